Source: an optimization exercise on an open RTL-to-GDS flow (aim: small area, a short achievable clock period and few clock cycles per item). Production flows keep margins and buffers that such runs may drop. In this exercise RTL edits were held to simulation tests only and were not proved equivalent to the original. Order is by start time. A run may have started before the one above it ended, and the first run may already hold edits. Not every run is shown, and edits may drop behaviour that the tests do not exercise.

--- flow/config.mk ---
export PLATFORM = sky130hd
export DESIGN_NAME = FloatALUUnit
export DESIGN_NICKNAME = FloatALUUnit
export VERILOG_FILES = /design/flow/design.v
export SDC_FILE = /design/flow/constraint.sdc
export NUM_CORES = 4
export LEC_CHECK = 0
export CAP_MARGIN = 20
export CORE_MARGIN = 2
export CORE_UTILIZATION = 40
export SLEW_MARGIN = 20
export SYNTH_HIERARCHICAL = 1
--- flow/constraint.sdc ---
create_clock -name core_clock -period 100.0 [get_ports {clk}]
set_input_delay 20.0000 -clock core_clock [delete_from_list [all_inputs] [get_ports {clk}]]
set_output_delay 20.0000 -clock core_clock [all_outputs]
set_load 0.01 [all_outputs]
--- flow/design.v ---
`timescale 1ns / 1ps
module FA(input a, input b, input c, output s, output co);
assign s  = a ^ b ^ c;
assign co = (a & b) | (a & c) | (b & c);
endmodule
module HAN(input a, input b, output s, output co);
assign s  = ~(a ^ b);
assign co = a | b;
endmodule
module HAS(input a, input b, output s, output co);
assign s  = a ^ ~b;
assign co = a & ~b;
endmodule
module AO22(input a1, input a2, input b1, input b2, output y);
assign y = (a1 & a2) | (b1 & b2);
endmodule
module Norm24(input [23:0] x, output reg [27:0] y);    
integer k;
reg [4:0] z;
reg found;
always @* begin
    z = 5'd0; found = 1'b0;
    for (k = 23; k >= 0; k = k - 1)
        if (!found && x[k]) begin z = 23 - k; found = 1'b1; end
    if (!found || z == 5'd19)
        y = 28'd0;
    else
        y = {z, x[22:0] << z};
end
endmodule
module NAND2(input a, input b, output y);
assign y = ~(a & b);
endmodule
module MulTree(input [23:0] a, input [23:0] b, output [47:0] xn, output [47:0] yn);
wire [575:0] ppn;
genvar gi, gj;
generate for (gi = 0; gi < 24; gi = gi + 1) begin : ppi
  for (gj = 0; gj < 24; gj = gj + 1) begin : ppj
    NAND2 u(.a(a[gi]), .b(b[gj]), .y(ppn[gi*24+gj]));
  end
end endgenerate
wire t1, t2; HAN ut1 (.a(ppn[19]), .b(ppn[42]), .s(t1), .co(t2));
wire t3, t4; FA ut3 (.a(ppn[20]), .b(ppn[43]), .c(ppn[66]), .s(t3), .co(t4));
wire t5, t6; HAN ut5 (.a(ppn[89]), .b(ppn[112]), .s(t5), .co(t6));
wire t7, t8; FA ut7 (.a(ppn[21]), .b(ppn[44]), .c(ppn[67]), .s(t7), .co(t8));
wire t9, t10; FA ut9 (.a(ppn[90]), .b(ppn[113]), .c(ppn[136]), .s(t9), .co(t10));
wire t11, t12; HAN ut11 (.a(ppn[159]), .b(ppn[182]), .s(t11), .co(t12));
wire t13, t14; FA ut13 (.a(ppn[22]), .b(ppn[45]), .c(ppn[68]), .s(t13), .co(t14));
wire t15, t16; FA ut15 (.a(ppn[91]), .b(ppn[114]), .c(ppn[137]), .s(t15), .co(t16));
wire t17, t18; FA ut17 (.a(ppn[160]), .b(ppn[183]), .c(ppn[206]), .s(t17), .co(t18));
wire t19, t20; HAN ut19 (.a(ppn[229]), .b(ppn[252]), .s(t19), .co(t20));
wire t21, t22; FA ut21 (.a(ppn[23]), .b(ppn[46]), .c(ppn[69]), .s(t21), .co(t22));
wire t23, t24; FA ut23 (.a(ppn[92]), .b(ppn[115]), .c(ppn[138]), .s(t23), .co(t24));
wire t25, t26; FA ut25 (.a(ppn[161]), .b(ppn[184]), .c(ppn[207]), .s(t25), .co(t26));
wire t27, t28; FA ut27 (.a(ppn[230]), .b(ppn[253]), .c(ppn[276]), .s(t27), .co(t28));
wire t29, t30; HAN ut29 (.a(ppn[299]), .b(ppn[322]), .s(t29), .co(t30));
wire t31, t32; FA ut31 (.a(ppn[47]), .b(ppn[70]), .c(ppn[93]), .s(t31), .co(t32));
wire t33, t34; FA ut33 (.a(ppn[116]), .b(ppn[139]), .c(ppn[162]), .s(t33), .co(t34));
wire t35, t36; FA ut35 (.a(ppn[185]), .b(ppn[208]), .c(ppn[231]), .s(t35), .co(t36));
wire t37, t38; FA ut37 (.a(ppn[254]), .b(ppn[277]), .c(ppn[300]), .s(t37), .co(t38));
wire t39, t40; HAN ut39 (.a(ppn[323]), .b(ppn[346]), .s(t39), .co(t40));
wire t41, t42; FA ut41 (.a(ppn[71]), .b(ppn[94]), .c(ppn[117]), .s(t41), .co(t42));
wire t43, t44; FA ut43 (.a(ppn[140]), .b(ppn[163]), .c(ppn[186]), .s(t43), .co(t44));
wire t45, t46; FA ut45 (.a(ppn[209]), .b(ppn[232]), .c(ppn[255]), .s(t45), .co(t46));
wire t47, t48; FA ut47 (.a(ppn[278]), .b(ppn[301]), .c(ppn[324]), .s(t47), .co(t48));
wire t49, t50; FA ut49 (.a(ppn[95]), .b(ppn[118]), .c(ppn[141]), .s(t49), .co(t50));
wire t51, t52; FA ut51 (.a(ppn[164]), .b(ppn[187]), .c(ppn[210]), .s(t51), .co(t52));
wire t53, t54; FA ut53 (.a(ppn[233]), .b(ppn[256]), .c(ppn[279]), .s(t53), .co(t54));
wire t55, t56; FA ut55 (.a(ppn[119]), .b(ppn[142]), .c(ppn[165]), .s(t55), .co(t56));
wire t57, t58; FA ut57 (.a(ppn[188]), .b(ppn[211]), .c(ppn[234]), .s(t57), .co(t58));
wire t59, t60; FA ut59 (.a(ppn[143]), .b(ppn[166]), .c(ppn[189]), .s(t59), .co(t60));
wire t61, t62; HAN ut61 (.a(ppn[13]), .b(ppn[36]), .s(t61), .co(t62));
wire t63, t64; FA ut63 (.a(ppn[14]), .b(ppn[37]), .c(ppn[60]), .s(t63), .co(t64));
wire t65, t66; HAN ut65 (.a(ppn[83]), .b(ppn[106]), .s(t65), .co(t66));
wire t67, t68; FA ut67 (.a(ppn[15]), .b(ppn[38]), .c(ppn[61]), .s(t67), .co(t68));
wire t69, t70; FA ut69 (.a(ppn[84]), .b(ppn[107]), .c(ppn[130]), .s(t69), .co(t70));
wire t71, t72; HAN ut71 (.a(ppn[153]), .b(ppn[176]), .s(t71), .co(t72));
wire t73, t74; FA ut73 (.a(ppn[16]), .b(ppn[39]), .c(ppn[62]), .s(t73), .co(t74));
wire t75, t76; FA ut75 (.a(ppn[85]), .b(ppn[108]), .c(ppn[131]), .s(t75), .co(t76));
wire t77, t78; FA ut77 (.a(ppn[154]), .b(ppn[177]), .c(ppn[200]), .s(t77), .co(t78));
wire t79, t80; HAN ut79 (.a(ppn[223]), .b(ppn[246]), .s(t79), .co(t80));
wire t81, t82; FA ut81 (.a(ppn[17]), .b(ppn[40]), .c(ppn[63]), .s(t81), .co(t82));
wire t83, t84; FA ut83 (.a(ppn[86]), .b(ppn[109]), .c(ppn[132]), .s(t83), .co(t84));
wire t85, t86; FA ut85 (.a(ppn[155]), .b(ppn[178]), .c(ppn[201]), .s(t85), .co(t86));
wire t87, t88; FA ut87 (.a(ppn[224]), .b(ppn[247]), .c(ppn[270]), .s(t87), .co(t88));
wire t89, t90; HAN ut89 (.a(ppn[293]), .b(ppn[316]), .s(t89), .co(t90));
wire t91, t92; FA ut91 (.a(ppn[18]), .b(ppn[41]), .c(ppn[64]), .s(t91), .co(t92));
wire t93, t94; FA ut93 (.a(ppn[87]), .b(ppn[110]), .c(ppn[133]), .s(t93), .co(t94));
wire t95, t96; FA ut95 (.a(ppn[156]), .b(ppn[179]), .c(ppn[202]), .s(t95), .co(t96));
wire t97, t98; FA ut97 (.a(ppn[225]), .b(ppn[248]), .c(ppn[271]), .s(t97), .co(t98));
wire t99, t100; FA ut99 (.a(ppn[294]), .b(ppn[317]), .c(ppn[340]), .s(t99), .co(t100));
wire t101, t102; HAN ut101 (.a(ppn[363]), .b(ppn[386]), .s(t101), .co(t102));
wire t103, t104; FA ut103 (.a(t1), .b(ppn[65]), .c(ppn[88]), .s(t103), .co(t104));
wire t105, t106; FA ut105 (.a(ppn[111]), .b(ppn[134]), .c(ppn[157]), .s(t105), .co(t106));
wire t107, t108; FA ut107 (.a(ppn[180]), .b(ppn[203]), .c(ppn[226]), .s(t107), .co(t108));
wire t109, t110; FA ut109 (.a(ppn[249]), .b(ppn[272]), .c(ppn[295]), .s(t109), .co(t110));
wire t111, t112; FA ut111 (.a(ppn[318]), .b(ppn[341]), .c(ppn[364]), .s(t111), .co(t112));
wire t113, t114; FA ut113 (.a(ppn[387]), .b(ppn[410]), .c(ppn[433]), .s(t113), .co(t114));
wire t115, t116; FA ut115 (.a(t2), .b(t3), .c(t5), .s(t115), .co(t116));
wire t117, t118; FA ut117 (.a(ppn[135]), .b(ppn[158]), .c(ppn[181]), .s(t117), .co(t118));
wire t119, t120; FA ut119 (.a(ppn[204]), .b(ppn[227]), .c(ppn[250]), .s(t119), .co(t120));
wire t121, t122; FA ut121 (.a(ppn[273]), .b(ppn[296]), .c(ppn[319]), .s(t121), .co(t122));
wire t123, t124; FA ut123 (.a(ppn[342]), .b(ppn[365]), .c(ppn[388]), .s(t123), .co(t124));
wire t125, t126; FA ut125 (.a(ppn[411]), .b(ppn[434]), .c(ppn[457]), .s(t125), .co(t126));
wire t127, t128; FA ut127 (.a(t4), .b(t6), .c(t7), .s(t127), .co(t128));
wire t129, t130; FA ut129 (.a(t9), .b(t11), .c(ppn[205]), .s(t129), .co(t130));
wire t131, t132; FA ut131 (.a(ppn[228]), .b(ppn[251]), .c(ppn[274]), .s(t131), .co(t132));
wire t133, t134; FA ut133 (.a(ppn[297]), .b(ppn[320]), .c(ppn[343]), .s(t133), .co(t134));
wire t135, t136; FA ut135 (.a(ppn[366]), .b(ppn[389]), .c(ppn[412]), .s(t135), .co(t136));
wire t137, t138; FA ut137 (.a(ppn[435]), .b(ppn[458]), .c(ppn[481]), .s(t137), .co(t138));
wire t139, t140; FA ut139 (.a(t8), .b(t10), .c(t12), .s(t139), .co(t140));
wire t141, t142; FA ut141 (.a(t13), .b(t15), .c(t17), .s(t141), .co(t142));
wire t143, t144; FA ut143 (.a(t19), .b(ppn[275]), .c(ppn[298]), .s(t143), .co(t144));
wire t145, t146; FA ut145 (.a(ppn[321]), .b(ppn[344]), .c(ppn[367]), .s(t145), .co(t146));
wire t147, t148; FA ut147 (.a(ppn[390]), .b(ppn[413]), .c(ppn[436]), .s(t147), .co(t148));
wire t149, t150; FA ut149 (.a(ppn[459]), .b(ppn[482]), .c(ppn[505]), .s(t149), .co(t150));
wire t151, t152; FA ut151 (.a(t14), .b(t16), .c(t18), .s(t151), .co(t152));
wire t153, t154; FA ut153 (.a(t20), .b(t21), .c(t23), .s(t153), .co(t154));
wire t155, t156; FA ut155 (.a(t25), .b(t27), .c(t29), .s(t155), .co(t156));
wire t157, t158; FA ut157 (.a(ppn[345]), .b(ppn[368]), .c(ppn[391]), .s(t157), .co(t158));
wire t159, t160; FA ut159 (.a(ppn[414]), .b(ppn[437]), .c(ppn[460]), .s(t159), .co(t160));
wire t161, t162; FA ut161 (.a(ppn[483]), .b(ppn[506]), .c(ppn[529]), .s(t161), .co(t162));
wire t163, t164; FA ut163 (.a(t22), .b(t24), .c(t26), .s(t163), .co(t164));
wire t165, t166; FA ut165 (.a(t28), .b(t30), .c(t31), .s(t165), .co(t166));
wire t167, t168; FA ut167 (.a(t33), .b(t35), .c(t37), .s(t167), .co(t168));
wire t169, t170; FA ut169 (.a(t39), .b(ppn[369]), .c(ppn[392]), .s(t169), .co(t170));
wire t171, t172; FA ut171 (.a(ppn[415]), .b(ppn[438]), .c(ppn[461]), .s(t171), .co(t172));
wire t173, t174; FA ut173 (.a(ppn[484]), .b(ppn[507]), .c(ppn[530]), .s(t173), .co(t174));
wire t175, t176; FA ut175 (.a(t32), .b(t34), .c(t36), .s(t175), .co(t176));
wire t177, t178; FA ut177 (.a(t38), .b(t40), .c(t41), .s(t177), .co(t178));
wire t179, t180; FA ut179 (.a(t43), .b(t45), .c(t47), .s(t179), .co(t180));
wire t181, t182; FA ut181 (.a(ppn[347]), .b(ppn[370]), .c(ppn[393]), .s(t181), .co(t182));
wire t183, t184; FA ut183 (.a(ppn[416]), .b(ppn[439]), .c(ppn[462]), .s(t183), .co(t184));
wire t185, t186; FA ut185 (.a(ppn[485]), .b(ppn[508]), .c(ppn[531]), .s(t185), .co(t186));
wire t187, t188; FA ut187 (.a(t42), .b(t44), .c(t46), .s(t187), .co(t188));
wire t189, t190; FA ut189 (.a(t48), .b(t49), .c(t51), .s(t189), .co(t190));
wire t191, t192; FA ut191 (.a(t53), .b(ppn[302]), .c(ppn[325]), .s(t191), .co(t192));
wire t193, t194; FA ut193 (.a(ppn[348]), .b(ppn[371]), .c(ppn[394]), .s(t193), .co(t194));
wire t195, t196; FA ut195 (.a(ppn[417]), .b(ppn[440]), .c(ppn[463]), .s(t195), .co(t196));
wire t197, t198; FA ut197 (.a(ppn[486]), .b(ppn[509]), .c(ppn[532]), .s(t197), .co(t198));
wire t199, t200; FA ut199 (.a(t50), .b(t52), .c(t54), .s(t199), .co(t200));
wire t201, t202; FA ut201 (.a(t55), .b(t57), .c(ppn[257]), .s(t201), .co(t202));
wire t203, t204; FA ut203 (.a(ppn[280]), .b(ppn[303]), .c(ppn[326]), .s(t203), .co(t204));
wire t205, t206; FA ut205 (.a(ppn[349]), .b(ppn[372]), .c(ppn[395]), .s(t205), .co(t206));
wire t207, t208; FA ut207 (.a(ppn[418]), .b(ppn[441]), .c(ppn[464]), .s(t207), .co(t208));
wire t209, t210; FA ut209 (.a(ppn[487]), .b(ppn[510]), .c(ppn[533]), .s(t209), .co(t210));
wire t211, t212; FA ut211 (.a(t56), .b(t58), .c(t59), .s(t211), .co(t212));
wire t213, t214; FA ut213 (.a(ppn[212]), .b(ppn[235]), .c(ppn[258]), .s(t213), .co(t214));
wire t215, t216; FA ut215 (.a(ppn[281]), .b(ppn[304]), .c(ppn[327]), .s(t215), .co(t216));
wire t217, t218; FA ut217 (.a(ppn[350]), .b(ppn[373]), .c(ppn[396]), .s(t217), .co(t218));
wire t219, t220; FA ut219 (.a(ppn[419]), .b(ppn[442]), .c(ppn[465]), .s(t219), .co(t220));
wire t221, t222; FA ut221 (.a(ppn[488]), .b(ppn[511]), .c(ppn[534]), .s(t221), .co(t222));
wire t223, t224; FA ut223 (.a(t60), .b(ppn[167]), .c(ppn[190]), .s(t223), .co(t224));
wire t225, t226; FA ut225 (.a(ppn[213]), .b(ppn[236]), .c(ppn[259]), .s(t225), .co(t226));
wire t227, t228; FA ut227 (.a(ppn[282]), .b(ppn[305]), .c(ppn[328]), .s(t227), .co(t228));
wire t229, t230; FA ut229 (.a(ppn[351]), .b(ppn[374]), .c(ppn[397]), .s(t229), .co(t230));
wire t231, t232; FA ut231 (.a(ppn[420]), .b(ppn[443]), .c(ppn[466]), .s(t231), .co(t232));
wire t233, t234; FA ut233 (.a(ppn[489]), .b(ppn[512]), .c(ppn[535]), .s(t233), .co(t234));
wire t235, t236; FA ut235 (.a(ppn[191]), .b(ppn[214]), .c(ppn[237]), .s(t235), .co(t236));
wire t237, t238; FA ut237 (.a(ppn[260]), .b(ppn[283]), .c(ppn[306]), .s(t237), .co(t238));
wire t239, t240; FA ut239 (.a(ppn[329]), .b(ppn[352]), .c(ppn[375]), .s(t239), .co(t240));
wire t241, t242; FA ut241 (.a(ppn[398]), .b(ppn[421]), .c(ppn[444]), .s(t241), .co(t242));
wire t243, t244; FA ut243 (.a(ppn[467]), .b(ppn[490]), .c(ppn[513]), .s(t243), .co(t244));
wire t245, t246; FA ut245 (.a(ppn[215]), .b(ppn[238]), .c(ppn[261]), .s(t245), .co(t246));
wire t247, t248; FA ut247 (.a(ppn[284]), .b(ppn[307]), .c(ppn[330]), .s(t247), .co(t248));
wire t249, t250; FA ut249 (.a(ppn[353]), .b(ppn[376]), .c(ppn[399]), .s(t249), .co(t250));
wire t251, t252; FA ut251 (.a(ppn[422]), .b(ppn[445]), .c(ppn[468]), .s(t251), .co(t252));
wire t253, t254; FA ut253 (.a(ppn[239]), .b(ppn[262]), .c(ppn[285]), .s(t253), .co(t254));
wire t255, t256; FA ut255 (.a(ppn[308]), .b(ppn[331]), .c(ppn[354]), .s(t255), .co(t256));
wire t257, t258; FA ut257 (.a(ppn[377]), .b(ppn[400]), .c(ppn[423]), .s(t257), .co(t258));
wire t259, t260; FA ut259 (.a(ppn[263]), .b(ppn[286]), .c(ppn[309]), .s(t259), .co(t260));
wire t261, t262; FA ut261 (.a(ppn[332]), .b(ppn[355]), .c(ppn[378]), .s(t261), .co(t262));
wire t263, t264; FA ut263 (.a(ppn[287]), .b(ppn[310]), .c(ppn[333]), .s(t263), .co(t264));
wire t265, t266; HAN ut265 (.a(ppn[9]), .b(ppn[32]), .s(t265), .co(t266));
wire t267, t268; FA ut267 (.a(ppn[10]), .b(ppn[33]), .c(ppn[56]), .s(t267), .co(t268));
wire t269, t270; HAN ut269 (.a(ppn[79]), .b(ppn[102]), .s(t269), .co(t270));
wire t271, t272; FA ut271 (.a(ppn[11]), .b(ppn[34]), .c(ppn[57]), .s(t271), .co(t272));
wire t273, t274; FA ut273 (.a(ppn[80]), .b(ppn[103]), .c(ppn[126]), .s(t273), .co(t274));
wire t275, t276; HAN ut275 (.a(ppn[149]), .b(ppn[172]), .s(t275), .co(t276));
wire t277, t278; FA ut277 (.a(ppn[12]), .b(ppn[35]), .c(ppn[58]), .s(t277), .co(t278));
wire t279, t280; FA ut279 (.a(ppn[81]), .b(ppn[104]), .c(ppn[127]), .s(t279), .co(t280));
wire t281, t282; FA ut281 (.a(ppn[150]), .b(ppn[173]), .c(ppn[196]), .s(t281), .co(t282));
wire t283, t284; HAN ut283 (.a(ppn[219]), .b(ppn[242]), .s(t283), .co(t284));
wire t285, t286; FA ut285 (.a(t61), .b(ppn[59]), .c(ppn[82]), .s(t285), .co(t286));
wire t287, t288; FA ut287 (.a(ppn[105]), .b(ppn[128]), .c(ppn[151]), .s(t287), .co(t288));
wire t289, t290; FA ut289 (.a(ppn[174]), .b(ppn[197]), .c(ppn[220]), .s(t289), .co(t290));
wire t291, t292; FA ut291 (.a(ppn[243]), .b(ppn[266]), .c(ppn[289]), .s(t291), .co(t292));
wire t293, t294; FA ut293 (.a(t62), .b(t63), .c(t65), .s(t293), .co(t294));
wire t295, t296; FA ut295 (.a(ppn[129]), .b(ppn[152]), .c(ppn[175]), .s(t295), .co(t296));
wire t297, t298; FA ut297 (.a(ppn[198]), .b(ppn[221]), .c(ppn[244]), .s(t297), .co(t298));
wire t299, t300; FA ut299 (.a(ppn[267]), .b(ppn[290]), .c(ppn[313]), .s(t299), .co(t300));
wire t301, t302; FA ut301 (.a(t64), .b(t66), .c(t67), .s(t301), .co(t302));
wire t303, t304; FA ut303 (.a(t69), .b(t71), .c(ppn[199]), .s(t303), .co(t304));
wire t305, t306; FA ut305 (.a(ppn[222]), .b(ppn[245]), .c(ppn[268]), .s(t305), .co(t306));
wire t307, t308; FA ut307 (.a(ppn[291]), .b(ppn[314]), .c(ppn[337]), .s(t307), .co(t308));
wire t309, t310; FA ut309 (.a(t68), .b(t70), .c(t72), .s(t309), .co(t310));
wire t311, t312; FA ut311 (.a(t73), .b(t75), .c(t77), .s(t311), .co(t312));
wire t313, t314; FA ut313 (.a(t79), .b(ppn[269]), .c(ppn[292]), .s(t313), .co(t314));
wire t315, t316; FA ut315 (.a(ppn[315]), .b(ppn[338]), .c(ppn[361]), .s(t315), .co(t316));
wire t317, t318; FA ut317 (.a(t74), .b(t76), .c(t78), .s(t317), .co(t318));
wire t319, t320; FA ut319 (.a(t80), .b(t81), .c(t83), .s(t319), .co(t320));
wire t321, t322; FA ut321 (.a(t85), .b(t87), .c(t89), .s(t321), .co(t322));
wire t323, t324; FA ut323 (.a(ppn[339]), .b(ppn[362]), .c(ppn[385]), .s(t323), .co(t324));
wire t325, t326; FA ut325 (.a(t82), .b(t84), .c(t86), .s(t325), .co(t326));
wire t327, t328; FA ut327 (.a(t88), .b(t90), .c(t91), .s(t327), .co(t328));
wire t329, t330; FA ut329 (.a(t93), .b(t95), .c(t97), .s(t329), .co(t330));
wire t331, t332; FA ut331 (.a(t99), .b(t101), .c(ppn[409]), .s(t331), .co(t332));
wire t333, t334; FA ut333 (.a(t92), .b(t94), .c(t96), .s(t333), .co(t334));
wire t335, t336; FA ut335 (.a(t98), .b(t100), .c(t102), .s(t335), .co(t336));
wire t337, t338; FA ut337 (.a(t103), .b(t105), .c(t107), .s(t337), .co(t338));
wire t339, t340; FA ut339 (.a(t109), .b(t111), .c(t113), .s(t339), .co(t340));
wire t341, t342; FA ut341 (.a(t104), .b(t106), .c(t108), .s(t341), .co(t342));
wire t343, t344; FA ut343 (.a(t110), .b(t112), .c(t114), .s(t343), .co(t344));
wire t345, t346; FA ut345 (.a(t115), .b(t117), .c(t119), .s(t345), .co(t346));
wire t347, t348; FA ut347 (.a(t121), .b(t123), .c(t125), .s(t347), .co(t348));
wire t349, t350; FA ut349 (.a(t116), .b(t118), .c(t120), .s(t349), .co(t350));
wire t351, t352; FA ut351 (.a(t122), .b(t124), .c(t126), .s(t351), .co(t352));
wire t353, t354; FA ut353 (.a(t127), .b(t129), .c(t131), .s(t353), .co(t354));
wire t355, t356; FA ut355 (.a(t133), .b(t135), .c(t137), .s(t355), .co(t356));
wire t357, t358; FA ut357 (.a(t128), .b(t130), .c(t132), .s(t357), .co(t358));
wire t359, t360; FA ut359 (.a(t134), .b(t136), .c(t138), .s(t359), .co(t360));
wire t361, t362; FA ut361 (.a(t139), .b(t141), .c(t143), .s(t361), .co(t362));
wire t363, t364; FA ut363 (.a(t145), .b(t147), .c(t149), .s(t363), .co(t364));
wire t365, t366; FA ut365 (.a(t140), .b(t142), .c(t144), .s(t365), .co(t366));
wire t367, t368; FA ut367 (.a(t146), .b(t148), .c(t150), .s(t367), .co(t368));
wire t369, t370; FA ut369 (.a(t151), .b(t153), .c(t155), .s(t369), .co(t370));
wire t371, t372; FA ut371 (.a(t157), .b(t159), .c(t161), .s(t371), .co(t372));
wire t373, t374; FA ut373 (.a(t152), .b(t154), .c(t156), .s(t373), .co(t374));
wire t375, t376; FA ut375 (.a(t158), .b(t160), .c(t162), .s(t375), .co(t376));
wire t377, t378; FA ut377 (.a(t163), .b(t165), .c(t167), .s(t377), .co(t378));
wire t379, t380; FA ut379 (.a(t169), .b(t171), .c(t173), .s(t379), .co(t380));
wire t381, t382; FA ut381 (.a(t164), .b(t166), .c(t168), .s(t381), .co(t382));
wire t383, t384; FA ut383 (.a(t170), .b(t172), .c(t174), .s(t383), .co(t384));
wire t385, t386; FA ut385 (.a(t175), .b(t177), .c(t179), .s(t385), .co(t386));
wire t387, t388; FA ut387 (.a(t181), .b(t183), .c(t185), .s(t387), .co(t388));
wire t389, t390; FA ut389 (.a(t176), .b(t178), .c(t180), .s(t389), .co(t390));
wire t391, t392; FA ut391 (.a(t182), .b(t184), .c(t186), .s(t391), .co(t392));
wire t393, t394; FA ut393 (.a(t187), .b(t189), .c(t191), .s(t393), .co(t394));
wire t395, t396; FA ut395 (.a(t193), .b(t195), .c(t197), .s(t395), .co(t396));
wire t397, t398; FA ut397 (.a(t188), .b(t190), .c(t192), .s(t397), .co(t398));
wire t399, t400; FA ut399 (.a(t194), .b(t196), .c(t198), .s(t399), .co(t400));
wire t401, t402; FA ut401 (.a(t199), .b(t201), .c(t203), .s(t401), .co(t402));
wire t403, t404; FA ut403 (.a(t205), .b(t207), .c(t209), .s(t403), .co(t404));
wire t405, t406; FA ut405 (.a(t200), .b(t202), .c(t204), .s(t405), .co(t406));
wire t407, t408; FA ut407 (.a(t206), .b(t208), .c(t210), .s(t407), .co(t408));
wire t409, t410; FA ut409 (.a(t211), .b(t213), .c(t215), .s(t409), .co(t410));
wire t411, t412; FA ut411 (.a(t217), .b(t219), .c(t221), .s(t411), .co(t412));
wire t413, t414; FA ut413 (.a(t212), .b(t214), .c(t216), .s(t413), .co(t414));
wire t415, t416; FA ut415 (.a(t218), .b(t220), .c(t222), .s(t415), .co(t416));
wire t417, t418; FA ut417 (.a(t223), .b(t225), .c(t227), .s(t417), .co(t418));
wire t419, t420; FA ut419 (.a(t229), .b(t231), .c(t233), .s(t419), .co(t420));
wire t421, t422; FA ut421 (.a(t224), .b(t226), .c(t228), .s(t421), .co(t422));
wire t423, t424; FA ut423 (.a(t230), .b(t232), .c(t234), .s(t423), .co(t424));
wire t425, t426; FA ut425 (.a(t235), .b(t237), .c(t239), .s(t425), .co(t426));
wire t427, t428; FA ut427 (.a(t241), .b(t243), .c(ppn[536]), .s(t427), .co(t428));
wire t429, t430; FA ut429 (.a(t236), .b(t238), .c(t240), .s(t429), .co(t430));
wire t431, t432; FA ut431 (.a(t242), .b(t244), .c(t245), .s(t431), .co(t432));
wire t433, t434; FA ut433 (.a(t247), .b(t249), .c(t251), .s(t433), .co(t434));
wire t435, t436; FA ut435 (.a(ppn[491]), .b(ppn[514]), .c(ppn[537]), .s(t435), .co(t436));
wire t437, t438; FA ut437 (.a(t246), .b(t248), .c(t250), .s(t437), .co(t438));
wire t439, t440; FA ut439 (.a(t252), .b(t253), .c(t255), .s(t439), .co(t440));
wire t441, t442; FA ut441 (.a(t257), .b(ppn[446]), .c(ppn[469]), .s(t441), .co(t442));
wire t443, t444; FA ut443 (.a(ppn[492]), .b(ppn[515]), .c(ppn[538]), .s(t443), .co(t444));
wire t445, t446; FA ut445 (.a(t254), .b(t256), .c(t258), .s(t445), .co(t446));
wire t447, t448; FA ut447 (.a(t259), .b(t261), .c(ppn[401]), .s(t447), .co(t448));
wire t449, t450; FA ut449 (.a(ppn[424]), .b(ppn[447]), .c(ppn[470]), .s(t449), .co(t450));
wire t451, t452; FA ut451 (.a(ppn[493]), .b(ppn[516]), .c(ppn[539]), .s(t451), .co(t452));
wire t453, t454; FA ut453 (.a(t260), .b(t262), .c(t263), .s(t453), .co(t454));
wire t455, t456; FA ut455 (.a(ppn[356]), .b(ppn[379]), .c(ppn[402]), .s(t455), .co(t456));
wire t457, t458; FA ut457 (.a(ppn[425]), .b(ppn[448]), .c(ppn[471]), .s(t457), .co(t458));
wire t459, t460; FA ut459 (.a(ppn[494]), .b(ppn[517]), .c(ppn[540]), .s(t459), .co(t460));
wire t461, t462; FA ut461 (.a(t264), .b(ppn[311]), .c(ppn[334]), .s(t461), .co(t462));
wire t463, t464; FA ut463 (.a(ppn[357]), .b(ppn[380]), .c(ppn[403]), .s(t463), .co(t464));
wire t465, t466; FA ut465 (.a(ppn[426]), .b(ppn[449]), .c(ppn[472]), .s(t465), .co(t466));
wire t467, t468; FA ut467 (.a(ppn[495]), .b(ppn[518]), .c(ppn[541]), .s(t467), .co(t468));
wire t469, t470; FA ut469 (.a(ppn[335]), .b(ppn[358]), .c(ppn[381]), .s(t469), .co(t470));
wire t471, t472; FA ut471 (.a(ppn[404]), .b(ppn[427]), .c(ppn[450]), .s(t471), .co(t472));
wire t473, t474; FA ut473 (.a(ppn[473]), .b(ppn[496]), .c(ppn[519]), .s(t473), .co(t474));
wire t475, t476; FA ut475 (.a(ppn[359]), .b(ppn[382]), .c(ppn[405]), .s(t475), .co(t476));
wire t477, t478; FA ut477 (.a(ppn[428]), .b(ppn[451]), .c(ppn[474]), .s(t477), .co(t478));
wire t479, t480; FA ut479 (.a(ppn[383]), .b(ppn[406]), .c(ppn[429]), .s(t479), .co(t480));
wire t481, t482; HAN ut481 (.a(ppn[6]), .b(ppn[29]), .s(t481), .co(t482));
wire t483, t484; FA ut483 (.a(ppn[7]), .b(ppn[30]), .c(ppn[53]), .s(t483), .co(t484));
wire t485, t486; HAN ut485 (.a(ppn[76]), .b(ppn[99]), .s(t485), .co(t486));
wire t487, t488; FA ut487 (.a(ppn[8]), .b(ppn[31]), .c(ppn[54]), .s(t487), .co(t488));
wire t489, t490; FA ut489 (.a(ppn[77]), .b(ppn[100]), .c(ppn[123]), .s(t489), .co(t490));
wire t491, t492; HAN ut491 (.a(ppn[146]), .b(ppn[169]), .s(t491), .co(t492));
wire t493, t494; FA ut493 (.a(t265), .b(ppn[55]), .c(ppn[78]), .s(t493), .co(t494));
wire t495, t496; FA ut495 (.a(ppn[101]), .b(ppn[124]), .c(ppn[147]), .s(t495), .co(t496));
wire t497, t498; FA ut497 (.a(ppn[170]), .b(ppn[193]), .c(ppn[216]), .s(t497), .co(t498));
wire t499, t500; FA ut499 (.a(t266), .b(t267), .c(t269), .s(t499), .co(t500));
wire t501, t502; FA ut501 (.a(ppn[125]), .b(ppn[148]), .c(ppn[171]), .s(t501), .co(t502));
wire t503, t504; FA ut503 (.a(ppn[194]), .b(ppn[217]), .c(ppn[240]), .s(t503), .co(t504));
wire t505, t506; FA ut505 (.a(t268), .b(t270), .c(t271), .s(t505), .co(t506));
wire t507, t508; FA ut507 (.a(t273), .b(t275), .c(ppn[195]), .s(t507), .co(t508));
wire t509, t510; FA ut509 (.a(ppn[218]), .b(ppn[241]), .c(ppn[264]), .s(t509), .co(t510));
wire t511, t512; FA ut511 (.a(t272), .b(t274), .c(t276), .s(t511), .co(t512));
wire t513, t514; FA ut513 (.a(t277), .b(t279), .c(t281), .s(t513), .co(t514));
wire t515, t516; FA ut515 (.a(t283), .b(ppn[265]), .c(ppn[288]), .s(t515), .co(t516));
wire t517, t518; FA ut517 (.a(t278), .b(t280), .c(t282), .s(t517), .co(t518));
wire t519, t520; FA ut519 (.a(t284), .b(t285), .c(t287), .s(t519), .co(t520));
wire t521, t522; FA ut521 (.a(t289), .b(t291), .c(ppn[312]), .s(t521), .co(t522));
wire t523, t524; FA ut523 (.a(t286), .b(t288), .c(t290), .s(t523), .co(t524));
wire t525, t526; FA ut525 (.a(t292), .b(t293), .c(t295), .s(t525), .co(t526));
wire t527, t528; FA ut527 (.a(t297), .b(t299), .c(ppn[336]), .s(t527), .co(t528));
wire t529, t530; FA ut529 (.a(t294), .b(t296), .c(t298), .s(t529), .co(t530));
wire t531, t532; FA ut531 (.a(t300), .b(t301), .c(t303), .s(t531), .co(t532));
wire t533, t534; FA ut533 (.a(t305), .b(t307), .c(ppn[360]), .s(t533), .co(t534));
wire t535, t536; FA ut535 (.a(t302), .b(t304), .c(t306), .s(t535), .co(t536));
wire t537, t538; FA ut537 (.a(t308), .b(t309), .c(t311), .s(t537), .co(t538));
wire t539, t540; FA ut539 (.a(t313), .b(t315), .c(ppn[384]), .s(t539), .co(t540));
wire t541, t542; FA ut541 (.a(t310), .b(t312), .c(t314), .s(t541), .co(t542));
wire t543, t544; FA ut543 (.a(t316), .b(t317), .c(t319), .s(t543), .co(t544));
wire t545, t546; FA ut545 (.a(t321), .b(t323), .c(ppn[408]), .s(t545), .co(t546));
wire t547, t548; FA ut547 (.a(t318), .b(t320), .c(t322), .s(t547), .co(t548));
wire t549, t550; FA ut549 (.a(t324), .b(t325), .c(t327), .s(t549), .co(t550));
wire t551, t552; FA ut551 (.a(t329), .b(t331), .c(ppn[432]), .s(t551), .co(t552));
wire t553, t554; FA ut553 (.a(t326), .b(t328), .c(t330), .s(t553), .co(t554));
wire t555, t556; FA ut555 (.a(t332), .b(t333), .c(t335), .s(t555), .co(t556));
wire t557, t558; FA ut557 (.a(t337), .b(t339), .c(ppn[456]), .s(t557), .co(t558));
wire t559, t560; FA ut559 (.a(t334), .b(t336), .c(t338), .s(t559), .co(t560));
wire t561, t562; FA ut561 (.a(t340), .b(t341), .c(t343), .s(t561), .co(t562));
wire t563, t564; FA ut563 (.a(t345), .b(t347), .c(ppn[480]), .s(t563), .co(t564));
wire t565, t566; FA ut565 (.a(t342), .b(t344), .c(t346), .s(t565), .co(t566));
wire t567, t568; FA ut567 (.a(t348), .b(t349), .c(t351), .s(t567), .co(t568));
wire t569, t570; FA ut569 (.a(t353), .b(t355), .c(ppn[504]), .s(t569), .co(t570));
wire t571, t572; FA ut571 (.a(t350), .b(t352), .c(t354), .s(t571), .co(t572));
wire t573, t574; FA ut573 (.a(t356), .b(t357), .c(t359), .s(t573), .co(t574));
wire t575, t576; FA ut575 (.a(t361), .b(t363), .c(ppn[528]), .s(t575), .co(t576));
wire t577, t578; FA ut577 (.a(t358), .b(t360), .c(t362), .s(t577), .co(t578));
wire t579, t580; FA ut579 (.a(t364), .b(t365), .c(t367), .s(t579), .co(t580));
wire t581, t582; FA ut581 (.a(t369), .b(t371), .c(ppn[552]), .s(t581), .co(t582));
wire t583, t584; FA ut583 (.a(t366), .b(t368), .c(t370), .s(t583), .co(t584));
wire t585, t586; FA ut585 (.a(t372), .b(t373), .c(t375), .s(t585), .co(t586));
wire t587, t588; FA ut587 (.a(t377), .b(t379), .c(ppn[553]), .s(t587), .co(t588));
wire t589, t590; FA ut589 (.a(t374), .b(t376), .c(t378), .s(t589), .co(t590));
wire t591, t592; FA ut591 (.a(t380), .b(t381), .c(t383), .s(t591), .co(t592));
wire t593, t594; FA ut593 (.a(t385), .b(t387), .c(ppn[554]), .s(t593), .co(t594));
wire t595, t596; FA ut595 (.a(t382), .b(t384), .c(t386), .s(t595), .co(t596));
wire t597, t598; FA ut597 (.a(t388), .b(t389), .c(t391), .s(t597), .co(t598));
wire t599, t600; FA ut599 (.a(t393), .b(t395), .c(ppn[555]), .s(t599), .co(t600));
wire t601, t602; FA ut601 (.a(t390), .b(t392), .c(t394), .s(t601), .co(t602));
wire t603, t604; FA ut603 (.a(t396), .b(t397), .c(t399), .s(t603), .co(t604));
wire t605, t606; FA ut605 (.a(t401), .b(t403), .c(ppn[556]), .s(t605), .co(t606));
wire t607, t608; FA ut607 (.a(t398), .b(t400), .c(t402), .s(t607), .co(t608));
wire t609, t610; FA ut609 (.a(t404), .b(t405), .c(t407), .s(t609), .co(t610));
wire t611, t612; FA ut611 (.a(t409), .b(t411), .c(ppn[557]), .s(t611), .co(t612));
wire t613, t614; FA ut613 (.a(t406), .b(t408), .c(t410), .s(t613), .co(t614));
wire t615, t616; FA ut615 (.a(t412), .b(t413), .c(t415), .s(t615), .co(t616));
wire t617, t618; FA ut617 (.a(t417), .b(t419), .c(ppn[558]), .s(t617), .co(t618));
wire t619, t620; FA ut619 (.a(t414), .b(t416), .c(t418), .s(t619), .co(t620));
wire t621, t622; FA ut621 (.a(t420), .b(t421), .c(t423), .s(t621), .co(t622));
wire t623, t624; FA ut623 (.a(t425), .b(t427), .c(ppn[559]), .s(t623), .co(t624));
wire t625, t626; FA ut625 (.a(t422), .b(t424), .c(t426), .s(t625), .co(t626));
wire t627, t628; FA ut627 (.a(t428), .b(t429), .c(t431), .s(t627), .co(t628));
wire t629, t630; FA ut629 (.a(t433), .b(t435), .c(ppn[560]), .s(t629), .co(t630));
wire t631, t632; FA ut631 (.a(t430), .b(t432), .c(t434), .s(t631), .co(t632));
wire t633, t634; FA ut633 (.a(t436), .b(t437), .c(t439), .s(t633), .co(t634));
wire t635, t636; FA ut635 (.a(t441), .b(t443), .c(ppn[561]), .s(t635), .co(t636));
wire t637, t638; FA ut637 (.a(t438), .b(t440), .c(t442), .s(t637), .co(t638));
wire t639, t640; FA ut639 (.a(t444), .b(t445), .c(t447), .s(t639), .co(t640));
wire t641, t642; FA ut641 (.a(t449), .b(t451), .c(ppn[562]), .s(t641), .co(t642));
wire t643, t644; FA ut643 (.a(t446), .b(t448), .c(t450), .s(t643), .co(t644));
wire t645, t646; FA ut645 (.a(t452), .b(t453), .c(t455), .s(t645), .co(t646));
wire t647, t648; FA ut647 (.a(t457), .b(t459), .c(ppn[563]), .s(t647), .co(t648));
wire t649, t650; FA ut649 (.a(t454), .b(t456), .c(t458), .s(t649), .co(t650));
wire t651, t652; FA ut651 (.a(t460), .b(t461), .c(t463), .s(t651), .co(t652));
wire t653, t654; FA ut653 (.a(t465), .b(t467), .c(ppn[564]), .s(t653), .co(t654));
wire t655, t656; FA ut655 (.a(t462), .b(t464), .c(t466), .s(t655), .co(t656));
wire t657, t658; FA ut657 (.a(t468), .b(t469), .c(t471), .s(t657), .co(t658));
wire t659, t660; FA ut659 (.a(t473), .b(ppn[542]), .c(ppn[565]), .s(t659), .co(t660));
wire t661, t662; FA ut661 (.a(t470), .b(t472), .c(t474), .s(t661), .co(t662));
wire t663, t664; FA ut663 (.a(t475), .b(t477), .c(ppn[497]), .s(t663), .co(t664));
wire t665, t666; FA ut665 (.a(ppn[520]), .b(ppn[543]), .c(ppn[566]), .s(t665), .co(t666));
wire t667, t668; FA ut667 (.a(t476), .b(t478), .c(t479), .s(t667), .co(t668));
wire t669, t670; FA ut669 (.a(ppn[452]), .b(ppn[475]), .c(ppn[498]), .s(t669), .co(t670));
wire t671, t672; FA ut671 (.a(ppn[521]), .b(ppn[544]), .c(ppn[567]), .s(t671), .co(t672));
wire t673, t674; FA ut673 (.a(t480), .b(ppn[407]), .c(ppn[430]), .s(t673), .co(t674));
wire t675, t676; FA ut675 (.a(ppn[453]), .b(ppn[476]), .c(ppn[499]), .s(t675), .co(t676));
wire t677, t678; FA ut677 (.a(ppn[522]), .b(ppn[545]), .c(ppn[568]), .s(t677), .co(t678));
wire t679, t680; FA ut679 (.a(ppn[431]), .b(ppn[454]), .c(ppn[477]), .s(t679), .co(t680));
wire t681, t682; FA ut681 (.a(ppn[500]), .b(ppn[523]), .c(ppn[546]), .s(t681), .co(t682));
wire t683, t684; FA ut683 (.a(ppn[455]), .b(ppn[478]), .c(ppn[501]), .s(t683), .co(t684));
wire t685, t686; HAN ut685 (.a(ppn[4]), .b(ppn[27]), .s(t685), .co(t686));
wire t687, t688; FA ut687 (.a(ppn[5]), .b(ppn[28]), .c(ppn[51]), .s(t687), .co(t688));
wire t689, t690; HAN ut689 (.a(ppn[74]), .b(ppn[97]), .s(t689), .co(t690));
wire t691, t692; FA ut691 (.a(t481), .b(ppn[52]), .c(ppn[75]), .s(t691), .co(t692));
wire t693, t694; FA ut693 (.a(ppn[98]), .b(ppn[121]), .c(ppn[144]), .s(t693), .co(t694));
wire t695, t696; FA ut695 (.a(t482), .b(t483), .c(t485), .s(t695), .co(t696));
wire t697, t698; FA ut697 (.a(ppn[122]), .b(ppn[145]), .c(ppn[168]), .s(t697), .co(t698));
wire t699, t700; FA ut699 (.a(t484), .b(t486), .c(t487), .s(t699), .co(t700));
wire t701, t702; FA ut701 (.a(t489), .b(t491), .c(ppn[192]), .s(t701), .co(t702));
wire t703, t704; FA ut703 (.a(t488), .b(t490), .c(t492), .s(t703), .co(t704));
wire t705, t706; FA ut705 (.a(t493), .b(t495), .c(t497), .s(t705), .co(t706));
wire t707, t708; FA ut707 (.a(t494), .b(t496), .c(t498), .s(t707), .co(t708));
wire t709, t710; FA ut709 (.a(t499), .b(t501), .c(t503), .s(t709), .co(t710));
wire t711, t712; FA ut711 (.a(t500), .b(t502), .c(t504), .s(t711), .co(t712));
wire t713, t714; FA ut713 (.a(t505), .b(t507), .c(t509), .s(t713), .co(t714));
wire t715, t716; FA ut715 (.a(t506), .b(t508), .c(t510), .s(t715), .co(t716));
wire t717, t718; FA ut717 (.a(t511), .b(t513), .c(t515), .s(t717), .co(t718));
wire t719, t720; FA ut719 (.a(t512), .b(t514), .c(t516), .s(t719), .co(t720));
wire t721, t722; FA ut721 (.a(t517), .b(t519), .c(t521), .s(t721), .co(t722));
wire t723, t724; FA ut723 (.a(t518), .b(t520), .c(t522), .s(t723), .co(t724));
wire t725, t726; FA ut725 (.a(t523), .b(t525), .c(t527), .s(t725), .co(t726));
wire t727, t728; FA ut727 (.a(t524), .b(t526), .c(t528), .s(t727), .co(t728));
wire t729, t730; FA ut729 (.a(t529), .b(t531), .c(t533), .s(t729), .co(t730));
wire t731, t732; FA ut731 (.a(t530), .b(t532), .c(t534), .s(t731), .co(t732));
wire t733, t734; FA ut733 (.a(t535), .b(t537), .c(t539), .s(t733), .co(t734));
wire t735, t736; FA ut735 (.a(t536), .b(t538), .c(t540), .s(t735), .co(t736));
wire t737, t738; FA ut737 (.a(t541), .b(t543), .c(t545), .s(t737), .co(t738));
wire t739, t740; FA ut739 (.a(t542), .b(t544), .c(t546), .s(t739), .co(t740));
wire t741, t742; FA ut741 (.a(t547), .b(t549), .c(t551), .s(t741), .co(t742));
wire t743, t744; FA ut743 (.a(t548), .b(t550), .c(t552), .s(t743), .co(t744));
wire t745, t746; FA ut745 (.a(t553), .b(t555), .c(t557), .s(t745), .co(t746));
wire t747, t748; FA ut747 (.a(t554), .b(t556), .c(t558), .s(t747), .co(t748));
wire t749, t750; FA ut749 (.a(t559), .b(t561), .c(t563), .s(t749), .co(t750));
wire t751, t752; FA ut751 (.a(t560), .b(t562), .c(t564), .s(t751), .co(t752));
wire t753, t754; FA ut753 (.a(t565), .b(t567), .c(t569), .s(t753), .co(t754));
wire t755, t756; FA ut755 (.a(t566), .b(t568), .c(t570), .s(t755), .co(t756));
wire t757, t758; FA ut757 (.a(t571), .b(t573), .c(t575), .s(t757), .co(t758));
wire t759, t760; FA ut759 (.a(t572), .b(t574), .c(t576), .s(t759), .co(t760));
wire t761, t762; FA ut761 (.a(t577), .b(t579), .c(t581), .s(t761), .co(t762));
wire t763, t764; FA ut763 (.a(t578), .b(t580), .c(t582), .s(t763), .co(t764));
wire t765, t766; FA ut765 (.a(t583), .b(t585), .c(t587), .s(t765), .co(t766));
wire t767, t768; FA ut767 (.a(t584), .b(t586), .c(t588), .s(t767), .co(t768));
wire t769, t770; FA ut769 (.a(t589), .b(t591), .c(t593), .s(t769), .co(t770));
wire t771, t772; FA ut771 (.a(t590), .b(t592), .c(t594), .s(t771), .co(t772));
wire t773, t774; FA ut773 (.a(t595), .b(t597), .c(t599), .s(t773), .co(t774));
wire t775, t776; FA ut775 (.a(t596), .b(t598), .c(t600), .s(t775), .co(t776));
wire t777, t778; FA ut777 (.a(t601), .b(t603), .c(t605), .s(t777), .co(t778));
wire t779, t780; FA ut779 (.a(t602), .b(t604), .c(t606), .s(t779), .co(t780));
wire t781, t782; FA ut781 (.a(t607), .b(t609), .c(t611), .s(t781), .co(t782));
wire t783, t784; FA ut783 (.a(t608), .b(t610), .c(t612), .s(t783), .co(t784));
wire t785, t786; FA ut785 (.a(t613), .b(t615), .c(t617), .s(t785), .co(t786));
wire t787, t788; FA ut787 (.a(t614), .b(t616), .c(t618), .s(t787), .co(t788));
wire t789, t790; FA ut789 (.a(t619), .b(t621), .c(t623), .s(t789), .co(t790));
wire t791, t792; FA ut791 (.a(t620), .b(t622), .c(t624), .s(t791), .co(t792));
wire t793, t794; FA ut793 (.a(t625), .b(t627), .c(t629), .s(t793), .co(t794));
wire t795, t796; FA ut795 (.a(t626), .b(t628), .c(t630), .s(t795), .co(t796));
wire t797, t798; FA ut797 (.a(t631), .b(t633), .c(t635), .s(t797), .co(t798));
wire t799, t800; FA ut799 (.a(t632), .b(t634), .c(t636), .s(t799), .co(t800));
wire t801, t802; FA ut801 (.a(t637), .b(t639), .c(t641), .s(t801), .co(t802));
wire t803, t804; FA ut803 (.a(t638), .b(t640), .c(t642), .s(t803), .co(t804));
wire t805, t806; FA ut805 (.a(t643), .b(t645), .c(t647), .s(t805), .co(t806));
wire t807, t808; FA ut807 (.a(t644), .b(t646), .c(t648), .s(t807), .co(t808));
wire t809, t810; FA ut809 (.a(t649), .b(t651), .c(t653), .s(t809), .co(t810));
wire t811, t812; FA ut811 (.a(t650), .b(t652), .c(t654), .s(t811), .co(t812));
wire t813, t814; FA ut813 (.a(t655), .b(t657), .c(t659), .s(t813), .co(t814));
wire t815, t816; FA ut815 (.a(t656), .b(t658), .c(t660), .s(t815), .co(t816));
wire t817, t818; FA ut817 (.a(t661), .b(t663), .c(t665), .s(t817), .co(t818));
wire t819, t820; FA ut819 (.a(t662), .b(t664), .c(t666), .s(t819), .co(t820));
wire t821, t822; FA ut821 (.a(t667), .b(t669), .c(t671), .s(t821), .co(t822));
wire t823, t824; FA ut823 (.a(t668), .b(t670), .c(t672), .s(t823), .co(t824));
wire t825, t826; FA ut825 (.a(t673), .b(t675), .c(t677), .s(t825), .co(t826));
wire t827, t828; FA ut827 (.a(t674), .b(t676), .c(t678), .s(t827), .co(t828));
wire t829, t830; FA ut829 (.a(t679), .b(t681), .c(ppn[569]), .s(t829), .co(t830));
wire t831, t832; FA ut831 (.a(t680), .b(t682), .c(t683), .s(t831), .co(t832));
wire t833, t834; FA ut833 (.a(ppn[524]), .b(ppn[547]), .c(ppn[570]), .s(t833), .co(t834));
wire t835, t836; FA ut835 (.a(t684), .b(ppn[479]), .c(ppn[502]), .s(t835), .co(t836));
wire t837, t838; FA ut837 (.a(ppn[525]), .b(ppn[548]), .c(ppn[571]), .s(t837), .co(t838));
wire t839, t840; FA ut839 (.a(ppn[503]), .b(ppn[526]), .c(ppn[549]), .s(t839), .co(t840));
wire t841, t842; HAN ut841 (.a(ppn[3]), .b(ppn[26]), .s(t841), .co(t842));
wire t843, t844; FA ut843 (.a(t685), .b(ppn[50]), .c(ppn[73]), .s(t843), .co(t844));
wire t845, t846; FA ut845 (.a(t686), .b(t687), .c(t689), .s(t845), .co(t846));
wire t847, t848; FA ut847 (.a(t688), .b(t690), .c(t691), .s(t847), .co(t848));
wire t849, t850; FA ut849 (.a(t692), .b(t694), .c(t695), .s(t849), .co(t850));
wire t851, t852; FA ut851 (.a(t696), .b(t698), .c(t699), .s(t851), .co(t852));
wire t853, t854; FA ut853 (.a(t700), .b(t702), .c(t703), .s(t853), .co(t854));
wire t855, t856; FA ut855 (.a(t704), .b(t706), .c(t707), .s(t855), .co(t856));
wire t857, t858; FA ut857 (.a(t708), .b(t710), .c(t711), .s(t857), .co(t858));
wire t859, t860; FA ut859 (.a(t712), .b(t714), .c(t715), .s(t859), .co(t860));
wire t861, t862; FA ut861 (.a(t716), .b(t718), .c(t719), .s(t861), .co(t862));
wire t863, t864; FA ut863 (.a(t720), .b(t722), .c(t723), .s(t863), .co(t864));
wire t865, t866; FA ut865 (.a(t724), .b(t726), .c(t727), .s(t865), .co(t866));
wire t867, t868; FA ut867 (.a(t728), .b(t730), .c(t731), .s(t867), .co(t868));
wire t869, t870; FA ut869 (.a(t732), .b(t734), .c(t735), .s(t869), .co(t870));
wire t871, t872; FA ut871 (.a(t736), .b(t738), .c(t739), .s(t871), .co(t872));
wire t873, t874; FA ut873 (.a(t740), .b(t742), .c(t743), .s(t873), .co(t874));
wire t875, t876; FA ut875 (.a(t744), .b(t746), .c(t747), .s(t875), .co(t876));
wire t877, t878; FA ut877 (.a(t748), .b(t750), .c(t751), .s(t877), .co(t878));
wire t879, t880; FA ut879 (.a(t752), .b(t754), .c(t755), .s(t879), .co(t880));
wire t881, t882; FA ut881 (.a(t756), .b(t758), .c(t759), .s(t881), .co(t882));
wire t883, t884; FA ut883 (.a(t760), .b(t762), .c(t763), .s(t883), .co(t884));
wire t885, t886; FA ut885 (.a(t764), .b(t766), .c(t767), .s(t885), .co(t886));
wire t887, t888; FA ut887 (.a(t768), .b(t770), .c(t771), .s(t887), .co(t888));
wire t889, t890; FA ut889 (.a(t772), .b(t774), .c(t775), .s(t889), .co(t890));
wire t891, t892; FA ut891 (.a(t776), .b(t778), .c(t779), .s(t891), .co(t892));
wire t893, t894; FA ut893 (.a(t780), .b(t782), .c(t783), .s(t893), .co(t894));
wire t895, t896; FA ut895 (.a(t784), .b(t786), .c(t787), .s(t895), .co(t896));
wire t897, t898; FA ut897 (.a(t788), .b(t790), .c(t791), .s(t897), .co(t898));
wire t899, t900; FA ut899 (.a(t792), .b(t794), .c(t795), .s(t899), .co(t900));
wire t901, t902; FA ut901 (.a(t796), .b(t798), .c(t799), .s(t901), .co(t902));
wire t903, t904; FA ut903 (.a(t800), .b(t802), .c(t803), .s(t903), .co(t904));
wire t905, t906; FA ut905 (.a(t804), .b(t806), .c(t807), .s(t905), .co(t906));
wire t907, t908; FA ut907 (.a(t808), .b(t810), .c(t811), .s(t907), .co(t908));
wire t909, t910; FA ut909 (.a(t812), .b(t814), .c(t815), .s(t909), .co(t910));
wire t911, t912; FA ut911 (.a(t816), .b(t818), .c(t819), .s(t911), .co(t912));
wire t913, t914; FA ut913 (.a(t820), .b(t822), .c(t823), .s(t913), .co(t914));
wire t915, t916; FA ut915 (.a(t824), .b(t826), .c(t827), .s(t915), .co(t916));
wire t917, t918; FA ut917 (.a(t828), .b(t830), .c(t831), .s(t917), .co(t918));
wire t919, t920; FA ut919 (.a(t832), .b(t834), .c(t835), .s(t919), .co(t920));
wire t921, t922; FA ut921 (.a(t836), .b(t838), .c(t839), .s(t921), .co(t922));
wire t923, t924; FA ut923 (.a(t840), .b(ppn[527]), .c(ppn[550]), .s(t923), .co(t924));
wire t925, t926; HAN ut925 (.a(ppn[2]), .b(ppn[25]), .s(t925), .co(t926));
wire t927, t928; FA ut927 (.a(t841), .b(ppn[49]), .c(ppn[72]), .s(t927), .co(t928));
wire t929, t930; FA ut929 (.a(t842), .b(t843), .c(ppn[96]), .s(t929), .co(t930));
wire t931, t932; FA ut931 (.a(t844), .b(t845), .c(ppn[120]), .s(t931), .co(t932));
wire t933, t934; FA ut933 (.a(t846), .b(t847), .c(t693), .s(t933), .co(t934));
wire t935, t936; FA ut935 (.a(t848), .b(t849), .c(t697), .s(t935), .co(t936));
wire t937, t938; FA ut937 (.a(t850), .b(t851), .c(t701), .s(t937), .co(t938));
wire t939, t940; FA ut939 (.a(t852), .b(t853), .c(t705), .s(t939), .co(t940));
wire t941, t942; FA ut941 (.a(t854), .b(t855), .c(t709), .s(t941), .co(t942));
wire t943, t944; FA ut943 (.a(t856), .b(t857), .c(t713), .s(t943), .co(t944));
wire t945, t946; FA ut945 (.a(t858), .b(t859), .c(t717), .s(t945), .co(t946));
wire t947, t948; FA ut947 (.a(t860), .b(t861), .c(t721), .s(t947), .co(t948));
wire t949, t950; FA ut949 (.a(t862), .b(t863), .c(t725), .s(t949), .co(t950));
wire t951, t952; FA ut951 (.a(t864), .b(t865), .c(t729), .s(t951), .co(t952));
wire t953, t954; FA ut953 (.a(t866), .b(t867), .c(t733), .s(t953), .co(t954));
wire t955, t956; FA ut955 (.a(t868), .b(t869), .c(t737), .s(t955), .co(t956));
wire t957, t958; FA ut957 (.a(t870), .b(t871), .c(t741), .s(t957), .co(t958));
wire t959, t960; FA ut959 (.a(t872), .b(t873), .c(t745), .s(t959), .co(t960));
wire t961, t962; FA ut961 (.a(t874), .b(t875), .c(t749), .s(t961), .co(t962));
wire t963, t964; FA ut963 (.a(t876), .b(t877), .c(t753), .s(t963), .co(t964));
wire t965, t966; FA ut965 (.a(t878), .b(t879), .c(t757), .s(t965), .co(t966));
wire t967, t968; FA ut967 (.a(t880), .b(t881), .c(t761), .s(t967), .co(t968));
wire t969, t970; FA ut969 (.a(t882), .b(t883), .c(t765), .s(t969), .co(t970));
wire t971, t972; FA ut971 (.a(t884), .b(t885), .c(t769), .s(t971), .co(t972));
wire t973, t974; FA ut973 (.a(t886), .b(t887), .c(t773), .s(t973), .co(t974));
wire t975, t976; FA ut975 (.a(t888), .b(t889), .c(t777), .s(t975), .co(t976));
wire t977, t978; FA ut977 (.a(t890), .b(t891), .c(t781), .s(t977), .co(t978));
wire t979, t980; FA ut979 (.a(t892), .b(t893), .c(t785), .s(t979), .co(t980));
wire t981, t982; FA ut981 (.a(t894), .b(t895), .c(t789), .s(t981), .co(t982));
wire t983, t984; FA ut983 (.a(t896), .b(t897), .c(t793), .s(t983), .co(t984));
wire t985, t986; FA ut985 (.a(t898), .b(t899), .c(t797), .s(t985), .co(t986));
wire t987, t988; FA ut987 (.a(t900), .b(t901), .c(t801), .s(t987), .co(t988));
wire t989, t990; FA ut989 (.a(t902), .b(t903), .c(t805), .s(t989), .co(t990));
wire t991, t992; FA ut991 (.a(t904), .b(t905), .c(t809), .s(t991), .co(t992));
wire t993, t994; FA ut993 (.a(t906), .b(t907), .c(t813), .s(t993), .co(t994));
wire t995, t996; FA ut995 (.a(t908), .b(t909), .c(t817), .s(t995), .co(t996));
wire t997, t998; FA ut997 (.a(t910), .b(t911), .c(t821), .s(t997), .co(t998));
wire t999, t1000; FA ut999 (.a(t912), .b(t913), .c(t825), .s(t999), .co(t1000));
wire t1001, t1002; FA ut1001 (.a(t914), .b(t915), .c(t829), .s(t1001), .co(t1002));
wire t1003, t1004; FA ut1003 (.a(t916), .b(t917), .c(t833), .s(t1003), .co(t1004));
wire t1005, t1006; FA ut1005 (.a(t918), .b(t919), .c(t837), .s(t1005), .co(t1006));
wire t1007, t1008; FA ut1007 (.a(t920), .b(t921), .c(ppn[572]), .s(t1007), .co(t1008));
wire t1009, t1010; FA ut1009 (.a(t922), .b(t923), .c(ppn[573]), .s(t1009), .co(t1010));
wire t1011, t1012; FA ut1011 (.a(t924), .b(ppn[551]), .c(ppn[574]), .s(t1011), .co(t1012));
assign xn = {1'b1, t1012, t1010, t1008, t1006, t1004, t1002, t1000, t998, t996, t994, t992, t990, t988, t986, t984, t982, t980, t978, t976, t974, t972, t970, t968, t966, t964, t962, t960, t958, t956, t954, t952, t950, t948, t946, t944, t942, t940, t938, t936, t934, t932, t930, t928, t926, t925, ppn[1], ppn[0]};
assign yn = {1'b1, ppn[575], t1011, t1009, t1007, t1005, t1003, t1001, t999, t997, t995, t993, t991, t989, t987, t985, t983, t981, t979, t977, t975, t973, t971, t969, t967, t965, t963, t961, t959, t957, t955, t953, t951, t949, t947, t945, t943, t941, t939, t937, t935, t933, t931, t929, t927, ppn[48], ppn[24], 1'b1};
endmodule
module Mul24(input [23:0] a, input [23:0] b, output [47:0] p);
wire [47:0] xn, yn;
MulTree T(.a(a), .b(b), .xn(xn), .yn(yn));
assign p = ~(xn + yn + 48'd1);
endmodule
`timescale 1ns / 1ps
module SrtStep(input [26:1] s2, input [26:1] c2, input [22:0] dm, input [22:0] dmn,
               output [26:0] so, output [26:2] cm, output p, output n);
wire [3:0] t  = s2[26:23] ^ c2[26:23];
wire [3:0] g  = s2[26:23] & c2[26:23];
wire       c3 = g[2] | (t[2] & g[1]) | (t[2] & t[1] & g[0]);
wire       y3 = t[3] ^ c3;
assign p = ~y3;
assign n = y3 & ~&t;
wire [26:1] a;
genvar i;
AO22 s0(.a1(p), .a2(dmn[0]), .b1(n), .b2(dm[0]), .y(so[0]));
generate for (i = 1; i < 23; i = i + 1) begin : sel
    AO22 u(.a1(p), .a2(dmn[i]), .b1(n), .b2(dm[i]), .y(a[i]));
end endgenerate
assign a[23] = n;
assign a[26:24] = {3{p}};
wire unused_c27;
generate for (i = 1; i < 26; i = i + 1) begin : fa
    FA u(.a(s2[i]), .b(c2[i]), .c(a[i]), .s(so[i]), .co(cm[i+1]));
end endgenerate
FA f26(.a(s2[26]), .b(c2[26]), .c(a[26]), .s(so[26]), .co(unused_c27));
endmodule
module SrtFirst(input [22:0] xm, input [22:0] dm, output [22:0] s, output [22:0] c);
genvar i;
generate for (i = 0; i < 23; i = i + 1) begin : hs
    HAS u(.a(xm[i]), .b(dm[i]), .s(s[i]), .co(c[i]));
end endgenerate
endmodule
`timescale 1ns / 1ps
module FloatALUUnit(
    input             clk,
    input             rst,
    input             in_valid,
    output            in_ready,
    input      [1:0]  oper,
    input      [31:0] n1,
    input      [31:0] n2,
    output reg        out_valid,
    output reg [31:0] result,
    output reg        LessThan,
    output reg        Overflow,
    output reg        Underflow,
    output reg        Exception
    );
localparam N1 = 7, N2 = 7, N3 = 7, N4 = 4;    
reg        v1, st1, nst1, lts1;
reg [1:0]  op1;
reg [31:0] a1, b1;
reg [4:0]  k1, k2;
wire       rdy1 = a1[22] | ~|a1[22:0];
wire       rdy2 = b1[22] | ~|b1[22:0];
wire       irdy1 = n1[22] | ~|n1[22:0];
wire       irdy2 = n2[22] | ~|n2[22:0];
assign in_ready = ~st1;
always @(posedge clk) begin
    if (st1) begin
        st1  <= ~rst & ~((rdy1 | a1[21]) & (rdy2 | b1[21]));
        v1   <= ~rst & v1;
        if (!rdy1) begin a1[22:0] <= {a1[21:0], 1'b0}; k1 <= k1 + 5'd1; end
        if (!rdy2) begin b1[22:0] <= {b1[21:0], 1'b0}; k2 <= k2 + 5'd1; end
        nst1 <= 1'b1;
        if (!nst1) lts1 <= lt;
    end else begin
        st1  <= ~rst & in_valid & (oper == 2'd3) & ~|n1[30:23] & ~(irdy1 & irdy2);
        v1   <= ~rst & in_valid;
        op1  <= oper;
        a1   <= n1;
        b1   <= n2;
        k1   <= 5'd0;
        k2   <= 5'd0;
        nst1 <= 1'b0;
    end
end
wire        sa = a1[31], sb = b1[31];
wire [7:0]  e1 = a1[30:23], e2 = b1[30:23];
wire        h  = |e1;
wire [23:0] A  = {h, a1[22:0]};
wire [23:0] B  = {h, b1[22:0]};
wire        exc_ab = (&e1) | (&e2);
wire [8:0]  ediff = {1'b0, e1} - {1'b0, e2};
wire        isGT  = ~ediff[8];
wire [7:0]  ad    = isGT ? ediff[7:0] : (8'd0 - ediff[7:0]);
wire [7:0]  Ebig  = isGT ? e1 : e2;
wire [23:0] big   = isGT ? A : B;
wire [23:0] sml   = isGT ? B : A;
wire [23:0] shd   = sml >> ad;
wire [24:0] asum  = {1'b0, big} + {1'b0, shd};
wire [24:0] adif  = {1'b0, big} - {1'b0, shd};
wire [23:0] adifn = shd - big;
wire        bge   = ~adif[24];
wire        deq   = (adif[23:0] == 24'd0);
wire        mcmp  = isGT ? bge : (~bge | deq);       
wire [23:0] aabs  = bge ? adif[23:0] : adifn;
wire        ro    = op1[0] ^ sa ^ sb;
wire        acar  = ~ro & asum[24];
wire [23:0] ax    = ro ? aabs : asum[23:0];
wire [27:0] anrm;
Norm24 NA(.x(ax), .y(anrm));
wire [22:0] acM   = asum[23:1] + {22'd0, asum[0]};
wire [22:0] aM    = acar ? acM : anrm[22:0];
wire [4:0]  ash   = acar ? 5'd0 : anrm[27:23];
wire [7:0]  anE   = acar ? Ebig + 8'd1 : Ebig;
wire [8:0]  aE    = {1'b0, anE} - {4'd0, ash};
wire        aUf   = aE[8];
wire        aOv   = (Ebig == 8'd254) & (ash == 5'd0);
wire        asg   = ro ? (sa ~^ mcmp) : sa;
wire        lt    = (sa ^ sb) ? sa : (sa ~^ mcmp);
wire [47:0] P;
Mul24 MT(.a(A), .b(B), .p(P));
wire        p47  = P[47];
wire        mrnd = p47 ? |P[23:0] : |P[22:0];
wire [22:0] mM   = (p47 ? P[46:24] : P[45:23]) + {22'd0, mrnd};
wire [9:0]  mEs  = {2'd0, e1} + {2'd0, e2} + {9'd0, p47};
wire [9:0]  mEf  = mEs - 10'd127;
wire        mUf  = mEf[9];
wire        mOv  = ~mEf[9] & mEf[8];
wire        ismul = op1 == 2'd2;
wire        isdiv = op1 == 2'd3;
wire [31:0] r4  = ismul ? {sa ^ sb, mEf[7:0], mM} : {asg, aE[7:0], aM};
wire        fOv = ismul ? mOv : aOv;
wire        fUf = ismul ? mUf : aUf;
wire        fEx = exc_ab;
wire [31:0] nres = fOv ? {r4[31], 8'hff, 23'd0} :
                   fUf ? {r4[31], 31'd0} :
                   fEx ? 32'hffffffff : r4;
wire        dExc = exc_ab | ~|b1[30:0];
wire [7:0]  subE = e1 - e2;
wire        zq1  = ~|a1[22:0] | (k1 == 5'd18);
wire        zq2  = ~|b1[22:0] | (k2 == 5'd18);
wire [27:0] dn1  = h ? {5'd0, a1[22:0]} : zq1 ? 28'd0 : {k1 + 5'd1, a1[21:0], 1'b0};
wire [27:0] dn2  = h ? {5'd0, b1[22:0]} : zq2 ? 28'd0 : {k2 + 5'd1, b1[21:0], 1'b0};
wire [7:0]  tE1  = subE + 8'd127 - {3'd0, dn1[27:23]};
wire [8:0]  tE2  = {1'b0, tE1} + {4'd0, dn2[27:23]};
wire [26:0] s_1, c_1;
wire [N1-1:0] qp_1, qn_1;
wire [26:0] sv1 [0:N1-1];
wire [26:0] cv1 [0:N1-1];
wire [22:0] dmn1 = ~dn2[22:0];
wire [22:0] fs1, fc1;
SrtFirst F1(.xm(dn1[22:0]), .dm(dn2[22:0]), .s(fs1), .c(fc1));
assign sv1[0] = {4'b1111, fs1};
assign cv1[0] = {3'b000, fc1, 1'b1};
assign qp_1[N1-1] = 1'b1;
assign qn_1[N1-1] = 1'b0;
genvar g1;
generate for (g1 = 1; g1 < N1; g1 = g1 + 1) begin : ch1
    wire [26:2] cm;
    wire [26:1] si, ci;
    assign si = sv1[g1-1][25:0];
    assign ci = cv1[g1-1][25:0];
    SrtStep S(.s2(si), .c2(ci), .dm(dn2[22:0]), .dmn(dmn1), .so(sv1[g1]), .cm(cm),
              .p(qp_1[N1-1-g1]), .n(qn_1[N1-1-g1]));
    assign cv1[g1] = {cm, 1'b0, qp_1[N1-1-g1]};
end endgenerate
assign s_1 = sv1[N1-1];
assign c_1 = cv1[N1-1];
reg        v2, isd2, lt2;
reg [26:0] s2r, c2r;
reg [22:0] dm2;
reg [N1-1:0] qp2, qn2;
reg [8:0]  tE2r2;
reg        dsg2, dex2;
always @(posedge clk) begin
    v2    <= ~rst & v1 & ~st1;
    isd2  <= isdiv;
    lt2   <= nst1 ? lts1 : lt;
    s2r   <= s_1;
    c2r   <= c_1;
    dm2   <= isdiv ? dn2[22:0] : nres[22:0];
    tE2r2 <= isdiv ? tE2 : nres[31:23];
    dsg2  <= sa ^ sb;
    dex2  <= dExc;
    qp2   <= isdiv ? qp_1 : {fOv, fUf, fEx, {(N1-3){1'b0}}};
    qn2   <= qn_1;
end
wire [26:0] s_2, c_2;
wire [N2-1:0] qp_2, qn_2;
wire [26:0] sv2 [0:N2-1];
wire [26:0] cv2 [0:N2-1];
wire [22:0] dmn2 = ~dm2;
genvar g2;
generate for (g2 = 0; g2 < N2; g2 = g2 + 1) begin : ch2
    wire [26:2] cm;
    wire [26:1] si, ci;
    if (g2 == 0) begin : in
        assign si = s2r[25:0];
        assign ci = c2r[25:0];
    end else begin : mid
        assign si = sv2[g2-1][25:0];
        assign ci = cv2[g2-1][25:0];
    end
    SrtStep S(.s2(si), .c2(ci), .dm(dm2), .dmn(dmn2), .so(sv2[g2]), .cm(cm),
              .p(qp_2[N2-1-g2]), .n(qn_2[N2-1-g2]));
    assign cv2[g2] = {cm, 1'b0, qp_2[N2-1-g2]};
end endgenerate
assign s_2 = sv2[N2-1];
assign c_2 = cv2[N2-1];
reg        v3, isd3, lt3;
reg [26:0] s3r, c3r;
reg [22:0] dm3;
reg [N1+N2-1:0] qp3, qn3;
reg [8:0]  tE2r3;
reg        dsg3, dex3;
always @(posedge clk) begin
    v3 <= rst ? 1'b0 : v2;
    isd3 <= isd2; lt3 <= lt2;
    s3r <= s_2; c3r <= c_2; dm3 <= dm2;
    qp3 <= {qp2, qp_2}; qn3 <= {qn2, qn_2};
    tE2r3 <= tE2r2; dsg3 <= dsg2; dex3 <= dex2;
end
wire [26:0] s_3, c_3;
wire [N3-1:0] qp_3, qn_3;
wire [26:0] sv3 [0:N3-1];
wire [26:0] cv3 [0:N3-1];
wire [22:0] dmn3 = ~dm3;
genvar g3;
generate for (g3 = 0; g3 < N3; g3 = g3 + 1) begin : ch3
    wire [26:2] cm;
    wire [26:1] si, ci;
    if (g3 == 0) begin : in
        assign si = s3r[25:0];
        assign ci = c3r[25:0];
    end else begin : mid
        assign si = sv3[g3-1][25:0];
        assign ci = cv3[g3-1][25:0];
    end
    SrtStep S(.s2(si), .c2(ci), .dm(dm3), .dmn(dmn3), .so(sv3[g3]), .cm(cm),
              .p(qp_3[N3-1-g3]), .n(qn_3[N3-1-g3]));
    assign cv3[g3] = {cm, 1'b0, qp_3[N3-1-g3]};
end endgenerate
assign s_3 = sv3[N3-1];
assign c_3 = cv3[N3-1];
reg        v4, isd4, lt4;
reg [26:0] s4r, c4r;
reg [22:0] dm4;
reg [N1+N2+N3-1:0] qp4, qn4;
reg [8:0]  tE2r4;
reg        dsg4, dex4;
always @(posedge clk) begin
    v4 <= rst ? 1'b0 : v3;
    isd4 <= isd3; lt4 <= lt3;
    s4r <= s_3; c4r <= c_3; dm4 <= dm3;
    qp4 <= {qp3, qp_3}; qn4 <= {qn3, qn_3};
    tE2r4 <= tE2r3; dsg4 <= dsg3; dex4 <= dex3;
end
wire [26:0] s_4, c_4;
wire [N4-1:0] qp_4, qn_4;
wire [26:0] sv4 [0:N4-1];
wire [26:0] cv4 [0:N4-1];
wire [22:0] dmn4 = ~dm4;
genvar g4;
generate for (g4 = 0; g4 < N4; g4 = g4 + 1) begin : ch4
    wire [26:2] cm;
    wire [26:1] si, ci;
    if (g4 == 0) begin : in
        assign si = s4r[25:0];
        assign ci = c4r[25:0];
    end else begin : mid
        assign si = sv4[g4-1][25:0];
        assign ci = cv4[g4-1][25:0];
    end
    SrtStep S(.s2(si), .c2(ci), .dm(dm4), .dmn(dmn4), .so(sv4[g4]), .cm(cm),
              .p(qp_4[N4-1-g4]), .n(qn_4[N4-1-g4]));
    assign cv4[g4] = {cm, 1'b0, qp_4[N4-1-g4]};
end endgenerate
assign s_4 = sv4[N4-1];
assign c_4 = cv4[N4-1];
wire [26:0] wfin = s_4 + c_4;
wire        wneg = wfin[26];
wire [24:0] Qp   = {qp4, qp_4};
wire [24:0] Qn   = {qn4, qn_4};
wire [24:0] Q    = Qp - Qn - {24'd0, wneg};
wire        q24  = Q[24];
wire [22:0] dM   = q24 ? Q[23:1] : Q[22:0];
wire [7:0]  E3   = tE2r4[7:0] - 8'd1;
wire        E3c  = |tE2r4[7:0];
wire [7:0]  dE   = q24 ? tE2r4[7:0] : E3;
wire        dOv  = q24 ? 1'b0 : (tE2r4[8] & E3c);
wire        dUf  = q24 ? ~tE2r4[8] : ~(tE2r4[8] | E3c);
wire [31:0] dres = dOv ? {dsg4, 8'hff, 23'd0} :
                   dUf ? {dsg4, 31'd0} :
                   dex4 ? 32'hffffffff : {dsg4, dE, dM};
localparam QT = N1 + N2 + N3 - 1;
always @(posedge clk) begin
    out_valid <= rst ? 1'b0 : v4;
    LessThan  <= lt4;
    if (isd4) begin
        result <= dres; Overflow <= dOv; Underflow <= dUf; Exception <= dex4;
    end else begin
        result <= {tE2r4, dm4}; Overflow <= qp4[QT]; Underflow <= qp4[QT-1];
        Exception <= qp4[QT-2];
    end
end
endmodule
--- flow/run.sh ---
#!/bin/bash
# synth_recipe.tcl (not shown) runs the flow's synth.tcl, then flattens the netlist and writes it again
# the make line also repeats each setting of config.mk as NAME=value (left out here)
make -C /OpenROAD-flow-scripts/flow DESIGN_CONFIG=/design/flow/config.mk WORK_HOME=/design/flow/orfs CLKGATE_MAP_FILE= SYNTH_SCRIPT=/design/flow/synth_recipe.tcl finish
==> results by group, run 1 <==
Floorplan
  • Die Width: 400 µm
  • Core area: 156000 µm²
  • Initial Util: around two fifths
  • Die height: 400 µm
  • Die area: 160000 µm²
  • I/O pins: 107
  • Row cnt: between 100 and 150

Global routing
  • Initial antenna violation count: 3
  • Vias in the first global route: 51486
  • First-pass GRT wire length: 311000 µm
  • GR Util All Layers: between 20% and 30%
  • GR Overflow Total: 0
  • Largest net degree at the start of global routing: 55

Timing
  • Final period util: 22.0%
  • Setup violators final: 0
  • Final TNS setup: 0 ns
  • Post-layout min period: 21.97 ns
  • Hold_ws: 0.315 ns
  • Final hold violations: 0
  • Max-Slew Margin vs Limit: 25.3%
  • Setup Skew: between 0.02 and 0.03 ns
  • Max Clock Freq: 45.5 MHz
  • Worst-margin pin slew: 1.12 ns
  • RSZ-0062 raised after global routing: no
  • Final Max Tran Viols: 0

Setup path
  • Reg2Reg Capture Point: result[1]
  • Startpoint types: register
  • Worst Setup EP: in_ready
  • CP arrival: 1.97 ns
  • R2r setup slk: 84.07 ns
  • FF-to-FF Start: s4r[23]
  • Crit path launch: st1
  • CP endpoint kind: output pin
  • Worst Path Required: 80.00 ns
  • Critical path peak fanout: 7
  • Critical path class: register to output pin
  • Reg2reg path depth: 57

Final layout
  • Layout cell share with drive strength beyond 1: 6.86%
  • Area grow syn2layout: 9.18%
  • Fin cells: 8429
  • Filler Cells Inserted: 14891
  • Fin area: 68400 µm²
  • Fin nets: 7864
  • Commonest non-fill, non-tap cells in the layout: fa_1, nand2_1, a22o_1, inv_1, dfxtp_1
  • Most common cell after layout, fill and taps aside: fa_1

Route
  • WL per Instance: 24.0 µm
  • Starting DRT DRC Count: 4444
  • Residual DRC: 0
  • Antenna Nets Post-Route: 0
  • Via count: 50020
  • Drt first pass iters: 6
  • Via/cell ratio: 5.93
  • Routed Wire Length: 202000 µm

Clocking
  • Sink Count: 460
  • Clock latency (worst-skew pair): 0.66 ns
  • Num CTS Buffers: 50
  • Post CTS Setup Buffer Count: 0
  • Hold_buf cts: 0
  • CTS tree: built
  • CTS resizes: 0
  • CTS H-tree depth: 2
  • CTS clk-pin slew, worst paths: 0.07 ns
  • Root buffer cell: clkbuf_16
  • Clk buf depth: 3

Logic synthesis
  • Yosys synthesis warning count: 8
  • Synth Cell Area: approximately 63000 µm²
  • Mapped Cells: 6238
  • Avg Synthesized Cell Area: between 10 and 15 µm²

Job
  • MaxCap Viol Count: 0

Placed design
  • Cells after DPL: 8333
  • Gpl congestion: 0.968
  • Port bufs: 106
  • Post-DP HPWL: 155000 µm
  • Dpl cell area: approximately 67000 µm²

Run status
  • Run status: complete, no violations

Min path
  • Hold path start: qn2[4]
  • HP Class: register to register
-- worst max-delay path: stages (launching register included) --
cell and delay (ns):
dfxtp_2 0.31, clkinv_1 0.13, buf_4 0.28, clkdlybuf4s50_1 0.58
-- per-stage QoR --
stage | worst slack (ns) | utilization (%)
after floorplan | 78.63 | -
after global placement | 77.87 | 42.7
after detailed placement | 77.95 | 42.7
after CTS | 78.00 | 43.9
after global routing | 77.97 | 43.9
final | 78.03 | 43.9
-- how the worst min path moves through the flow --
stage	endpoint	cells past startpoint	slack [ns]
after floorplan	LessThan	0	0.31
after global placement	qn4[7]	0	0.31
after detailed placement	lt3	0	0.31
after CTS	qn3[11]	0	0.31
after global routing	qn3[10]	0	0.33
final	qn3[11]	0	0.31
-- cell type report --
cell class                 count  area (µm²)  area share (%)
antenna                        1        2.50         0.00366
multi-input combinational   5124       50300            73.6
clock inverter                34         427           0.624
inverter                     442        1660            2.43
clock buffer                  60        1380            2.02
sequential                   460        9880            14.4
tap                         2058        2570            3.77
timing repair buffer         250        2140            3.13
-- routing by layer --
metal	GRT usage (%)	vias to the layer above	wire length [µm]
li1	-	21913	-
met3	3.99	419	16400
met5	0	-	0
met2	40.0	2144	91000
met4	9.63	0	8560
met1	34.5	25544	86400
-- registers in the layout, indices dropped and copies added (netlist names), 2 cells and up --
register	flops
a1	32
b1	32
c2r	25
c3r	24
c4r	24
dm2	23
dm3	23
dm4	23
k1	5
k2	5
op1	2
qn2	6
qn3	13
qn4	20
qp2	7
qp3	14
qp4	21
result	32
s2r	26
s3r	26
s4r	26
tE2r2	9
tE2r3	9
tE2r4	9
Testbench counts, summed over its fixed seeds: cycles 32,040, items 32,000.
Power of run 1 is left out: the tool's default activity adds up to more than one toggle a clock period on the data nets, which glitch-free logic cannot reach.
==> inputs of run 2 (changes only) <==
==> flow/flow/run.sh (new file) <==
#!/bin/bash
# The standard layout, with the port buffers made plain buf_2 cells rather
# than the delay buffers buffer_ports picks by default.
set -euo pipefail
export BUFFER_PORTS_ARGS="-buffer_cell sky130_fd_sc_hd__buf_2"
bash standard.sh > make_flow.log 2>&1
==> flow/standard.sh (new file) <==
#!/bin/bash
# synth_recipe.tcl (not shown) runs the flow's synth.tcl, then flattens the netlist and writes it again
# the make line also repeats each setting of config.mk as NAME=value (left out here)
make -C /OpenROAD-flow-scripts/flow DESIGN_CONFIG=/design/flow/config.mk WORK_HOME=/design/flow/orfs CLKGATE_MAP_FILE= SYNTH_SCRIPT=/design/flow/synth_recipe.tcl "${@:-finish}"
removed: flow/run.sh
==> results by group, run 2 <==
Logic synthesis
  • Avg Synthesized Cell Area: 10.0 µm²
  • Yosys synthesis warning count: 8
  • Mapped Cells: a little over 6000
  • Synth Cell Area: approximately 63000 µm²

Timing
  • Setup Skew: 0.0760 ns
  • Max-Slew Margin vs Limit: 27.7%
  • RSZ-0062 raised after global routing: no
  • Final hold violations: 0
  • Final period util: around 22%
  • Final Max Tran Viols: 0
  • Worst-margin pin slew: 1.06 ns
  • Max Clock Freq: 45.4 MHz
  • Final TNS setup: 0 ns
  • Setup violators final: 0
  • Final worst slack: 77.95 ns
  • Post-layout min period: 22.05 ns

Final layout
  • Commonest non-fill, non-tap cells in the layout: fa_1, nand2_1, a22o_1, inv_1, dfxtp_1
  • Area grow syn2layout: 8.19%
  • Most common cell after layout, fill and taps aside: fa_1
  • Register area: 9880 µm²
  • Layout cell share with drive strength beyond 1: 8.48%
  • Biggest regs: a1: 32 flops, b1: 32 flops, result: 32 flops
  • Filler Cells Inserted: 15002
  • Multi-input gate area: 50300 µm²
  • Fin area: a little under 70000 µm²
  • Fin nets: 7862

Floorplan
  • Die height: approximately 400 µm
  • Die area: 160000 µm²
  • Initial Util: 40.2%
  • Core area: 156000 µm²
  • Die Width: 400 µm
  • Row cnt: 145
  • I/O pins: 107

Setup path
  • CP arrival: 2.05 ns
  • Critical path peak fanout: 9
  • CP endpoint kind: output pin
  • Startpoint types: register
  • Worst Path Required: 80.00 ns
  • Critical path class: register to output pin

Placed design
  • Post-DP HPWL: 155000 µm
  • Dpl cell area: 66000 µm²
  • Worst slack at placement: 78.35 ns
  • Port bufs: 106
  • Gpl congestion: 0.960

Run status
  • Run status: complete, no violations

Global routing
  • Initial antenna violation count: 3
  • Vias in the first global route: 52168
  • GR Overflow Total: 0
  • First-pass GRT wire length: about 310000 µm
  • Largest net degree at the start of global routing: 55
  • GR Util All Layers: 25.2%

Clocking
  • CTS H-tree depth: 2
  • Clock latency (worst-skew pair): 0.69 ns
  • CTS resizes: 0
  • Sink Count: 460
  • Post CTS Setup Buffer Count: 0
  • CTS tree: built
  • CTS clk-pin slew, worst paths: 0.06 ns
  • Clk buf depth: 3
  • Hold_buf cts: 0
  • Num CTS Buffers: 51
  • Root buffer cell: clkbuf_16

Route
  • Via count: 50267
  • Starting DRT DRC Count: about 4200
  • WL per Instance: between 20 and 25 µm
  • Residual DRC: 0
  • Via/cell ratio: 5.96
  • Routed Wire Length: 202000 µm
  • Drt first pass iters: 6
  • Antenna Nets Post-Route: 0

Min path
  • HP Class: register to register

Job
  • MaxCap Viol Count: 0
-- run 2: worst max-delay path: stages, from the launching register on --
cell      delay (ns)
dfxtp_2         0.33
clkinv_1        0.63
buf_2           0.40
-- run 2: through the flow --
stage / hold slack [ns] / std cells / utilization, %
floorplan: 0.310 / 6270 / -
global placement: 0.311 / 8331 / 42.4
detailed placement: 0.312 / 8331 / 42.4
CTS: 0.322 / 8426 / 43.5
global route: 0.328 / 8426 / 43.5
finish: 0.319 / 8430 / 43.5
-- run 2: final cells by class --
cell class | instances | share of cell area (%)
multi-input combinational | 5124 | 74.3
clock inverter | 32 | 0.495
inverter | 442 | 2.45
clock buffer | 63 | 2.05
antenna | 4 | 0.0148
tap | 2058 | 3.80
timing repair buffer | 247 | 2.34
sequential | 460 | 14.6
-- run 2: per-layer routing --
metal,part of all wire (%),track usage (%)
met5,0.0040,0
met4,4.6,10.5
met3,7.8,3.81
met2,45,39.9
met1,43,34.6
-- run 2: path summary, 6_finish.rpt --
| check | from | end | slack [ns] | depth (start not counted) |
|---|---|---|---|---|
| worst max-delay path | st1 | in_ready | 77.95 | 2 |
| worst max register to register | a1[24] | s2r[5] | 83.57 | 50 |
| worst min register to register | qp3[13] | qp4[20] | 0.32 | 0 |
| worst min-delay path | qp3[13] | qp4[20] | 0.32 | 0 |
Power of run 2 is left out for the same reason.
==> inputs of run 3 (changes only) <==
--- a/flow/design.v
+++ b/flow/design.v
@@ -31,7 +31,20 @@
 module NAND2(input a, input b, output y);
 assign y = ~(a & b);
 endmodule
-module MulTree(input [23:0] a, input [23:0] b, output [47:0] xn, output [47:0] yn);
+module AOI22(input a1, input a2, input b1, input b2, output y);
+assign y = ~((a1 & a2) | (b1 & b2));
+endmodule
+module HASN(input a, input b, output s, output co);
+assign s  = a ^ b;
+assign co = ~a | b;
+endmodule
+module HA(input a, input b, output s, output co);
+assign s  = a ^ b;
+assign co = a & b;
+endmodule
+`timescale 1ns / 1ps
+module Mul24(input [23:0] a, input [23:0] b, output [47:23] ph, output lz);
+wire [47:0] xn, yn;
 wire [575:0] ppn;
 genvar gi, gj;
 generate for (gi = 0; gi < 24; gi = gi + 1) begin : ppi
@@ -547,14 +560,19 @@
 wire t1011, t1012; FA ut1011 (.a(t924), .b(ppn[551]), .c(ppn[574]), .s(t1011), .co(t1012));
 assign xn = {1'b1, t1012, t1010, t1008, t1006, t1004, t1002, t1000, t998, t996, t994, t992, t990, t988, t986, t984, t982, t980, t978, t976, t974, t972, t970, t968, t966, t964, t962, t960, t958, t956, t954, t952, t950, t948, t946, t944, t942, t940, t938, t936, t934, t932, t930, t928, t926, t925, ppn[1], ppn[0]};
 assign yn = {1'b1, ppn[575], t1011, t1009, t1007, t1005, t1003, t1001, t999, t997, t995, t993, t991, t989, t987, t985, t983, t981, t979, t977, t975, t973, t971, t969, t967, t965, t963, t961, t959, t957, t955, t953, t951, t949, t947, t945, t943, t941, t939, t937, t935, t933, t931, t929, t927, ppn[48], ppn[24], 1'b1};
-endmodule
-module Mul24(input [23:0] a, input [23:0] b, output [47:0] p);
-wire [47:0] xn, yn;
-MulTree T(.a(a), .b(b), .xn(xn), .yn(yn));
-assign p = ~(xn + yn + 48'd1);
+wire [23:0] cl;
+wire [22:0] tl;
+assign cl[0] = 1'b1;
+genvar i;
+generate for (i = 0; i < 23; i = i + 1) begin : lo
+    FA u(.a(xn[i]), .b(yn[i]), .c(cl[i]), .s(tl[i]), .co(cl[i+1]));
+end endgenerate
+wire [24:0] th = xn[47:23] + yn[47:23] + {24'd0, cl[23]};
+assign ph = ~th;
+assign lz = &tl;
 endmodule
 `timescale 1ns / 1ps
-module SrtStep(input [26:1] s2, input [26:1] c2, input [22:0] dm, input [22:0] dmn,
+module SrtStep #(parameter C2Z = 1) (input [26:1] s2, input [26:1] c2, input [22:0] dm, input [22:0] dmn,
                output [26:0] so, output [26:2] cm, output p, output n);
 wire [3:0] t  = s2[26:23] ^ c2[26:23];
 wire [3:0] g  = s2[26:23] & c2[26:23];
@@ -572,7 +590,11 @@
 assign a[26:24] = {3{p}};
 wire unused_c27;
 generate for (i = 1; i < 26; i = i + 1) begin : fa
-    FA u(.a(s2[i]), .b(c2[i]), .c(a[i]), .s(so[i]), .co(cm[i+1]));
+    if (i == 2 && C2Z) begin : h
+        HA u(.a(s2[i]), .b(a[i]), .s(so[i]), .co(cm[i+1]));
+    end else begin : f
+        FA u(.a(s2[i]), .b(c2[i]), .c(a[i]), .s(so[i]), .co(cm[i+1]));
+    end
 end endgenerate
 FA f26(.a(s2[26]), .b(c2[26]), .c(a[26]), .s(so[26]), .co(unused_c27));
 endmodule
@@ -599,7 +621,7 @@
     output reg        Exception
     );
 localparam N1 = 7, N2 = 7, N3 = 7, N4 = 4;    
-reg        v1, st1, nst1, lts1;
+reg        v1, st1, nst1, lts1, irq;    
 reg [1:0]  op1;
 reg [31:0] a1, b1;
 reg [4:0]  k1, k2;
@@ -607,17 +629,21 @@
 wire       rdy2 = b1[22] | ~|b1[22:0];
 wire       irdy1 = n1[22] | ~|n1[22:0];
 wire       irdy2 = n2[22] | ~|n2[22:0];
-assign in_ready = ~st1;
+assign in_ready = irq;
+wire st1_hold = ~((rdy1 | a1[21]) & (rdy2 | b1[21]));
+wire st1_new  = in_valid & (oper == 2'd3) & ~|n1[30:23] & ~(irdy1 & irdy2);
 always @(posedge clk) begin
     if (st1) begin
-        st1  <= ~rst & ~((rdy1 | a1[21]) & (rdy2 | b1[21]));
+        st1  <= ~rst & st1_hold;
+        irq  <= rst | ~st1_hold;
         v1   <= ~rst & v1;
         if (!rdy1) begin a1[22:0] <= {a1[21:0], 1'b0}; k1 <= k1 + 5'd1; end
         if (!rdy2) begin b1[22:0] <= {b1[21:0], 1'b0}; k2 <= k2 + 5'd1; end
         nst1 <= 1'b1;
         if (!nst1) lts1 <= lt;
     end else begin
-        st1  <= ~rst & in_valid & (oper == 2'd3) & ~|n1[30:23] & ~(irdy1 & irdy2);
+        st1  <= ~rst & st1_new;
+        irq  <= rst | ~st1_new;
         v1   <= ~rst & in_valid;
         op1  <= oper;
         a1   <= n1;
@@ -640,20 +666,16 @@
 wire [23:0] big   = isGT ? A : B;
 wire [23:0] sml   = isGT ? B : A;
 wire [23:0] shd   = sml >> ad;
-wire [24:0] asum  = {1'b0, big} + {1'b0, shd};
-wire [24:0] adif  = {1'b0, big} - {1'b0, shd};
-wire [23:0] adifn = shd - big;
-wire        bge   = ~adif[24];
-wire        deq   = (adif[23:0] == 24'd0);
-wire        mcmp  = isGT ? bge : (~bge | deq);       
-wire [23:0] aabs  = bge ? adif[23:0] : adifn;
-wire        ro    = op1[0] ^ sa ^ sb;
-wire        acar  = ~ro & asum[24];
-wire [23:0] ax    = ro ? aabs : asum[23:0];
+wire        ro    = op1[0] ^ sa ^ sb;              
+wire [24:0] ares  = {1'b0, big} + {1'b0, ro ? ~shd : shd} + {24'd0, ro};
+wire        cge   = big >= shd;
+wire        ceq   = big == shd;
+wire        mcmp  = isGT ? cge : (~cge | ceq);       
+wire        acar  = ~ro & ares[24];
+wire        aneg  = ro & ~ares[24];
+wire [23:0] ax    = aneg ? 24'd0 - ares[23:0] : ares[23:0];
 wire [27:0] anrm;
 Norm24 NA(.x(ax), .y(anrm));
-wire [22:0] acM   = asum[23:1] + {22'd0, asum[0]};
-wire [22:0] aM    = acar ? acM : anrm[22:0];
 wire [4:0]  ash   = acar ? 5'd0 : anrm[27:23];
 wire [7:0]  anE   = acar ? Ebig + 8'd1 : Ebig;
 wire [8:0]  aE    = {1'b0, anE} - {4'd0, ash};
@@ -661,18 +683,20 @@
 wire        aOv   = (Ebig == 8'd254) & (ash == 5'd0);
 wire        asg   = ro ? (sa ~^ mcmp) : sa;
 wire        lt    = (sa ^ sb) ? sa : (sa ~^ mcmp);
-wire [47:0] P;
-Mul24 MT(.a(A), .b(B), .p(P));
+wire [47:23] P;
+wire        plz;
+Mul24 MT(.a(A), .b(B), .ph(P), .lz(plz));
 wire        p47  = P[47];
-wire        mrnd = p47 ? |P[23:0] : |P[22:0];
-wire [22:0] mM   = (p47 ? P[46:24] : P[45:23]) + {22'd0, mrnd};
+wire        mrnd = ~plz | (p47 & P[23]);
 wire [9:0]  mEs  = {2'd0, e1} + {2'd0, e2} + {9'd0, p47};
 wire [9:0]  mEf  = mEs - 10'd127;
 wire        mUf  = mEf[9];
 wire        mOv  = ~mEf[9] & mEf[8];
 wire        ismul = op1 == 2'd2;
 wire        isdiv = op1 == 2'd3;
-wire [31:0] r4  = ismul ? {sa ^ sb, mEf[7:0], mM} : {asg, aE[7:0], aM};
+wire [22:0] incr = (ismul ? (p47 ? P[46:24] : P[45:23]) : ares[23:1]) + {22'd0, ismul ? mrnd : ares[0]};
+wire [22:0] r4M = (ismul | acar) ? incr : anrm[22:0];
+wire [31:0] r4  = ismul ? {sa ^ sb, mEf[7:0], r4M} : {asg, aE[7:0], r4M};
 wire        fOv = ismul ? mOv : aOv;
 wire        fUf = ismul ? mUf : aUf;
 wire        fEx = exc_ab;
@@ -704,7 +728,7 @@
     wire [26:1] si, ci;
     assign si = sv1[g1-1][25:0];
     assign ci = cv1[g1-1][25:0];
-    SrtStep S(.s2(si), .c2(ci), .dm(dn2[22:0]), .dmn(dmn1), .so(sv1[g1]), .cm(cm),
+    SrtStep #(.C2Z(g1 > 1)) S(.s2(si), .c2(ci), .dm(dn2[22:0]), .dmn(dmn1), .so(sv1[g1]), .cm(cm),
               .p(qp_1[N1-1-g1]), .n(qn_1[N1-1-g1]));
     assign cv1[g1] = {cm, 1'b0, qp_1[N1-1-g1]};
 end endgenerate
==> results by group, run 3 <==
Run status
  • Run status: complete, no violations

Timing
  • Setup Skew: 0.0444 ns
  • Final hold violations: 0
  • Final period util: 21.1%
  • Worst-margin pin slew: between 1 and 1.5 ns
  • Setup violators final: 0
  • Final Max Tran Viols: 0
  • Post-layout min period: ~21 ns
  • Final TNS setup: 0 ns
  • RSZ-0062 raised after global routing: no
  • Max Clock Freq: 47.3 MHz
  • Hold_ws: between 0.2 and 0.3 ns
  • Max-Slew Margin vs Limit: 26.3%

Clocking
  • CTS tree: built
  • CTS H-tree depth: 2
  • Post CTS Setup Buffer Count: 0
  • Clk buf depth: 3
  • Hold_buf cts: 0
  • CTS clk-pin slew, worst paths: around 0.070 ns
  • Root buffer cell: clkbuf_16
  • Sink Count: 461
  • Clock latency (worst-skew pair): 0.68 ns
  • CTS resizes: 0
  • Num CTS Buffers: 51

Final layout
  • Multi-input gate area: 47800 µm²
  • Area grow syn2layout: 9.60%
  • Filler Cells Inserted: 14006
  • Register area: about 10000 µm²
  • Most common cell after layout, fill and taps aside: fa_1
  • Biggest regs: a1: 32 flops, b1: 32 flops, result: 32 flops
  • Fin nets: 7360
  • Layout cell share with drive strength beyond 1: 9.01%
  • Commonest non-fill, non-tap cells in the layout: fa_1, nand2_1, a22o_1, dfxtp_1, inv_1

Floorplan
  • I/O pins: 107
  • Initial Util: 40.2%
  • Die area: about 150000 µm²
  • Die Width: 389 µm
  • Row cnt: 141
  • Die height: around 390 µm
  • Core area: 147000 µm²

Setup path
  • Reg2Reg Capture Point: dm2[12]
  • FF-to-FF Start: a1[0]
  • CP arrival: between 1 and 1.5 ns
  • Crit-path max cell delay: 0.32 ns
  • Critical-path cell list: buf_2
  • Crit path depth: 1
  • Critical path peak fanout: 1
  • CP top delay family: flip-flops
  • Worst Setup EP: result[0]
  • Worst Path Required: 80.00 ns
  • CP Buf/Inv Count: 1
  • Startpoint types: register
  • Crit path launch: result[0]
  • Critical path class: register to output pin
  • R2r setup slk: 82.51 ns
  • Reg2reg path depth: 53
  • CP max stage cell: dfxtp_1
  • CP endpoint kind: output pin

Job
  • MaxCap Viol Count: 0

Placed design
  • Gpl congestion: 0.936
  • Post-DP HPWL: 139000 µm
  • Port bufs: 106

Global routing
  • First-pass GRT wire length: around 290000 µm
  • GR Overflow Total: 0
  • Initial antenna violation count: 4
  • Vias in the first global route: 50377
  • GR Util All Layers: 24.7%
  • Largest net degree at the start of global routing: 57

Route
  • Routed Wire Length: 184000 µm
  • Residual DRC: 0
  • Via count: 46663
  • Starting DRT DRC Count: 3721
  • Via/cell ratio: 5.96
  • WL per Instance: 23.5 µm
  • Drt first pass iters: 8
  • Antenna Nets Post-Route: 0

Min path
  • HP Class: register to register

Logic synthesis
  • Mapped Cells: 5673
  • Avg Synthesized Cell Area: 10.4 µm²
  • Yosys synthesis warning count: 8
  • Synth Cell Area: 59200 µm²
[run 3: cell count changes in the layout (fill, tap and decap cells not counted), sizes merged, moves of 13 or more]
cell	previous run	this run
mux2i	146	106
xnor2	151	115
nand2b	37	21
inv	445	383
nand2	922	865
nor2	248	210
mux4	2	17
a21oi	264	191
a211oi	60	38
and2	40	27
ha	368	342
conb	35	11
[run 3: through the flow]
stage,worst slack [ns],utilization (%),cells,area (µm²)
3_5_place_dp,78.37,42.8,7728,63100
4_1_cts,78.82,44.1,7822,64900
5_1_grt,78.82,44.1,7822,64900
2_1_floorplan,78.79,-,5681,59300
3_3_place_gp,78.38,42.8,7728,63100
6_report,78.88,44.1,7823,64900
[run 3: final cells by class]
type	instances	area share (%)
antenna	1	0.00385
clock buffer	68	2.25
clock inverter	26	0.542
inverter	380	2.20
multi-input combinational	4713	73.6
sequential	461	15.2
tap	1930	3.72
timing repair buffer	244	2.41
[run 3: worst min path at each step]
stage	cells after the start	slack (ns)	endpoint	from
3_5_place_dp	0	0.31	qp3[11]	qp2[4]
6_report	0	0.29	qn3[7]	qn2[0]
4_1_cts	0	0.27	qn3[7]	qn2[0]
3_3_place_gp	0	0.31	qp4[18]	qp3[11]
2_1_floorplan	0	0.31	LessThan	lt4
5_1_grt	0	0.29	qn3[7]	qn2[0]
[run 3: per-layer routing]
metal  share of wire [%]  vias up  track usage (%)
met5              0.0098        -                0
met4                 3.7        2             8.44
met3                 7.6      383             4.13
met2                  48     1913             41.4
met1                  41    24039             32.3
li1                    -    20326                -
Testbench counts for the RTL of run 3, summed over its fixed seeds: cycles 32,040, items 32,000.
Power of run 3 is left out for the same reason.
==> inputs of run 4 (changes only) <==
--- a/flow/design.v
+++ b/flow/design.v
@@ -622,6 +622,8 @@
     );
 localparam N1 = 7, N2 = 7, N3 = 7, N4 = 4;    
 reg        v1, st1, nst1, lts1, irq;    
+reg        cf1;                         
+reg        v2, isd2;
 reg [1:0]  op1;
 reg [31:0] a1, b1;
 reg [4:0]  k1, k2;
@@ -632,18 +634,26 @@
 assign in_ready = irq;
 wire st1_hold = ~((rdy1 | a1[21]) & (rdy2 | b1[21]));
 wire st1_new  = in_valid & (oper == 2'd3) & ~|n1[30:23] & ~(irdy1 & irdy2);
+wire cf1_new  = in_valid & (oper == 2'd3) & v2 & isd2;     
+wire cf1_hold = v1 & (op1 == 2'd3) & v2 & isd2;            
 always @(posedge clk) begin
     if (st1) begin
         st1  <= ~rst & st1_hold;
-        irq  <= rst | ~st1_hold;
+        cf1  <= ~rst & cf1_hold;
+        irq  <= rst | ~(st1_hold | cf1_hold);
         v1   <= ~rst & v1;
         if (!rdy1) begin a1[22:0] <= {a1[21:0], 1'b0}; k1 <= k1 + 5'd1; end
         if (!rdy2) begin b1[22:0] <= {b1[21:0], 1'b0}; k2 <= k2 + 5'd1; end
         nst1 <= 1'b1;
         if (!nst1) lts1 <= lt;
+    end else if (cf1) begin
+        cf1  <= ~rst & cf1_hold;
+        irq  <= rst | ~cf1_hold;
+        v1   <= ~rst & v1;
     end else begin
         st1  <= ~rst & st1_new;
-        irq  <= rst | ~st1_new;
+        cf1  <= ~rst & cf1_new;
+        irq  <= rst | ~(st1_new | cf1_new);
         v1   <= ~rst & in_valid;
         op1  <= oper;
         a1   <= n1;
@@ -711,144 +721,97 @@
 wire [27:0] dn2  = h ? {5'd0, b1[22:0]} : zq2 ? 28'd0 : {k2 + 5'd1, b1[21:0], 1'b0};
 wire [7:0]  tE1  = subE + 8'd127 - {3'd0, dn1[27:23]};
 wire [8:0]  tE2  = {1'b0, tE1} + {4'd0, dn2[27:23]};
-wire [26:0] s_1, c_1;
-wire [N1-1:0] qp_1, qn_1;
-wire [26:0] sv1 [0:N1-1];
-wire [26:0] cv1 [0:N1-1];
-wire [22:0] dmn1 = ~dn2[22:0];
+reg        v3, isd3, v4, isd4;
+reg [26:0] s2r, c2r, s3r, c3r, s4r, c4r;
+reg [22:0] dm2, dm3, dm4;
+wire       selX = v3 & isd3;
 wire [22:0] fs1, fc1;
 SrtFirst F1(.xm(dn1[22:0]), .dm(dn2[22:0]), .s(fs1), .c(fc1));
-assign sv1[0] = {4'b1111, fs1};
-assign cv1[0] = {3'b000, fc1, 1'b1};
-assign qp_1[N1-1] = 1'b1;
-assign qn_1[N1-1] = 1'b0;
+wire [26:2] g0cm;
+wire [26:0] g0s;
+wire        g0p, g0n;
+wire [22:0] dmn3 = ~dm3;
+SrtStep G0(.s2(s3r[25:0]), .c2(c3r[25:0]), .dm(dm3), .dmn(dmn3), .so(g0s), .cm(g0cm), .p(g0p), .n(g0n));
+wire [22:0] dmX  = selX ? dm3 : dn2[22:0];
+wire [22:0] dmnX = ~dmX;
+wire [26:0] sv1 [0:6];
+wire [26:0] cv1 [0:6];
+wire [5:0]  qpX, qnX;
+assign sv1[0] = selX ? g0s : {4'b1111, fs1};
+assign cv1[0] = selX ? {g0cm, 1'b0, g0p} : {3'b000, fc1, 1'b1};
 genvar g1;
-generate for (g1 = 1; g1 < N1; g1 = g1 + 1) begin : ch1
+generate for (g1 = 1; g1 < 7; g1 = g1 + 1) begin : chx
+    wire [26:2] cm;
+    SrtStep #(.C2Z(g1 > 1)) S(.s2(sv1[g1-1][25:0]), .c2(cv1[g1-1][25:0]), .dm(dmX), .dmn(dmnX),
+              .so(sv1[g1]), .cm(cm), .p(qpX[6-g1]), .n(qnX[6-g1]));
+    assign cv1[g1] = {cm, 1'b0, qpX[6-g1]};
+end endgenerate
+wire        selY = v4 & isd4;
+wire [26:0] sY0  = selY ? s4r : s2r;
+wire [26:0] cY0  = selY ? c4r : c2r;
+wire [22:0] dmY  = selY ? dm4 : dm2;
+wire [22:0] dmnY = ~dmY;
+wire [26:0] sv2 [0:6];
+wire [26:0] cv2 [0:6];
+wire [6:0]  qpY, qnY;
+genvar g2;
+generate for (g2 = 0; g2 < 7; g2 = g2 + 1) begin : chy
     wire [26:2] cm;
     wire [26:1] si, ci;
-    assign si = sv1[g1-1][25:0];
-    assign ci = cv1[g1-1][25:0];
-    SrtStep #(.C2Z(g1 > 1)) S(.s2(si), .c2(ci), .dm(dn2[22:0]), .dmn(dmn1), .so(sv1[g1]), .cm(cm),
-              .p(qp_1[N1-1-g1]), .n(qn_1[N1-1-g1]));
-    assign cv1[g1] = {cm, 1'b0, qp_1[N1-1-g1]};
+    if (g2 == 0) begin : in
+        assign si = sY0[25:0];
+        assign ci = cY0[25:0];
+    end else begin : mid
+        assign si = sv2[g2-1][25:0];
+        assign ci = cv2[g2-1][25:0];
+    end
+    SrtStep S(.s2(si), .c2(ci), .dm(dmY), .dmn(dmnY), .so(sv2[g2]), .cm(cm),
+              .p(qpY[6-g2]), .n(qnY[6-g2]));
+    assign cv2[g2] = {cm, 1'b0, qpY[6-g2]};
 end endgenerate
-assign s_1 = sv1[N1-1];
-assign c_1 = cv1[N1-1];
-reg        v2, isd2, lt2;
-reg [26:0] s2r, c2r;
-reg [22:0] dm2;
-reg [N1-1:0] qp2, qn2;
+reg        lt2;
+reg [6:0]  qp2, qn2;
 reg [8:0]  tE2r2;
 reg        dsg2, dex2;
 always @(posedge clk) begin
-    v2    <= ~rst & v1 & ~st1;
+    v2    <= ~rst & v1 & ~st1 & ~cf1;
     isd2  <= isdiv;
     lt2   <= nst1 ? lts1 : lt;
-    s2r   <= s_1;
-    c2r   <= c_1;
+    s2r   <= sv1[6];
+    c2r   <= cv1[6];
     dm2   <= isdiv ? dn2[22:0] : nres[22:0];
     tE2r2 <= isdiv ? tE2 : nres[31:23];
     dsg2  <= sa ^ sb;
     dex2  <= dExc;
-    qp2   <= isdiv ? qp_1 : {fOv, fUf, fEx, {(N1-3){1'b0}}};
-    qn2   <= qn_1;
+    qp2   <= isdiv ? {1'b1, qpX} : {fOv, fUf, fEx, 4'b0000};
+    qn2   <= {1'b0, qnX};
 end
-wire [26:0] s_2, c_2;
-wire [N2-1:0] qp_2, qn_2;
-wire [26:0] sv2 [0:N2-1];
-wire [26:0] cv2 [0:N2-1];
-wire [22:0] dmn2 = ~dm2;
-genvar g2;
-generate for (g2 = 0; g2 < N2; g2 = g2 + 1) begin : ch2
-    wire [26:2] cm;
-    wire [26:1] si, ci;
-    if (g2 == 0) begin : in
-        assign si = s2r[25:0];
-        assign ci = c2r[25:0];
-    end else begin : mid
-        assign si = sv2[g2-1][25:0];
-        assign ci = cv2[g2-1][25:0];
-    end
-    SrtStep S(.s2(si), .c2(ci), .dm(dm2), .dmn(dmn2), .so(sv2[g2]), .cm(cm),
-              .p(qp_2[N2-1-g2]), .n(qn_2[N2-1-g2]));
-    assign cv2[g2] = {cm, 1'b0, qp_2[N2-1-g2]};
-end endgenerate
-assign s_2 = sv2[N2-1];
-assign c_2 = cv2[N2-1];
-reg        v3, isd3, lt3;
-reg [26:0] s3r, c3r;
-reg [22:0] dm3;
-reg [N1+N2-1:0] qp3, qn3;
+reg        lt3;
+reg [13:0] qp3, qn3;
 reg [8:0]  tE2r3;
 reg        dsg3, dex3;
 always @(posedge clk) begin
-    v3 <= rst ? 1'b0 : v2;
+    v3 <= ~rst & v2;
     isd3 <= isd2; lt3 <= lt2;
-    s3r <= s_2; c3r <= c_2; dm3 <= dm2;
-    qp3 <= {qp2, qp_2}; qn3 <= {qn2, qn_2};
+    s3r <= sv2[6]; c3r <= cv2[6]; dm3 <= dm2;
+    qp3 <= {qp2, qpY}; qn3 <= {qn2, qnY};
     tE2r3 <= tE2r2; dsg3 <= dsg2; dex3 <= dex2;
 end
-wire [26:0] s_3, c_3;
-wire [N3-1:0] qp_3, qn_3;
-wire [26:0] sv3 [0:N3-1];
-wire [26:0] cv3 [0:N3-1];
-wire [22:0] dmn3 = ~dm3;
-genvar g3;
-generate for (g3 = 0; g3 < N3; g3 = g3 + 1) begin : ch3
-    wire [26:2] cm;
-    wire [26:1] si, ci;
-    if (g3 == 0) begin : in
-        assign si = s3r[25:0];
-        assign ci = c3r[25:0];
-    end else begin : mid
-        assign si = sv3[g3-1][25:0];
-        assign ci = cv3[g3-1][25:0];
-    end
-    SrtStep S(.s2(si), .c2(ci), .dm(dm3), .dmn(dmn3), .so(sv3[g3]), .cm(cm),
-              .p(qp_3[N3-1-g3]), .n(qn_3[N3-1-g3]));
-    assign cv3[g3] = {cm, 1'b0, qp_3[N3-1-g3]};
-end endgenerate
-assign s_3 = sv3[N3-1];
-assign c_3 = cv3[N3-1];
-reg        v4, isd4, lt4;
-reg [26:0] s4r, c4r;
-reg [22:0] dm4;
-reg [N1+N2+N3-1:0] qp4, qn4;
+reg        lt4;
+reg [20:0] qp4, qn4;
 reg [8:0]  tE2r4;
 reg        dsg4, dex4;
 always @(posedge clk) begin
-    v4 <= rst ? 1'b0 : v3;
+    v4 <= ~rst & v3;
     isd4 <= isd3; lt4 <= lt3;
-    s4r <= s_3; c4r <= c_3; dm4 <= dm3;
-    qp4 <= {qp3, qp_3}; qn4 <= {qn3, qn_3};
+    s4r <= sv1[6]; c4r <= cv1[6]; dm4 <= dm3;
+    qp4 <= {qp3, g0p, qpX}; qn4 <= {qn3, g0n, qnX};
     tE2r4 <= tE2r3; dsg4 <= dsg3; dex4 <= dex3;
 end
-wire [26:0] s_4, c_4;
-wire [N4-1:0] qp_4, qn_4;
-wire [26:0] sv4 [0:N4-1];
-wire [26:0] cv4 [0:N4-1];
-wire [22:0] dmn4 = ~dm4;
-genvar g4;
-generate for (g4 = 0; g4 < N4; g4 = g4 + 1) begin : ch4
-    wire [26:2] cm;
-    wire [26:1] si, ci;
-    if (g4 == 0) begin : in
-        assign si = s4r[25:0];
-        assign ci = c4r[25:0];
-    end else begin : mid
-        assign si = sv4[g4-1][25:0];
-        assign ci = cv4[g4-1][25:0];
-    end
-    SrtStep S(.s2(si), .c2(ci), .dm(dm4), .dmn(dmn4), .so(sv4[g4]), .cm(cm),
-              .p(qp_4[N4-1-g4]), .n(qn_4[N4-1-g4]));
-    assign cv4[g4] = {cm, 1'b0, qp_4[N4-1-g4]};
-end endgenerate
-assign s_4 = sv4[N4-1];
-assign c_4 = cv4[N4-1];
-wire [26:0] wfin = s_4 + c_4;
+wire [26:0] wfin = sv2[3] + cv2[3];
 wire        wneg = wfin[26];
-wire [24:0] Qp   = {qp4, qp_4};
-wire [24:0] Qn   = {qn4, qn_4};
+wire [24:0] Qp   = {qp4, qpY[6:3]};
+wire [24:0] Qn   = {qn4, qnY[6:3]};
 wire [24:0] Q    = Qp - Qn - {24'd0, wneg};
 wire        q24  = Q[24];
 wire [22:0] dM   = q24 ? Q[23:1] : Q[22:0];
@@ -860,15 +823,14 @@
 wire [31:0] dres = dOv ? {dsg4, 8'hff, 23'd0} :
                    dUf ? {dsg4, 31'd0} :
                    dex4 ? 32'hffffffff : {dsg4, dE, dM};
-localparam QT = N1 + N2 + N3 - 1;
 always @(posedge clk) begin
-    out_valid <= rst ? 1'b0 : v4;
+    out_valid <= ~rst & v4;
     LessThan  <= lt4;
     if (isd4) begin
         result <= dres; Overflow <= dOv; Underflow <= dUf; Exception <= dex4;
     end else begin
-        result <= {tE2r4, dm4}; Overflow <= qp4[QT]; Underflow <= qp4[QT-1];
-        Exception <= qp4[QT-2];
+        result <= {tE2r4, dm4}; Overflow <= qp4[20]; Underflow <= qp4[19];
+        Exception <= qp4[18];
     end
 end
 endmodule
==> results by group, run 4 <==
Timing
  • Worst-margin pin slew: around 1.1 ns
  • Final hold violations: 0
  • Post-layout min period: 21.14 ns
  • Max-Slew Margin vs Limit: 26.7%
  • Setup violators final: 0
  • Final period util: 21.1%
  • Max Clock Freq: 47.3 MHz
  • Setup Skew: around 0.032 ns
  • Final TNS setup: 0 ns
  • Hold_ws: approximately 0.32 ns
  • RSZ-0062 raised after global routing: no
  • Final Max Tran Viols: 0

Placed design
  • Post-DP HPWL: 135000 µm
  • Port bufs: 106
  • Gpl congestion: 0.948

Clocking
  • CTS tree: built
  • CTS H-tree depth: 2
  • Sink Count: 405
  • Num CTS Buffers: 49
  • Root buffer cell: clkbuf_16
  • CTS resizes: 0
  • CTS clk-pin slew, worst paths: roughly 0.060 ns
  • Clk buf depth: 3
  • Post CTS Setup Buffer Count: 0
  • Hold_buf cts: 0
  • Clock latency (worst-skew pair): 0.67 ns

Floorplan
  • Die Width: approximately 360 µm
  • I/O pins: 107
  • Die area: 132000 µm²
  • Row cnt: between 100 and 150
  • Core area: 128000 µm²
  • Die height: 363 µm
  • Initial Util: ~40%

Logic synthesis
  • Avg Synthesized Cell Area: 9.96 µm²
  • Yosys synthesis warning count: 8
  • Synth Cell Area: 51500 µm²
  • Mapped Cells: roughly 5200

Route
  • Residual DRC: 0
  • Antenna Nets Post-Route: 0
  • WL per Instance: about 26 µm
  • Drt first pass iters: 6
  • Starting DRT DRC Count: between 4000 and 5000
  • Via/cell ratio: approximately 6
  • Routed Wire Length: ~180000 µm
  • Via count: 42274

Run status
  • Run status: complete, no violations

Min path
  • HP Class: register to register

Setup path
  • Critical path class: primary input to register
  • CP endpoint kind: register
  • Crit-path max cell delay: 0.50 ns
  • R2r setup slk: 82.15 ns
  • Critical path peak fanout: 2
  • CP max stage cell: or4_1
  • Worst Path Required: 100.55 ns
  • CP arrival: 21.69 ns
  • Critical-path cell list: buf_2, or4_1, nor4_1, o22ai_1, nand4b_1, nor2_1, o21ba_2
  • Startpoint types: primary input

Final layout
  • Commonest non-fill, non-tap cells in the layout: nand2_1, fa_1, inv_1, a22o_1, dfxtp_1
  • Most common cell after layout, fill and taps aside: nand2_1
  • Area grow syn2layout: 9.81%
  • Fin nets: between 6000 and 7000
  • Filler Cells Inserted: 12153
  • Multi-input gate area: 40800 µm²
  • Register area: 8880 µm²
  • Biggest regs: a1: 32 flops, b1: 32 flops, result: 32 flops
  • Layout cell share with drive strength beyond 1: 10.3%

Global routing
  • Vias in the first global route: 43856
  • GR Overflow Total: 0
  • GR Util All Layers: 27.6%
  • Largest net degree at the start of global routing: 76
  • First-pass GRT wire length: 276000 µm
  • Initial antenna violation count: 5

Job
  • MaxCap Viol Count: 0
==> run 4: per-layer routing <==
metal	vias to the layer above	track usage, %	share of wire [%]
met2	2210	43.0	44
met1	21340	38.2	42
met4	4	9.24	3.8
met3	388	5.90	9.9
met5	-	0	0.015
li1	18332	-	-
==> run 4: path summary, 6_finish.rpt <==
path	depth (start not counted)	to	start
max	7	st1	n1[16]
min reg2reg	0	qp4[15]	qp3[8]
min	0	qp4[15]	qp3[8]
max reg2reg	56	dm2[16]	b1[3]
==> run 4: metrics by stage <==
| step | utilization (%) | cell area, µm² | setup WS, ns | instances |
|---|---|---|---|---|
| floorplan | - | 51500 | 78.72 | 5174 |
| global placement | 43.0 | 54900 | 78.19 | 6943 |
| detailed placement | 43.0 | 54900 | 78.17 | 6943 |
| CTS | 44.3 | 56500 | 78.86 | 7029 |
| global route | 44.3 | 56600 | 78.78 | 7030 |
| finish | 44.3 | 56600 | 78.86 | 7032 |
==> run 4: area by class of cell <==
cell class | count | area share (%)
sequential | 405 | 15.7
antenna | 2 | 0.00885
clock buffer | 58 | 2.32
inverter | 392 | 2.60
multi-input combinational | 4233 | 72.2
timing repair buffer | 252 | 2.88
clock inverter | 28 | 0.666
tap | 1662 | 3.68
==> run 4: critical path: cells and delay by family <==
| kind | cells | cell delay (ns) |
|---|---|---|
| and+or+nand+nor | 4 | 1.12 |
| buffers and inverters | 1 | 0.11 |
| AOI/OAI and AO/OA | 2 | 0.46 |
Testbench counts for the RTL of run 4, summed over its fixed seeds: cycles 34,437, items 32,000.
Power of run 4 is left out for the same reason.
==> inputs of run 5 (changes only) <==
--- a/flow/config.mk
+++ b/flow/config.mk
@@ -5,8 +5,8 @@
 export SDC_FILE = /design/flow/constraint.sdc
 export NUM_CORES = 4
 export LEC_CHECK = 0
-export CAP_MARGIN = 20
+export CAP_MARGIN = 0
 export CORE_MARGIN = 2
 export CORE_UTILIZATION = 40
-export SLEW_MARGIN = 20
+export SLEW_MARGIN = 0
 export SYNTH_HIERARCHICAL = 1
==> results by group, run 5 <==
Run status
  • Run status: complete, no violations

Timing
  • Final period util: 21.1%
  • Setup Skew: 0.0314 ns
  • Setup violators final: 0
  • Final TNS setup: 0 ns
  • Max-Slew Margin vs Limit: 21.5%
  • Post-layout min period: around 21 ns
  • Worst-margin pin slew: 1.17 ns
  • Final Max Tran Viols: 0
  • RSZ-0062 raised after global routing: no
  • Max Clock Freq: between 40 and 50 MHz
  • Final hold violations: 0

Logic synthesis
  • Yosys synthesis warning count: 8
  • Synth Cell Area: roughly 50000 µm²
  • Avg Synthesized Cell Area: 9.96 µm²
  • Mapped Cells: ~5200

Clocking
  • CTS resizes: 0
  • Post CTS Setup Buffer Count: 0
  • Clock latency (worst-skew pair): 0.67 ns
  • CTS tree: built
  • Root buffer cell: clkbuf_16
  • CTS clk-pin slew, worst paths: 0.06 ns
  • Sink Count: slightly above 400
  • Clk buf depth: 3
  • Num CTS Buffers: slightly below 50
  • CTS H-tree depth: 2
  • Hold_buf cts: 0

Min path
  • HP Class: register to register
  • Hold path start: qp3[8]

Floorplan
  • Die Width: 363 µm
  • I/O pins: 107
  • Core area: between 100000 and 150000 µm²
  • Initial Util: between 40% and 50%
  • Die height: 363 µm
  • Row cnt: ~130
  • Die area: 132000 µm²

Route
  • Residual DRC: 0
  • Via count: 42291
  • Antenna Nets Post-Route: 0
  • Drt first pass iters: 6
  • Routed Wire Length: 180000 µm
  • WL per Instance: approximately 26 µm
  • Via/cell ratio: 6.02
  • Starting DRT DRC Count: 4438

Final layout
  • Commonest non-fill, non-tap cells in the layout: nand2_1, fa_1, inv_1, a22o_1, dfxtp_1
  • Fin nets: 6561
  • Antenna diode count: 0
  • Most common cell after layout, fill and taps aside: nand2_1
  • Layout cell share with drive strength beyond 1: 10.3%
  • Biggest regs: a1: 32 flops, b1: 32 flops, result: 32 flops
  • Area grow syn2layout: 9.78%

Global routing
  • GR Overflow Total: 0
  • Initial antenna violation count: 5
  • Vias in the first global route: 43856
  • First-pass GRT wire length: 276000 µm
  • Largest net degree at the start of global routing: 76
  • GR Util All Layers: between 20 and 30%

Setup path
  • Critical path class: primary input to register
  • Crit path launch: n1[16]
  • Worst Path Required: 100.55 ns
  • FF-to-FF Start: b1[3]
  • CP endpoint kind: register
  • Startpoint types: primary input
  • Critical path peak fanout: 2
  • CP arrival: 21.67 ns

Placed design
  • Post-DP HPWL: approximately 140000 µm
  • Gpl congestion: 0.948
  • Port bufs: 106

Job
  • MaxCap Viol Count: 0
-- run 5: layout make-up --
| class | count | area (µm²) |
|---|---|---|
| Fill cell | 12151 | 71100 |
| Multi-Input combinational cell | 4233 | 40800 |
| Sequential cell | 405 | 8880 |
| Tap cell | 1662 | 2080 |
| Timing Repair Buffer | 251 | 1620 |
| Clock inverter | 28 | 377 |
| Clock buffer | 58 | 1310 |
| Inverter | 392 | 1470 |
-- run 5: critical path: stages --
cell and delay [ns]:
buf_2 0.11, or4_1 0.50, nor4_1 0.39, o22ai_1 0.22
nand4b_1 0.17, nor2_1 0.05, o21ba_2 0.22
-- run 5: metal layers --
metal / part of all wire (%) / vias to the layer above / routed length (µm) / GRT usage, %
li1: - / 18332 / - / -
met1: 42 / 21446 / 75800 / 38.2
met2: 45 / 2147 / 80400 / 43.0
met3: 9.6 / 362 / 17300 / 5.90
met4: 3.7 / 4 / 6660 / 9.24
met5: 0.015 / - / 27 / 0
-- run 5: path summary, 6_finish.rpt --
kind              endpoint  cells after the start  slack [ns]
hold reg to reg    qp4[15]                      0        0.32
setup reg to reg   dm2[16]                     56       82.12
hold / removal     qp4[15]                      0        0.32
setup / recovery       st1                      7       78.88
-- run 5: through the flow --
stage          setup WS [ns]  area [µm²]  utilization (%)  hold slack (ns)  std cells
2_1_floorplan          78.72       51500                -            0.310       5174
3_3_place_gp           78.19       54900             43.0            0.311       6943
3_5_place_dp           78.17       54900             43.0            0.312       6943
4_1_cts                78.86       56500             44.3            0.321       7029
5_1_grt                78.78       56500             44.3            0.327       7029
6_report               78.88       56500             44.3            0.319       7029
Power of run 5 is left out for the same reason.
==> inputs of run 6 (changes only) <==
--- a/flow/design.v
+++ b/flow/design.v
@@ -3,10 +3,6 @@
 assign s  = a ^ b ^ c;
 assign co = (a & b) | (a & c) | (b & c);
 endmodule
-module HAN(input a, input b, output s, output co);
-assign s  = ~(a ^ b);
-assign co = a | b;
-endmodule
 module HAS(input a, input b, output s, output co);
 assign s  = a ^ ~b;
 assign co = a & ~b;
@@ -14,30 +10,25 @@
 module AO22(input a1, input a2, input b1, input b2, output y);
 assign y = (a1 & a2) | (b1 & b2);
 endmodule
-module Norm24(input [23:0] x, output reg [27:0] y);    
-integer k;
-reg [4:0] z;
-reg found;
-always @* begin
-    z = 5'd0; found = 1'b0;
-    for (k = 23; k >= 0; k = k - 1)
-        if (!found && x[k]) begin z = 23 - k; found = 1'b1; end
-    if (!found || z == 5'd19)
-        y = 28'd0;
-    else
-        y = {z, x[22:0] << z};
-end
+module Norm24(input [23:0] x, output [27:0] y);    
+wire        z4 = ~|x[23:8];
+wire [23:0] x1 = z4 ? {x[7:0], 16'd0} : x;
+wire        z3 = ~|x1[23:16];
+wire [23:0] x2 = z3 ? {x1[15:0], 8'd0} : x1;
+wire        z2 = ~|x2[23:20];
+wire [23:0] x3 = z2 ? {x2[19:0], 4'd0} : x2;
+wire        z1 = ~|x3[23:22];
+wire [23:0] x4 = z1 ? {x3[21:0], 2'd0} : x3;
+wire        z0 = ~x4[23];
+wire [22:0] x5 = z0 ? {x4[21:0], 1'b0} : x4[22:0];
+wire [4:0]  z  = {z4, z3, z2, z1, z0};
+wire        q19 = (z == 5'd19);
+wire        nz  = ~(z4 & z3);                   
+assign y = {z & {5{nz & ~q19}}, x5 & {23{~q19}}};
 endmodule
 module NAND2(input a, input b, output y);
 assign y = ~(a & b);
 endmodule
-module AOI22(input a1, input a2, input b1, input b2, output y);
-assign y = ~((a1 & a2) | (b1 & b2));
-endmodule
-module HASN(input a, input b, output s, output co);
-assign s  = a ^ b;
-assign co = ~a | b;
-endmodule
 module HA(input a, input b, output s, output co);
 assign s  = a ^ b;
 assign co = a & b;
@@ -52,26 +43,26 @@
     NAND2 u(.a(a[gi]), .b(b[gj]), .y(ppn[gi*24+gj]));
   end
 end endgenerate
-wire t1, t2; HAN ut1 (.a(ppn[19]), .b(ppn[42]), .s(t1), .co(t2));
+wire t1, t2; FA ut1 (.a(ppn[19]), .b(ppn[42]), .c(1'b1), .s(t1), .co(t2));
 wire t3, t4; FA ut3 (.a(ppn[20]), .b(ppn[43]), .c(ppn[66]), .s(t3), .co(t4));
-wire t5, t6; HAN ut5 (.a(ppn[89]), .b(ppn[112]), .s(t5), .co(t6));
+wire t5, t6; FA ut5 (.a(ppn[89]), .b(ppn[112]), .c(1'b1), .s(t5), .co(t6));
 wire t7, t8; FA ut7 (.a(ppn[21]), .b(ppn[44]), .c(ppn[67]), .s(t7), .co(t8));
 wire t9, t10; FA ut9 (.a(ppn[90]), .b(ppn[113]), .c(ppn[136]), .s(t9), .co(t10));
-wire t11, t12; HAN ut11 (.a(ppn[159]), .b(ppn[182]), .s(t11), .co(t12));
+wire t11, t12; FA ut11 (.a(ppn[159]), .b(ppn[182]), .c(1'b1), .s(t11), .co(t12));
 wire t13, t14; FA ut13 (.a(ppn[22]), .b(ppn[45]), .c(ppn[68]), .s(t13), .co(t14));
 wire t15, t16; FA ut15 (.a(ppn[91]), .b(ppn[114]), .c(ppn[137]), .s(t15), .co(t16));
 wire t17, t18; FA ut17 (.a(ppn[160]), .b(ppn[183]), .c(ppn[206]), .s(t17), .co(t18));
-wire t19, t20; HAN ut19 (.a(ppn[229]), .b(ppn[252]), .s(t19), .co(t20));
+wire t19, t20; FA ut19 (.a(ppn[229]), .b(ppn[252]), .c(1'b1), .s(t19), .co(t20));
 wire t21, t22; FA ut21 (.a(ppn[23]), .b(ppn[46]), .c(ppn[69]), .s(t21), .co(t22));
 wire t23, t24; FA ut23 (.a(ppn[92]), .b(ppn[115]), .c(ppn[138]), .s(t23), .co(t24));
 wire t25, t26; FA ut25 (.a(ppn[161]), .b(ppn[184]), .c(ppn[207]), .s(t25), .co(t26));
 wire t27, t28; FA ut27 (.a(ppn[230]), .b(ppn[253]), .c(ppn[276]), .s(t27), .co(t28));
-wire t29, t30; HAN ut29 (.a(ppn[299]), .b(ppn[322]), .s(t29), .co(t30));
+wire t29, t30; FA ut29 (.a(ppn[299]), .b(ppn[322]), .c(1'b1), .s(t29), .co(t30));
 wire t31, t32; FA ut31 (.a(ppn[47]), .b(ppn[70]), .c(ppn[93]), .s(t31), .co(t32));
 wire t33, t34; FA ut33 (.a(ppn[116]), .b(ppn[139]), .c(ppn[162]), .s(t33), .co(t34));
 wire t35, t36; FA ut35 (.a(ppn[185]), .b(ppn[208]), .c(ppn[231]), .s(t35), .co(t36));
 wire t37, t38; FA ut37 (.a(ppn[254]), .b(ppn[277]), .c(ppn[300]), .s(t37), .co(t38));
-wire t39, t40; HAN ut39 (.a(ppn[323]), .b(ppn[346]), .s(t39), .co(t40));
+wire t39, t40; FA ut39 (.a(ppn[323]), .b(ppn[346]), .c(1'b1), .s(t39), .co(t40));
 wire t41, t42; FA ut41 (.a(ppn[71]), .b(ppn[94]), .c(ppn[117]), .s(t41), .co(t42));
 wire t43, t44; FA ut43 (.a(ppn[140]), .b(ppn[163]), .c(ppn[186]), .s(t43), .co(t44));
 wire t45, t46; FA ut45 (.a(ppn[209]), .b(ppn[232]), .c(ppn[255]), .s(t45), .co(t46));
@@ -82,27 +73,27 @@
 wire t55, t56; FA ut55 (.a(ppn[119]), .b(ppn[142]), .c(ppn[165]), .s(t55), .co(t56));
 wire t57, t58; FA ut57 (.a(ppn[188]), .b(ppn[211]), .c(ppn[234]), .s(t57), .co(t58));
 wire t59, t60; FA ut59 (.a(ppn[143]), .b(ppn[166]), .c(ppn[189]), .s(t59), .co(t60));
-wire t61, t62; HAN ut61 (.a(ppn[13]), .b(ppn[36]), .s(t61), .co(t62));
+wire t61, t62; FA ut61 (.a(ppn[13]), .b(ppn[36]), .c(1'b1), .s(t61), .co(t62));
 wire t63, t64; FA ut63 (.a(ppn[14]), .b(ppn[37]), .c(ppn[60]), .s(t63), .co(t64));
-wire t65, t66; HAN ut65 (.a(ppn[83]), .b(ppn[106]), .s(t65), .co(t66));
+wire t65, t66; FA ut65 (.a(ppn[83]), .b(ppn[106]), .c(1'b1), .s(t65), .co(t66));
 wire t67, t68; FA ut67 (.a(ppn[15]), .b(ppn[38]), .c(ppn[61]), .s(t67), .co(t68));
 wire t69, t70; FA ut69 (.a(ppn[84]), .b(ppn[107]), .c(ppn[130]), .s(t69), .co(t70));
-wire t71, t72; HAN ut71 (.a(ppn[153]), .b(ppn[176]), .s(t71), .co(t72));
+wire t71, t72; FA ut71 (.a(ppn[153]), .b(ppn[176]), .c(1'b1), .s(t71), .co(t72));
 wire t73, t74; FA ut73 (.a(ppn[16]), .b(ppn[39]), .c(ppn[62]), .s(t73), .co(t74));
 wire t75, t76; FA ut75 (.a(ppn[85]), .b(ppn[108]), .c(ppn[131]), .s(t75), .co(t76));
 wire t77, t78; FA ut77 (.a(ppn[154]), .b(ppn[177]), .c(ppn[200]), .s(t77), .co(t78));
-wire t79, t80; HAN ut79 (.a(ppn[223]), .b(ppn[246]), .s(t79), .co(t80));
+wire t79, t80; FA ut79 (.a(ppn[223]), .b(ppn[246]), .c(1'b1), .s(t79), .co(t80));
 wire t81, t82; FA ut81 (.a(ppn[17]), .b(ppn[40]), .c(ppn[63]), .s(t81), .co(t82));
 wire t83, t84; FA ut83 (.a(ppn[86]), .b(ppn[109]), .c(ppn[132]), .s(t83), .co(t84));
 wire t85, t86; FA ut85 (.a(ppn[155]), .b(ppn[178]), .c(ppn[201]), .s(t85), .co(t86));
 wire t87, t88; FA ut87 (.a(ppn[224]), .b(ppn[247]), .c(ppn[270]), .s(t87), .co(t88));
-wire t89, t90; HAN ut89 (.a(ppn[293]), .b(ppn[316]), .s(t89), .co(t90));
+wire t89, t90; FA ut89 (.a(ppn[293]), .b(ppn[316]), .c(1'b1), .s(t89), .co(t90));
 wire t91, t92; FA ut91 (.a(ppn[18]), .b(ppn[41]), .c(ppn[64]), .s(t91), .co(t92));
 wire t93, t94; FA ut93 (.a(ppn[87]), .b(ppn[110]), .c(ppn[133]), .s(t93), .co(t94));
 wire t95, t96; FA ut95 (.a(ppn[156]), .b(ppn[179]), .c(ppn[202]), .s(t95), .co(t96));
 wire t97, t98; FA ut97 (.a(ppn[225]), .b(ppn[248]), .c(ppn[271]), .s(t97), .co(t98));
 wire t99, t100; FA ut99 (.a(ppn[294]), .b(ppn[317]), .c(ppn[340]), .s(t99), .co(t100));
-wire t101, t102; HAN ut101 (.a(ppn[363]), .b(ppn[386]), .s(t101), .co(t102));
+wire t101, t102; FA ut101 (.a(ppn[363]), .b(ppn[386]), .c(1'b1), .s(t101), .co(t102));
 wire t103, t104; FA ut103 (.a(t1), .b(ppn[65]), .c(ppn[88]), .s(t103), .co(t104));
 wire t105, t106; FA ut105 (.a(ppn[111]), .b(ppn[134]), .c(ppn[157]), .s(t105), .co(t106));
 wire t107, t108; FA ut107 (.a(ppn[180]), .b(ppn[203]), .c(ppn[226]), .s(t107), .co(t108));
@@ -184,16 +175,16 @@
 wire t259, t260; FA ut259 (.a(ppn[263]), .b(ppn[286]), .c(ppn[309]), .s(t259), .co(t260));
 wire t261, t262; FA ut261 (.a(ppn[332]), .b(ppn[355]), .c(ppn[378]), .s(t261), .co(t262));
 wire t263, t264; FA ut263 (.a(ppn[287]), .b(ppn[310]), .c(ppn[333]), .s(t263), .co(t264));
-wire t265, t266; HAN ut265 (.a(ppn[9]), .b(ppn[32]), .s(t265), .co(t266));
+wire t265, t266; FA ut265 (.a(ppn[9]), .b(ppn[32]), .c(1'b1), .s(t265), .co(t266));
 wire t267, t268; FA ut267 (.a(ppn[10]), .b(ppn[33]), .c(ppn[56]), .s(t267), .co(t268));
-wire t269, t270; HAN ut269 (.a(ppn[79]), .b(ppn[102]), .s(t269), .co(t270));
+wire t269, t270; FA ut269 (.a(ppn[79]), .b(ppn[102]), .c(1'b1), .s(t269), .co(t270));
 wire t271, t272; FA ut271 (.a(ppn[11]), .b(ppn[34]), .c(ppn[57]), .s(t271), .co(t272));
 wire t273, t274; FA ut273 (.a(ppn[80]), .b(ppn[103]), .c(ppn[126]), .s(t273), .co(t274));
-wire t275, t276; HAN ut275 (.a(ppn[149]), .b(ppn[172]), .s(t275), .co(t276));
+wire t275, t276; FA ut275 (.a(ppn[149]), .b(ppn[172]), .c(1'b1), .s(t275), .co(t276));
 wire t277, t278; FA ut277 (.a(ppn[12]), .b(ppn[35]), .c(ppn[58]), .s(t277), .co(t278));
 wire t279, t280; FA ut279 (.a(ppn[81]), .b(ppn[104]), .c(ppn[127]), .s(t279), .co(t280));
 wire t281, t282; FA ut281 (.a(ppn[150]), .b(ppn[173]), .c(ppn[196]), .s(t281), .co(t282));
-wire t283, t284; HAN ut283 (.a(ppn[219]), .b(ppn[242]), .s(t283), .co(t284));
+wire t283, t284; FA ut283 (.a(ppn[219]), .b(ppn[242]), .c(1'b1), .s(t283), .co(t284));
 wire t285, t286; FA ut285 (.a(t61), .b(ppn[59]), .c(ppn[82]), .s(t285), .co(t286));
 wire t287, t288; FA ut287 (.a(ppn[105]), .b(ppn[128]), .c(ppn[151]), .s(t287), .co(t288));
 wire t289, t290; FA ut289 (.a(ppn[174]), .b(ppn[197]), .c(ppn[220]), .s(t289), .co(t290));
@@ -292,12 +283,12 @@
 wire t475, t476; FA ut475 (.a(ppn[359]), .b(ppn[382]), .c(ppn[405]), .s(t475), .co(t476));
 wire t477, t478; FA ut477 (.a(ppn[428]), .b(ppn[451]), .c(ppn[474]), .s(t477), .co(t478));
 wire t479, t480; FA ut479 (.a(ppn[383]), .b(ppn[406]), .c(ppn[429]), .s(t479), .co(t480));
-wire t481, t482; HAN ut481 (.a(ppn[6]), .b(ppn[29]), .s(t481), .co(t482));
+wire t481, t482; FA ut481 (.a(ppn[6]), .b(ppn[29]), .c(1'b1), .s(t481), .co(t482));
 wire t483, t484; FA ut483 (.a(ppn[7]), .b(ppn[30]), .c(ppn[53]), .s(t483), .co(t484));
-wire t485, t486; HAN ut485 (.a(ppn[76]), .b(ppn[99]), .s(t485), .co(t486));
+wire t485, t486; FA ut485 (.a(ppn[76]), .b(ppn[99]), .c(1'b1), .s(t485), .co(t486));
 wire t487, t488; FA ut487 (.a(ppn[8]), .b(ppn[31]), .c(ppn[54]), .s(t487), .co(t488));
 wire t489, t490; FA ut489 (.a(ppn[77]), .b(ppn[100]), .c(ppn[123]), .s(t489), .co(t490));
-wire t491, t492; HAN ut491 (.a(ppn[146]), .b(ppn[169]), .s(t491), .co(t492));
+wire t491, t492; FA ut491 (.a(ppn[146]), .b(ppn[169]), .c(1'b1), .s(t491), .co(t492));
 wire t493, t494; FA ut493 (.a(t265), .b(ppn[55]), .c(ppn[78]), .s(t493), .co(t494));
 wire t495, t496; FA ut495 (.a(ppn[101]), .b(ppn[124]), .c(ppn[147]), .s(t495), .co(t496));
 wire t497, t498; FA ut497 (.a(ppn[170]), .b(ppn[193]), .c(ppn[216]), .s(t497), .co(t498));
@@ -394,9 +385,9 @@
 wire t679, t680; FA ut679 (.a(ppn[431]), .b(ppn[454]), .c(ppn[477]), .s(t679), .co(t680));
 wire t681, t682; FA ut681 (.a(ppn[500]), .b(ppn[523]), .c(ppn[546]), .s(t681), .co(t682));
 wire t683, t684; FA ut683 (.a(ppn[455]), .b(ppn[478]), .c(ppn[501]), .s(t683), .co(t684));
-wire t685, t686; HAN ut685 (.a(ppn[4]), .b(ppn[27]), .s(t685), .co(t686));
+wire t685, t686; FA ut685 (.a(ppn[4]), .b(ppn[27]), .c(1'b1), .s(t685), .co(t686));
 wire t687, t688; FA ut687 (.a(ppn[5]), .b(ppn[28]), .c(ppn[51]), .s(t687), .co(t688));
-wire t689, t690; HAN ut689 (.a(ppn[74]), .b(ppn[97]), .s(t689), .co(t690));
+wire t689, t690; FA ut689 (.a(ppn[74]), .b(ppn[97]), .c(1'b1), .s(t689), .co(t690));
 wire t691, t692; FA ut691 (.a(t481), .b(ppn[52]), .c(ppn[75]), .s(t691), .co(t692));
 wire t693, t694; FA ut693 (.a(ppn[98]), .b(ppn[121]), .c(ppn[144]), .s(t693), .co(t694));
 wire t695, t696; FA ut695 (.a(t482), .b(t483), .c(t485), .s(t695), .co(t696));
@@ -472,7 +463,7 @@
 wire t835, t836; FA ut835 (.a(t684), .b(ppn[479]), .c(ppn[502]), .s(t835), .co(t836));
 wire t837, t838; FA ut837 (.a(ppn[525]), .b(ppn[548]), .c(ppn[571]), .s(t837), .co(t838));
 wire t839, t840; FA ut839 (.a(ppn[503]), .b(ppn[526]), .c(ppn[549]), .s(t839), .co(t840));
-wire t841, t842; HAN ut841 (.a(ppn[3]), .b(ppn[26]), .s(t841), .co(t842));
+wire t841, t842; FA ut841 (.a(ppn[3]), .b(ppn[26]), .c(1'b1), .s(t841), .co(t842));
 wire t843, t844; FA ut843 (.a(t685), .b(ppn[50]), .c(ppn[73]), .s(t843), .co(t844));
 wire t845, t846; FA ut845 (.a(t686), .b(t687), .c(t689), .s(t845), .co(t846));
 wire t847, t848; FA ut847 (.a(t688), .b(t690), .c(t691), .s(t847), .co(t848));
@@ -514,7 +505,7 @@
 wire t919, t920; FA ut919 (.a(t832), .b(t834), .c(t835), .s(t919), .co(t920));
 wire t921, t922; FA ut921 (.a(t836), .b(t838), .c(t839), .s(t921), .co(t922));
 wire t923, t924; FA ut923 (.a(t840), .b(ppn[527]), .c(ppn[550]), .s(t923), .co(t924));
-wire t925, t926; HAN ut925 (.a(ppn[2]), .b(ppn[25]), .s(t925), .co(t926));
+wire t925, t926; FA ut925 (.a(ppn[2]), .b(ppn[25]), .c(1'b1), .s(t925), .co(t926));
 wire t927, t928; FA ut927 (.a(t841), .b(ppn[49]), .c(ppn[72]), .s(t927), .co(t928));
 wire t929, t930; FA ut929 (.a(t842), .b(t843), .c(ppn[96]), .s(t929), .co(t930));
 wire t931, t932; FA ut931 (.a(t844), .b(t845), .c(ppn[120]), .s(t931), .co(t932));
@@ -629,11 +620,9 @@
 reg [4:0]  k1, k2;
 wire       rdy1 = a1[22] | ~|a1[22:0];
 wire       rdy2 = b1[22] | ~|b1[22:0];
-wire       irdy1 = n1[22] | ~|n1[22:0];
-wire       irdy2 = n2[22] | ~|n2[22:0];
 assign in_ready = irq;
 wire st1_hold = ~((rdy1 | a1[21]) & (rdy2 | b1[21]));
-wire st1_new  = in_valid & (oper == 2'd3) & ~|n1[30:23] & ~(irdy1 & irdy2);
+wire st1_new  = in_valid & (oper == 2'd3) & ~|n1[30:23];   
 wire cf1_new  = in_valid & (oper == 2'd3) & v2 & isd2;     
 wire cf1_hold = v1 & (op1 == 2'd3) & v2 & isd2;            
 always @(posedge clk) begin
@@ -675,7 +664,12 @@
 wire [7:0]  Ebig  = isGT ? e1 : e2;
 wire [23:0] big   = isGT ? A : B;
 wire [23:0] sml   = isGT ? B : A;
-wire [23:0] shd   = sml >> ad;
+wire [23:0] sh0   = |ad[7:5] ? 24'd0 : sml;
+wire [23:0] sh1   = ad[4] ? {16'd0, sh0[23:16]} : sh0;
+wire [23:0] sh2   = ad[3] ? {8'd0, sh1[23:8]} : sh1;
+wire [23:0] sh3   = ad[2] ? {4'd0, sh2[23:4]} : sh2;
+wire [23:0] sh4   = ad[1] ? {2'd0, sh3[23:2]} : sh3;
+wire [23:0] shd   = ad[0] ? {1'd0, sh4[23:1]} : sh4;       
 wire        ro    = op1[0] ^ sa ^ sb;              
 wire [24:0] ares  = {1'b0, big} + {1'b0, ro ? ~shd : shd} + {24'd0, ro};
 wire        cge   = big >= shd;
@@ -812,7 +806,7 @@
 wire        wneg = wfin[26];
 wire [24:0] Qp   = {qp4, qpY[6:3]};
 wire [24:0] Qn   = {qn4, qnY[6:3]};
-wire [24:0] Q    = Qp - Qn - {24'd0, wneg};
+wire [24:0] Q    = Qp + ~Qn + {24'd0, ~wneg};    
 wire        q24  = Q[24];
 wire [22:0] dM   = q24 ? Q[23:1] : Q[22:0];
 wire [7:0]  E3   = tE2r4[7:0] - 8'd1;
--- a/flow/config.mk
+++ b/flow/config.mk
@@ -5,8 +5,8 @@
 export SDC_FILE = /design/flow/constraint.sdc
 export NUM_CORES = 4
 export LEC_CHECK = 0
-export CAP_MARGIN = 0
+export CAP_MARGIN = 20
 export CORE_MARGIN = 2
 export CORE_UTILIZATION = 40
-export SLEW_MARGIN = 0
+export SLEW_MARGIN = 20
 export SYNTH_HIERARCHICAL = 1
==> results by group, run 6 <==
Run status
  • Run status: complete, no violations

Clocking
  • CTS clk-pin slew, worst paths: 0.06 ns
  • Root buffer cell: clkbuf_16
  • Num CTS Buffers: 48
  • CTS H-tree depth: 2
  • Sink Count: 405
  • CTS resizes: 0
  • Hold_buf cts: 0
  • CTS tree: built
  • Clock latency (worst-skew pair): 0.66 ns
  • Post CTS Setup Buffer Count: 0
  • Clk buf depth: 3

Timing
  • Worst-margin pin slew: 1.23 ns
  • Post-layout min period: 21.08 ns
  • Final period util: 21.1%
  • Final TNS setup: 0 ns
  • Final Max Tran Viols: 0
  • Setup violators final: 0
  • Max Clock Freq: 47.4 MHz
  • Setup Skew: 0.0537 ns
  • Max-Slew Margin vs Limit: 17.3%
  • RSZ-0062 raised after global routing: no
  • Final hold violations: 0

Route
  • M1 WL: 70500 µm
  • Via/cell ratio: 5.90
  • Via count: 39661
  • Residual DRC: 0
  • Routed Wire Length: 168000 µm
  • Met3 WL: 14000 µm
  • Antenna Nets Post-Route: 0
  • WL per Instance: ~25 µm
  • DR top layer: met5
  • Drt first pass iters: 6
  • Routed wl met2: 76100 µm
  • Starting DRT DRC Count: 3145

Setup path
  • Critical-path cell list: buf_2
  • CP Buf/Inv Count: 1
  • Worst Path Required: 80.00 ns
  • CP max stage cell: dfxtp_1
  • CP endpoint kind: output pin
  • FF-to-FF Start: a1[0]
  • Reg2Reg Capture Point: tE2r2[8]
  • CP arrival: 1.08 ns
  • Crit-path max cell delay: approximately 0.32 ns
  • R2r setup slk: between 80 and 90 ns
  • CP top delay family: flip-flops
  • Startpoint types: register
  • Reg2reg path depth: 54
  • Critical path class: register to output pin
  • Critical path peak fanout: 1

Min path
  • HP Class: register to register
  • Hold path start: qp3[12]
  • Worst hold stages: 0
  • Hold endpoint: qp4[19]

Floorplan
  • Initial Util: 40.2%
  • Core area: 123000 µm²
  • Die area: 127000 µm²
  • Row cnt: 129
  • I/O pins: between 100 and 150
  • Die height: 356 µm
  • Die Width: 356 µm

Final layout
  • Filler Cells Inserted: 11877
  • Multi-input gate area: 39800 µm²
  • Register area: 8880 µm²
  • Area grow syn2layout: 10.6%
  • Fin nets: 6247
  • Layout cell share with drive strength beyond 1: 11.0%
  • Biggest regs: a1: 32 flops, b1: 32 flops, result: 32 flops
  • Most common cell after layout, fill and taps aside: fa_1
  • Commonest non-fill, non-tap cells in the layout: fa_1, nand2_1, a22o_1, dfxtp_1, ha_1

Global routing
  • GR Util All Layers: 26.8%
  • Initial antenna violation count: 8
  • GR Overflow Total: 0
  • Vias in the first global route: 41346
  • Largest net degree at the start of global routing: 68
  • First-pass GRT wire length: 259000 µm

Placed design
  • Gpl congestion: 0.948
  • Port bufs: 106
  • Post-DP HPWL: 129000 µm

Logic synthesis
  • Yosys synthesis warning count: 7
  • Synth Cell Area: 49600 µm²
  • Avg Synthesized Cell Area: about 10 µm²
  • Mapped Cells: 4840

Job
  • MaxCap Viol Count: 0
run 6: changes by cell type in the layout (fill, tap and decap cells not counted), moves of 11 or more:
| cell | before | now |
|---|---|---|
| buf_4 | 145 | 156 |
| ha_1 | 302 | 256 |
| fa_1 | 858 | 881 |
| a21o_1 | 97 | 73 |
| nand3_1 | 88 | 70 |
| inv_1 | 391 | 215 |
| a211oi_1 | 43 | 31 |
| conb_1 | 2 | 25 |
| mux2i_1 | 131 | 105 |
| o2bb2ai_1 | 1 | 23 |
| nor2_1 | 216 | 188 |
| nor2b_1 | 31 | 42 |
run 6: stage by stage:
step	util, %	std cells	instance area (µm²)	worst slack, ns	hold slack (ns)
after floorplan	-	4864	49700	78.80	0.310
after global placement	43.1	6628	53200	78.29	0.310
after detailed placement	43.1	6628	53200	78.29	0.312
after CTS	44.5	6717	54900	78.88	0.320
after global routing	44.5	6717	54900	78.86	0.330
final	44.5	6719	54900	78.92	0.316
run 6: metal layers:
metal | vias to the layer above | track usage (%)
met4 | 4 | 10.9
met2 | 1667 | 42.7
met5 | - | 0
li1 | 17365 | -
met3 | 363 | 4.72
met1 | 20262 | 36.1
run 6: area by class of cell:
| class | instances | share of cell area [%] |
|---|---|---|
| diodes | 2 | 0.00911 |
| clock buffers | 60 | 2.42 |
| clock inverters | 29 | 0.708 |
| inverters | 217 | 1.48 |
| multi-input cells | 4107 | 72.4 |
| flip-flops and latches | 405 | 16.2 |
| well taps | 1637 | 3.73 |
| repair buffers | 262 | 3.10 |
run 6: how the worst max path moves through the flow:
stage / from / end / slack (ns) / cells after the start
after global placement: n1[27] / irq / 78.29 / 8
after detailed placement: n1[27] / irq / 78.29 / 8
after CTS: result[13] / result[13] / 78.88 / 1
after floorplan: n1[23] / irq / 78.80 / 7
final: result[17] / result[17] / 78.92 / 1
after global routing: n1[27] / irq / 78.86 / 8
Testbench counts for the RTL of run 6, summed over its fixed seeds: cycles 34,437, items 32,000.
Power of run 6 is left out for the same reason.
==> inputs of run 7 (changes only) <==
--- a/flow/config.mk
+++ b/flow/config.mk
@@ -7,6 +7,9 @@
 export LEC_CHECK = 0
 export CAP_MARGIN = 20
 export CORE_MARGIN = 2
-export CORE_UTILIZATION = 40
+export CORE_UTILIZATION = 55
+export CTS_CLUSTER_DIAMETER = 100
+export CTS_CLUSTER_SIZE = 24
+export GPL_TIMING_DRIVEN = 0
 export SLEW_MARGIN = 20
 export SYNTH_HIERARCHICAL = 1
==> results by group, run 7 <==
Setup path
  • FF-to-FF Start: a1[0]
  • Reg2Reg Capture Point: dm2[5]
  • Critical path peak fanout: 2
  • Reg2reg path depth: 54
  • Critical path class: primary input to register
  • Worst Path Required: 100.52 ns
  • CP arrival: 21.73 ns
  • R2r setup slk: between 80 and 90 ns
  • Startpoint types: primary input
  • CP endpoint kind: register

Clocking
  • Hold_buf cts: 0
  • Clk buf depth: 3
  • CTS clk-pin slew, worst paths: 0.10 ns
  • CTS resizes: 0
  • Post CTS Setup Buffer Count: 0
  • Num CTS Buffers: 24
  • CTS H-tree depth: 1
  • Sink Count: 405
  • Root buffer cell: clkbuf_16
  • CTS tree: built
  • Clock latency (worst-skew pair): 0.64 ns

Logic synthesis
  • Synth Cell Area: 49600 µm²
  • Yosys synthesis warning count: 7
  • Avg Synthesized Cell Area: roughly 10 µm²
  • Mapped Cells: roughly 4800

Placed design
  • Gpl congestion: approximately 1
  • Port bufs: 106
  • Post-DP HPWL: 141000 µm

Route
  • Via count: 40634
  • Antenna Nets Post-Route: 0
  • WL per Instance: between 20 and 30 µm
  • Residual DRC: 0
  • Starting DRT DRC Count: 3424
  • Via/cell ratio: between 6 and 7
  • Routed Wire Length: 171000 µm
  • Drt first pass iters: 5

Final layout
  • Fin nets: 6337
  • Filler Cells Inserted: 7529
  • Area grow syn2layout: 12.1%
  • Biggest regs: a1: 32 flops, b1: 32 flops, result: 32 flops
  • Commonest non-fill, non-tap cells in the layout: fa_1, nand2_1, a22o_1, dfxtp_1, ha_1
  • Most common cell after layout, fill and taps aside: fa_1
  • Layout cell share with drive strength beyond 1: 9.81%

Global routing
  • Largest net degree at the start of global routing: 31
  • Initial antenna violation count: 2
  • Vias in the first global route: 42631
  • First-pass GRT wire length: 264000 µm
  • GR Overflow Total: 0
  • GR Util All Layers: approximately 37%

Timing
  • Final TNS setup: 0 ns
  • Max Clock Freq: 47.2 MHz
  • RSZ-0062 raised after global routing: no
  • Worst-margin pin slew: 1.15 ns
  • Final period util: a little over a fifth
  • Final hold violations: 0
  • Max-Slew Margin vs Limit: 23.2%
  • Final Max Tran Viols: 0
  • Post-layout min period: 21.21 ns
  • Hold_ws: between 0.3 and 0.4 ns
  • Setup Skew: 0.0305 ns
  • Setup violators final: 0

Run status
  • Run status: complete, no violations

Floorplan
  • Die area: between 90000 and 100000 µm²
  • I/O pins: 107
  • Core area: about 90000 µm²
  • Initial Util: 55.3%
  • Row cnt: 110
  • Die height: 304 µm
  • Die Width: 304 µm

Min path
  • Worst hold stages: 0
  • Hold endpoint: qp4[10]
  • HP Class: register to register
  • Hold path start: qp3[3]

Job
  • MaxCap Viol Count: 0
## run 7: how the worst max path moves through the flow
stage,from,end,slack (ns),cells past startpoint
2_1_floorplan,n1[23],irq,78.80,7
3_3_place_gp,a1[24],s2r[1],73.00,44
3_5_place_dp,n1[23],irq,78.11,8
4_1_cts,n1[23],irq,78.79,8
5_1_grt,n1[23],irq,78.63,8
6_report,n1[23],irq,78.79,8
## run 7: final cells by class
cell class | count | area [µm²] | area share (%)
well taps | 1176 | 1470 | 2.64
multi-input cells | 4107 | 40000 | 71.8
clock inverters | 11 | 146 | 0.263
plain buffers | 135 | 574 | 1.03
repair buffers | 241 | 3150 | 5.67
diodes | 1 | 2.50 | 0.00449
flip-flops and latches | 405 | 8880 | 15.9
clock buffers | 32 | 641 | 1.15
inverters | 217 | 815 | 1.46
## run 7: layer usage
layer	vias to the layer above	track usage (%)	share of wire, %
li1	17526	-	-
met1	20710	49.9	40
met5	-	0	0.016
met2	1965	60.0	46
met3	429	6.17	8.3
met4	4	17.5	5.6
## run 7: stage by stage
step                cells  utilization (%)  setup WS [ns]  area [µm²]
floorplan            4864                -          78.80       49700
global placement     6146             57.7          73.00       51700
detailed placement   6281             61.1          78.11       54900
CTS                  6324             62.0          78.79       55700
global route         6324             62.0          78.63       55700
finish               6325             62.0          78.79       55700
## run 7: critical path, cell delays in order
cell,delay (ns)
buf_2,0.11
or4_1,0.51
nor3_1,0.64
nor3_1,0.09
a21oi_1,0.14
nor2_1,0.05
nor2_1,0.09
o21ai_0,0.08
Power of run 7 is left out for the same reason.
==> inputs of run 8 (changes only) <==
--- a/flow/config.mk
+++ b/flow/config.mk
@@ -7,9 +7,8 @@
 export LEC_CHECK = 0
 export CAP_MARGIN = 20
 export CORE_MARGIN = 2
-export CORE_UTILIZATION = 55
+export CORE_UTILIZATION = 40
 export CTS_CLUSTER_DIAMETER = 100
 export CTS_CLUSTER_SIZE = 24
-export GPL_TIMING_DRIVEN = 0
 export SLEW_MARGIN = 20
 export SYNTH_HIERARCHICAL = 1
==> results by group, run 8 <==
Run status
  • Run status: complete, no violations

Clocking
  • Sink Count: 405
  • CTS tree: built
  • Clock latency (worst-skew pair): 0.66 ns
  • Post CTS Setup Buffer Count: 0
  • CTS H-tree depth: 1
  • Num CTS Buffers: 27
  • Root buffer cell: clkbuf_16
  • CTS clk-pin slew, worst paths: 0.09 ns
  • Hold_buf cts: 0
  • Clk buf depth: 3
  • CTS resizes: 0

Setup path
  • Crit path launch: result[17]
  • CP Buf/Inv Count: 1
  • Crit-path max cell delay: 0.33 ns
  • CP max stage cell: dfxtp_1
  • Reg2reg path depth: 54
  • CP top delay family: flip-flops
  • CP arrival: 1.11 ns
  • Critical-path cell list: buf_2
  • Critical path class: register to output pin
  • Startpoint types: register
  • CP endpoint kind: output pin
  • Critical path peak fanout: 1
  • Worst Path Required: 80.00 ns
  • FF-to-FF Start: a1[0]
  • Crit path depth: 1

Logic synthesis
  • Avg Synthesized Cell Area: around 10 µm²
  • Yosys synthesis warning count: 7
  • Mapped Cells: 4840
  • Synth Cell Area: a little under 50000 µm²

Timing
  • RSZ-0062 raised after global routing: no
  • Final Max Tran Viols: 0
  • Max-Slew Margin vs Limit: 24.5%
  • Max Clock Freq: 47.4 MHz
  • Worst-margin pin slew: around 1.1 ns
  • Post-layout min period: 21.11 ns
  • Setup Skew: 0.0489 ns
  • Final period util: 21.1%
  • Final hold violations: 0
  • Final TNS setup: 0 ns
  • Setup violators final: 0

Global routing
  • GR Util All Layers: 26.5%
  • Vias in the first global route: 41128
  • First-pass GRT wire length: 257000 µm
  • Initial antenna violation count: 8
  • Largest net degree at the start of global routing: 68
  • GR Overflow Total: 0

Route
  • Residual DRC: 0
  • Routed wl met2: 75500 µm
  • Met3 WL: 13700 µm
  • Starting DRT DRC Count: between 3000 and 4000
  • Routed Wire Length: 167000 µm
  • DR top layer: met5
  • Drt first pass iters: 8
  • Via/cell ratio: 5.91
  • Antenna Nets Post-Route: 0
  • M1 WL: 70300 µm
  • WL per Instance: 25.0 µm
  • Via count: between 30000 and 40000

Final layout
  • Commonest non-fill, non-tap cells in the layout: fa_1, nand2_1, a22o_1, dfxtp_1, ha_1
  • Area grow syn2layout: 9.16%
  • Biggest regs: a1: 32 flops, b1: 32 flops, result: 32 flops
  • Most common cell after layout, fill and taps aside: fa_1
  • Layout cell share with drive strength beyond 1: 10.3%
  • Filler Cells Inserted: 11943
  • Fin nets: 6226

Floorplan
  • Die Width: ~360 µm
  • Initial Util: 40.2%
  • Row cnt: between 100 and 150
  • I/O pins: 107
  • Die area: 127000 µm²
  • Die height: 356 µm
  • Core area: between 100000 and 150000 µm²

Placed design
  • Port bufs: 106
  • Gpl congestion: roughly 0.95
  • Post-DP HPWL: 129000 µm

Min path
  • Worst hold stages: 0
  • Hold path start: tE2r2[4]
  • HP Class: register to register

Job
  • MaxCap Viol Count: 0
## run 8: routing by layer
metal	vias up	GRT usage, %
met3	346	4.45
met5	-	0
met2	1649	42.5
li1	17298	-
met4	4	10.5
met1	20169	35.9
## run 8: cell type report
cell class	count	area [µm²]	area share, %
Antenna cell	4	10.0	0.0185
Clock buffer	30	708	1.31
Clock inverter	15	273	0.503
Inverter	217	815	1.50
Multi-Input combinational cell	4107	39800	73.4
Sequential cell	405	8880	16.4
Tap cell	1637	2050	3.78
Timing Repair Buffer	262	1700	3.14
## run 8: through the flow
step / instances / instance area, µm² / utilization [%] / worst slack [ns] / hold WS (ns)
after global routing: 6673 / 54200 / 43.9 / 78.81 / 0.329
after global placement: 6628 / 53200 / 43.1 / 78.29 / 0.310
after floorplan: 4864 / 49700 / - / 78.80 / 0.310
final: 6677 / 54200 / 43.9 / 78.89 / 0.324
after detailed placement: 6628 / 53200 / 43.1 / 78.29 / 0.312
after CTS: 6673 / 54200 / 43.9 / 78.83 / 0.325
## run 8: worst paths after layout
| check | to | slack [ns] |
|---|---|---|
| hold / removal | tE2r3[4] | 0.32 |
| setup / recovery | result[17] | 78.89 |
| hold reg to reg | tE2r3[4] | 0.32 |
| setup reg to reg | tE2r2[8] | 82.49 |
## run 8: worst reg2reg max path: cells and delay by family, from the launching register on
| family | cells | cell delay (ns) |
|---|---|---|
| AO/OA/AOI/OAI | 13 | 2.57 |
| adder cells (fa/ha/maj) | 27 | 10.90 |
| AND/OR/NAND/NOR | 6 | 1.60 |
| XOR/XNOR | 1 | 0.14 |
| buffers and inverters | 7 | 1.92 |
| flip-flops | 1 | 0.36 |
Power of run 8 is left out for the same reason.
==> inputs of run 9 (changes only) <==
--- a/flow/design.v
+++ b/flow/design.v
@@ -671,13 +671,15 @@
 wire [23:0] sh4   = ad[1] ? {2'd0, sh3[23:2]} : sh3;
 wire [23:0] shd   = ad[0] ? {1'd0, sh4[23:1]} : sh4;       
 wire        ro    = op1[0] ^ sa ^ sb;              
-wire [24:0] ares  = {1'b0, big} + {1'b0, ro ? ~shd : shd} + {24'd0, ro};
 wire        cge   = big >= shd;
+wire        sw    = ro & ~cge;                      
+wire [23:0] opA   = sw ? shd : big;
+wire [23:0] opB   = sw ? big : shd;
+wire [24:0] ares  = {1'b0, opA} + {1'b0, ro ? ~opB : opB} + {24'd0, ro};
 wire        ceq   = big == shd;
 wire        mcmp  = isGT ? cge : (~cge | ceq);       
 wire        acar  = ~ro & ares[24];
-wire        aneg  = ro & ~ares[24];
-wire [23:0] ax    = aneg ? 24'd0 - ares[23:0] : ares[23:0];
+wire [23:0] ax    = ares[23:0];
 wire [27:0] anrm;
 Norm24 NA(.x(ax), .y(anrm));
 wire [4:0]  ash   = acar ? 5'd0 : anrm[27:23];
==> results by group, run 9 <==
Logic synthesis
  • Yosys synthesis warning count: 7
  • Synth Cell Area: 50100 µm²
  • Mapped Cells: 4907
  • Avg Synthesized Cell Area: 10.2 µm²

Route
  • Drt first pass iters: 6
  • WL per Instance: approximately 26 µm
  • Routed Wire Length: between 150000 and 200000 µm
  • Via/cell ratio: 5.98
  • Antenna Nets Post-Route: 0
  • Starting DRT DRC Count: between 3000 and 4000
  • Via count: 40184
  • Residual DRC: 0

Global routing
  • Largest net degree at the start of global routing: 67
  • First-pass GRT wire length: 266000 µm
  • GR Overflow Total: 0
  • Initial antenna violation count: 6
  • GR Util All Layers: 27.5%
  • Vias in the first global route: 42233

Final layout
  • Fin nets: 6265
  • Layout cell share with drive strength beyond 1: 9.94%
  • Filler Cells Inserted: 11908
  • Most common cell after layout, fill and taps aside: fa_1
  • Biggest regs: a1: 32 flops, b1: 32 flops, result: 32 flops
  • Commonest non-fill, non-tap cells in the layout: fa_1, nand2_1, a22o_1, dfxtp_1, inv_1
  • Area grow syn2layout: 8.72%

Setup path
  • CP max stage cell: dfxtp_1
  • Critical-path cell list: buf_2
  • CP Buf/Inv Count: 1
  • Critical path peak fanout: 1
  • Critical path class: register to output pin
  • CP endpoint kind: output pin
  • Worst Path Required: 80.00 ns
  • Crit-path max cell delay: between 0.5 and 0.6 ns
  • CP top delay family: flip-flops
  • CP arrival: between 1 and 1.5 ns
  • Startpoint types: register

Timing
  • Post-layout min period: 21.42 ns
  • Final hold violations: 0
  • Final Max Tran Viols: 0
  • Setup violators final: 0
  • Max-Slew Margin vs Limit: a little under a quarter
  • Worst-margin pin slew: ~1.1 ns
  • Setup Skew: 0.0665 ns
  • RSZ-0062 raised after global routing: no
  • Max Clock Freq: 46.7 MHz
  • Final period util: between 20% and 30%
  • Final TNS setup: 0 ns

Floorplan
  • Row cnt: between 100 and 150
  • Core area: 124000 µm²
  • Initial Util: 40.4%
  • Die height: 358 µm
  • Die area: about 130000 µm²
  • Die Width: 358 µm
  • I/O pins: around 110

Clocking
  • Sink Count: slightly above 400
  • Clock latency (worst-skew pair): 0.67 ns
  • Num CTS Buffers: 29
  • CTS clk-pin slew, worst paths: around 0.10 ns
  • Clk buf depth: 3
  • CTS tree: built
  • CTS resizes: 0
  • Hold_buf cts: 0
  • Post CTS Setup Buffer Count: 0
  • CTS H-tree depth: 1
  • Root buffer cell: clkbuf_16

Placed design
  • Gpl congestion: ~0.96
  • Port bufs: 106
  • Post-DP HPWL: 133000 µm

Job
  • MaxCap Viol Count: 0

Run status
  • Run status: complete, no violations

Min path
  • HP Class: register to register
==> run 9: worst paths after layout <==
path	start	end	slack (ns)	depth (start not counted)
max reg2reg	a1[1]	dm2[22]	83.11	54
min reg2reg	qn3[11]	qn4[18]	0.33	0
min	qn3[11]	qn4[18]	0.33	0
max	irq	in_ready	78.58	1
==> run 9: through the flow <==
step	cells	area [µm²]	hold slack (ns)	worst slack (ns)	util, %
2_1_floorplan	4931	50200	0.310	78.80	-
3_3_place_gp	6666	53400	0.311	77.99	43.1
3_5_place_dp	6666	53400	0.312	78.06	43.1
4_1_cts	6717	54500	0.329	78.58	44.0
5_1_grt	6717	54500	0.329	78.53	44.0
6_report	6722	54500	0.326	78.58	44.0
==> run 9: area by class of cell <==
type	instances	area, µm²	share of cell area [%]
Antenna cell	5	12.5	0.0230
Clock buffer	34	754	1.38
Clock inverter	17	342	0.627
Inverter	268	1010	1.85
Multi-Input combinational cell	4121	40000	73.3
Sequential cell	405	8880	16.3
Tap cell	1637	2050	3.76
Timing Repair Buffer	235	1500	2.75
==> run 9: routing by layer <==
metal	vias up	wire [µm]	GRT usage [%]
li1	17522	-	-
met1	20423	72000	36.6
met2	1863	78000	43.4
met3	372	15000	5.51
met4	4	8800	12.0
met5	-	29	0
Testbench counts for the RTL of run 9, summed over its fixed seeds: cycles 34,437, items 32,000.
Power of run 9 is left out for the same reason.
==> inputs of run 10 (changes only) <==
--- a/flow/design.v
+++ b/flow/design.v
@@ -671,15 +671,13 @@
 wire [23:0] sh4   = ad[1] ? {2'd0, sh3[23:2]} : sh3;
 wire [23:0] shd   = ad[0] ? {1'd0, sh4[23:1]} : sh4;       
 wire        ro    = op1[0] ^ sa ^ sb;              
+wire [24:0] ares  = {1'b0, big} + {1'b0, ro ? ~shd : shd} + {24'd0, ro};
 wire        cge   = big >= shd;
-wire        sw    = ro & ~cge;                      
-wire [23:0] opA   = sw ? shd : big;
-wire [23:0] opB   = sw ? big : shd;
-wire [24:0] ares  = {1'b0, opA} + {1'b0, ro ? ~opB : opB} + {24'd0, ro};
 wire        ceq   = big == shd;
 wire        mcmp  = isGT ? cge : (~cge | ceq);       
 wire        acar  = ~ro & ares[24];
-wire [23:0] ax    = ares[23:0];
+wire        aneg  = ro & ~ares[24];
+wire [23:0] ax    = aneg ? 24'd0 - ares[23:0] : ares[23:0];
 wire [27:0] anrm;
 Norm24 NA(.x(ax), .y(anrm));
 wire [4:0]  ash   = acar ? 5'd0 : anrm[27:23];
--- a/flow/config.mk
+++ b/flow/config.mk
@@ -9,6 +9,6 @@
 export CORE_MARGIN = 2
 export CORE_UTILIZATION = 40
 export CTS_CLUSTER_DIAMETER = 100
-export CTS_CLUSTER_SIZE = 24
+export CTS_CLUSTER_SIZE = 30
 export SLEW_MARGIN = 20
 export SYNTH_HIERARCHICAL = 1
==> results by group, run 10 <==
Run status
  • Run status: complete, no violations

Setup path
  • CP Buf/Inv Count: 1
  • Reg2Reg Capture Point: tE2r2[8]
  • CP max stage cell: dfxtp_1
  • Critical-path cell list: buf_2
  • CP top delay family: flip-flops
  • Crit-path max cell delay: approximately 0.34 ns
  • Crit path depth: 1
  • Worst Setup EP: result[17]
  • R2r setup slk: 82.51 ns
  • Critical path class: register to output pin
  • Reg2reg path depth: 54
  • CP arrival: 1.11 ns
  • Worst Path Required: 80.00 ns
  • CP endpoint kind: output pin
  • Critical path peak fanout: 1
  • FF-to-FF Start: a1[0]
  • Startpoint types: register
  • Crit path launch: result[17]

Final layout
  • Filler Cells Inserted: 11948
  • Most common cell after layout, fill and taps aside: fa_1
  • Fin nets: 6223
  • Layout cell share with drive strength beyond 1: about a tenth
  • Area grow syn2layout: 8.99%
  • Commonest non-fill, non-tap cells in the layout: fa_1, nand2_1, a22o_1, dfxtp_1, ha_1
  • Biggest regs: a1: 32 flops, b1: 32 flops, result: 32 flops

Route
  • Starting DRT DRC Count: 3185
  • Routed Wire Length: 167000 µm
  • Antenna Nets Post-Route: 0
  • Drt first pass iters: 7
  • Via count: just under 40000
  • Residual DRC: 0
  • Via/cell ratio: 5.90
  • WL per Instance: 25.0 µm

Placed design
  • Gpl congestion: between 0.9 and 1
  • Port bufs: between 100 and 150
  • Post-DP HPWL: 129000 µm

Timing
  • Final TNS setup: 0 ns
  • Final hold violations: 0
  • Max-Slew Margin vs Limit: about 29%
  • Setup violators final: 0
  • Post-layout min period: around 21 ns
  • Hold_ws: 0.328 ns
  • RSZ-0062 raised after global routing: no
  • Final Max Tran Viols: 0
  • Worst-margin pin slew: 1.05 ns
  • Final period util: 21.1%
  • Setup Skew: 0.0366 ns
  • Max Clock Freq: 47.4 MHz

Clocking
  • CTS resizes: 0
  • CTS tree: built
  • Post CTS Setup Buffer Count: 0
  • CTS clk-pin slew, worst paths: 0.11 ns
  • Clock latency (worst-skew pair): about 0.64 ns
  • Root buffer cell: clkbuf_16
  • Clk buf depth: 3
  • Sink Count: 405
  • Hold_buf cts: 0
  • CTS H-tree depth: 1
  • Num CTS Buffers: 24

Floorplan
  • Initial Util: 40.2%
  • Row cnt: 129
  • Die area: 127000 µm²
  • Die height: 356 µm
  • I/O pins: between 100 and 150
  • Die Width: 356 µm
  • Core area: 123000 µm²

Min path
  • Worst hold stages: 0
  • Hold path start: qn3[10]
  • HP Class: register to register

Job
  • MaxCap Viol Count: 0

Global routing
  • Largest net degree at the start of global routing: 68
  • Initial antenna violation count: 9
  • Vias in the first global route: 41088
  • GR Util All Layers: 26.5%
  • GR Overflow Total: 0
  • First-pass GRT wire length: 257000 µm

Logic synthesis
  • Yosys synthesis warning count: 7
  • Mapped Cells: 4840
  • Synth Cell Area: 49600 µm²
  • Avg Synthesized Cell Area: between 10 and 15 µm²
[run 10: layer usage]
layer  GRT usage [%]  part of all wire (%)  vias to the layer above
met1            35.9                    42                    20075
met3            4.51                   8.2                      340
met4            10.4                   4.5                        4
li1                -                     -                    17293
met5               0                 0.019                        -
met2            42.4                    45                     1654
[run 10: worst min-delay path by stage]
stage,end,slack [ns]
finish,qn4[17],0.33
global route,qn4[13],0.34
CTS,qn4[13],0.33
detailed placement,dsg3,0.31
global placement,qp3[8],0.31
floorplan,LessThan,0.31
[run 10: area by class of cell]
type                            count  area, µm²  area share (%)
Antenna cell                        3       7.51          0.0139
Clock buffer                       26        618            1.14
Clock inverter                     15        283           0.523
Inverter                          217        815            1.51
Multi-Input combinational cell   4107      39800            73.5
Sequential cell                   405       8880            16.4
Tap cell                         1637       2050            3.79
Timing Repair Buffer              262       1700            3.14
[run 10: metrics by stage]
step / cells / instance area (µm²) / util [%] / setup slack (ns)
final: 6672 / 54100 / 43.8 / 78.89
after floorplan: 4864 / 49700 / - / 78.80
after CTS: 6669 / 54100 / 43.8 / 78.84
after global routing: 6669 / 54100 / 43.8 / 78.83
after detailed placement: 6628 / 53200 / 43.1 / 78.29
after global placement: 6628 / 53200 / 43.1 / 78.29
Testbench counts for the RTL of run 10, summed over its fixed seeds: cycles 34,437, items 32,000.
Power of run 10 is left out for the same reason.

port drivers added, routing unchanged:
Ports are ideal in the flow. The routed layouts listed here were re-timed in OpenROAD. Step 1 assumes that a clkbuf_16 drives the clock port and a buf_2 every other input. Step 2 times the ports against the registers' clock, not the clock port: input delays grow and output delays shrink by t, the midpoint of the rising clock arrivals with the driver on. Slacks: ideal / step 1 / step 2; pairs: ideal / step 1.
| run | shift t [ns] | setup WS [ns] | worst setup path at the end | clock arrival spread, ns | worst slew at a driven data input, ns |
|---|---|---|---|---|---|
| run 1 | 0.724 | 78.030 / 77.947 / 77.934 | input to register | 0.029 / 0.029 | 0.05 |
| run 2 | 0.750 | 77.949 / 77.853 / 78.400 | input to register | 0.081 / 0.081 | 0.04 |
| run 3 | 0.736 | 78.876 / 78.795 / 78.316 | input to register | 0.049 / 0.049 | 0.04 |
| run 4 | 0.740 | 78.858 / 78.805 / 78.181 | input to register | 0.032 / 0.033 | 0.06 |
| run 5 | 0.735 | 78.875 / 78.808 / 78.203 | input to register | 0.032 / 0.032 | 0.06 |
| run 6 | 0.707 | 78.916 / 78.839 / 78.367 | input to register | 0.054 / 0.054 | 0.04 |
| run 7 | 0.700 | 78.792 / 78.803 / 78.136 | input to register | 0.031 / 0.031 | 0.06 |
| run 8 | 0.711 | 78.886 / 78.809 / 78.401 | input to register | 0.049 / 0.049 | 0.04 |
| run 9 | 0.718 | 78.583 / 78.504 / 77.969 | input to register | 0.067 / 0.066 | 0.05 |
| run 10 | 0.706 | 78.895 / 78.813 / 78.390 | input to register | 0.036 / 0.036 | 0.04 |
After both steps setup and hold are still met in every run listed. For run 4, which loses most, drivers alone change the setup slack by -0.053 ns; drivers and shift together by -0.677 ns.
